This is an optimization exercise on Yosys and OpenROAD, whose aim is small area, not a production implementation.
At most, simulation tests tie the RTL to the original design; equivalence was not proved.
Runs are listed by start time; runs that overlapped did not see each other's results, and the first one shown may already differ from the original design.
Some runs may be left out. An edit can pass the tests and still lose a function that they never use.
For runs 6 to 8, only the layout was checked, not whether the RTL still works.
The flow treats the clock pin as an ideal source, which a real chip does not have.
Power and IR drop assume default switching activity.

==> design.v <==
module		iic_if
(
	input			RSTN,
	input			MCK,
	input			iSCL,
	input			iSDA,
	output	reg		SDO,				 
	input	[ 6:0]	SLAVE,				 
	input	[ 3:0]	SDO_MARGIN,			 
	output	reg		SLAVE_EN,
	input	[31:0]	MDO,
	output	[15:0]	MAD,
	output	[31:0]	MDI,
	output	[31:0]	MBE,
	output			MWE,
	output			MRE
);
	reg				SCL;
	always @(posedge MCK or negedge RSTN) begin
		if(!RSTN)			SCL <= 1'd1;
		else				SCL <= iSCL;
	end
	reg				SDA;
	always @(posedge MCK or negedge RSTN) begin
		if(!RSTN)			SDA <= 1'd0;
		else				SDA <= iSDA;
	end
	reg				SCL_Q;
	always @(posedge MCK or negedge RSTN) begin
		if(!RSTN)			SCL_Q <= 1'd1;
		else				SCL_Q <= SCL;
	end
	reg				SDA_Q;
	always @(posedge MCK or negedge RSTN) begin
		if(!RSTN)			SDA_Q <= 1'd0;
		else				SDA_Q <= SDA;
	end
	wire			SCL_RE = SCL & ~SCL_Q;		 
	wire			SCL_FE = ~SCL & SCL_Q;		 
	wire			SDA_RE = SDA & ~SDA_Q;		 
	wire			SDA_FE = ~SDA & SDA_Q;		 
	reg				SP_T1;
	always @(posedge MCK or negedge RSTN) begin
		if(!RSTN)		SP_T1 <= 1'd0;
		else if(SDA_FE) begin
			if(SCL)	SP_T1 <= 1'd1;
			else			SP_T1 <= 1'd0;
		end
	end
	reg				SP_T2;
	always @(posedge MCK or negedge RSTN) begin
		if(!RSTN)		SP_T2 <= 1'd0;
		else if(SCL_RE) begin
			SP_T2 <= SP_T1;
		end
	end
	wire			SP = SP_T1 & ~SP_T2;
	reg				EP;
	always @(posedge MCK or negedge RSTN) begin
		if(!RSTN)		EP <= 1'd1;
		else if(SDA_RE) begin
			if(SCL)	EP <= 1'd1;
			else			EP <= 1'd0;
		end
	end
	wire			SDA_EN = ~EP | SP_T1;
	reg		[ 3:0]	SDA_CNT;			 
	wire			SDA_CNT_RS = SDA_CNT == 4'h8;
	always @(posedge MCK or negedge RSTN) begin
		if(!RSTN)			SDA_CNT <= 4'h0;
		else if(SCL_RE) begin
			if(SP)			SDA_CNT <= 4'h0;
			else if(SDA_EN)		begin
				if(SDA_CNT_RS)	SDA_CNT <= 4'h0;
				else			SDA_CNT <= SDA_CNT + 4'h1;
			end
			else 				SDA_CNT <= 4'h0;
		end
	end
	wire			SDA_CNTE = SDA_CNT == 4'd7;
	reg		[ 2:0]	DCNT;				 
	wire			DCNT_INC = SDA_CNT_RS & (~&DCNT);
	always @(posedge MCK or negedge RSTN) begin
		if(!RSTN)			DCNT <= 3'd0;
		else if(SCL_RE) begin
			if(SP)			DCNT <= 3'd0;
			else if(DCNT_INC)	DCNT <= DCNT + 3'd1;
		end
	end
	reg		[ 7:0]	SDA_SFT;			 
	always @(posedge MCK or negedge RSTN) begin
		if(!RSTN)			SDA_SFT <= 8'hFF;
		else if(SCL_RE) begin
			if(~SDA_CNTE)	SDA_SFT <= {SDA_SFT[6:0], SDA};
		end
	end
	wire			ID_OK_T = SDA_SFT[7:1] == SLAVE;
	reg				ID_OK_T2;				 
	wire			SDA_SFT1_CT = SDA_CNTE & (DCNT == 3'd0);
	always @(posedge MCK or negedge RSTN) begin
		if(!RSTN)			ID_OK_T2 <= 1'd0;
		else if(SCL_RE) begin
			if(SDA_SFT1_CT)ID_OK_T2 <= ID_OK_T;
			else if(SP)			ID_OK_T2 <= 1'd0;
		end
	end
	wire			ID_OK = ID_OK_T2 | (SDA_SFT1_CT&ID_OK_T);	 
	reg				RW;					 
	wire			RW_END = RW & SDA_CNTE & SDA;
	always @(posedge MCK or negedge RSTN) begin
		if(!RSTN)			RW <= 1'd0;
		else if(SCL_RE) begin
			if(SDA_SFT1_CT)RW <= SDA_SFT[0];
			else if(RW_END)		RW <= 1'd0;
		end
	end
	reg				RW_1D;				 
	always @(posedge MCK or negedge RSTN) begin
		if(!RSTN)			RW_1D <= 1'd0;
		else if(SCL_RE) begin
			RW_1D <= RW;
		end
	end
	reg		[15:0]	SDA_SFT2;			 
	wire			ADDR_EN = (DCNT == 3'd1) | (DCNT == 3'd2);
	wire			SDA_SFT2_CT = SDA_CNTE & ADDR_EN;
	always @(posedge MCK or negedge RSTN) begin
		if(!RSTN)			SDA_SFT2 <= 16'd0;
		else if(SCL_RE) begin
			if(SDA_SFT2_CT)SDA_SFT2 <= {SDA_SFT2[7:0],SDA_SFT};
		end
	end
	wire	[15:0]	MAD_T = SDA_SFT2;
	reg		[31:0]	SDA_SFT3;			 
	wire			DATA_EN = DCNT >= 3'd3;
	wire			SDA_SFT3_CT = SDA_CNTE & DATA_EN & (~RW);
	always @(posedge MCK or negedge RSTN) begin
		if(!RSTN)			SDA_SFT3 <= 32'd0;
		else if(SCL_RE) begin
			if(~SDA_EN)	SDA_SFT3 <= 32'hFFFFFFFF;
			else if(SDA_SFT3_CT)SDA_SFT3 <= {SDA_SFT, SDA_SFT3[31:8]};
		end
	end
	wire	[31:0]	MDI_T = {32{~RW}} & SDA_SFT3;
	wire			WEN_T1 = DCNT == 3'd6;
	wire			WEN_T2 = SDA_CNT_RS & ~RW_1D & ID_OK;
	wire			WEN = WEN_T1 & WEN_T2;
	reg		[ 3:0]	MWE_T1;				 
	always @(posedge MCK or negedge RSTN) begin
		if(!RSTN)			MWE_T1 <= 4'd0;
		else if(WEN)		MWE_T1 <= {MWE_T1[2:0], 1'd1};
		else if(EP)			MWE_T1 <= {MWE_T1[2:0], 1'd0};
	end
	wire			MWE_T = ~MWE_T1[2] & MWE_T1[3];
	reg				MWE8;				 
	always @(posedge MCK or negedge RSTN) begin
		if(!RSTN)			MWE8 <= 1'd0;
		else				MWE8 <= MWE_T;
	end
	wire			MRE_T0 = (DCNT >= 2'd1) & RW_1D & ID_OK;
	wire			MRE_T1 = SDA_CNT_RS & MRE_T0;
	reg		[ 5:0]	MRE_T2;				 
	always @(posedge MCK or negedge RSTN) begin
		if(!RSTN)			MRE_T2 <= 6'd0;
		else 				MRE_T2 <= {MRE_T2[4:0], MRE_T1};
	end
	wire			MRE_T = MRE_T2[4] & ~MRE_T2[5];
	wire			MREN_T0 = (DCNT == 2'd0) & RW & ID_OK;
	wire			MREN_T1 = SDA_CNT_RS & MREN_T0;
	reg		[ 3:0]	MREN_T2;				 
	always @(posedge MCK or negedge RSTN) begin
		if(!RSTN)			MREN_T2 <= 4'd0;
		else 				MREN_T2 <= {MREN_T2[2:0], MREN_T1};
	end
	wire			MREN_T = MREN_T2[2] & ~MREN_T2[3];
	wire			ADEN_T = DCNT == 2'd2;
	wire			ADEN = ADEN_T & SDA_CNT_RS & ID_OK & ~RW_1D;
	reg		[ 3:0]	ADE_T1;				 
	always @(posedge MCK or negedge RSTN) begin
		if(!RSTN)			ADE_T1 <= 4'd0;
		else 				ADE_T1 <= {ADE_T1[2:0], ADEN};
	end
	wire			ADE = ADE_T1[2] & ~ADE_T1[3];
	reg				MRE8;				 
	always @(posedge MCK or negedge RSTN) begin
		if(!RSTN)			MRE8 <= 1'd0;
		else				MRE8 <= (MREN_T) & RW ;
	end
	reg		[15:0]	MAD16;				 
	always @(posedge MCK or negedge RSTN) begin
		if(!RSTN)			MAD16 <= 16'd0;
		else if(ADE)		MAD16 <= MAD_T;
	end
	reg		[31:0]	MDI32;				 
	always @(posedge MCK or negedge RSTN) begin
		if(!RSTN)			MDI32 <= 32'd0;
		else if(MWE_T)		MDI32 <= MDI_T;
	end
	reg		[15:0]	MAD16_1D;
	reg		[31:0]	MDI32_1D;
	reg				MWE_TMP;
	always@(posedge MCK or negedge RSTN) begin
		if(!RSTN)	 	MWE_TMP <= 1'h0;
		else			MWE_TMP <= MWE8;
	end
	reg				MRE_TMP;
	always@(posedge MCK or negedge RSTN) begin
		if(!RSTN)	 	MRE_TMP <= 1'h0;
		else			MRE_TMP <= MRE8;
	end
	always@(posedge MCK or negedge RSTN) begin
		if(!RSTN)	 			MAD16_1D <= 16'hFFff;
		else if(MWE8 | MRE8)	MAD16_1D <= MAD16;
	end
	always@(posedge MCK or negedge RSTN) begin
		if(!RSTN)	 			MDI32_1D <= 32'hFFFFFFff;
		else if(MWE8 | MRE8)	MDI32_1D <= MDI32;
	end
	assign			MAD = 	MAD16_1D;
	assign			MDI = 	MDI32_1D;
	assign			MBE = 	{32{MWE_TMP}};
	assign			MWE = 	MWE_TMP;
	assign			MRE = 	MRE_TMP;
	reg		[31:0]	MDO32;
	always @(posedge MCK or negedge RSTN) begin
		if(!RSTN)			MDO32 <= 32'd0;
		else if(MRE)		MDO32 <= MDO;
		else if(MRE_T)		MDO32 <= {8'd0,MDO32[31:8]};
	end
	wire	[ 7:0]	MDO8 = MDO32[7:0];
	reg		[ 7:0]	SDO_SFT;			 
	wire			REN_T = RW & (~SDA_CNTE);
	wire			REN = ID_OK & REN_T;
	always @(posedge MCK or negedge RSTN) begin
		if(!RSTN)			SDO_SFT <= 8'hFF;
		else if(SCL_FE) begin
			if(SDA_CNT_RS)	SDO_SFT <= MDO8;
			else if(REN)		SDO_SFT <= {SDO_SFT[6:0], 1'd1};
		end
	end
	wire			ACK_T1 = (~RW) & SDA_EN & SDA_CNTE;
	wire			ACK_T2 = ACK_T1 & ID_OK;
	reg				ACK;
	always @(posedge MCK or negedge RSTN) begin
		if(!RSTN)			ACK <= 1'd0;
		else if(SCL_FE) begin
			ACK <= ACK_T2;
		end
	end
	reg				REN_NT;
	always @(posedge MCK or negedge RSTN) begin
		if(!RSTN)			REN_NT <= 1'd0;
		else if(SCL_FE) begin
			REN_NT <= REN;
		end
	end
	wire			REN_N = REN_NT & ~EP;
	wire			SDO_T = SDO_SFT[7];
	wire			SDO_T2 = 	REN_N ? SDO_T :
								ACK ? 1'd0 : 1'd1;
	reg		[17:0]	SDO_D;
	always @(posedge MCK or negedge RSTN) begin
		if(!RSTN)			SDO_D <= 18'h3FFFF;
		else 				SDO_D <= {SDO_D[16:0],SDO_T2};
	end
	wire			SDO_DT = 	(SDO_MARGIN == 4'h0) ? SDO_D[2]  :
								(SDO_MARGIN == 4'h1) ? SDO_D[3]  :
								(SDO_MARGIN == 4'h2) ? SDO_D[4]  :
								(SDO_MARGIN == 4'h3) ? SDO_D[5]  :
								(SDO_MARGIN == 4'h4) ? SDO_D[6]  :
								(SDO_MARGIN == 4'h5) ? SDO_D[7]  :
								(SDO_MARGIN == 4'h6) ? SDO_D[8]  :
								(SDO_MARGIN == 4'h7) ? SDO_D[9]  :
								(SDO_MARGIN == 4'h8) ? SDO_D[10] :
								(SDO_MARGIN == 4'h9) ? SDO_D[11] :
								(SDO_MARGIN == 4'hA) ? SDO_D[12] :
								(SDO_MARGIN == 4'hB) ? SDO_D[13] :
								(SDO_MARGIN == 4'hC) ? SDO_D[14] :
								(SDO_MARGIN == 4'hD) ? SDO_D[15] :
								(SDO_MARGIN == 4'hE) ? SDO_D[16] : SDO_D[17];
	always @(posedge MCK or negedge RSTN) begin
		if(!RSTN)			SDO <= 1'd1;
		else 				SDO <= SDO_DT;
	end
	always @(posedge MCK or negedge RSTN) begin
		if(!RSTN)			SLAVE_EN <= 1'd0;
		else if(SCL_FE) begin
			SLAVE_EN <= (REN_T|ACK_T1)&(~ID_OK);
		end
	end
endmodule
==> run.sh <==
#!/bin/bash
# synth_recipe.tcl (not shown) runs the flow's synth.tcl, then flattens the netlist and writes it again
# the make line also repeats each setting of config.mk as NAME=value (left out here)
make -C /OpenROAD-flow-scripts/flow DESIGN_CONFIG=/design/flow/config.mk WORK_HOME=/design/flow/orfs CLKGATE_MAP_FILE= SYNTH_SCRIPT=/design/flow/synth_recipe.tcl finish
==> config.mk <==
export PLATFORM = sky130hd
export DESIGN_NAME = iic_if
export DESIGN_NICKNAME = iic_if
export VERILOG_FILES = /design/flow/design.v
export SDC_FILE = /design/flow/constraint.sdc
export NUM_CORES = 4
export LEC_CHECK = 0
export CAP_MARGIN = 20
export CORE_MARGIN = 2
export CORE_UTILIZATION = 40
export SLEW_MARGIN = 20
==> constraint.sdc <==
create_clock -name core_clock -period 5.0 [get_ports {MCK}]
set_input_delay 1.0000 -clock core_clock [delete_from_list [all_inputs] [get_ports {MCK}]]
set_output_delay 1.0000 -clock core_clock [all_outputs]
set_load 0.01 [all_outputs]
==> flow_summary.ini, run 1 <==
[route]
viasPerCell = 4.89
num_vias = 6079
first_iter_violations = 322
first_pass_iters = 4
route.detailed.drc = 0
ant_nets = 0
drt_wl_total_um = 19000
wl_per_cell_um = 15.2

[global_routing]
grt_first_pass_wirelength_um = 32100
grt_antenna_before_repair = 0
grt_max_degree = 114
overflow = 0
grt.total_usage_pct = 14.6
grt_pass1_vias = 6211

[floorplan]
fp.dieW_um = 165
num_rows = 58
die_h_um = 165
fp.coreArea_sq_mm = 0.0253
die_area_sq_mm = 0.0271
io_pins = 131
start_util_pct = 40.8

[clocking]
cts.repair.resized = 0
cts_buffers = 27
clock_sinks = 253
htree_levels = 1
ctsRootBufferMaster = clkbuf_16
clk_pin_slew_ns = 0.06
clk_latency_ns = 0.53
cts_tree = built
cts_setup_buffers = 0
cts_hold_buf = 0
cts_buffer_depth = 3

[sta]
hold_viol_final = 0
setup_viol = 0
worst_slew_pin_slew_ns = 0.928
fin_crit_sh_pct = 60.7
grt_setup_unrepaired = no
slew_violations = 0
fin_setup_tns_ns = 0
fmax_mhz = 330
max_slew_margin_pct = 38.1
finalCriticalPeriod_ns = 3.03
setup_slack_ns = 1.97
clock_skew_ns = 0.0132

[critical_path]
arrival_ns = 2.03
endpoint_kind = primary output
slowest_stage = dfrtp_1
cp.required_ns = 4.00
worst_setup_path_start_kind = flop
slowest_delay_ns = 0.83
crit_chain = clkdlybuf4s50_1
path_buf_inv = 1
crit_fanout = 33
critPathTopFamily = flip-flops
crit_type = reg2out

[final_layout]
nets = 947
drive_gt1_share_pct = 26.9
diodes = 0
area_growth_pct = 21.8

[power]
p_leak_uw = 0.00547
power.density_mw_per_mm2 = 376
max-vdd-ir-drop_mv = 0.232

[yosys]
synth_edf_count = 0
synth_cell_types = 46
yosys_warnings = 1
netlist_instances = 803
syn-num-nets = 858
syn_area_sq_mm = 0.0103
syn_area_per_cell_sq_um = 12.8
synth.ff_latch_count = 253
ys.flop_type = dfrtp_1
ys_async_sr_fraction_pct = 100
ys_seq_area_share_pct = 62.5

[placement]
io_buffers = 130
place_congestion = 0.750
post-place-ws_ns = 2.17
dp_hpwl_um = 12500

[job]
maxCapViolCount = 0

[hold_path]
worstHoldPathType = reg2reg

[status]
status = no timing/DRC/antenna violations
## cell families after synthesis
family | share of synthesized area, %
mux | 14.2
xor+xnor | 0.595
fa+ha+maj | 0.971
compound gates | 8.06
flops | 62.5
buf+inv | 4.64
simple gates | 9.07
## through the flow
step / hold slack [ns] / cells / util (%) / power, uW / area [sq um]
floorplan: 0.331 / 803 / - / 2610 / 10300
global placement: 0.333 / 1192 / 46.2 / 2810 / 11700
detailed placement: 0.336 / 1192 / 46.2 / 2820 / 11700
CTS: 0.349 / 1242 / 49.6 / 4790 / 12500
global route: 0.361 / 1243 / 49.7 / 4950 / 12500
finish: 0.347 / 1243 / 49.7 / 4710 / 12500
## final timing paths
path	start	to	slack, ns	depth (start not counted)
max in group asynchronous	RSTN	MAD16_1D[11]	3.41	2
worst min-delay path	MRE_T2[3]	MRE_T2[4]	0.35	0
worst max register to register	SCL	SDA_SFT3[22]	2.54	4
worst min register to register	MRE_T2[3]	MRE_T2[4]	0.35	0
worst max-delay path	MWE_TMP	MBE[2]	1.97	1
min in group asynchronous	RSTN	MDO32[29]	0.51	1
## sequential cells by signal (all words and copies together), names as in the netlist, 3 cells and up
signal    count
MAD16        16
SDO_D        18
ADE_T1        4
SDA_CNT       4
MREN_T2       4
MDI32        32
SDO_SFT       8
DCNT          3
MDI32_1D     32
MRE_T2        6
SDA_SFT       8
SDA_SFT3     32
MDO32        32
MAD16_1D     16
MWE_T1        4
SDA_SFT2     16
## cell type report
cell class | instances | area, sq um
fillers | 2275 | 12700
flip-flops and latches | 253 | 6440
multi-input cells | 464 | 3410
repair buffers | 138 | 1380
clock buffers | 45 | 823
well taps | 330 | 413
clock inverters | 5 | 53.8
inverters | 8 | 30.0
## cells in the mapped netlist (all sizes together) (2+ instances only)
master	n	area [sq um]
nor2	6	30.0
a211oi	2	15.0
nor3b	2	15.0
nand2	107	402
ha	8	100
buf	50	343
a21o	3	22.5
nor2b	9	56.3
mux4	3	67.6
clkbuf	28	105
nand4	3	18.8
nand3	4	20.0
dfrtp	167	4180
inv	8	30.0
dfstp	86	2260
o22a	32	280
nor3	6	30.0
nor4	3	33.8
and3b	2	17.5
a32o	3	30.0
mux2i	28	280
nand3b	2	27.5
xor2	7	61.3
nand2b	38	238
mux2	99	1110
o21ai	80	400
a21oi	5	25.0
## layer usage
layer	part of all wire [%]	GRT usage [%]	routed length, um	vias up
met3	5.1	3.24	976	22
met4	1.7	3.52	323	0
met5	0	0	0	-
li1	-	-	-	2919
met1	45	19.5	8600	3017
met2	48	24.4	9060	121
## placed cells by master, fill, tap and decap left out, types with 2 or more instances in the layout
cell type	synthesis	layout
nor2_4	1	2
nor3_1	6	6
dfrtp_1	167	166
clkbuf_1	28	10
inv_1	8	8
mux2_2	98	98
dfstp_2	86	86
ha_1	8	8
a21oi_1	5	5
mux4_2	3	3
xor2_1	7	7
o22a_1	32	32
a32o_1	3	3
clkinv_2	0	3
nor3b_1	2	2
a21o_1	3	3
nand3_1	4	4
nor2b_1	9	9
o21ai_0	80	80
clkbuf_8	0	8
a211oi_1	2	2
nand2_1	107	107
clkdlybuf4s50_1	0	129
and3b_1	2	2
nand4_1	3	3
nor4_1	2	2
buf_4	33	6
nor2_1	5	4
nand2b_1	38	36
clkbuf_16	0	27
mux2i_1	28	28
## power breakdown
part | switching, uW | internal (uW)
Combinational | 224 | 212
Clock | 772 | 1170
Sequential | 137 | 2200
==> run 2: changes to the inputs <==
==> design.v (replaced) <==
module		iic_if
(
	input			RSTN,
	input			MCK,
	input			iSCL,
	input			iSDA,
	output			SDO,				 
	input	[ 6:0]	SLAVE,				 
	input	[ 3:0]	SDO_MARGIN,			 
	output	reg		SLAVE_EN,
	input	[31:0]	MDO,
	output	[15:0]	MAD,
	output	[31:0]	MDI,
	output	[31:0]	MBE,
	output			MWE,
	output			MRE
);
	reg				SCL;
	always @(posedge MCK or negedge RSTN) begin
		if(!RSTN)			SCL <= 1'd1;
		else				SCL <= iSCL;
	end
	reg				SDA;
	always @(posedge MCK or negedge RSTN) begin
		if(!RSTN)			SDA <= 1'd0;
		else				SDA <= iSDA;
	end
	reg				SCL_Q;
	always @(posedge MCK or negedge RSTN) begin
		if(!RSTN)			SCL_Q <= 1'd1;
		else				SCL_Q <= SCL;
	end
	reg				SDA_Q;
	always @(posedge MCK or negedge RSTN) begin
		if(!RSTN)			SDA_Q <= 1'd0;
		else				SDA_Q <= SDA;
	end
	wire			SCL_RE = SCL & ~SCL_Q;
	wire			SCL_FE = ~SCL & SCL_Q;
	wire			SDA_RE = SDA & ~SDA_Q;
	wire			SDA_FE = ~SDA & SDA_Q;
	reg				SP_T1;
	always @(posedge MCK or negedge RSTN) begin
		if(!RSTN)		SP_T1 <= 1'd0;
		else if(SDA_FE)	SP_T1 <= SCL;
	end
	reg				SP_T2;
	always @(posedge MCK or negedge RSTN) begin
		if(!RSTN)		SP_T2 <= 1'd0;
		else if(SCL_RE)	SP_T2 <= SP_T1;
	end
	wire			SP = SP_T1 & ~SP_T2;
	reg				EP;
	always @(posedge MCK or negedge RSTN) begin
		if(!RSTN)		EP <= 1'd1;
		else if(SDA_RE)	EP <= SCL;
	end
	wire			SDA_EN = ~EP | SP_T1;
	reg		[ 3:0]	SDA_CNT;
	wire			SDA_CNT_RS = SDA_CNT == 4'h8;
	wire			SDA_CNTE = SDA_CNT == 4'd7;
	always @(posedge MCK or negedge RSTN) begin
		if(!RSTN)			SDA_CNT <= 4'h0;
		else if(SCL_RE) begin
			if(SP | ~SDA_EN | SDA_CNT_RS)	SDA_CNT <= 4'h0;
			else							SDA_CNT <= SDA_CNT + 4'h1;
		end
	end
	reg		[ 2:0]	DCNT;
	always @(posedge MCK or negedge RSTN) begin
		if(!RSTN)			DCNT <= 3'd0;
		else if(SCL_RE) begin
			if(SP)			DCNT <= 3'd0;
			else if(SDA_CNT_RS & (~&DCNT))	DCNT <= DCNT + 3'd1;
		end
	end
	reg		[ 2:0]	RCNT;
	always @(posedge MCK) begin
		if(SCL_RE)			RCNT <= 3'd0;
		else if(~&RCNT)		RCNT <= RCNT + 3'd1;
	end
	wire			ACT = SDA_CNT_RS & (RCNT == 3'd5);
	reg		[ 7:0]	SDA_SFT;
	always @(posedge MCK or negedge RSTN) begin
		if(!RSTN)			SDA_SFT <= 8'hFF;
		else if(SCL_RE & ~SDA_CNTE)	SDA_SFT <= {SDA_SFT[6:0], SDA};
	end
	wire			ID_OK_T = SDA_SFT[7:1] == SLAVE;
	reg				ID_OK_T2;
	wire			SDA_SFT1_CT = SDA_CNTE & (DCNT == 3'd0);
	always @(posedge MCK or negedge RSTN) begin
		if(!RSTN)			ID_OK_T2 <= 1'd0;
		else if(SCL_RE) begin
			if(SDA_SFT1_CT)	ID_OK_T2 <= ID_OK_T;
			else if(SP)		ID_OK_T2 <= 1'd0;
		end
	end
	wire			ID_OK = ID_OK_T2 | (SDA_SFT1_CT & ID_OK_T);
	reg				RW;
	always @(posedge MCK or negedge RSTN) begin
		if(!RSTN)			RW <= 1'd0;
		else if(SCL_RE) begin
			if(SDA_SFT1_CT)	RW <= SDA_SFT[0];
			else if(RW & SDA_CNTE & SDA)	RW <= 1'd0;
		end
	end
	reg				RW_1D;
	always @(posedge MCK or negedge RSTN) begin
		if(!RSTN)			RW_1D <= 1'd0;
		else if(SCL_RE)		RW_1D <= RW;
	end
	reg		[ 7:0]	ADH;
	wire			ADH_CT = SDA_CNTE & ((DCNT == 3'd1) | ((DCNT == 3'd2) & (SP | ~SDA_EN)));
	always @(posedge MCK) begin
		if(SCL_RE & ADH_CT)	ADH <= SDA_SFT;
	end
	wire			ADE = ACT & (DCNT == 3'd2) & ID_OK_T2 & ~RW_1D;
	reg		[15:0]	MAD16;
	always @(posedge MCK or negedge RSTN) begin
		if(!RSTN)			MAD16 <= 16'd0;
		else if(ADE)		MAD16 <= {ADH, SDA_SFT};
	end
	reg		[31:0]	SDA_SFT3;
	wire			SDA_SFT3_CT = SDA_CNTE & (DCNT >= 3'd3) & (~RW);
	always @(posedge MCK or negedge RSTN) begin
		if(!RSTN)			SDA_SFT3 <= 32'd0;
		else if(SCL_RE) begin
			if(~SDA_EN)		SDA_SFT3 <= 32'hFFFFFFFF;
			else if(SDA_SFT3_CT)	SDA_SFT3 <= {SDA_SFT, SDA_SFT3[31:8]};
		end
	end
	wire			WEN = (DCNT == 3'd6) & SDA_CNT_RS & ~RW_1D & ID_OK_T2;
	reg		[ 3:0]	MWE_T1;
	always @(posedge MCK or negedge RSTN) begin
		if(!RSTN)			MWE_T1 <= 4'd0;
		else if(WEN)		MWE_T1 <= {MWE_T1[2:0], 1'd1};
		else if(EP)			MWE_T1 <= {MWE_T1[2:0], 1'd0};
	end
	reg		[ 1:0]	MWE_D;
	always @(posedge MCK or negedge RSTN) begin
		if(!RSTN)			MWE_D <= 2'd0;
		else				MWE_D <= {MWE_D[0], ~MWE_T1[2] & MWE_T1[3]};
	end
	wire			MRE_T = ACT & (DCNT != 3'd0) & RW_1D & ID_OK_T2;
	assign			MRE   = ACT & (DCNT == 3'd0) & RW & ID_OK_T2;
	assign			MAD = 	MAD16;
	assign			MDI = 	{32{~RW}} & SDA_SFT3;
	assign			MBE = 	{32{MWE_D[1]}};
	assign			MWE = 	MWE_D[1];
	reg		[31:0]	MDO32;
	always @(posedge MCK or negedge RSTN) begin
		if(!RSTN)			MDO32 <= 32'd0;
		else if(MRE)		MDO32 <= MDO;
		else if(MRE_T)		MDO32 <= {8'd0,MDO32[31:8]};
	end
	wire			REN_T = RW & (~SDA_CNTE);
	wire			REN = ID_OK & REN_T;
	reg		[ 3:0]	SBIT;
	always @(posedge MCK or negedge RSTN) begin
		if(!RSTN)			SBIT <= 4'd8;
		else if(SCL_FE) begin
			if(SDA_CNT_RS)	SBIT <= 4'd0;
			else if(REN & ~SBIT[3])	SBIT <= SBIT + 4'd1;
		end
	end
	wire			SDO_T = SBIT[3] | MDO32[~SBIT[2:0]];
	wire			ACK_T1 = (~RW) & SDA_EN & SDA_CNTE;
	reg				ACK;
	always @(posedge MCK or negedge RSTN) begin
		if(!RSTN)			ACK <= 1'd0;
		else if(SCL_FE)		ACK <= ACK_T1 & ID_OK;
	end
	reg				REN_NT;
	always @(posedge MCK or negedge RSTN) begin
		if(!RSTN)			REN_NT <= 1'd0;
		else if(SCL_FE)		REN_NT <= REN;
	end
	wire			REN_N = REN_NT & ~EP;
	wire			SDO_T2 = REN_N ? SDO_T : ~ACK;
	reg				SDO_V;
	reg		[ 4:0]	SDO_P;
	always @(posedge MCK or negedge RSTN) begin
		if(!RSTN) begin
			SDO_V <= 1'd1;
			SDO_P <= 5'd0;
		end
		else begin
			SDO_V <= SDO_T2;
			if(SDO_T2 ^ SDO_V)	SDO_P <= {1'b0, SDO_MARGIN} + 5'd3;
			else if(|SDO_P)		SDO_P <= SDO_P - 5'd1;
		end
	end
	assign			SDO = SDO_V ^ (|SDO_P);
	always @(posedge MCK or negedge RSTN) begin
		if(!RSTN)			SLAVE_EN <= 1'd0;
		else if(SCL_FE)		SLAVE_EN <= (REN_T|ACK_T1)&(~ID_OK);
	end
endmodule
==> run 2 against run 1 <==
Compared with the run above: clock skew fell by 0.0055 ns; non-clock buffer count did not move; sequential cell count fell by 118; wire length fell by 20%; register-to-register slack barely moved; combinational power rose by 130%; setup slack got worse by 0.63 ns; critical endpoint is now MRE; clock-buffer cell count fell by 22; critical path depth rose by 7; first-iteration DRC count fell by 25%; core utilization rose by 2.0 points.
==> flow_summary.ini, run 2 <==
[power]
p_seq_share_pct = 40.1
power.switching_uw = 1110
p_leak_uw = 0.00366
p_clk_share_pct = 32.9
max-vdd-ir-drop_mv = 0.299
netSwitchingFraction_pct = 29.4
internal_power_uw = 2670
comb_power_share_pct = 27.0
power.density_mw_per_mm2 = 445

[sta]
setup_slack_ns = 1.33
fin_setup_tns_ns = 0
setup_viol = 0
worst_slew_pin_slew_ns = 1.06
grt_setup_unrepaired = no
hold_viol_final = 0
slew_violations = 0
hold_slack_ns = 0.345
fmax_mhz = 273
clock_skew_ns = 0.00778
finalCriticalPeriod_ns = 3.67
max_slew_margin_pct = 29.3
fin_crit_sh_pct = 73.4

[critical_path]
endpoint_kind = primary output
worst_setup_path_start_kind = flop
slowest_stage = clkdlybuf4s50_1
crit_fanout = 33
crit_chain = inv_1, ha_1, and2b_2, nand3_1, buf_4, nor2_2, buf_4, clkdlybuf4s50_1
slowest_delay_ns = 0.61
cp.required_ns = 4.00
path_common_cell = buf_4
crit_type = reg2out
arrival_ns = 2.67

[yosys]
synth_fa_ha_area_share_pct = 2.81
synth.largest_area_cell = dfrtp_1
yosys-top-cells-count = 111 x dfrtp_1, 87 x nand2_1, 69 x nor2_1
netlist_instances = 678
ys_async_sr_fraction_pct = 91.9
synth_simple_gate_area_share_pct = 18.1
yosysMostFrequentCell = dfrtp_1
synth_xor_xnor_area_share_pct = 1.70
yosysTopAreaCellShare_pct = 41.5
synth_mux_area_share_pct = 7.07
yosys_warnings = 1
ys_seq_area_share_pct = 51.2
synth_cell_types = 58
syn_area_sq_mm = 0.00669
synth_top_family_by_area = simple AND/OR/NAND/NOR gates
synth.ff_latch_count = 135
synth.area.top_cells = dfrtp_1 42%, dfstp_2 5.1%, mux2_2 5.1%
synth_edf_count = 8
synth_compound_area_share_pct = 11.9
ys.flop_type = dfrtp_1
syn_area_per_cell_sq_um = 9.86
syn-num-nets = 740

[route]
wl_per_cell_um = 15.2
first_pass_iters = 4
viasPerCell = 5.02
first_iter_violations = 243
route.detailed.drc = 0
num_vias = 5023
drt_wl_total_um = 15200
ant_nets = 0

[clocking]
clk_pin_slew_ns = 0.05
cts_hold_buf = 0
cts_setup_buffers = 0
cts_buffers = 17
clock_sinks = 135
clk_latency_ns = 0.42
htree_levels = 4
cts.repair.resized = 0
ctsRootBufferMaster = clkbuf_16
cts_buffer_depth = 2
cts_tree = built

[final_layout]
instances_no_fill = 1000
fin_util_pct = 51.7
layout_common_cells = 129 x clkdlybuf4s50_1, 111 x dfrtp_1, 87 x nand2_1
diodes = 0
largestRegisters = MDO32 x32, SDA_SFT3 x32, MAD16 x16
area_growth_pct = 27.4
fillers = 1481
regArea_sq_mm = 0.00342
layout_commonest_cell = clkdlybuf4s50_1
drive_gt1_share_pct = 11.9
nets = 829
multi_input_area_sq_mm = 0.00282

[global_routing]
grt_first_pass_wirelength_um = 25400
overflow = 0
grt_max_degree = 65
grt_antenna_before_repair = 0
grt.total_usage_pct = 17.9
grt_pass1_vias = 5028

[job]
maxCapViolCount = 0

[floorplan]
num_rows = 47
die_h_um = 133
fp.coreArea_sq_mm = 0.0165
die_area_sq_mm = 0.0178
fp.dieW_um = 133
io_pins = 131
start_util_pct = 40.6

[placement]
io_buffers = 130
dp_hpwl_um = 10300
dp_cells = 967
place_congestion = 0.823
post-place-ws_ns = 1.78

[hold_path]
worstHoldPathType = reg2reg

[status]
status = no timing/DRC/antenna violations
run 2: path summary, 6_finish.rpt:
path | start | endpoint | slack, ns | cells past startpoint
hold reg to reg | MWE_D[0] | MWE_D[1] | 0.35 | 0
hold / removal | MWE_D[0] | MWE_D[1] | 0.35 | 0
max in group asynchronous | RSTN | MDO32[16] | 3.48 | 2
min in group asynchronous | RSTN | MAD16[6] | 0.52 | 1
setup / recovery | DCNT[0] | MRE | 1.33 | 8
setup reg to reg | EP | ADH[7] | 2.54 | 4
run 2: area by class of cell:
class	instances	area share, %
Sequential cell	135	40.2
Clock buffer	23	5.38
Multi-Input combinational cell	460	33.1
Clock inverter	9	1.50
Inverter	15	0.661
Tap cell	220	3.23
Timing Repair Buffer	138	16.0
run 2: power by group through the flow:
| stage | sequential (uW) | clock, uW | combinational [uW] |
|---|---|---|---|
| finish | 1520 | 1250 | 1020 |
| global route | 1550 | 1330 | 1140 |
| floorplan | 1460 | 0 | 586 |
| global placement | 1530 | 0 | 1000 |
| CTS | 1520 | 1280 | 1030 |
| detailed placement | 1530 | 0 | 1020 |
run 2: cells by family (layout without fill, tap and decap cells):
family	count (synthesis)	count (layout)
compound gates	139	139
xor+xnor	13	13
fa+ha+maj	15	15
buf+inv	83	185
flops	135	135
mux	43	43
simple gates	250	250
run 2: per-stage QoR:
stage | total power (uW) | cell area, sq um
after global placement | 2530 | 7900
after CTS | 3830 | 8490
after detailed placement | 2550 | 7900
after global routing | 4020 | 8520
after floorplan | 2050 | 6690
final | 3790 | 8520
run 2: metal layers:
metal / GRT usage, % / vias up / routed length [um]
met1: 23.6 / 2412 / 7110
met4: 6.91 / 0 / 274
li1: - / 2463 / -
met5: 0 / - / 0
met2: 28.6 / 127 / 7080
met3: 4.45 / 21 / 687
run 2: critical path, delay by kind of cell (launching register included):
kind / cells / cell delay [ns]
adder cells (fa/ha/maj): 1 / 0.15
buffers and inverters: 4 / 1.27
flip-flops: 1 / 0.44
AND/OR/NAND/NOR: 3 / 0.37
==> run 3: changes to the inputs <==
==> flow/run.sh (new file) <==
#!/bin/bash
# Standard ORFS layout, with the smallest buffer on each port and a clock tree
# built from small clock buffers without dummy loads.
set -euo pipefail
export BUFFER_PORTS_ARGS="-buffer_cell sky130_fd_sc_hd__buf_1"
export CTS_ARGS="-sink_clustering_enable -repair_clock_nets -dont_use_dummy_load -buf_list sky130_fd_sc_hd__clkbuf_8 -sink_clustering_size 20"
bash standard.sh > standard.log 2>&1
==> standard.sh (new file) <==
#!/bin/bash
# synth_recipe.tcl (not shown) runs the flow's synth.tcl, then flattens the netlist and writes it again
# the make line also repeats each setting of config.mk as NAME=value (left out here)
make -C /OpenROAD-flow-scripts/flow DESIGN_CONFIG=/design/flow/config.mk WORK_HOME=/design/flow/orfs CLKGATE_MAP_FILE= SYNTH_SCRIPT=/design/flow/synth_recipe.tcl "${@:-finish}"
--- a/config.mk
+++ b/config.mk
@@ -6,4 +6,5 @@
 export NUM_CORES = 4
 export LEC_CHECK = 0
+export ABC_AREA = 1
 export CAP_MARGIN = 20
 export CORE_MARGIN = 2
removed: run.sh
==> run 3 against run 2 <==
Compared with the run above: clock skew is 0.028 ns higher; sequential cell count stayed put; setup slack better by 0.41 ns; critical endpoint unchanged; highest routed layer unchanged.
==> flow_summary.ini, run 3 <==
[critical_path]
crit_end = MRE
worstSetupStartpoint = DCNT[0]
crit_fanout = 50
timing.rr.start = SCL
worst_setup_path_start_kind = flop
crit_type = reg2out
regToRegEndpoint = ADH[0]
worstRegToRegCells = 4
arrival_ns = 2.26
r2r_slack_ns = 2.67
endpoint_kind = primary output
cp.required_ns = 4.00

[global_routing]
grt.total_usage_pct = 15.2
grt_first_pass_wirelength_um = 21200
grt_antenna_before_repair = 0
grt_max_degree = 65
overflow = 0
grt_pass1_vias = 4363

[yosys]
yosysMostFrequentCell = o21ai_0
synth.area.top_cells = dfrtp_1 43%, o21ai_0 9.2%, nand2_1 6.1%
synth.largest_area_cell = dfrtp_1
ys_seq_area_share_pct = 52.6
synth_cell_types = 42
yosysTopAreaCellShare_pct = 42.7
ys_async_sr_fraction_pct = 91.9
syn_area_sq_mm = 0.00651
synth_edf_count = 8
yosys_warnings = 1
netlist_instances = 717
yosys-top-cells-count = 120 x o21ai_0, 111 x dfrtp_1, 106 x nand2_1
syn_area_per_cell_sq_um = 9.07
ys.flop_type = dfrtp_1
syn-num-nets = 779
synth.ff_latch_count = 135

[route]
route.detailed.drc = 0
viasPerCell = 4.68
num_vias = 4802
first_iter_violations = 236
ant_nets = 0
wl_per_cell_um = 12.5
first_pass_iters = 5
drt_wl_total_um = 12900

[sta]
fmax_mhz = 307
worst_slew_pin_slew_ns = 0.895
fin_crit_sh_pct = 65.2
clock_skew_ns = 0.0355
finalCriticalPeriod_ns = 3.26
fin_setup_tns_ns = 0
setup_viol = 0
max_slew_margin_pct = 40.2
hold_viol_final = 0
slew_violations = 0
grt_setup_unrepaired = no

[hold_path]
worstHoldPathType = reg2reg
holdPathStages = 0
hold_start = MWE_D[0]

[placement]
io_buffers = 130
dp_cells = 1008
dp_hpwl_um = 9060
place_congestion = 0.825

[clocking]
clk_pin_slew_ns = 0.07
clock_sinks = 135
cts.repair.resized = 0
cts_buffers = 17
cts_setup_buffers = 0
ctsRootBufferMaster = clkbuf_8
cts_buffer_depth = 2
clk_latency_ns = 0.45
cts_hold_buf = 0
htree_levels = 4
cts_tree = built

[power]
netSwitchingFraction_pct = 35.2
power.switching_uw = 1050
total_power_uw = 2990
p_seq_share_pct = 49.7
comb_power_share_pct = 28.7
internal_power_uw = 1940
max-vdd-ir-drop_mv = 0.183
p_leak_uw = 0.00323
power.density_mw_per_mm2 = 417
p_clk_share_pct = 21.6

[final_layout]
layout_commonest_cell = buf_1
largestRegisters = MDO32 x32, SDA_SFT3 x32, MAD16 x16
fillers = 1646
instances_no_fill = 1026
diodes = 0
regArea_sq_mm = 0.00342
area_growth_pct = 10.1
nets = 874
drive_gt1_share_pct = 8.02
multi_input_area_sq_mm = 0.00228
layout_common_cells = 129 x buf_1, 120 x o21ai_0, 111 x dfrtp_1

[floorplan]
die_area_sq_mm = 0.0173
fp.coreArea_sq_mm = 0.0159
io_pins = 131
fp.dieW_um = 132
start_util_pct = 41.0
num_rows = 46
die_h_um = 132

[status]
status = no timing/DRC/antenna violations

[job]
maxCapViolCount = 0
-- run 3: changes by cell type after synthesis, sizes merged, moves of 21 or more --
| cell | delta |
|---|---|
| inv | +91 |
| o21ai | +51 |
| nor2b | -40 |
| o22ai | -27 |
| o211ai | +25 |
| mux2 | -22 |
| nand2 | +21 |
-- run 3: kinds of logic (layout without fill, tap and decap cells) --
group	after synthesis	in the layout	share of synthesized area (%)
simple gates	204	204	13.6
compound gates	172	172	14.8
buf+inv	167	260	12.6
flops	135	135	52.6
fa+ha+maj	15	15	2.88
xor+xnor	15	15	2.02
mux	9	9	1.56
-- run 3: final cells by class --
class,count,share of cell area [%]
repair buffers,136,7.77
well taps,216,3.77
inverters,107,5.61
clock buffers,17,3.27
multi-input cells,415,31.9
flip-flops and latches,135,47.7
-- run 3: worst min-delay path by stage --
| stage | slack [ns] | to |
|---|---|---|
| floorplan | 0.33 | MWE_D[1] |
| global placement | 0.33 | MWE_D[1] |
| detailed placement | 0.34 | MWE_D[1] |
| CTS | 0.36 | MWE_D[1] |
| global route | 0.37 | MWE_D[1] |
| finish | 0.35 | MWE_D[1] |
-- run 3: through the flow --
step	worst slack, ns	instance area, sq um	utilization [%]	hold WS (ns)
final	1.74	7160	45.1	0.353
after detailed placement	2.19	6890	43.4	0.342
after CTS	1.70	7130	44.9	0.358
after floorplan	2.60	6510	-	0.331
after global routing	1.49	7160	45.1	0.368
after global placement	2.22	6890	43.4	0.335
-- run 3: critical path, cell delays in order, from the launching register on --
cell and delay [ns]:
dfrtp_1 0.38, inv_1 0.10, ha_1 0.20, nand2_1 0.12, nor3_1 0.08, nand2_2 0.05
buf_4 0.38, clkinv_1 0.31, buf_1 0.20
-- run 3: layer usage --
layer  GRT usage, %  wire (um)  vias up
li1               -          -     2460
met1           21.0       6200     2231
met2           23.2       5990      101
met3           4.13        535       10
met4           5.43        142        0
met5              0          0        -
-- run 3: power by group through the flow --
stage,sequential [uW],combinational (uW),clock [uW]
after floorplan,1470,667,0
after global placement,1500,857,0
after detailed placement,1510,866,0
after CTS,1490,870,670
after global routing,1520,981,722
final,1480,857,645
==> run 4: changes to the inputs <==
==> flow/run.sh (replaced) <==
#!/bin/bash
# Standard ORFS layout, with the smallest buffer on each port and a clock tree
# built from small clock buffers without dummy loads.
set -euo pipefail
export BUFFER_PORTS_ARGS="-buffer_cell sky130_fd_sc_hd__buf_1"
export CTS_ARGS="-sink_clustering_enable -repair_clock_nets -dont_use_dummy_load -buf_list sky130_fd_sc_hd__clkbuf_4 -sink_clustering_size 20"
bash standard.sh > standard.log 2>&1
--- a/config.mk
+++ b/config.mk
@@ -9,4 +9,5 @@
 export CAP_MARGIN = 20
 export CORE_MARGIN = 2
-export CORE_UTILIZATION = 40
+export CORE_UTILIZATION = 65
+export PLACE_DENSITY = 0.75
 export SLEW_MARGIN = 20
==> run 4 against run 3 <==
Compared with the run above: critical path depth down 3; sequential cell count unchanged; clock skew down 0.00067 ns; total power down 5.6%; clock-buffer cell count unchanged; fmax down 20%; largest cell class unchanged.
==> flow_summary.ini, run 4 <==
[sta]
hold_viol_final = 0
worst_slew_pin_slew_ns = 1.07
fin_crit_sh_pct = 81.6
slew_violations = 0
finalCriticalPeriod_ns = 4.08
fin_setup_tns_ns = 0
fmax_mhz = 245
grt_setup_unrepaired = no
max_slew_margin_pct = 28.3
setup_viol = 0
clock_skew_ns = 0.0348

[clocking]
clk_latency_ns = 0.52
ctsRootBufferMaster = clkbuf_4
cts.repair.resized = 0
clock_sinks = 135
cts_tree = built
clk_pin_slew_ns = 0.10
cts_setup_buffers = 0
htree_levels = 4
cts_buffer_depth = 2
cts_hold_buf = 0
cts_buffers = 17

[critical_path]
slowest_stage = dfrtp_1
endpoint_kind = primary output
worstRegToRegCells = 7
crit_fanout = 50
regToRegEndpoint = MDO32[2]
worstSetupStartpoint = RW
arrival_ns = 3.08
worst_setup_path_start_kind = flop
crit_type = reg2out
crit_chain = inv_2, nor3_1, nand2_2, clkinv_1, buf_1
cp.required_ns = 4.00
slowest_delay_ns = 1.03
timing.rr.start = RW
r2r_slack_ns = 1.97

[yosys]
yosys_warnings = 1
syn_area_sq_mm = 0.00651
yosysTopAreaCellShare_pct = 42.7
ys_async_sr_fraction_pct = 91.9
synth_cell_types = 42
synth.area.top_cells = dfrtp_1 43%, o21ai_0 9.2%, nand2_1 6.1%
synth.ff_latch_count = 135
ys.flop_type = dfrtp_1
syn_area_per_cell_sq_um = 9.07
synth.largest_area_cell = dfrtp_1
yosysMostFrequentCell = o21ai_0
synth_edf_count = 8
yosys-top-cells-count = 120 x o21ai_0, 111 x dfrtp_1, 106 x nand2_1
ys_seq_area_share_pct = 52.6
netlist_instances = 717
syn-num-nets = 779

[final_layout]
layout_commonest_cell = buf_1
nets = 872
layout_common_cells = 129 x buf_1, 120 x o21ai_0, 111 x dfrtp_1
largestRegisters = MDO32 x32, SDA_SFT3 x32, MAD16 x16
diodes = 0
area_growth_pct = 6.52
drive_gt1_share_pct = 7.80

[floorplan]
start_util_pct = 66.9
fp.dieW_um = 104
die_area_sq_mm = 0.0108
num_rows = 36
io_pins = 131
die_h_um = 104
fp.coreArea_sq_mm = 0.00973

[global_routing]
overflow = 0
grt_pass1_vias = 4646
grt_first_pass_wirelength_um = 21100
grt.total_usage_pct = 24.2
grt_max_degree = 65
grt_antenna_before_repair = 0

[hold_path]
hold_path_end = MWE_D[1]
hold_start = MWE_D[0]
worstHoldPathType = reg2reg
holdPathStages = 0

[power]
power.switching_uw = 1030
p_clk_share_pct = 16.8
p_seq_share_pct = 53.2
max-vdd-ir-drop_mv = 0.241
total_power_uw = 2820
comb_power_share_pct = 30.0
netSwitchingFraction_pct = 36.6
internal_power_uw = 1790
p_leak_uw = 0.00317
power.density_mw_per_mm2 = 407

[placement]
dp_hpwl_um = 9000
place_congestion = 0.845
io_buffers = 130

[route]
ant_nets = 0
viasPerCell = 5.26
first_pass_iters = 5
num_vias = 4949
wl_per_cell_um = 13.4
drt_wl_total_um = 12600
route.detailed.drc = 0
first_iter_violations = 246

[job]
maxCapViolCount = 0

[status]
status = no timing/DRC/antenna violations
run 4: cell counts after synthesis:
No cell type changed its count.
run 4: cell type report:
class                           instances  area [sq um]
Sequential cell                       135          3420
Fill cell                             809          2800
Multi-Input combinational cell        415          2270
Timing Repair Buffer                  134           542
Inverter                              107           402
Tap cell                              133           166
Clock buffer                           17           128
run 4: cell families (layout without fill, tap and decap cells):
group                      Yosys count  count (layout)  share of synthesized area (%)
AOI/OAI and AO/OA                  172             172                           14.8
xor gates and xnor gates            15              15                           2.02
adders and majority gates           15              15                           2.88
buffers and inverters              167             258                           12.6
DFF                                135             135                           52.6
muxes                                9               9                           1.56
and+or+nand+nor                    204             204                           13.6
run 4: how the worst max path moves through the flow:
stage               depth (start not counted)  slack [ns]  endpoint
finish                                      5        0.92       MRE
global route                                5        0.63       MRE
CTS                                         5        0.86       MRE
detailed placement                          5        1.45       MRE
global placement                            5        1.49       MRE
floorplan                                   5        2.60    ADH[0]
run 4: critical path, delay by kind of cell, from the launching register on:
family	cells	cell delay (ns)
flip-flops	1	1.03
AND/OR/NAND/NOR	2	0.82
buffers and inverters	3	0.72
run 4: power groups by stage:
stage	clock network, uW	logic [uW]	registers (uW)
floorplan	0	667	1470
global placement	0	817	1510
detailed placement	0	848	1530
CTS	489	853	1510
global route	534	963	1530
finish	474	846	1500
run 4: layer usage:
layer / routed length [um] / part of all wire (%) / global-route usage, % / vias up
met3: 607 / 4.8 / 6.39 / 17
li1: - / - / - / 2462
met1: 5650 / 45 / 32.4 / 2342
met2: 6180 / 49 / 39.1 / 128
met5: 0 / 0 / 0 / -
met4: 146 / 1.2 / 7.53 / 0
run 4: per-stage QoR:
step	util, %	instance area [sq um]	worst slack [ns]	hold WS, ns	cells
final	71.2	6930	0.921	0.359	941
after global routing	71.2	6930	0.628	0.377	941
after global placement	69.6	6780	1.49	0.337	923
after CTS	70.9	6900	0.856	0.360	940
after floorplan	-	6510	2.60	0.331	717
after detailed placement	69.6	6780	1.45	0.337	923
==> run 5: changes to the inputs <==
==> flow/run.sh (replaced) <==
#!/bin/bash
# Standard ORFS layout, with the smallest buffer on each port and a clock tree
# built from small clock buffers without dummy loads.
set -euo pipefail
export BUFFER_PORTS_ARGS="-buffer_cell sky130_fd_sc_hd__buf_1"
export CTS_ARGS="-sink_clustering_enable -repair_clock_nets -dont_use_dummy_load -buf_list {sky130_fd_sc_hd__clkbuf_2 sky130_fd_sc_hd__clkbuf_4 sky130_fd_sc_hd__clkbuf_8} -sink_clustering_size 20"
bash standard.sh > standard.log 2>&1
--- a/config.mk
+++ b/config.mk
@@ -9,5 +9,4 @@
 export CAP_MARGIN = 20
 export CORE_MARGIN = 2
-export CORE_UTILIZATION = 65
-export PLACE_DENSITY = 0.75
+export CORE_UTILIZATION = 40
 export SLEW_MARGIN = 20
==> run 5 against run 4 <==
Compared with the run above: still clean; wire length up 2.3%; final cell count up 9.0%; clock power up 36%; critical path type unchanged; critical endpoint unchanged.
==> flow_summary.ini, run 5 <==
[sta]
hold_slack_ns = 0.353
hold_viol_final = 0
fin_setup_tns_ns = 0
clock_skew_ns = 0.0355
fin_crit_sh_pct = 65.2
fmax_mhz = 307
grt_setup_unrepaired = no
slew_violations = 0
finalCriticalPeriod_ns = 3.26
setup_slack_ns = 1.74
worst_slew_pin_slew_ns = 0.895
setup_viol = 0
max_slew_margin_pct = 40.2

[yosys]
synth_top_family_by_area = compound AO/OA/AOI/OAI gates
synth_simple_gate_area_share_pct = 13.6
yosys_warnings = 1
ys_seq_area_share_pct = 52.6
syn_area_sq_mm = 0.00651
yosysTopAreaCellShare_pct = 42.7
ys.flop_type = dfrtp_1
synth.ff_latch_count = 135
synth_compound_area_share_pct = 14.8
synth_xor_xnor_area_share_pct = 2.02
synth.largest_area_cell = dfrtp_1
netlist_instances = 717
yosysMostFrequentCell = o21ai_0
syn-num-nets = 779
synth_mux_area_share_pct = 1.56
synth_fa_ha_area_share_pct = 2.88
synth_edf_count = 8
synth.area.top_cells = dfrtp_1 43%, o21ai_0 9.2%, nand2_1 6.1%
synth_cell_types = 42
ys_async_sr_fraction_pct = 91.9
syn_area_per_cell_sq_um = 9.07
yosys-top-cells-count = 120 x o21ai_0, 111 x dfrtp_1, 106 x nand2_1

[clocking]
cts.repair.resized = 0
cts_setup_buffers = 0
cts_tree = built
htree_levels = 4
clk_pin_slew_ns = 0.07
clk_latency_ns = 0.45
ctsRootBufferMaster = clkbuf_8
cts_buffers = 17
cts_hold_buf = 0
clock_sinks = 135
cts_buffer_depth = 2

[critical_path]
worstRegToRegCells = 4
regToRegEndpoint = ADH[0]
cp.required_ns = 4.00
crit_fanout = 50
r2r_slack_ns = 2.67
endpoint_kind = primary output
crit_end = MRE
crit_type = reg2out
timing.rr.start = SCL
worstSetupStartpoint = DCNT[0]
worst_setup_path_start_kind = flop
arrival_ns = 2.26

[power]
netSwitchingFraction_pct = 35.2
p_clk_share_pct = 21.6
p_leak_uw = 0.00323
power.switching_uw = 1050
max-vdd-ir-drop_mv = 0.183
internal_power_uw = 1940
power.density_mw_per_mm2 = 417
comb_power_share_pct = 28.7
p_seq_share_pct = 49.7
total_power_uw = 2990

[hold_path]
worstHoldPathType = reg2reg

[global_routing]
grt_first_pass_wirelength_um = 21200
grt.total_usage_pct = 15.2
grt_max_degree = 65
overflow = 0
grt_pass1_vias = 4363
grt_antenna_before_repair = 0

[route]
ant_nets = 0
num_vias = 4802
route.detailed.drc = 0
viasPerCell = 4.68
first_pass_iters = 5
wl_per_cell_um = 12.5
drt_wl_total_um = 12900
first_iter_violations = 236

[floorplan]
fp.coreArea_sq_mm = 0.0159
io_pins = 131
fp.dieW_um = 132
die_h_um = 132
start_util_pct = 41.0
num_rows = 46
die_area_sq_mm = 0.0173

[status]
status = no timing/DRC/antenna violations

[final_layout]
nets = 874
fillers = 1646
diodes = 0
layout_commonest_cell = buf_1
largestRegisters = MDO32 x32, SDA_SFT3 x32, MAD16 x16
instances_no_fill = 1026
drive_gt1_share_pct = 8.02
area_growth_pct = 10.1
layout_common_cells = 129 x buf_1, 120 x o21ai_0, 111 x dfrtp_1

[placement]
place_congestion = 0.825
dp_hpwl_um = 9060
io_buffers = 130
dp_cells = 1008
post-place-ws_ns = 2.19

[job]
maxCapViolCount = 0
[run 5: critical path, cell delays in order (launching register included)]
cell,delay [ns]
dfrtp_1,0.38
inv_1,0.10
ha_1,0.20
nand2_1,0.12
nor3_1,0.08
nand2_2,0.05
buf_4,0.38
clkinv_1,0.31
buf_1,0.20
[run 5: metal layers]
metal  wire length, um  global-route usage, %  vias to the layer above
li1                  -                      -                     2460
met5                 0                      0                        -
met1              6200                   21.0                     2231
met4               142                   5.43                        0
met3               535                   4.13                       10
met2              5990                   23.2                      101
[run 5: cell type report]
| class | instances | area [sq um] | area share [%] |
|---|---|---|---|
| clock buffers | 17 | 234 | 3.27 |
| flip-flops and latches | 135 | 3420 | 47.7 |
| repair buffers | 136 | 557 | 7.77 |
| multi-input cells | 415 | 2280 | 31.9 |
| inverters | 107 | 402 | 5.61 |
| well taps | 216 | 270 | 3.77 |
[run 5: worst min path at each step]
| stage | startpoint | to | slack [ns] | cells past startpoint |
|---|---|---|---|---|
| 5_1_grt | MWE_D[0] | MWE_D[1] | 0.37 | 0 |
| 6_report | MWE_D[0] | MWE_D[1] | 0.35 | 0 |
| 3_3_place_gp | MWE_D[0] | MWE_D[1] | 0.33 | 0 |
| 2_1_floorplan | MWE_D[0] | MWE_D[1] | 0.33 | 0 |
| 4_1_cts | MWE_D[0] | MWE_D[1] | 0.36 | 0 |
| 3_5_place_dp | MWE_D[0] | MWE_D[1] | 0.34 | 0 |
[run 5: power by group through the flow]
stage	clock network [uW]	registers, uW	logic [uW]
2_1_floorplan	0	1470	667
3_3_place_gp	0	1500	857
3_5_place_dp	0	1510	866
4_1_cts	670	1490	870
5_1_grt	722	1520	981
6_report	645	1480	857
[run 5: cell families after synthesis]
| kind of cell | after synthesis |
|---|---|
| DFF | 135 |
| adders and majority gates | 15 |
| AOI/OAI and AO/OA | 172 |
| buffers and inverters | 167 |
| and+or+nand+nor | 204 |
| muxes | 9 |
| xor gates and xnor gates | 15 |
[run 5: metrics by stage]
step | cell area, sq um | util [%]
3_3_place_gp | 6890 | 43.4
6_report | 7160 | 45.1
3_5_place_dp | 6890 | 43.4
2_1_floorplan | 6510 | -
5_1_grt | 7160 | 45.1
4_1_cts | 7130 | 44.9
==> run 6: changes to the inputs <==
--- a/design.v
+++ b/design.v
@@ -76,9 +76,13 @@
 	end
 	reg		[ 2:0]	RCNT;
+	reg				RCNT_SCL;
 	always @(posedge MCK) begin
-		if(SCL_RE)			RCNT <= 3'd0;
+		if(SCL_RE | SDA_RE)	RCNT <= 3'd0;
 		else if(~&RCNT)		RCNT <= RCNT + 3'd1;
-	end
-	wire			ACT = SDA_CNT_RS & (RCNT == 3'd5);
+		if(SCL_RE)			RCNT_SCL <= 1'd1;
+		else if(SDA_RE)		RCNT_SCL <= 1'd0;
+	end
+	wire			RCNT5 = RCNT == 3'd5;
+	wire			ACT = SDA_CNT_RS & RCNT_SCL & RCNT5;
 	reg		[ 7:0]	SDA_SFT;
 	always @(posedge MCK or negedge RSTN) begin
@@ -131,14 +135,10 @@
 	end
 	wire			WEN = (DCNT == 3'd6) & SDA_CNT_RS & ~RW_1D & ID_OK_T2;
-	reg		[ 3:0]	MWE_T1;
-	always @(posedge MCK or negedge RSTN) begin
-		if(!RSTN)			MWE_T1 <= 4'd0;
-		else if(WEN)		MWE_T1 <= {MWE_T1[2:0], 1'd1};
-		else if(EP)			MWE_T1 <= {MWE_T1[2:0], 1'd0};
-	end
-	reg		[ 1:0]	MWE_D;
-	always @(posedge MCK or negedge RSTN) begin
-		if(!RSTN)			MWE_D <= 2'd0;
-		else				MWE_D <= {MWE_D[0], ~MWE_T1[2] & MWE_T1[3]};
+	reg				WARM;
+	wire			MWE_T = WARM & ~WEN & EP & RCNT5;
+	always @(posedge MCK or negedge RSTN) begin
+		if(!RSTN)			WARM <= 1'd0;
+		else if(WEN)		WARM <= 1'd1;
+		else if(MWE_T)		WARM <= 1'd0;
 	end
 	wire			MRE_T = ACT & (DCNT != 3'd0) & RW_1D & ID_OK_T2;
@@ -146,11 +146,15 @@
 	assign			MAD = 	MAD16;
 	assign			MDI = 	{32{~RW}} & SDA_SFT3;
-	assign			MBE = 	{32{MWE_D[1]}};
-	assign			MWE = 	MWE_D[1];
+	assign			MBE = 	{32{MWE_T}};
+	assign			MWE = 	MWE_T;
 	reg		[31:0]	MDO32;
-	always @(posedge MCK or negedge RSTN) begin
-		if(!RSTN)			MDO32 <= 32'd0;
-		else if(MRE)		MDO32 <= MDO;
+	always @(posedge MCK) begin
+		if(MRE)				MDO32 <= MDO;
 		else if(MRE_T)		MDO32 <= {8'd0,MDO32[31:8]};
+	end
+	reg				MDO_OK;
+	always @(posedge MCK or negedge RSTN) begin
+		if(!RSTN)			MDO_OK <= 1'd0;
+		else if(MRE)		MDO_OK <= 1'd1;
 	end
 	wire			REN_T = RW & (~SDA_CNTE);
@@ -164,5 +168,5 @@
 		end
 	end
-	wire			SDO_T = SBIT[3] | MDO32[~SBIT[2:0]];
+	wire			SDO_T = SBIT[3] | (MDO_OK & MDO32[~SBIT[2:0]]);
 	wire			ACK_T1 = (~RW) & SDA_EN & SDA_CNTE;
 	reg				ACK;
==> flow/run.sh (replaced) <==
#!/bin/bash
# Standard ORFS layout, with the smallest buffer on each port and a clock tree
# built from small clock buffers without dummy loads.
set -euo pipefail
export BUFFER_PORTS_ARGS="-buffer_cell sky130_fd_sc_hd__buf_1"
export CTS_ARGS="-sink_clustering_enable -repair_clock_nets -dont_use_dummy_load -buf_list sky130_fd_sc_hd__clkbuf_4 -sink_clustering_size 20"
bash standard.sh > standard.log 2>&1
--- a/config.mk
+++ b/config.mk
@@ -9,4 +9,5 @@
 export CAP_MARGIN = 20
 export CORE_MARGIN = 2
-export CORE_UTILIZATION = 40
+export CORE_UTILIZATION = 65
+export PLACE_DENSITY = 0.75
 export SLEW_MARGIN = 20
==> run 6 against run 5 <==
Compared with the run above: total power fell by 19%; die area fell by 39%; area after synthesis shrank 2.5%; clock skew down 0.0072 ns; global-route usage rose by 8.3 points; sequential cell count decreased by 3; core utilization up 26 points; clock power down 28%; final cell count fell by 10%; setup slack got worse by 0.44 ns; largest cell class unchanged; largest power group unchanged.
==> flow_summary.ini, run 6 <==
[status]
status = no timing/DRC/antenna violations

[yosys]
synth.largest_area_cell = dfrtp_1
synth_edf_count = 40
yosys_warnings = 1
synth_cell_types = 43
synth.ff_latch_count = 132
syn-num-nets = 753
netlist_instances = 691
syn_area_sq_mm = 0.00635
ys_seq_area_share_pct = 55.1
yosysTopAreaCellShare_pct = 29.6
yosys-top-cells-count = 145 x nand2_1, 89 x inv_1, 85 x o21ai_0
ys.flop_type = dfrtp_1
yosysMostFrequentCell = nand2_1
syn_area_per_cell_sq_um = 9.18
ys_async_sr_fraction_pct = 66.7
synth.area.top_cells = dfrtp_1 30%, edfxtp_1 19%, nand2_1 8.6%

[global_routing]
grt_max_degree = 65
grt.total_usage_pct = 23.5
grt_pass1_vias = 4271
overflow = 0
grt_first_pass_wirelength_um = 19200
grt_antenna_before_repair = 0

[clocking]
htree_levels = 4
cts_buffers = 17
cts_hold_buf = 0
clk_pin_slew_ns = 0.10
cts_tree = built
ctsRootBufferMaster = clkbuf_4
clock_sinks = 132
clk_latency_ns = 0.51
cts_buffer_depth = 2
cts.repair.resized = 0
cts_setup_buffers = 0

[critical_path]
crit_type = reg2out
cp.required_ns = 4.00
crit_chain = inv_1, ha_1, nand2_1, nor2_4, nand4_2, inv_2, nand2_2, inv_2, buf_1
worstSetupStartpoint = SDA_CNT[0]
slowest_stage = inv_2
arrival_ns = 2.70
endpoint_kind = primary output
worst_setup_path_start_kind = flop
path_common_cell = inv_2
slowest_delay_ns = 0.47
crit_fanout = 33
timing.rr.start = SDA_CNT[0]

[route]
drt_wl_total_um = 11700
wl_per_cell_um = 12.7
num_vias = 4715
viasPerCell = 5.11
first_iter_violations = 171
first_pass_iters = 5
route.detailed.drc = 0
ant_nets = 0

[floorplan]
start_util_pct = 65.8
io_pins = 131
fp.dieW_um = 103
die_area_sq_mm = 0.0106
num_rows = 36
die_h_um = 103
fp.coreArea_sq_mm = 0.00964

[power]
max-vdd-ir-drop_mv = 0.183
p_clk_share_pct = 19.1
comb_power_share_pct = 23.7
p_seq_share_pct = 57.2
p_leak_uw = 0.00316
total_power_uw = 2430
power.switching_uw = 779
power.density_mw_per_mm2 = 354
internal_power_uw = 1650
netSwitchingFraction_pct = 32.1

[sta]
fmax_mhz = 270
fin_setup_tns_ns = 0
finalCriticalPeriod_ns = 3.70
max_slew_margin_pct = 57.8
clock_skew_ns = 0.0283
hold_viol_final = 0
slew_violations = 0
setup_viol = 0
worst_slew_pin_slew_ns = 0.633
fin_crit_sh_pct = 74.0
grt_setup_unrepaired = no

[final_layout]
fillers = 764
area_growth_pct = 8.10
nets = 853
fin_util_pct = 71.2
layout_commonest_cell = nand2_1
final_cell_area_sq_mm = 0.00686
instances_no_fill = 922
largestRegisters = MDO32 x32, SDA_SFT3 x32, MAD16 x16
drive_gt1_share_pct = 8.75
layout_common_cells = 145 x nand2_1, 129 x buf_1, 88 x inv_1
diodes = 0

[placement]
dp_hpwl_um = 8260
place_congestion = 0.865
dpl-instance-area_sq_mm = 0.00670
dp_cells = 904
io_buffers = 130

[hold_path]
worstHoldPathType = reg2reg
hold_start = SCL

[job]
maxCapViolCount = 0
==> run 6: changes by cell type after synthesis, moves of 7 or more <==
cell | before | now
o211ai_1 | 24 | 0
nand2_1 | 106 | 145
dfrtp_1 | 111 | 75
nor2_1 | 54 | 71
o21ai_0 | 120 | 85
edfxtp_1 | 8 | 40
buf_6 | 8 | 1
inv_1 | 102 | 89
==> run 6: area by class of cell <==
class / count / area, sq um / share of cell area [%]
flip-flops and latches: 132 / 3500 / 51.0
repair buffers: 135 / 549 / 8.01
inverters: 93 / 349 / 5.09
clock buffers: 17 / 128 / 1.86
multi-input cells: 412 / 2170 / 31.6
well taps: 133 / 166 / 2.43
==> run 6: cells by family after synthesis <==
group,share of synthesized area [%]
xor+xnor,2.07
compound gates,9.03
fa+ha+maj,2.96
buf+inv,10.8
flops,55.1
simple gates,17.8
mux,2.11
==> run 6: power groups by stage <==
stage	Clock, uW	Sequential [uW]	Combinational [uW]
global route	516	1410	659
CTS	472	1390	582
global placement	0	1400	552
floorplan	0	1380	395
detailed placement	0	1410	577
finish	463	1390	576
==> run 6: layer usage <==
layer  vias up  GRT usage, %  wire [um]
met1      2194          30.2       5200
met3        13          5.29        564
li1       2362             -          -
met4         0          8.70        131
met2       146          39.5       5800
met5         -             0          0
==> run 6: path summary, 6_finish.rpt <==
check / slack [ns] / to / cells after the start
min: 0.38 / SCL_Q / 0
min in group asynchronous: 0.46 / MAD16[4] / 1
min reg2reg: 0.38 / SCL_Q / 0
max reg2reg: 2.01 / MDO32[16] / 10
max in group asynchronous: 3.50 / SDA_SFT3[25] / 2
max: 1.30 / MRE / 9
==> run 6: metrics by stage <==
stage	setup WS (ns)	hold WS [ns]
finish	1.30	0.381
global route	1.06	0.396
CTS	1.28	0.389
detailed placement	1.67	0.370
global placement	1.77	0.373
floorplan	1.67	0.361
==> run 6: critical path: cells and delay by family (launching register included) <==
kind          cells  cell delay (ns)
buf+inv           4             0.89
fa+ha+maj         1             0.15
simple gates      4             0.72
flops             1             0.41
==> run 7: changes to the inputs <==
--- a/config.mk
+++ b/config.mk
@@ -9,5 +9,5 @@
 export CAP_MARGIN = 20
 export CORE_MARGIN = 2
-export CORE_UTILIZATION = 65
-export PLACE_DENSITY = 0.75
+export CORE_UTILIZATION = 80
+export PLACE_DENSITY = 0.9
 export SLEW_MARGIN = 20
==> run 7 against run 6 <==
Compared with the run above: via count is 6.8% higher; die area is 18% lower; total power is 1.3% higher; fmax hardly changed; setup slack better by 0.0013 ns; critical endpoint unchanged; largest power group unchanged.
==> flow_summary.ini, run 7 <==
[status]
status = no timing/DRC/antenna violations

[clocking]
cts.repair.resized = 0
cts_buffer_depth = 2
ctsRootBufferMaster = clkbuf_4
cts_setup_buffers = 0
htree_levels = 4
cts_hold_buf = 0
clk_pin_slew_ns = 0.08
cts_buffers = 17
clk_latency_ns = 0.52
clock_sinks = 132
cts_tree = built

[route]
wl_per_cell_um = 15.1
first_pass_iters = 7
route.detailed.drc = 0
drt_wl_total_um = 13500
ant_nets = 0
num_vias = 5034
viasPerCell = 5.65
first_iter_violations = 433

[floorplan]
die_area_sq_mm = 0.00866
fp.dieW_um = 93.1
io_pins = 131
start_util_pct = 82.6
die_h_um = 93.1
fp.coreArea_sq_mm = 0.00769
num_rows = 32

[critical_path]
slowest_stage = inv_2
critPathTopFamily = buffers and inverters
worst_setup_path_start_kind = flop
regToRegEndpoint = MDO32[2]
r2r_slack_ns = 2.00
crit_chain = inv_1, ha_1, nand2_1, nor2_4, nand4_2, inv_2, nand2_2, inv_2, buf_1
cp.depth = 9
cp.required_ns = 4.00
arrival_ns = 2.70
timing.rr.start = SDA_CNT[0]
crit_fanout = 33
path_buf_inv = 4
slowest_delay_ns = 0.48
path_common_cell = inv_2
crit_type = reg2out
endpoint_kind = primary output
worstRegToRegCells = 10

[global_routing]
grt_pass1_vias = 4769
overflow = 0
grt_max_degree = 65
grt_first_pass_wirelength_um = 21400
grt_antenna_before_repair = 0
grt.total_usage_pct = 32.0

[final_layout]
layout_common_cells = 145 x nand2_1, 129 x buf_1, 88 x inv_1
drive_gt1_share_pct = 8.75
multi_input_area_sq_mm = 0.00216
instances_no_fill = 891
area_growth_pct = 7.41
final_cell_area_sq_mm = 0.00682
regArea_sq_mm = 0.00350
fillers = 390
nets = 853
fin_util_pct = 88.7
largestRegisters = MDO32 x32, SDA_SFT3 x32, MAD16 x16
diodes = 0
layout_commonest_cell = nand2_1

[yosys]
yosysMostFrequentCell = nand2_1
synth.ff_latch_count = 132
synth_edf_count = 40
yosys_warnings = 1
ys_async_sr_fraction_pct = 66.7
syn_area_per_cell_sq_um = 9.18
syn-num-nets = 753
ys_seq_area_share_pct = 55.1
synth_cell_types = 43
yosys-top-cells-count = 145 x nand2_1, 89 x inv_1, 85 x o21ai_0
ys.flop_type = dfrtp_1
synth.largest_area_cell = dfrtp_1
netlist_instances = 691
yosysTopAreaCellShare_pct = 29.6
synth.area.top_cells = dfrtp_1 30%, edfxtp_1 19%, nand2_1 8.6%
syn_area_sq_mm = 0.00635

[placement]
dpl-instance-area_sq_mm = 0.00666
dp_cells = 873
dp_hpwl_um = 9480
place_congestion = 0.824
io_buffers = 130

[hold_path]
worstHoldPathType = reg2reg
hold_path_end = SCL_Q
hold_start = SCL
holdPathStages = 0

[power]
p_leak_uw = 0.00316
max-vdd-ir-drop_mv = 0.272
power.density_mw_per_mm2 = 360
total_power_uw = 2460

[sta]
fin_crit_sh_pct = 74.0
setup_viol = 0
finalCriticalPeriod_ns = 3.70
worst_slew_pin_slew_ns = 0.970
fin_setup_tns_ns = 0
max_slew_margin_pct = 35.3
clock_skew_ns = 0.0436
grt_setup_unrepaired = no
fmax_mhz = 270
hold_viol_final = 0
slew_violations = 0

[job]
maxCapViolCount = 0
==> run 7: cell counts after synthesis <==
Identical to the previous run, type by type.
==> run 7: cell type report <==
type,instances,share of cell area (%)
Clock buffer,17,1.87
Timing Repair Buffer,135,8.06
Multi-Input combinational cell,412,31.7
Inverter,93,5.12
Tap cell,102,1.87
Sequential cell,132,51.3
==> run 7: how the worst max path moves through the flow <==
stage                     startpoint        end  slack [ns]
after floorplan           SDA_CNT[0]     MBE[0]        1.67
after global placement    SDA_CNT[0]  MDO32[29]        1.79
final                     SDA_CNT[0]        MRE        1.30
after CTS                 SDA_CNT[0]        MRE        1.27
after detailed placement  SDA_CNT[0]  MDO32[26]        1.63
after global routing      SDA_CNT[0]        MRE        1.07
==> run 7: cells by family (layout without fill, tap and decap cells) <==
| family | Yosys count | in the layout | synth area share, % |
|---|---|---|---|
| buffers and inverters | 147 | 245 | 10.8 |
| multiplexers | 10 | 10 | 2.11 |
| AO/OA/AOI/OAI | 108 | 108 | 9.03 |
| AND/OR/NAND/NOR | 264 | 264 | 17.8 |
| XOR/XNOR | 15 | 15 | 2.07 |
| adder cells (fa/ha/maj) | 15 | 15 | 2.96 |
| flip-flops | 132 | 132 | 55.1 |
==> run 7: report_power, final <==
part | total [uW] | switching [uW] | internal [uW] | leakage, uW
registers | 1390 | 106 | 1280 | 0.00153
clock network | 469 | 314 | 155 | 0.0000782
logic | 598 | 390 | 208 | 0.00155
==> run 7: worst register-to-register path: stages, from the launching register on <==
cell and delay [ns]:
dfrtp_1 0.40, inv_1 0.11, ha_1 0.16, nand2_1 0.08, nor2_4 0.19, nand4_2 0.11, inv_2 0.13, nand2_2 0.34
inv_2 0.48, a41oi_1 0.11, inv_2 0.51
==> run 7: per-stage QoR <==
step | setup WS [ns] | hold WS [ns]
finish | 1.30 | 0.387
global route | 1.07 | 0.389
CTS | 1.27 | 0.385
detailed placement | 1.63 | 0.381
global placement | 1.79 | 0.384
floorplan | 1.67 | 0.361
==> run 7: per-layer routing <==
| layer | vias to the layer above | global-route usage (%) | routed length (um) |
|---|---|---|---|
| li1 | 2362 | - | - |
| met1 | 2348 | 39.4 | 5110 |
| met2 | 265 | 55.0 | 7030 |
| met3 | 59 | 6.77 | 950 |
| met4 | 0 | 14.1 | 366 |
| met5 | - | 0 | 0 |
==> run 8: changes to the inputs <==
==> flow/run.sh (replaced) <==
#!/bin/bash
# Standard ORFS layout, with the smallest buffer on each port, a clock tree
# built from small clock buffers without dummy loads, and cells with spare
# slack downsized after placement.
set -euo pipefail
export BUFFER_PORTS_ARGS="-buffer_cell sky130_fd_sc_hd__buf_1"
export CTS_ARGS="-sink_clustering_enable -repair_clock_nets -dont_use_dummy_load -buf_list sky130_fd_sc_hd__clkbuf_4 -sink_clustering_size 20"
export POST_RESIZE_TCL="$PWD/flow/post_resize.tcl"
bash standard.sh > standard.log 2>&1
==> flow/post_resize.tcl (new file) <==
# Downsize cells that have timing slack to spare (run after the placement resize step).
repair_timing -recover_power 100 -verbose
--- a/config.mk
+++ b/config.mk
@@ -9,5 +9,5 @@
 export CAP_MARGIN = 20
 export CORE_MARGIN = 2
-export CORE_UTILIZATION = 80
-export PLACE_DENSITY = 0.9
+export CORE_UTILIZATION = 65
+export PLACE_DENSITY = 0.75
 export SLEW_MARGIN = 20
==> run 8 against run 7 <==
Compared with the run above: worst hold slack got worse by 0.064 ns; critical path type unchanged; highest routed layer unchanged; final cell count rose by 3.7%; die area up 22%; largest power group unchanged; core utilization down 18 points.
==> flow_summary.ini, run 8 <==
[status]
status = no timing/DRC/antenna violations

[floorplan]
num_rows = 36
fp.coreArea_sq_mm = 0.00964
die_area_sq_mm = 0.0106
die_h_um = 103
fp.dieW_um = 103
io_pins = 131
start_util_pct = 65.8

[clocking]
cts_tree = built
cts_buffer_depth = 2
htree_levels = 4
clk_latency_ns = 0.50
cts_buffers = 17
cts_setup_buffers = 0
cts_hold_buf = 0
clock_sinks = 132
clk_pin_slew_ns = 0.11
ctsRootBufferMaster = clkbuf_4

[critical_path]
cp.required_ns = 4.00
arrival_ns = 3.41
crit_type = reg2out
endpoint_kind = primary output
crit_fanout = 33
slowest_stage = clkinvlp_4
r2r_slack_ns = 1.31
slowest_delay_ns = 0.65
crit_chain = inv_1, ha_1, nand2_1, nor2_1, nand4_2, inv_1, nand2_1, clkinvlp_4, buf_1
worst_setup_path_start_kind = flop

[yosys]
yosys-top-cells-count = 145 x nand2_1, 89 x inv_1, 85 x o21ai_0
synth_edf_count = 40
netlist_instances = 691
syn-num-nets = 753
syn_area_per_cell_sq_um = 9.18
ys.flop_type = dfrtp_1
synth.area.top_cells = dfrtp_1 30%, edfxtp_1 19%, nand2_1 8.6%
synth_xor_xnor_area_share_pct = 2.07
yosysTopAreaCellShare_pct = 29.6
yosys_warnings = 1
synth_cell_types = 43
synth_mux_area_share_pct = 2.11
syn_area_sq_mm = 0.00635
synth_top_family_by_area = simple AND/OR/NAND/NOR gates
synth.largest_area_cell = dfrtp_1
synth.ff_latch_count = 132
ys_seq_area_share_pct = 55.1
yosysMostFrequentCell = nand2_1
synth_compound_area_share_pct = 9.03
synth_simple_gate_area_share_pct = 17.8
ys_async_sr_fraction_pct = 66.7
synth_fa_ha_area_share_pct = 2.96

[hold_path]
worstHoldPathType = in2async

[final_layout]
drive_gt1_share_pct = 6.19
diodes = 0
instances_no_fill = 924
layout_common_cells = 147 x nand2_1, 129 x buf_1, 93 x o21ai_0
area_growth_pct = 7.57
layout_commonest_cell = nand2_1
final_cell_area_sq_mm = 0.00683
largestRegisters = MDO32 x32, SDA_SFT3 x32, MAD16 x16
nets = 855
fillers = 786

[sta]
finalCriticalPeriod_ns = 4.41
fin_crit_sh_pct = 88.2
max_slew_margin_pct = 29.3
fmax_mhz = 227
clock_skew_ns = 0.0308
slew_violations = 0
worst_slew_pin_slew_ns = 1.06
grt_setup_unrepaired = no
fin_setup_tns_ns = 0
hold_viol_final = 0
setup_viol = 0

[route]
wl_per_cell_um = 12.8
ant_nets = 0
first_iter_violations = 194
drt_wl_total_um = 11900
viasPerCell = 5.04
num_vias = 4660
route.detailed.drc = 0
first_pass_iters = 5

[global_routing]
overflow = 0
grt_max_degree = 65
grt_first_pass_wirelength_um = 19000
grt_antenna_before_repair = 0
grt_pass1_vias = 4180
grt.total_usage_pct = 23.5

[placement]
place_congestion = 0.865
dpl-instance-area_sq_mm = 0.00662
dp_cells = 904
dp_hpwl_um = 8370
io_buffers = 130

[power]
total_power_uw = 2420
max-vdd-ir-drop_mv = 0.204
p_leak_uw = 0.00314
power.density_mw_per_mm2 = 354

[job]
maxCapViolCount = 0
==> run 8: cell counts after synthesis <==
Identical to the previous run, type by type.
==> run 8: timing repair <==
item	4_1_cts	5_1_grt
endpoints found under the setup margin	0	1
hold endpoints to repair	0	0
gates resized for setup	0	1
==> run 8: metrics by stage <==
stage / hold WS (ns) / utilization, % / setup WS, ns
after detailed placement: 0.379 / 68.6 / 0.785
after global routing: 0.281 / 70.8 / 0.141
final: 0.323 / 70.8 / 0.589
after global placement: 0.373 / 69.5 / 1.77
after CTS: 0.391 / 70.0 / 0.348
after floorplan: 0.361 / - / 1.67
==> run 8: kinds of logic (layout without fill, tap and decap cells) <==
group                    after synthesis  after routing
AND/OR/NAND/NOR                      264            264
XOR/XNOR                              15             15
buffers and inverters                147            247
flip-flops                           132            132
adder cells (fa/ha/maj)               15             15
multiplexers                          10             10
AO/OA/AOI/OAI                        108            108
==> run 8: power breakdown <==
part	total, uW	switching, uW	internal [uW]	leakage, uW
Clock	464	308	156	0.0000782
Combinational	574	368	206	0.00153
Sequential	1380	103	1280	0.00153
==> run 8: area by class of cell <==
cell class	instances	area [sq um]	share of cell area (%)
Clock buffer	17	128	1.87
Sequential cell	132	3500	51.3
Multi-Input combinational cell	412	2110	30.9
Inverter	93	353	5.17
Tap cell	133	166	2.44
Timing Repair Buffer	137	569	8.34
==> run 8: worst paths after layout <==
check,endpoint,start,cells after the start
max,MRE,SDA_CNT[0],9
min,MAD16[4],RSTN,1
max reg2reg,MDO32[16],SDA_CNT[0],10
min reg2reg,SCL_Q,SCL,0
max in group asynchronous,MAD16[14],RSTN,3
min in group core_clock,SCL_Q,SCL,0
==> run 8: per-layer routing <==
metal  track usage, %  wire [um]  vias to the layer above
met4             6.78         66                        0
met1             31.0       5430                     2167
li1                 -          -                     2359
met5                0          0                        -
met3             6.44        493                        5
met2             38.7       5880                      129
==> run 8: worst max-delay path: cells and delay by family (launching register included) <==
kind / cells / cell delay (ns)
and+or+nand+nor: 4 / 1.19
buffers and inverters: 4 / 1.12
DFF: 1 / 0.43
adders and majority gates: 1 / 0.16
==> run 9: changes to the inputs <==
--- a/design.v
+++ b/design.v
@@ -149,6 +149,7 @@
 	assign			MWE = 	MWE_T;
 	reg		[31:0]	MDO32;
-	always @(posedge MCK) begin
-		if(MRE)				MDO32 <= MDO;
+	always @(posedge MCK or negedge RSTN) begin
+		if(!RSTN)			MDO32 <= 32'd0;
+		else if(MRE)		MDO32 <= MDO;
 		else if(MRE_T)		MDO32 <= {8'd0,MDO32[31:8]};
 	end
@@ -168,5 +169,5 @@
 		end
 	end
-	wire			SDO_T = SBIT[3] | (MDO_OK & MDO32[~SBIT[2:0]]);
+	wire			SDO_T = SBIT[3] | MDO32[~SBIT[2:0]];
 	wire			ACK_T1 = (~RW) & SDA_EN & SDA_CNTE;
 	reg				ACK;
--- a/config.mk
+++ b/config.mk
@@ -9,5 +9,5 @@
 export CAP_MARGIN = 20
 export CORE_MARGIN = 2
-export CORE_UTILIZATION = 65
-export PLACE_DENSITY = 0.75
+export CORE_UTILIZATION = 55
+export PLACE_DENSITY = 0.7
 export SLEW_MARGIN = 20
==> run 9 against run 8 <==
Compared with the run above: non-clock buffer count unchanged; design area shrank 0.31%; largest power group unchanged; die area is 16% higher; total power increased by 1.7%; global-route usage decreased by 2.5 points; setup slack improved by 0.50 ns; fmax up 13%; core utilization fell by 10 points; area after synthesis shrank 1.1%; combinational power grew about 10%; sequential share of layout area fell by 2.6 points; critical path type unchanged; wire length is 6.1% higher; still clean on timing, DRC and antenna.
==> flow_summary.ini, run 9 <==
[yosys]
syn_area_sq_mm = 0.00628
synth_cell_types = 41
synth_edf_count = 8
yosys-top-cells-count = 106 x dfrtp_1, 105 x inv_1, 101 x o21ai_0
synth_mux_area_share_pct = 1.77
syn_area_per_cell_sq_um = 8.82
synth.largest_area_cell = dfrtp_1
ys.flop_type = dfrtp_1
yosysMostFrequentCell = dfrtp_1
syn-num-nets = 774
synth.area.top_cells = dfrtp_1 42%, o21ai_0 8.1%, inv_1 6.3%
synth_simple_gate_area_share_pct = 11.8
yosysTopAreaCellShare_pct = 42.2
synth_fa_ha_area_share_pct = 2.99
synth_compound_area_share_pct = 16.2
synth_top_family_by_area = compound AO/OA/AOI/OAI gates
ys_async_sr_fraction_pct = 90.8
ys_seq_area_share_pct = 52.8
synth_xor_xnor_area_share_pct = 2.23
netlist_instances = 712
synth.ff_latch_count = 131
yosys_warnings = 1

[sta]
fmax_mhz = 255
clock_skew_ns = 0.0324
slew_violations = 0
worst_slew_pin_slew_ns = 1.04
fin_crit_sh_pct = 78.3
fin_setup_tns_ns = 0
finalCriticalPeriod_ns = 3.92
setup_viol = 0
hold_viol_final = 0
max_slew_margin_pct = 30.9
grt_setup_unrepaired = no

[floorplan]
start_util_pct = 55.7
io_pins = 131
fp.coreArea_sq_mm = 0.0113
num_rows = 39
fp.dieW_um = 111
die_area_sq_mm = 0.0123
die_h_um = 111

[global_routing]
grt_pass1_vias = 4578
grt_max_degree = 65
overflow = 0
grt_first_pass_wirelength_um = 21100
grt_antenna_before_repair = 0
grt.total_usage_pct = 21.0

[clocking]
cts_buffer_depth = 2
htree_levels = 4
cts_tree = built
cts_hold_buf = 0
clock_sinks = 131
ctsRootBufferMaster = clkbuf_4
cts_buffers = 17
cts_setup_buffers = 0
cts.repair.resized = 0
clk_pin_slew_ns = 0.10
clk_latency_ns = 0.51

[critical_path]
critPathTopFamily = flip-flops
crit_type = reg2out
crit_chain = inv_1, nor3_1, nand2_1, clkbuf_2, buf_12, inv_2, buf_1
arrival_ns = 2.92
slowest_delay_ns = 1.03
timing.rr.start = RW
worstSetupStartpoint = RW
crit_fanout = 43
slowest_stage = dfrtp_1
crit_end = MRE
worst_setup_path_start_kind = flop
r2r_slack_ns = 1.82
path_buf_inv = 5
regToRegEndpoint = MDO32[2]
cp.depth = 7
worstRegToRegCells = 5
cp.required_ns = 4.00
endpoint_kind = primary output

[route]
first_iter_violations = 255
wl_per_cell_um = 13.3
ant_nets = 0
num_vias = 4888
route.detailed.drc = 0
drt_wl_total_um = 12600
viasPerCell = 5.15
first_pass_iters = 4

[power]
max-vdd-ir-drop_mv = 0.219
power.density_mw_per_mm2 = 362
p_leak_uw = 0.00321

[final_layout]
nets = 871
drive_gt1_share_pct = 5.08
area_growth_pct = 8.39
largestRegisters = MDO32 x32, SDA_SFT3 x32, MAD16 x16
layout_commonest_cell = buf_1
fillers = 1012
diodes = 0
fin_util_pct = 60.4
layout_common_cells = 129 x buf_1, 128 x o21ai_0, 108 x inv_1

[placement]
place_congestion = 0.909
dp_hpwl_um = 8930
io_buffers = 130

[hold_path]
hold_start = SDA
worstHoldPathType = reg2reg

[status]
status = no timing/DRC/antenna violations

[job]
maxCapViolCount = 0
## run 9: worst min path at each step
stage	to	slack [ns]	depth (start not counted)
final	SDA_Q	0.38	0
after global routing	SCL_Q	0.41	0
after CTS	SDA_Q	0.39	0
after detailed placement	SDA_Q	0.36	0
after global placement	SDA_Q	0.36	0
after floorplan	SDA_Q	0.35	0
## run 9: power breakdown
group | total, uW | switching (uW) | internal, uW
Combinational | 633 | 406 | 226
Sequential | 1360 | 113 | 1250
Clock | 465 | 310 | 155
Total | 2460 | 828 | 1630
## run 9: kinds of logic (layout without fill, tap and decap cells)
family | count (synthesis) | after routing
adders and majority gates | 15 | 15
muxes | 10 | 10
xor gates and xnor gates | 16 | 16
AOI/OAI and AO/OA | 197 | 197
DFF | 131 | 131
and+or+nand+nor | 174 | 174
buffers and inverters | 169 | 264
## run 9: per-layer routing
metal  share of wire (%)  GRT usage (%)  vias up
met5                   0              0        -
met4                 1.1           6.25        0
met3                 4.5           4.81       12
met2                  48           33.9      130
met1                  46           28.7     2295
li1                    -              -     2451
## run 9: per-stage QoR
stage	cell area (sq um)	power, uW	setup slack (ns)	std cells	hold WS [ns]
2_1_floorplan	6280	1800	0.124	712	0.354
3_5_place_dp	6580	2020	0.906	930	0.365
5_1_grt	6810	2650	0.768	950	0.408
4_1_cts	6710	2480	0.362	947	0.391
3_3_place_gp	6640	2000	1.88	930	0.363
6_report	6810	2460	1.08	950	0.384
## run 9: area by class of cell
cell class	instances	area, sq um	share of cell area (%)
timing repair buffer	137	587	8.62
sequential	131	3310	48.7
tap	143	179	2.63
inverter	110	413	6.07
clock buffer	17	128	1.88
multi-input combinational	412	2180	32.1
==> run 10: changes to the inputs <==
==> flow/run.sh (replaced) <==
#!/bin/bash
# Standard ORFS layout with: the standard synthesis re-mapped for area (flip-flops
# untouched, equivalence proven, else the standard netlist is kept), the smallest
# buffer on each port, a clock tree of small clock buffers without dummy loads
# (leaves upsized where the clock slew is high), and cells with spare slack
# downsized after placement.
set -euo pipefail
W=$PWD
R=$W/orfs/results/$FLOW_PLATFORM/iic_if/base
YOSYS=$FLOW_HOME/../tools/install/yosys/bin/yosys
[[ -x $YOSYS ]] || YOSYS=yosys
export BUFFER_PORTS_ARGS="-buffer_cell sky130_fd_sc_hd__buf_1"
export CTS_ARGS="-sink_clustering_enable -repair_clock_nets -dont_use_dummy_load -buf_list sky130_fd_sc_hd__clkbuf_4 -sink_clustering_size 20"
export POST_CTS_TCL="$W/flow/post_cts.tcl"
export POST_RESIZE_TCL="$W/flow/post_resize.tcl"

bash standard.sh synth > synth.log 2>&1

export REMAP_LIB=$FLOW_HOME/platforms/$FLOW_PLATFORM/lib/sky130_fd_sc_hd__tt_025C_1v80.lib
export REMAP_DONT_USE=$W/flow/dont_use.txt
export REMAP_ABC=$W/flow/remap.abc
export REMAP_TOP=$FLOW_TOP
export REMAP_IN=$W/std_synth.v
export REMAP_OUT=$W/remap_synth.v
cp $R/1_2_yosys.v $REMAP_IN
if $YOSYS -c $W/flow/remap.tcl > remap.log 2>&1 && $YOSYS -c $W/flow/eqv.tcl > remap_eqv.log 2>&1; then
  echo "remap: using the re-mapped netlist" | tee -a remap.log
  cp $REMAP_OUT $R/1_2_yosys.v
  rm -f $R/1_synth.odb $R/1_synth.sdc
  bash standard.sh synth > synth2.log 2>&1
else
  echo "remap: failed, keeping the standard netlist" | tee -a remap.log
fi

bash standard.sh > standard.log 2>&1
==> flow/dont_use.txt (new file) <==
sky130_fd_sc_hd__lpflow_bleeder_1
sky130_fd_sc_hd__lpflow_clkbufkapwr_1
sky130_fd_sc_hd__lpflow_clkbufkapwr_16
sky130_fd_sc_hd__lpflow_clkbufkapwr_2
sky130_fd_sc_hd__lpflow_clkbufkapwr_4
sky130_fd_sc_hd__lpflow_clkbufkapwr_8
sky130_fd_sc_hd__lpflow_clkinvkapwr_1
sky130_fd_sc_hd__lpflow_clkinvkapwr_16
sky130_fd_sc_hd__lpflow_clkinvkapwr_2
sky130_fd_sc_hd__lpflow_clkinvkapwr_4
sky130_fd_sc_hd__lpflow_clkinvkapwr_8
sky130_fd_sc_hd__lpflow_decapkapwr_12
sky130_fd_sc_hd__lpflow_decapkapwr_3
sky130_fd_sc_hd__lpflow_decapkapwr_4
sky130_fd_sc_hd__lpflow_decapkapwr_6
sky130_fd_sc_hd__lpflow_decapkapwr_8
sky130_fd_sc_hd__lpflow_inputiso0n_1
sky130_fd_sc_hd__lpflow_inputiso0p_1
sky130_fd_sc_hd__lpflow_inputiso1n_1
sky130_fd_sc_hd__lpflow_inputiso1p_1
sky130_fd_sc_hd__lpflow_inputisolatch_1
sky130_fd_sc_hd__lpflow_isobufsrc_1
sky130_fd_sc_hd__lpflow_isobufsrc_16
sky130_fd_sc_hd__lpflow_isobufsrc_2
sky130_fd_sc_hd__lpflow_isobufsrc_4
sky130_fd_sc_hd__lpflow_isobufsrc_8
sky130_fd_sc_hd__lpflow_isobufsrckapwr_16
sky130_fd_sc_hd__lpflow_lsbuf_lh_hl_isowell_tap_1
sky130_fd_sc_hd__lpflow_lsbuf_lh_hl_isowell_tap_2
sky130_fd_sc_hd__lpflow_lsbuf_lh_hl_isowell_tap_4
sky130_fd_sc_hd__lpflow_lsbuf_lh_isowell_4
sky130_fd_sc_hd__lpflow_lsbuf_lh_isowell_tap_1
sky130_fd_sc_hd__lpflow_lsbuf_lh_isowell_tap_2
sky130_fd_sc_hd__lpflow_lsbuf_lh_isowell_tap_4
sky130_fd_sc_hd__probe_p_8
sky130_fd_sc_hd__probec_p_8
==> flow/eqv.tcl (new file) <==
# Prove the re-mapped netlist equivalent to the standard one (registers paired by name).
set lib $::env(REMAP_LIB)
yosys read_liberty -ignore_miss_func $lib
yosys read_verilog $::env(REMAP_IN)
yosys rename $::env(REMAP_TOP) gold
yosys read_verilog $::env(REMAP_OUT)
yosys rename $::env(REMAP_TOP) gate
yosys flatten gold gate
yosys async2sync
yosys opt_clean
yosys equiv_make gold gate equiv
yosys equiv_simple -seq 2
yosys equiv_induct
yosys equiv_status -assert
==> flow/post_cts.tcl (new file) <==
# Upsize any leaf clock buffer whose flip-flop clock pins see a slow slew.
estimate_parasitics -placement
set changed 0
foreach inst [get_cells clkbuf_*] {
  if {[get_property $inst ref_name] ne "sky130_fd_sc_hd__clkbuf_4"} { continue }
  set worst 0
  foreach opin [get_pins -of_objects $inst -filter "direction == output"] {
    foreach p [get_pins -of_objects [get_nets -of_objects $opin] -filter "direction == input"] {
      set s [get_property $p slew_max]
      if {$s > $worst} { set worst $s }
    }
  }
  if {$worst > 0.100} {
    puts "post_cts: [get_name $inst] worst sink slew $worst, upsizing"
    replace_cell $inst sky130_fd_sc_hd__clkbuf_8
    incr changed
  }
}
puts "post_cts: upsized $changed clock buffers"
if {$changed > 0} {
  estimate_parasitics -placement
  detailed_placement
  check_placement -verbose
}
==> flow/remap.abc (new file) <==
strash
ifraig
dc2
dch -f
amap
topo
==> flow/remap.tcl (new file) <==
# Re-map the combinational logic of the standard synthesis netlist for area.
# Flip-flop instances (names and cell types) are kept as they are.
set lib $::env(REMAP_LIB)
set dont_use {}
set f [open $::env(REMAP_DONT_USE)]
foreach c [split [read $f] "\n"] { if {$c ne ""} { lappend dont_use -dont_use $c } }
close $f
yosys read_liberty -overwrite -setattr liberty_cell -ignore_miss_func $lib
yosys read_verilog -overwrite $::env(REMAP_IN)
yosys hierarchy -top $::env(REMAP_TOP)
# sequential cells and tie cells stay as instances
foreach m [yosys tee -q -s result.string ls] {}
foreach c {dfrtp dfstp dfxtp edfxtp dfrbp dfbbp dfbbn dfsbp edfxbp dfrtn dfxbp sdfrtp sdfstp sdfxtp dlxtp dlxtn dlrtp conb} {
  foreach d {1 2 4} {
    catch { yosys setattr -mod -set keep_hierarchy 1 sky130_fd_sc_hd__${c}_$d }
  }
}
yosys flatten
yosys opt -purge
yosys abc -liberty $lib -script $::env(REMAP_ABC) {*}$dont_use
yosys opt_clean -purge
yosys stat -liberty $lib
yosys select -module $::env(REMAP_TOP)
yosys write_verilog -noattr -selected $::env(REMAP_OUT)
--- a/config.mk
+++ b/config.mk
@@ -9,5 +9,5 @@
 export CAP_MARGIN = 20
 export CORE_MARGIN = 2
-export CORE_UTILIZATION = 55
-export PLACE_DENSITY = 0.7
+export CORE_UTILIZATION = 65
+export PLACE_DENSITY = 0.75
 export SLEW_MARGIN = 20
==> run 10 against run 9 <==
Compared with the run above: largest cell class unchanged; sequential cell count stayed put; area after synthesis is 14% lower; register-to-register slack worse by 0.59 ns; critical endpoint unchanged; setup slack worse by 0.14 ns; design area is 7.9% lower.
==> flow_summary.ini, run 10 <==
[sta]
worst_slew_pin_slew_ns = 0.776
hold_viol_final = 0
fmax_mhz = 247
clock_skew_ns = 0.0310
finalCriticalPeriod_ns = 4.05
slew_violations = 0
max_slew_margin_pct = 46.9
setup_slack_ns = 0.947
setup_viol = 0
fin_setup_tns_ns = 0
grt_setup_unrepaired = no
fin_crit_sh_pct = 81.1

[placement]
dp_hpwl_um = 8180
place_congestion = 0.927
io_buffers = 130
post-place-ws_ns = 0.537

[clocking]
cts_tree = built
clock_sinks = 131
clk_latency_ns = 0.41
clk_pin_slew_ns = 0.08

[global_routing]
grt_antenna_before_repair = 0
grt_pass1_vias = 4112
overflow = 0
grt_max_degree = 47
grt.total_usage_pct = 26.8
grt_first_pass_wirelength_um = 18600

[yosys]
netlist_instances = 511
yosys_warnings = 1
syn_area_per_cell_sq_um = 10.6
syn_area_sq_mm = 0.00540
syn-num-nets = 558

[route]
route.detailed.drc = 0
first_iter_violations = 211
num_vias = 4319
first_pass_iters = 5
wl_met1_um = 4820
met2_length_um = 5800
drt_wl_total_um = 11400
wl_per_cell_um = 14.8
met3_length_um = 630
viasPerCell = 5.59
ant_nets = 0
routed.top_layer = met4

[final_layout]
nets = 716
diodes = 0
drive_gt1_share_pct = 4.50
layout_commonest_cell = buf_1
fillers = 597
layout_common_cells = 129 x buf_1, 106 x dfrtp_1, 81 x clkinv_1
largestRegisters = MDO32 x32, SDA_SFT3 x32, MAD16 x16
area_growth_pct = 16.0

[critical_path]
arrival_ns = 3.05
slowest_delay_ns = 0.50
slowest_stage = nor4_1
crit_chain = nor4_1, clkinv_1, or3_1, or2_0, nor3_1, clkbuf_1, buf_1
path_buf_inv = 3
cp.required_ns = 4.00
crit_type = reg2out
worst_setup_path_start_kind = flop
critPathTopFamily = simple AND/OR/NAND/NOR gates
crit_fanout = 11
endpoint_kind = primary output

[hold_path]
worstHoldPathType = reg2reg

[power]
power.density_mw_per_mm2 = 413
total_power_uw = 2590
p_leak_uw = 0.00238
max-vdd-ir-drop_mv = 0.217

[floorplan]
num_rows = 33
die_area_sq_mm = 0.00906
fp.coreArea_sq_mm = 0.00813
start_util_pct = 66.4
io_pins = 131
die_h_um = 95.2
fp.dieW_um = 95.2

[status]
status = no timing/DRC/antenna violations

[job]
maxCapViolCount = 0
-- run 10: final cells by class --
class	instances	area (sq um)	area share, %
multi-input cells	299	1810	28.8
clock buffers	17	159	2.53
repair buffers	139	554	8.84
well taps	105	131	2.09
inverters	81	304	4.85
flip-flops and latches	131	3310	52.9
-- run 10: power breakdown --
part	switching, uW	internal (uW)
clock	318	200
sequential	135	1270
combinational	395	277
-- run 10: worst paths after layout --
path	start	endpoint	slack (ns)	cells past startpoint
setup reg to reg	SDA_CNT[2]	MDO32[1]	1.23	8
setup / recovery	SDA_CNT[2]	MRE	0.95	7
max in group asynchronous	RSTN	SDA_CNT[3]	3.26	2
hold / removal	SDA	SDA_Q	0.40	0
min in group asynchronous	RSTN	SDA_SFT3[5]	0.65	1
hold reg to reg	SDA	SDA_Q	0.40	0
-- run 10: worst register-to-register path: cells and delay by family, from the launching register on --
| family | cells | cell delay [ns] |
|---|---|---|
| DFF | 1 | 0.40 |
| buffers and inverters | 3 | 1.46 |
| and+or+nand+nor | 4 | 1.30 |
| AOI/OAI and AO/OA | 1 | 0.49 |
-- run 10: per-layer routing --
metal,track usage (%),vias up
met2,45.1,132
met4,9.54,0
met3,7.27,21
met1,33.5,2044
met5,0,-
li1,-,2122
-- run 10: per-stage QoR --
stage	hold WS, ns	utilization, %	instance area [sq um]	std cells
floorplan	0.361	-	5420	511
finish	0.402	77.1	6270	772
global route	0.415	77.1	6270	772
detailed placement	0.376	74.6	6070	753
global placement	0.368	75.0	6100	753
==> run 11: changes to the inputs <==
--- a/flow/run.sh
+++ b/flow/run.sh
@@ -19,16 +19,27 @@
 export REMAP_LIB=$FLOW_HOME/platforms/$FLOW_PLATFORM/lib/sky130_fd_sc_hd__tt_025C_1v80.lib
 export REMAP_DONT_USE=$W/flow/dont_use.txt
-export REMAP_ABC=$W/flow/remap.abc
 export REMAP_TOP=$FLOW_TOP
 export REMAP_IN=$W/std_synth.v
-export REMAP_OUT=$W/remap_synth.v
 cp $R/1_2_yosys.v $REMAP_IN
-if $YOSYS -c $W/flow/remap.tcl > remap.log 2>&1 && $YOSYS -c $W/flow/eqv.tcl > remap_eqv.log 2>&1; then
-  echo "remap: using the re-mapped netlist" | tee -a remap.log
-  cp $REMAP_OUT $R/1_2_yosys.v
+# try several ABC scripts; keep the smallest netlist proven equivalent
+best=""; best_area=""
+for abc in $W/flow/remap*.abc; do
+  n=$(basename $abc .abc)
+  export REMAP_ABC=$abc REMAP_OUT=$W/$n.v
+  if $YOSYS -c $W/flow/remap.tcl > $n.log 2>&1 && $YOSYS -c $W/flow/eqv.tcl > ${n}_eqv.log 2>&1; then
+    a=$(grep "Chip area for top module" $n.log | tail -1 | awk '{print $NF}')
+    echo "remap: $n area $a (proven equivalent)" | tee -a remap.log
+    if [[ -z $best_area ]] || awk -v a=$a -v b=$best_area 'BEGIN{exit !(a<b)}'; then best=$REMAP_OUT; best_area=$a; fi
+  else
+    echo "remap: $n failed" | tee -a remap.log
+  fi
+done
+if [[ -n $best ]]; then
+  echo "remap: using $best ($best_area)" | tee -a remap.log
+  cp $best $R/1_2_yosys.v
   rm -f $R/1_synth.odb $R/1_synth.sdc
   bash standard.sh synth > synth2.log 2>&1
 else
-  echo "remap: failed, keeping the standard netlist" | tee -a remap.log
+  echo "remap: keeping the standard netlist" | tee -a remap.log
 fi
 
--- a/flow/eqv.tcl
+++ b/flow/eqv.tcl
@@ -7,4 +7,6 @@
 yosys rename $::env(REMAP_TOP) gate
 yosys flatten gold gate
+# pair only ports and registers: hide the netlists' auto-generated names
+yosys rename -hide gold/w:_* gate/w:_* gold/c:_* gate/c:_*
 yosys async2sync
 yosys opt_clean
==> flow/remap1.abc (new file) <==
strash
ifraig
dc2
dch -f
amap
topo
==> flow/remap2.abc (new file) <==
strash
dc2
dch -f
amap
topo
==> flow/remap3.abc (new file) <==
strash
dch -f
amap
topo
==> flow/remap4.abc (new file) <==
strash
ifraig
resub -K 8
dc2
dch -f
amap
topo
==> flow/remap5.abc (new file) <==
strash
dc2
dch -f
amap
strash
dc2
dch -f
amap
topo
==> flow/remap6.abc (new file) <==
strash
ifraig
drw
drf
dc2
dch -f
amap
topo
removed: flow/remap.abc
==> run 11 against run 10 <==
Compared with the run above: critical path type unchanged; largest cell class unchanged; sequential share of layout area rose by 0.96 points; clock power barely moved; combinational power fell by 21%; still clean on timing, DRC and antenna; area after synthesis fell by 1.4%; fmax rose by 15%.
==> flow_summary.ini, run 11 <==
[status]
status = no timing/DRC/antenna violations

[hold_path]
holdPathStages = 0
hold_path_end = SCL_Q
worstHoldPathType = reg2reg
hold_start = SCL

[floorplan]
die_h_um = 94.5
fp.dieW_um = 94.5
io_pins = 131
die_area_sq_mm = 0.00893
fp.coreArea_sq_mm = 0.00809
num_rows = 33
start_util_pct = 65.8

[clocking]
clock_sinks = 131
clk_pin_slew_ns = 0.08
clk_latency_ns = 0.41
cts_tree = built

[critical_path]
regToRegEndpoint = MDO32[6]
timing.rr.start = SDA_CNT[2]
crit_fanout = 11
arrival_ns = 2.52
cp.required_ns = 4.00
worst_setup_path_start_kind = flop
worstRegToRegCells = 9
r2r_slack_ns = 1.71
endpoint_kind = primary output
crit_type = reg2out

[yosys]
syn-num-nets = 552
syn_area_sq_mm = 0.00533
netlist_instances = 505
yosys_warnings = 1
syn_area_per_cell_sq_um = 10.5

[global_routing]
overflow = 0
grt_max_degree = 47
grt.total_usage_pct = 27.6
grt_first_pass_wirelength_um = 18700
grt_pass1_vias = 4050
grt_antenna_before_repair = 0

[sta]
fin_crit_sh_pct = 70.4
slew_violations = 0
setup_viol = 0
worst_slew_pin_slew_ns = 0.896
fin_setup_tns_ns = 0
grt_setup_unrepaired = no
fmax_mhz = 284
hold_viol_final = 0
finalCriticalPeriod_ns = 3.52
max_slew_margin_pct = 40.0
clock_skew_ns = 0.0306

[final_layout]
regArea_sq_mm = 0.00331
nets = 708
layout_commonest_cell = buf_1
diodes = 0
drive_gt1_share_pct = 4.55
layout_common_cells = 129 x buf_1, 106 x dfrtp_1, 80 x nor2_1
largestRegisters = MDO32 x32, SDA_SFT3 x32, MAD16 x16
multi_input_area_sq_mm = 0.00180
area_growth_pct = 15.6
instances_no_fill = 764
fillers = 578

[placement]
dp_cells = 746
place_congestion = 0.885
io_buffers = 130
dp_hpwl_um = 8300

[route]
viasPerCell = 5.70
route.detailed.drc = 0
met3_length_um = 789
wl_per_cell_um = 15.5
ant_nets = 0
met2_length_um = 5650
num_vias = 4353
wl_met1_um = 5150
routed.top_layer = met4
first_pass_iters = 5
drt_wl_total_um = 11800
first_iter_violations = 299

[power]
p_leak_uw = 0.00242
max-vdd-ir-drop_mv = 0.211
power.density_mw_per_mm2 = 383

[job]
maxCapViolCount = 0
## run 11: layout make-up
class | instances | share of cell area, %
clock buffer | 17 | 2.58
tap | 105 | 2.13
inverter | 57 | 3.47
sequential | 131 | 53.8
timing repair buffer | 137 | 8.73
multi-input combinational | 317 | 29.3
## run 11: critical path: stages (launching register included)
cell and delay (ns):
dfrtp_1 0.41, nor4_1 0.36, buf_4 0.19, nand4_1 0.11, or2_0 0.24, nor3_1 0.14
clkbuf_1 0.45, buf_1 0.20
## run 11: stage by stage
| stage | setup slack (ns) | total power, uW | area, sq um | util [%] | hold WS (ns) |
|---|---|---|---|---|---|
| 2_1_floorplan | 0.694 | 1670 | 5330 | - | 0.361 |
| 3_3_place_gp | 2.01 | 1840 | 6000 | 74.1 | 0.367 |
| 3_5_place_dp | 1.58 | 1860 | 5980 | 73.9 | 0.378 |
| 5_1_grt | 1.19 | 2490 | 6160 | 76.1 | 0.402 |
| 6_report | 1.48 | 2360 | 6160 | 76.1 | 0.387 |
## run 11: per-layer routing
| layer | vias to the layer above | track usage [%] |
|---|---|---|
| li1 | 2112 | - |
| met1 | 2036 | 36.4 |
| met2 | 179 | 44.2 |
| met3 | 26 | 7.34 |
| met4 | 0 | 10.9 |
| met5 | - | 0 |
## run 11: worst max-delay path by stage
stage          startpoint   endpoint  slack, ns  cells after the start
2_1_floorplan     RCNT[0]     MBE[0]       0.69                      5
3_3_place_gp   SDA_CNT[3]  MDO32[18]       2.01                     11
3_5_place_dp         RSTN    SBIT[3]       1.58                      2
5_1_grt        SDA_CNT[2]        MRE       1.19                      7
6_report       SDA_CNT[2]        MRE       1.48                      7
## run 11: power by group
part	total (uW)	switching (uW)	internal, uW	leakage [uW]
sequential	1310	95.8	1210	0.00154
clock	517	317	200	0.0000912
combinational	531	330	201	0.000783
total	2360	743	1610	0.00242
==> run 12: changes to the inputs <==
--- a/design.v
+++ b/design.v
@@ -17,12 +17,8 @@
 );
 	reg				SCL;
-	always @(posedge MCK or negedge RSTN) begin
-		if(!RSTN)			SCL <= 1'd1;
-		else				SCL <= iSCL;
-	end
 	reg				SDA;
-	always @(posedge MCK or negedge RSTN) begin
-		if(!RSTN)			SDA <= 1'd0;
-		else				SDA <= iSDA;
+	always @(posedge MCK) begin
+		SCL <= iSCL;
+		SDA <= iSDA;
 	end
 	reg				SCL_Q;
@@ -32,7 +28,6 @@
 	end
 	reg				SDA_Q;
-	always @(posedge MCK or negedge RSTN) begin
-		if(!RSTN)			SDA_Q <= 1'd0;
-		else				SDA_Q <= SDA;
+	always @(posedge MCK) begin
+		SDA_Q <= SDA;
 	end
 	wire			SCL_RE = SCL & ~SCL_Q;
@@ -109,8 +104,7 @@
 		end
 	end
-	reg				RW_1D;
-	always @(posedge MCK or negedge RSTN) begin
-		if(!RSTN)			RW_1D <= 1'd0;
-		else if(SCL_RE)		RW_1D <= RW;
+	reg				RW_1D;				 
+	always @(posedge MCK) begin
+		if(SCL_RE)			RW_1D <= RW;
 	end
 	reg		[ 7:0]	ADH;
==> flow/remap7.abc (new file) <==
strash
dc2
dch -f
amap -m
topo
==> flow/remap8.abc (new file) <==
strash
dc2
irw
dch -f
amap
topo
==> flow/remap9.abc (new file) <==
strash
&get -n
&deepsyn -T 20
&put
dc2
dch -f
amap
topo
==> flow/remapa.abc (new file) <==
strash
&get -n
&deepsyn -T 20 -S 7
&put
dch -f
amap
topo
==> flow/remapb.abc (new file) <==
strash
ifraig
dc2
dch -f
amap -m
topo
==> run 12 against run 11 <==
Compared with the run above: combinational power grew 26%; global-route usage shrank 0.46 points; total power grew 8.5%; critical path depth is the same; die area shrank 0.51%; clock power shrank 5.6%; fmax shrank 4.0%; core utilization grew 2.5 points; first-iteration DRC count shrank 10%; via count shrank 0.11%; design area shrank 0.41%; non-clock buffer count grew 2; critical path type unchanged; critical endpoint unchanged; largest cell class unchanged.
==> flow_summary.ini, run 12 <==
[floorplan]
fp.dieW_um = 94.3
io_pins = 131
start_util_pct = 67.9
fp.coreArea_sq_mm = 0.00781
die_h_um = 94.3
num_rows = 32
die_area_sq_mm = 0.00889

[critical_path]
crit_chain = clkinv_1, nand4_1, or2_0, or3_1, nor3_2, clkbuf_2, buf_1
slowest_stage = clkbuf_2
arrival_ns = 2.66
path_buf_inv = 3
slowest_delay_ns = 0.54
critPathTopFamily = simple AND/OR/NAND/NOR gates
cp.required_ns = 4.00
endpoint_kind = primary output
crit_type = reg2out
worst_setup_path_start_kind = flop
crit_fanout = 33

[route]
viasPerCell = 5.91
num_vias = 4348
ant_nets = 0
route.detailed.drc = 0
first_pass_iters = 6
drt_wl_total_um = 11500
wl_per_cell_um = 15.6
first_iter_violations = 269

[global_routing]
grt_antenna_before_repair = 0
overflow = 0
grt_pass1_vias = 3991
grt_first_pass_wirelength_um = 18500
grt.total_usage_pct = 27.2
grt_max_degree = 71

[final_layout]
nets = 683
final_cell_area_sq_mm = 0.00613
fin_util_pct = 78.6
layout_common_cells = 129 x buf_1, 103 x dfrtp_1, 74 x clkinv_1
diodes = 0
drive_gt1_share_pct = 5.21
area_growth_pct = 15.8
layout_commonest_cell = buf_1
largestRegisters = MDO32 x32, SDA_SFT3 x32, MAD16 x16

[job]
maxCapViolCount = 0

[power]
max-vdd-ir-drop_mv = 0.216
p_leak_uw = 0.00244
power.density_mw_per_mm2 = 417

[status]
status = no timing/DRC/antenna violations

[placement]
dpl-instance-area_sq_mm = 0.00597
place_congestion = 0.879
io_buffers = 130
dp_hpwl_um = 8190
post-place-ws_ns = 1.18

[hold_path]
worstHoldPathType = reg2reg

[sta]
max_slew_margin_pct = 38.8
grt_setup_unrepaired = no
clock_skew_ns = 0.0309
setup_viol = 0
fin_crit_sh_pct = 73.3
fmax_mhz = 273
fin_setup_tns_ns = 0
worst_slew_pin_slew_ns = 0.918
finalCriticalPeriod_ns = 3.66
slew_violations = 0
hold_viol_final = 0
setup_slack_ns = 1.34

[yosys]
yosys_warnings = 1
syn_area_sq_mm = 0.00530
syn-num-nets = 525
netlist_instances = 478
syn_area_per_cell_sq_um = 11.1

[clocking]
clock_sinks = 131
cts_tree = built
clk_latency_ns = 0.41
clk_pin_slew_ns = 0.09
## run 12: where the power goes
part / internal [uW] / leakage, uW / switching [uW]
registers: 1250 / 0.00154 / 143
clock network: 183 / 0.0000860 / 304
logic: 275 / 0.000817 / 395
## run 12: metal layers
layer / global-route usage (%) / vias up / part of all wire (%)
met3: 6.42 / 21 / 6.5
met1: 37.4 / 2108 / 43
met2: 44.0 / 175 / 49
met5: 0 / - / 0
met4: 7.00 / 0 / 1.4
li1: - / 2044 / -
## run 12: worst paths after layout
path / slack, ns / end / cells past startpoint / start
max reg2reg: 1.64 / SDA_SFT3[27] / 11 / SCL
max: 1.34 / MRE / 7 / SDA_CNT[1]
min: 0.30 / SCL_Q / 0 / SCL
min in group asynchronous: 0.75 / SDA_SFT3[8] / 1 / RSTN
min reg2reg: 0.30 / SCL_Q / 0 / SCL
max in group asynchronous: 3.11 / MDO32[8] / 2 / RSTN
## run 12: through the flow
step           hold WS, ns  total power, uW  instances
2_1_floorplan        0.301             1840        478
3_3_place_gp         0.303             2060        718
3_5_place_dp         0.312             2090        718
5_1_grt              0.306             2720        736
6_report             0.300             2560        736
## run 12: final cells by class
| cell class | count | area [sq um] |
|---|---|---|
| timing repair buffer | 139 | 547 |
| tap | 102 | 128 |
| sequential | 131 | 3300 |
| fill | 547 | 1670 |
| clock buffer | 17 | 146 |
| inverter | 74 | 278 |
| multi-input combinational | 273 | 1730 |
## run 12: worst reg2reg max path, cell delays in order (launching register included)
cell and delay (ns):
dfxtp_1 0.34, clkinv_1 0.12, nor2_1 0.27, clkinv_1 0.26
nor2_1 0.23, nand2_1 0.11, nor2_1 0.16, nand2_1 0.16
nor3_1 0.22, clkbuf_1 0.37, clkinv_1 0.64, o22a_1 0.36
==> run 13: changes to the inputs <==
--- a/design.v
+++ b/design.v
@@ -17,8 +17,12 @@
 );
 	reg				SCL;
+	always @(posedge MCK or negedge RSTN) begin
+		if(!RSTN)			SCL <= 1'd1;
+		else				SCL <= iSCL;
+	end
 	reg				SDA;
-	always @(posedge MCK) begin
-		SCL <= iSCL;
-		SDA <= iSDA;
+	always @(posedge MCK or negedge RSTN) begin
+		if(!RSTN)			SDA <= 1'd0;
+		else				SDA <= iSDA;
 	end
 	reg				SCL_Q;
@@ -28,6 +32,7 @@
 	end
 	reg				SDA_Q;
-	always @(posedge MCK) begin
-		SDA_Q <= SDA;
+	always @(posedge MCK or negedge RSTN) begin
+		if(!RSTN)			SDA_Q <= 1'd0;
+		else				SDA_Q <= SDA;
 	end
 	wire			SCL_RE = SCL & ~SCL_Q;
@@ -104,7 +109,8 @@
 		end
 	end
-	reg				RW_1D;				 
-	always @(posedge MCK) begin
-		if(SCL_RE)			RW_1D <= RW;
+	reg				RW_1D;
+	always @(posedge MCK or negedge RSTN) begin
+		if(!RSTN)			RW_1D <= 1'd0;
+		else if(SCL_RE)		RW_1D <= RW;
 	end
 	reg		[ 7:0]	ADH;
--- a/config.mk
+++ b/config.mk
@@ -7,7 +7,7 @@
 export LEC_CHECK = 0
 export ABC_AREA = 1
-export CAP_MARGIN = 20
+export CAP_MARGIN = 0
 export CORE_MARGIN = 2
 export CORE_UTILIZATION = 65
 export PLACE_DENSITY = 0.75
-export SLEW_MARGIN = 20
+export SLEW_MARGIN = 0
removed: flow/remap7.abc
removed: flow/remap8.abc
removed: flow/remap9.abc
removed: flow/remapa.abc
removed: flow/remapb.abc
==> run 13 against run 12 <==
Compared with the run above: via count is 0.78% higher; clock-buffer cell count stayed put; largest power group unchanged; fmax is 4.2% higher; clock skew is 0.0025 ns higher; clock power is 6.8% higher; total power is 7.6% lower; setup slack better by 0.15 ns; sequential power is 6% lower; combinational power is 21% lower.
==> flow_summary.ini, run 13 <==
[status]
status = no timing/DRC/antenna violations

[floorplan]
fp.dieW_um = 94.5
fp.coreArea_sq_mm = 0.00809
die_h_um = 94.5
num_rows = 33
die_area_sq_mm = 0.00893
start_util_pct = 65.8
io_pins = 131

[job]
maxCapViolCount = 0

[sta]
fin_setup_tns_ns = 0
max_slew_margin_pct = 24.5
fin_crit_sh_pct = 70.3
worst_slew_pin_slew_ns = 1.13
setup_slack_ns = 1.48
clock_skew_ns = 0.0334
grt_setup_unrepaired = no
hold_viol_final = 0
fmax_mhz = 284
finalCriticalPeriod_ns = 3.52
slew_violations = 0
setup_viol = 0

[critical_path]
crit_fanout = 11
slowest_stage = clkbuf_1
crit_type = reg2out
cp.depth = 7
worstRegToRegCells = 9
critPathTopFamily = simple AND/OR/NAND/NOR gates
crit_chain = nor4_1, buf_4, nand4_1, or2_0, nor3_1, clkbuf_1, buf_1
endpoint_kind = primary output
arrival_ns = 2.52
worst_setup_path_start_kind = flop
cp.required_ns = 4.00
path_buf_inv = 3
slowest_delay_ns = 0.45

[power]
max-vdd-ir-drop_mv = 0.211
p_seq_share_pct = 55.4
power.density_mw_per_mm2 = 383
p_clk_share_pct = 22.1
comb_power_share_pct = 22.6
power.switching_uw = 748
internal_power_uw = 1610
netSwitchingFraction_pct = 31.7
p_leak_uw = 0.00242
total_power_uw = 2360

[route]
drt_wl_total_um = 11800
ant_nets = 0
num_vias = 4382
first_pass_iters = 5
route.detailed.drc = 0
viasPerCell = 5.74
first_iter_violations = 265
wl_per_cell_um = 15.5

[clocking]
cts_tree = built
clk_latency_ns = 0.42
clock_sinks = 131
clk_pin_slew_ns = 0.08

[final_layout]
area_growth_pct = 15.7
final_cell_area_sq_mm = 0.00616
largestRegisters = MDO32 x32, SDA_SFT3 x32, MAD16 x16
layout_common_cells = 129 x buf_1, 106 x dfrtp_1, 80 x nor2_1
drive_gt1_share_pct = 4.25
layout_commonest_cell = buf_1
nets = 708
instances_no_fill = 764
diodes = 0

[global_routing]
grt_pass1_vias = 4050
grt_first_pass_wirelength_um = 18700
grt.total_usage_pct = 27.6
overflow = 0
grt_max_degree = 47
grt_antenna_before_repair = 0

[hold_path]
holdPathStages = 0
worstHoldPathType = reg2reg

[placement]
dp_cells = 746
post-place-ws_ns = 1.58
dp_hpwl_um = 8300
place_congestion = 0.885
dpl-instance-area_sq_mm = 0.00598
io_buffers = 130

[yosys]
syn-num-nets = 552
syn_area_sq_mm = 0.00533
syn_area_per_cell_sq_um = 10.5
yosys_warnings = 1
netlist_instances = 505
## run 13: power groups by stage
stage | clock (uW) | combinational, uW | sequential, uW
finish | 521 | 533 | 1310
global route | 572 | 598 | 1320
detailed placement | 0 | 531 | 1330
global placement | 0 | 510 | 1330
floorplan | 0 | 348 | 1320
## run 13: stage by stage
step	hold WS, ns	utilization (%)
after floorplan	0.361	-
after global placement	0.367	74.1
after detailed placement	0.378	73.9
after global routing	0.402	76.2
final	0.387	76.2
## run 13: final timing paths
check / from / endpoint / slack (ns)
max in group asynchronous: RSTN / SBIT[3] / 3.48
hold reg to reg: SCL / SCL_Q / 0.39
setup / recovery: SDA_CNT[2] / MRE / 1.48
hold / removal: SCL / SCL_Q / 0.39
min in group asynchronous: RSTN / SDA_SFT3[13] / 0.44
setup reg to reg: SDA_CNT[2] / MDO32[6] / 1.71
## run 13: cell type report
cell class | instances | area, sq um
Multi-Input combinational cell | 317 | 1800
Fill cell | 569 | 1930
Tap cell | 105 | 131
Inverter | 57 | 214
Clock buffer | 17 | 159
Timing Repair Buffer | 137 | 544
Sequential cell | 131 | 3310
## run 13: metal layers
metal	up-vias	global-route usage (%)	part of all wire [%]
met5	-	0	0
met1	2057	36.4	43
met4	0	10.9	2.0
met2	182	44.2	48
li1	2115	-	-
met3	28	7.34	6.8
==> run 14: changes to the inputs <==
--- a/design.v
+++ b/design.v
@@ -17,12 +17,8 @@
 );
 	reg				SCL;
-	always @(posedge MCK or negedge RSTN) begin
-		if(!RSTN)			SCL <= 1'd1;
-		else				SCL <= iSCL;
-	end
 	reg				SDA;
-	always @(posedge MCK or negedge RSTN) begin
-		if(!RSTN)			SDA <= 1'd0;
-		else				SDA <= iSDA;
+	always @(posedge MCK) begin
+		SCL <= iSCL;
+		SDA <= iSDA;
 	end
 	reg				SCL_Q;
@@ -32,7 +28,6 @@
 	end
 	reg				SDA_Q;
-	always @(posedge MCK or negedge RSTN) begin
-		if(!RSTN)			SDA_Q <= 1'd0;
-		else				SDA_Q <= SDA;
+	always @(posedge MCK) begin
+		SDA_Q <= SDA;
 	end
 	wire			SCL_RE = SCL & ~SCL_Q;
@@ -109,8 +104,7 @@
 		end
 	end
-	reg				RW_1D;
-	always @(posedge MCK or negedge RSTN) begin
-		if(!RSTN)			RW_1D <= 1'd0;
-		else if(SCL_RE)		RW_1D <= RW;
+	reg				RW_1D;				 
+	always @(posedge MCK) begin
+		if(SCL_RE)			RW_1D <= RW;
 	end
 	reg		[ 7:0]	ADH;
--- a/flow/run.sh
+++ b/flow/run.sh
@@ -22,17 +22,9 @@
 export REMAP_IN=$W/std_synth.v
 cp $R/1_2_yosys.v $REMAP_IN
-# try several ABC scripts; keep the smallest netlist proven equivalent
-best=""; best_area=""
-for abc in $W/flow/remap*.abc; do
-  n=$(basename $abc .abc)
-  export REMAP_ABC=$abc REMAP_OUT=$W/$n.v
-  if $YOSYS -c $W/flow/remap.tcl > $n.log 2>&1 && $YOSYS -c $W/flow/eqv.tcl > ${n}_eqv.log 2>&1; then
-    a=$(grep "Chip area for top module" $n.log | tail -1 | awk '{print $NF}')
-    echo "remap: $n area $a (proven equivalent)" | tee -a remap.log
-    if [[ -z $best_area ]] || awk -v a=$a -v b=$best_area 'BEGIN{exit !(a<b)}'; then best=$REMAP_OUT; best_area=$a; fi
-  else
-    echo "remap: $n failed" | tee -a remap.log
-  fi
-done
+# try several ABC scripts in parallel; keep the smallest netlist proven equivalent
+ls $W/flow/remap*.abc | xargs -P ${NUM_CORES:-4} -I{} bash $W/flow/remap_one.sh {} $W $YOSYS > remap_results.txt
+cat remap_results.txt >> remap.log
+best=$(grep -v '^failed' remap_results.txt | sort -g | head -1 | awk '{print $2}' || true)
+best_area=$(grep -v '^failed' remap_results.txt | sort -g | head -1 | awk '{print $1}' || true)
 if [[ -n $best ]]; then
   echo "remap: using $best ($best_area)" | tee -a remap.log
==> flow/remap7.abc (new file) <==
strash
dc2
dch -f
amap -m
topo
==> flow/remap8.abc (new file) <==
strash
dc2
irw
dch -f
amap
topo
==> flow/remap_one.sh (new file) <==
#!/bin/bash
# re-map with one ABC script and prove the result equivalent; prints "area file" on success
abc=$1; W=$2; YOSYS=$3
n=$(basename $abc .abc)
export REMAP_ABC=$abc REMAP_OUT=$W/$n.v
if $YOSYS -c $W/flow/remap.tcl > $W/$n.log 2>&1 && $YOSYS -c $W/flow/eqv.tcl > $W/${n}_eqv.log 2>&1; then
  echo "$(grep 'Chip area for top module' $W/$n.log | tail -1 | awk '{print $NF}') $REMAP_OUT"
else
  echo "failed $REMAP_OUT"
fi
==> flow/remapb.abc (new file) <==
strash
ifraig
dc2
dch -f
amap -m
topo
==> flow/remapd1.abc (new file) <==
strash
&get -n
&deepsyn -T 30 -S 1
&put
dch -f
amap
topo
==> flow/remapd2.abc (new file) <==
strash
&get -n
&deepsyn -T 30 -S 2
&put
dch -f
amap
topo
==> flow/remapd3.abc (new file) <==
strash
&get -n
&deepsyn -T 30 -S 3
&put
dch -f
amap
topo
==> flow/remapd4.abc (new file) <==
strash
&get -n
&deepsyn -T 30 -S 4
&put
dch -f
amap
topo
==> flow/remapd5.abc (new file) <==
strash
&get -n
&deepsyn -T 30 -S 5
&put
dch -f
amap
topo
==> flow/remapd6.abc (new file) <==
strash
&get -n
&deepsyn -T 30 -S 6
&put
dch -f
amap
topo
==> flow/remapd7.abc (new file) <==
strash
&get -n
&deepsyn -T 30 -S 7
&put
dch -f
amap
topo
==> flow/remapd8.abc (new file) <==
strash
&get -n
&deepsyn -T 30 -S 8
&put
dch -f
amap
topo
--- a/config.mk
+++ b/config.mk
@@ -7,7 +7,7 @@
 export LEC_CHECK = 0
 export ABC_AREA = 1
-export CAP_MARGIN = 0
+export CAP_MARGIN = 20
 export CORE_MARGIN = 2
 export CORE_UTILIZATION = 65
 export PLACE_DENSITY = 0.75
-export SLEW_MARGIN = 0
+export SLEW_MARGIN = 20
==> run 14 against run 13 <==
Compared with the run above: critical endpoint unchanged; combinational power rose by 14%; wire length decreased by 5.4%; worst hold slack lost 0.051 ns; sequential power rose by 8%; register-to-register slack lost 0.28 ns; clock power is 4.6% lower; fmax decreased by 7.6%; synthesized cell count shrank 9.7%.
==> flow_summary.ini, run 14 <==
[global_routing]
grt_max_degree = 41
grt_antenna_before_repair = 0
grt.total_usage_pct = 26.9
grt_first_pass_wirelength_um = 18300
grt_pass1_vias = 3919
overflow = 0

[critical_path]
cp.required_ns = 4.00
worstSetupStartpoint = RW
worst_setup_path_start_kind = flop
timing.rr.start = SCL
endpoint_kind = primary output
arrival_ns = 2.80
crit_type = reg2out
crit_fanout = 34

[final_layout]
drive_gt1_share_pct = 5.72
layout_commonest_cell = buf_1
fillers = 521
multi_input_area_sq_mm = 0.00176
area_growth_pct = 16.6
diodes = 0
largestRegisters = MDO32 x32, SDA_SFT3 x32, MAD16 x16
regArea_sq_mm = 0.00330
instances_no_fill = 714
nets = 661
layout_common_cells = 129 x buf_1, 103 x dfrtp_1, 59 x clkinv_1

[power]
power.density_mw_per_mm2 = 410
total_power_uw = 2510
max-vdd-ir-drop_mv = 0.200
p_leak_uw = 0.00242

[clocking]
clock_sinks = 131
clk_pin_slew_ns = 0.09
cts_tree = built
clk_latency_ns = 0.41

[floorplan]
fp.dieW_um = 93.9
die_area_sq_mm = 0.00882
start_util_pct = 67.6
fp.coreArea_sq_mm = 0.00777
num_rows = 32
die_h_um = 93.9
io_pins = 131

[route]
route.detailed.drc = 0
num_vias = 4179
first_iter_violations = 304
wl_per_cell_um = 15.7
viasPerCell = 5.85
drt_wl_total_um = 11200
first_pass_iters = 5
ant_nets = 0

[placement]
place_congestion = 0.922
dp_cells = 695
dp_hpwl_um = 7840
io_buffers = 130

[yosys]
syn-num-nets = 503
syn_area_per_cell_sq_um = 11.5
yosys_warnings = 1
syn_area_sq_mm = 0.00525
netlist_instances = 456

[sta]
max_slew_margin_pct = 28.9
finalCriticalPeriod_ns = 3.80
setup_viol = 0
fin_setup_tns_ns = 0
grt_setup_unrepaired = no
fin_crit_sh_pct = 76.1
hold_viol_final = 0
fmax_mhz = 263
clock_skew_ns = 0.0272
slew_violations = 0
worst_slew_pin_slew_ns = 1.06

[hold_path]
worstHoldPathType = reg2reg
hold_start = SCL

[job]
maxCapViolCount = 0

[status]
status = no timing/DRC/antenna violations
[run 14: final cells by class]
type,count,area share (%)
sequential,131,53.9
multi-input combinational,266,28.7
timing repair buffer,139,9.17
inverter,59,3.62
clock buffer,17,2.49
tap,102,2.08
[run 14: metal layers]
layer / track usage [%] / part of all wire (%)
met4: 9.06 / 1.4
met1: 37.6 / 42
met2: 41.8 / 48
met5: 0 / 0
met3: 6.58 / 8.1
[run 14: through the flow]
step	worst slack [ns]	hold slack [ns]	area, sq um	util, %
5_1_grt	0.925	0.351	6120	78.8
6_report	1.20	0.336	6120	78.8
3_3_place_gp	1.87	0.303	5950	76.6
3_5_place_dp	1.03	0.306	5930	76.3
2_1_floorplan	0.340	0.301	5260	-
[run 14: critical path, stage by stage, from the launching register on]
cell	delay [ns]
dfrtp_1	1.01
clkinv_1	0.36
nor4_2	0.27
clkbuf_2	0.55
buf_1	0.21
[run 14: report_power, final]
part           internal (uW)  switching (uW)
Sequential              1240             164
Combinational            275             330
Clock                    192             306
Total                   1710             799
[run 14: path summary, 6_finish.rpt]
path                                end  slack (ns)  depth (start not counted)
max                                 MRE        1.20                          4
max reg2reg                SDA_SFT3[20]        1.43                         12
min reg2reg                       SCL_Q        0.34                          0
min                               SCL_Q        0.34                          0
min in group asynchronous   SDA_SFT3[6]        0.43                          1
max in group asynchronous         SDO_V        3.55                          3
==> run 15: changes to the inputs <==
--- a/design.v
+++ b/design.v
@@ -178,17 +178,18 @@
 	wire			SDO_T2 = REN_N ? SDO_T : ~ACK;
 	reg				SDO_V;
-	reg		[ 4:0]	SDO_P;
+	reg		[ 4:0]	SDO_P;				 
+	wire			SDO_PE = SDO_P == 5'b11101;
 	always @(posedge MCK or negedge RSTN) begin
 		if(!RSTN) begin
 			SDO_V <= 1'd1;
-			SDO_P <= 5'd0;
+			SDO_P <= 5'b11101;
 		end
 		else begin
 			SDO_V <= SDO_T2;
-			if(SDO_T2 ^ SDO_V)	SDO_P <= {1'b0, SDO_MARGIN} + 5'd3;
-			else if(|SDO_P)		SDO_P <= SDO_P - 5'd1;
+			if(SDO_T2 ^ SDO_V)	SDO_P <= {1'b0, SDO_MARGIN};
+			else if(~SDO_PE)	SDO_P <= SDO_P - 5'd1;
 		end
 	end
-	assign			SDO = SDO_V ^ (|SDO_P);
+	assign			SDO = SDO_V ^ ~SDO_PE;
 	always @(posedge MCK or negedge RSTN) begin
 		if(!RSTN)			SLAVE_EN <= 1'd0;
==> flow/remape1.abc (new file) <==
strash
&get -n
&deepsyn -T 30 -S 1
&put
dch
amap
topo
==> flow/remape2.abc (new file) <==
strash
&get -n
&deepsyn -T 30 -S 2
&put
dch
amap
topo
==> flow/remape3.abc (new file) <==
strash
&get -n
&deepsyn -T 30 -S 3
&put
dch
amap
topo
==> flow/remape4.abc (new file) <==
strash
&get -n
&deepsyn -T 30 -S 4
&put
dch
amap
topo
==> run 15 against run 14 <==
Compared with the run above: die area fell by 0.41%; core utilization fell by 0.72 points; clock skew is 0.0012 ns higher; via count grew 1.7%.
==> flow_summary.ini, run 15 <==
[clocking]
clk_latency_ns = 0.40
clk_pin_slew_ns = 0.08
cts_tree = built
clock_sinks = 131

[critical_path]
regToRegEndpoint = MAD16[12]
slowest_stage = clkbuf_2
crit_chain = clkbuf_2, clkinv_1, nor3_2, buf_4, buf_1
worstRegToRegCells = 7
timing.rr.start = SDA_CNT[1]
crit_fanout = 34
r2r_slack_ns = 1.69
arrival_ns = 2.40
worst_setup_path_start_kind = flop
slowest_delay_ns = 0.53
endpoint_kind = primary output
crit_type = reg2out
cp.required_ns = 4.00

[route]
route.detailed.drc = 0
drt_wl_total_um = 11200
wl_per_cell_um = 15.3
first_pass_iters = 5
viasPerCell = 5.80
num_vias = 4249
ant_nets = 0
first_iter_violations = 245

[final_layout]
nets = 679
area_growth_pct = 16.0
multi_input_area_sq_mm = 0.00169
regArea_sq_mm = 0.00331
layout_common_cells = 129 x buf_1, 99 x dfrtp_1, 66 x clkinv_1
fillers = 557
diodes = 0
drive_gt1_share_pct = 6.83
largestRegisters = MDO32 x32, SDA_SFT3 x32, MAD16 x16
layout_commonest_cell = buf_1

[hold_path]
holdPathStages = 0
hold_path_end = SCL_Q
hold_start = SCL
worstHoldPathType = reg2reg

[sta]
worst_slew_pin_slew_ns = 1.02
setup_viol = 0
finalCriticalPeriod_ns = 3.40
fin_setup_tns_ns = 0
fin_crit_sh_pct = 68.0
hold_viol_final = 0
clock_skew_ns = 0.0284
slew_violations = 0
hold_slack_ns = 0.338
max_slew_margin_pct = 31.5
grt_setup_unrepaired = no
fmax_mhz = 294

[yosys]
syn-num-nets = 521
syn_area_per_cell_sq_um = 11.0
yosys_warnings = 1
netlist_instances = 474
syn_area_sq_mm = 0.00523

[power]
p_leak_uw = 0.00241
comb_power_share_pct = 28.0
internal_power_uw = 1720
power.switching_uw = 872
p_clk_share_pct = 18.9
p_seq_share_pct = 53.0
max-vdd-ir-drop_mv = 0.364
power.density_mw_per_mm2 = 428
netSwitchingFraction_pct = 33.6

[floorplan]
num_rows = 32
fp.coreArea_sq_mm = 0.00777
die_h_um = 93.7
io_pins = 131
fp.dieW_um = 93.7
die_area_sq_mm = 0.00878
start_util_pct = 67.3

[global_routing]
grt_pass1_vias = 3918
grt.total_usage_pct = 26.9
overflow = 0
grt_max_degree = 49
grt_first_pass_wirelength_um = 18100
grt_antenna_before_repair = 0

[placement]
io_buffers = 130
place_congestion = 0.826
dp_hpwl_um = 7820

[status]
status = no timing/DRC/antenna violations

[job]
maxCapViolCount = 0
[run 15: layout make-up]
type / instances / area share [%]
well taps: 102 / 2.10
clock buffers: 17 / 2.41
multi-input cells: 277 / 27.8
flip-flops and latches: 131 / 54.5
repair buffers: 139 / 9.09
inverters: 66 / 4.08
[run 15: routing by layer]
| layer | routed length (um) | share of wire (%) | track usage, % | vias up |
|---|---|---|---|---|
| li1 | - | - | - | 2009 |
| met1 | 4570 | 41 | 35.1 | 2066 |
| met2 | 5580 | 50 | 43.5 | 156 |
| met3 | 845 | 7.6 | 8.19 | 18 |
| met4 | 165 | 1.5 | 8.94 | 0 |
| met5 | 0 | 0 | 0 | - |
[run 15: worst max-delay path, delay by kind of cell (launching register included)]
kind | cells | cell delay (ns)
buffers and inverters | 4 | 1.43
DFF | 1 | 0.32
and+or+nand+nor | 1 | 0.24
[run 15: power groups by stage]
stage | logic (uW) | clock network, uW | registers [uW]
after floorplan | 459 | 0 | 1390
after global placement | 713 | 0 | 1390
after detailed placement | 732 | 0 | 1400
after global routing | 820 | 545 | 1400
final | 728 | 492 | 1380
[run 15: worst max-delay path by stage]
stage | startpoint | endpoint | slack, ns
finish | RW | MRE | 1.60
detailed placement | RW | SDA_SFT3[4] | 0.92
global route | SDA_CNT[1] | MAD16[5] | 1.33
global placement | SLAVE[2] | SBIT[2] | 1.72
floorplan | EP | MBE[0] | 0.72
[run 15: per-stage QoR]
step | cell area [sq um] | worst slack, ns | power (uW) | utilization (%) | instances
floorplan | 5230 | 0.720 | 1850 | - | 474
global placement | 5930 | 1.72 | 2100 | 76.3 | 714
detailed placement | 5900 | 0.922 | 2130 | 76.0 | 714
global route | 6070 | 1.33 | 2770 | 78.1 | 732
finish | 6070 | 1.60 | 2600 | 78.1 | 732
==> run 16: changes to the inputs <==
--- a/config.mk
+++ b/config.mk
@@ -9,5 +9,5 @@
 export CAP_MARGIN = 20
 export CORE_MARGIN = 2
-export CORE_UTILIZATION = 65
-export PLACE_DENSITY = 0.75
+export CORE_UTILIZATION = 75
+export PLACE_DENSITY = 0.85
 export SLEW_MARGIN = 20
==> run 16 against run 15 <==
Compared with the run above: non-clock buffer count fell by 1; combinational power rose by 2%; first-iteration DRC count rose by 67%; register-to-register slack got worse by 0.06 ns; fmax fell by 1.5%; synthesized cell count did not move; clock skew rose by 0.0020 ns; still clean on timing, DRC and antenna; core utilization rose by 11 points.
==> flow_summary.ini, run 16 <==
[status]
status = no timing/DRC/antenna violations

[placement]
dpl-instance-area_sq_mm = 0.00587
place_congestion = 0.805
dp_hpwl_um = 8330
io_buffers = 130
post-place-ws_ns = 0.875

[sta]
worst_slew_pin_slew_ns = 0.956
slew_violations = 0
fmax_mhz = 290
fin_setup_tns_ns = 0
clock_skew_ns = 0.0304
fin_crit_sh_pct = 69.1
finalCriticalPeriod_ns = 3.45
setup_slack_ns = 1.55
max_slew_margin_pct = 35.8
grt_setup_unrepaired = no
hold_viol_final = 0
hold_slack_ns = 0.359
setup_viol = 0

[global_routing]
grt_max_degree = 63
grt_pass1_vias = 4164
overflow = 0
grt.total_usage_pct = 33.0
grt_first_pass_wirelength_um = 19200
grt_antenna_before_repair = 0

[final_layout]
layout_common_cells = 129 x buf_1, 99 x dfrtp_1, 66 x clkinv_1
drive_gt1_share_pct = 6.68
multi_input_area_sq_mm = 0.00169
diodes = 0
nets = 678
layout_commonest_cell = buf_1
fillers = 306
final_cell_area_sq_mm = 0.00604
area_growth_pct = 15.5
regArea_sq_mm = 0.00331
largestRegisters = MDO32 x32, SDA_SFT3 x32, MAD16 x16

[power]
power.density_mw_per_mm2 = 435
power.switching_uw = 895
max-vdd-ir-drop_mv = 0.341
p_seq_share_pct = 52.5
p_clk_share_pct = 19.1
comb_power_share_pct = 28.4
netSwitchingFraction_pct = 34.1
p_leak_uw = 0.00241
internal_power_uw = 1730

[yosys]
yosys_warnings = 1
syn_area_per_cell_sq_um = 11.0
syn-num-nets = 521
netlist_instances = 474
syn_area_sq_mm = 0.00523

[clocking]
clk_latency_ns = 0.41
clk_pin_slew_ns = 0.09
clock_sinks = 131
cts_tree = built

[floorplan]
fp.coreArea_sq_mm = 0.00676
die_area_sq_mm = 0.00766
die_h_um = 87.5
io_pins = 131
num_rows = 30
start_util_pct = 77.4
fp.dieW_um = 87.5

[job]
maxCapViolCount = 0

[critical_path]
worst_setup_path_start_kind = flop
worstRegToRegCells = 7
cp.required_ns = 4.00
crit_type = reg2out
arrival_ns = 2.45
crit_fanout = 34
endpoint_kind = primary output

[route]
first_pass_iters = 8
route.detailed.drc = 0
drt_wl_total_um = 12000
num_vias = 4380
first_iter_violations = 408
wl_per_cell_um = 16.9
viasPerCell = 6.18
ant_nets = 0

[hold_path]
holdPathStages = 0
worstHoldPathType = reg2reg
==> run 16: worst max-delay path: stages (launching register included) <==
cell and delay (ns):
dfrtp_1 0.33, clkbuf_2 0.53, clkinv_1 0.39, nor3_2 0.27
buf_4 0.35, buf_1 0.19
==> run 16: through the flow <==
stage,power (uW),util (%),instances
final,2630,89.4,709
after global placement,2090,87.2,691
after global routing,2780,89.4,709
after detailed placement,2140,86.9,691
after floorplan,1850,-,474
==> run 16: cell type report <==
class | instances | area share (%)
sequential | 131 | 54.8
multi-input combinational | 277 | 27.9
timing repair buffer | 138 | 9.05
inverter | 66 | 4.10
clock buffer | 17 | 2.53
tap | 80 | 1.66
==> run 16: worst paths after layout <==
kind | from | to | slack (ns)
setup / recovery | RW | MRE | 1.55
hold / removal | SCL | SCL_Q | 0.36
setup reg to reg | RW | SDA_SFT3[10] | 1.63
hold reg to reg | SCL | SCL_Q | 0.36
min in group asynchronous | RSTN | MDO32[26] | 0.66
max in group asynchronous | RSTN | SDA_CNT[2] | 3.06
==> run 16: per-layer routing <==
metal,vias up,global-route usage [%],part of all wire [%]
met3,30,8.72,7.4
met1,2102,41.3,38
li1,2022,-,-
met5,-,0,0
met4,0,13.0,1.8
met2,226,55.6,52
==> run 16: power groups by stage <==
| stage | sequential, uW | combinational (uW) | clock (uW) |
|---|---|---|---|
| 2_1_floorplan | 1390 | 459 | 0 |
| 3_3_place_gp | 1390 | 702 | 0 |
| 3_5_place_dp | 1400 | 743 | 0 |
| 5_1_grt | 1400 | 823 | 552 |
| 6_report | 1380 | 746 | 503 |
==> run 17: changes to the inputs <==
--- a/flow/run.sh
+++ b/flow/run.sh
@@ -22,6 +22,16 @@
 export REMAP_IN=$W/std_synth.v
 cp $R/1_2_yosys.v $REMAP_IN
+export REMAP_GOLD=$REMAP_IN
 # try several ABC scripts in parallel; keep the smallest netlist proven equivalent
+# to the standard one; then a second round starting from that netlist
 ls $W/flow/remap*.abc | xargs -P ${NUM_CORES:-4} -I{} bash $W/flow/remap_one.sh {} $W $YOSYS > remap_results.txt
+best=$(grep -v '^failed' remap_results.txt | sort -g | head -1 | awk '{print $2}' || true)
+if [[ -n $best ]]; then
+  mkdir -p $W/round2
+  cp $best $W/round2/start.v
+  export REMAP_IN=$W/round2/start.v
+  ls $W/flow/remap*.abc | xargs -P ${NUM_CORES:-4} -I{} bash $W/flow/remap_one.sh {} $W/round2 $YOSYS $W > remap_results2.txt
+  cat remap_results2.txt >> remap_results.txt
+fi
 cat remap_results.txt >> remap.log
 best=$(grep -v '^failed' remap_results.txt | sort -g | head -1 | awk '{print $2}' || true)
--- a/flow/eqv.tcl
+++ b/flow/eqv.tcl
@@ -2,5 +2,5 @@
 set lib $::env(REMAP_LIB)
 yosys read_liberty -ignore_miss_func $lib
-yosys read_verilog $::env(REMAP_IN)
+yosys read_verilog $::env(REMAP_GOLD)
 yosys rename $::env(REMAP_TOP) gold
 yosys read_verilog $::env(REMAP_OUT)
==> flow/remap_one.sh (replaced) <==
#!/bin/bash
# re-map with one ABC script and prove the result equivalent to the standard
# netlist; prints "area file" on success
abc=$1; O=$2; YOSYS=$3; W=${4:-$2}
n=$(basename $abc .abc)
export REMAP_ABC=$abc REMAP_OUT=$O/$n.v
if $YOSYS -c $W/flow/remap.tcl > $O/$n.log 2>&1 && $YOSYS -c $W/flow/eqv.tcl > $O/${n}_eqv.log 2>&1; then
  echo "$(grep 'Chip area for top module' $O/$n.log | tail -1 | awk '{print $NF}') $REMAP_OUT"
else
  echo "failed $REMAP_OUT"
fi
--- a/config.mk
+++ b/config.mk
@@ -9,5 +9,5 @@
 export CAP_MARGIN = 20
 export CORE_MARGIN = 2
-export CORE_UTILIZATION = 75
-export PLACE_DENSITY = 0.85
+export CORE_UTILIZATION = 65
+export PLACE_DENSITY = 0.75
 export SLEW_MARGIN = 20
==> run 17 against run 16 <==
Compared with the run above: via count shrank 6.2%; worst hold slack lost 0.017 ns; critical path type unchanged; area after synthesis shrank 0.43%; die area grew 14%; core utilization shrank 11 points; sequential power is essentially flat; clock-buffer cell count is the same; wire length shrank 8.5%; first-iteration DRC count shrank 34%; sequential cell count is the same; design area grew 0.54%.
==> flow_summary.ini, run 17 <==
[status]
status = no timing/DRC/antenna violations

[hold_path]
hold_start = SCL
hold_path_end = SCL_Q
worstHoldPathType = reg2reg
holdPathStages = 0

[critical_path]
crit_fanout = 35
worst_setup_path_start_kind = flop
worstRegToRegCells = 13
endpoint_kind = primary output
timing.rr.start = SDA_CNT[0]
crit_type = reg2out
r2r_slack_ns = 1.68
regToRegEndpoint = SBIT[3]
cp.required_ns = 4.00
arrival_ns = 2.85

[sta]
setup_viol = 0
hold_viol_final = 0
fin_setup_tns_ns = 0
slew_violations = 0
grt_setup_unrepaired = no
fin_crit_sh_pct = 77.0
worst_slew_pin_slew_ns = 1.09
hold_slack_ns = 0.342
max_slew_margin_pct = 27.1
fmax_mhz = 260
clock_skew_ns = 0.0250
finalCriticalPeriod_ns = 3.85

[global_routing]
use_met3_pct = 5.24
use_met1_pct = 38.0
top_usage_layer = met2
met2_usage_pct = 42.2
grt_first_pass_wirelength_um = 18200
overflow = 0
grt_pass1_vias = 3824
grt.total_usage_pct = 27.0
grt_antenna_before_repair = 0
grt_max_degree = 44

[clocking]
clk_latency_ns = 0.40
clock_sinks = 131
clk_pin_slew_ns = 0.09
cts_tree = built

[floorplan]
fp.dieW_um = 93.5
fp.coreArea_sq_mm = 0.00773
die_h_um = 93.5
io_pins = 131
start_util_pct = 67.4
num_rows = 32
die_area_sq_mm = 0.00874

[final_layout]
largestRegisters = MDO32 x32, SDA_SFT3 x32, MAD16 x16
drive_gt1_share_pct = 6.36
layout_common_cells = 129 x buf_1, 99 x dfrtp_1, 58 x clkinv_1
diodes = 0
nets = 662
fin_util_pct = 78.6
area_growth_pct = 16.6
layout_commonest_cell = buf_1
fillers = 528
instances_no_fill = 715

[placement]
dp_hpwl_um = 7670
place_congestion = 0.849
io_buffers = 130
dp_cells = 696

[yosys]
syn-num-nets = 503
syn_area_per_cell_sq_um = 11.4
netlist_instances = 456
yosys_warnings = 1
syn_area_sq_mm = 0.00521

[power]
p_clk_share_pct = 20.7
p_leak_uw = 0.00242
power.switching_uw = 731
power.density_mw_per_mm2 = 395
internal_power_uw = 1670
total_power_uw = 2400
p_seq_share_pct = 57.5
max-vdd-ir-drop_mv = 0.256
comb_power_share_pct = 21.7
netSwitchingFraction_pct = 30.4

[route]
viasPerCell = 5.74
drt_wl_total_um = 11000
ant_nets = 0
first_pass_iters = 5
wl_per_cell_um = 15.3
num_vias = 4107
first_iter_violations = 270
route.detailed.drc = 0

[job]
maxCapViolCount = 0
[run 17: cell count changes in the layout (fill, tap and decap cells not counted), sizes merged, moves of 6 or more]
cell,previous run,this run
nor2,60,39
o22a,26,40
a21oi,23,14
clkinv,66,58
nor2b,26,33
o21a,6,0
o21ai,21,27
[run 17: worst max path at each step]
| stage | from | to | slack, ns | depth (start not counted) |
|---|---|---|---|---|
| after global placement | SLAVE[6] | SBIT[2] | 1.74 | 13 |
| after detailed placement | RW | SDA_SFT3[15] | 1.02 | 5 |
| after floorplan | RCNT[2] | MBE[0] | 0.53 | 5 |
| after global routing | RW | MRE | 0.99 | 4 |
| final | RW | MRE | 1.15 | 4 |
[run 17: layout make-up]
cell class / count / area (sq um) / share of cell area [%]
flip-flops and latches: 131 / 3310 / 54.5
multi-input cells: 267 / 1700 / 28.0
repair buffers: 140 / 567 / 9.33
inverters: 58 / 218 / 3.58
clock buffers: 17 / 153 / 2.51
well taps: 102 / 128 / 2.10
[run 17: through the flow]
step	area, sq um	worst slack [ns]
after detailed placement	5880	1.02
after floorplan	5210	0.531
after global placement	5900	1.74
final	6070	1.15
after global routing	6070	0.989
[run 17: critical path: stages (launching register included)]
cell and delay, ns:
dfrtp_1 1.07, clkinv_1 0.36, nor3_2 0.25, clkbuf_2 0.55, buf_1 0.21
[run 17: power groups by stage]
stage               sequential (uW)  clock (uW)  combinational [uW]
global placement               1400           0                 507
floorplan                      1360           0                 361
detailed placement             1400           0                 524
global route                   1410         544                 588
finish                         1380         498                 522
[run 17: metal layers]
metal,vias up,share of wire [%]
li1,1983,-
met1,1953,43
met2,160,50
met3,11,6.0
met4,0,1.1
met5,-,0
==> run 18: changes to the inputs <==
--- a/design.v
+++ b/design.v
@@ -17,8 +17,12 @@
 );
 	reg				SCL;
+	always @(posedge MCK or negedge RSTN) begin
+		if(!RSTN)			SCL <= 1'd1;
+		else				SCL <= iSCL;
+	end
 	reg				SDA;
-	always @(posedge MCK) begin
-		SCL <= iSCL;
-		SDA <= iSDA;
+	always @(posedge MCK or negedge RSTN) begin
+		if(!RSTN)			SDA <= 1'd0;
+		else				SDA <= iSDA;
 	end
 	reg				SCL_Q;
@@ -28,6 +32,7 @@
 	end
 	reg				SDA_Q;
-	always @(posedge MCK) begin
-		SDA_Q <= SDA;
+	always @(posedge MCK or negedge RSTN) begin
+		if(!RSTN)			SDA_Q <= 1'd0;
+		else				SDA_Q <= SDA;
 	end
 	wire			SCL_RE = SCL & ~SCL_Q;
@@ -104,7 +109,8 @@
 		end
 	end
-	reg				RW_1D;				 
-	always @(posedge MCK) begin
-		if(SCL_RE)			RW_1D <= RW;
+	reg				RW_1D;
+	always @(posedge MCK or negedge RSTN) begin
+		if(!RSTN)			RW_1D <= 1'd0;
+		else if(SCL_RE)		RW_1D <= RW;
 	end
 	reg		[ 7:0]	ADH;
==> run 18 against run 17 <==
Compared with the run above: still clean on timing, DRC and antenna; total power is 1.4% higher; critical path type unchanged; sequential share of layout area is essentially flat; largest cell class unchanged; sequential power is essentially flat; fmax up 3.4%; global-route usage decreased by 0.56 points; non-clock buffer count is 2 lower; worst hold slack improved by 0.042 ns.
==> flow_summary.ini, run 18 <==
[global_routing]
grt_pass1_vias = 3905
grt_max_degree = 50
grt.total_usage_pct = 26.4
grt_antenna_before_repair = 0
overflow = 0
grt_first_pass_wirelength_um = 18100

[route]
ant_nets = 0
num_vias = 4116
first_pass_iters = 5
route.detailed.drc = 0
wl_per_cell_um = 15.8
first_iter_violations = 273
viasPerCell = 5.81
drt_wl_total_um = 11200

[final_layout]
nets = 655
instances_no_fill = 708
largestRegisters = MDO32 x32, SDA_SFT3 x32, MAD16 x16
layout_commonest_cell = buf_1
area_growth_pct = 16.2
diodes = 0
drive_gt1_share_pct = 6.11
layout_common_cells = 129 x buf_1, 101 x dfrtp_1, 60 x clkinv_1

[sta]
clock_skew_ns = 0.0307
worst_slew_pin_slew_ns = 0.833
setup_slack_ns = 1.28
fmax_mhz = 269
slew_violations = 0
hold_viol_final = 0
grt_setup_unrepaired = no
setup_viol = 0
fin_crit_sh_pct = 74.4
finalCriticalPeriod_ns = 3.72
fin_setup_tns_ns = 0
max_slew_margin_pct = 44.5

[hold_path]
worstHoldPathType = reg2reg
hold_start = SDA
hold_path_end = SDA_Q
holdPathStages = 0

[critical_path]
regToRegEndpoint = MAD16[13]
endpoint_kind = primary output
worstRegToRegCells = 7
arrival_ns = 2.72
crit_type = reg2out
crit_fanout = 33
timing.rr.start = SDA_CNT[1]
cp.required_ns = 4.00
worst_setup_path_start_kind = flop
r2r_slack_ns = 1.63

[floorplan]
io_pins = 131
die_area_sq_mm = 0.00880
num_rows = 32
fp.dieW_um = 93.8
fp.coreArea_sq_mm = 0.00777
start_util_pct = 67.5
die_h_um = 93.8

[yosys]
syn_area_sq_mm = 0.00525
syn-num-nets = 498
netlist_instances = 451
yosys_warnings = 1
syn_area_per_cell_sq_um = 11.6

[placement]
place_congestion = 0.825
post-place-ws_ns = 0.961
dp_cells = 690
dp_hpwl_um = 7790
io_buffers = 130

[clocking]
clk_pin_slew_ns = 0.06
clk_latency_ns = 0.40
cts_tree = built
clock_sinks = 131

[power]
max-vdd-ir-drop_mv = 0.236
total_power_uw = 2440
p_leak_uw = 0.00239
power.density_mw_per_mm2 = 400

[job]
maxCapViolCount = 0

[status]
status = no timing/DRC/antenna violations
-- run 18: worst max-delay path, stage by stage, from the launching register on --
cell and delay [ns]:
dfrtp_1 0.41, nor4_1 0.50, nand2_1 0.16, or3_1 0.39, nor3_2 0.13, clkbuf_2 0.54, buf_1 0.21
-- run 18: stage by stage --
stage / util [%] / instance area (sq um) / hold slack (ns)
6_report: 78.5 / 6100 / 0.384
3_5_place_dp: 76.1 / 5910 / 0.372
2_1_floorplan: - / 5250 / 0.361
3_3_place_gp: 76.4 / 5940 / 0.369
5_1_grt: 78.5 / 6100 / 0.400
-- run 18: metal layers --
metal / up-vias / GRT usage (%) / share of wire, % / routed length (um)
met2: 134 / 44.2 / 51 / 5670
met5: - / 0 / 0 / 0
met4: 0 / 7.13 / 0.78 / 87
li1: 1978 / - / - / -
met1: 1992 / 35.5 / 43 / 4810
met3: 12 / 5.78 / 5.7 / 634
-- run 18: how the worst max path moves through the flow --
stage                from      endpoint  slack [ns]
6_report       SDA_CNT[1]           MRE        1.28
3_3_place_gp     SLAVE[0]       SBIT[2]        1.82
3_5_place_dp           RW  SDA_SFT3[16]        0.96
2_1_floorplan          EP        MBE[0]        0.63
5_1_grt        SDA_CNT[1]           MRE        1.12
-- run 18: cell type report --
class	instances	area, sq um
well taps	102	128
flip-flops and latches	131	3320
repair buffers	138	546
multi-input cells	260	1720
fillers	522	1670
inverters	60	225
clock buffers	17	159
-- run 18: power by group --
| group | switching (uW) | internal [uW] |
|---|---|---|
| logic | 280 | 239 |
| registers | 160 | 1250 |
| clock network | 305 | 200 |

-- what the ideal ports hide --
The flow's constraints put no driver on any port. The routed layouts listed below were extracted and timed again, unchanged, in two steps.
Step 1 sets driving cells, clkbuf_16 on the clock port and buf_2 on the other inputs (assumed; they add their load-dependent delay and slew).
Step 2 times the ports against the registers' clock, not the clock port: input delays grow and output delays shrink by t, the midpoint of the rising clock arrivals with the driver on.
Slacks: ideal ports / drivers / drivers and shift; pairs: ideal ports / drivers.
| run | t, ns | setup WS [ns] | worst hold slack (ns) | slew at the worst register clock pin (ns) | pins driven straight from the clock port |
|---|---|---|---|---|---|
| run 1 | 0.564 | 1.965 / 1.923 / 2.231 | 0.347 / 0.347 / 0.347 | 0.06 / 0.06 | 1 |
| run 2 | 0.461 | 1.332 / 1.289 / 1.750 | 0.345 / 0.345 / 0.345 | 0.06 / 0.06 | 1 |
| run 3 | 0.466 | 1.739 / 1.703 / 2.169 | 0.353 / 0.353 / 0.353 | 0.09 / 0.09 | 1 |
| run 4 | 0.532 | 0.921 / 0.890 / 1.422 | 0.359 / 0.359 / 0.359 | 0.11 / 0.11 | 1 |
| run 5 | 0.466 | 1.739 / 1.703 / 2.169 | 0.353 / 0.353 / 0.353 | 0.09 / 0.09 | 1 |
| run 6 | 0.528 | 1.301 / 1.269 / 1.797 | 0.381 / 0.381 / 0.381 | 0.11 / 0.11 | 1 |
| run 7 | 0.529 | 1.302 / 1.273 / 1.802 | 0.387 / 0.387 / 0.387 | 0.12 / 0.12 | 1 |
| run 8 | 0.518 | 0.589 / 0.557 / 1.075 | 0.323 / 0.318 / 0.382 | 0.11 / 0.11 | 1 |
| run 9 | 0.520 | 1.085 / 1.053 / 1.574 | 0.384 / 0.384 / 0.384 | 0.11 / 0.11 | 1 |
| run 10 | 0.424 | 0.947 / 0.915 / 1.203 | 0.402 / 0.402 / 0.402 | 0.10 / 0.10 | 1 |
| run 11 | 0.432 | 1.482 / 1.446 / 1.708 | 0.387 / 0.387 / 0.387 | 0.10 / 0.10 | 1 |
| run 12 | 0.418 | 1.337 / 1.310 / 1.640 | 0.300 / 0.300 / 0.300 | 0.10 / 0.10 | 1 |
| run 13 | 0.433 | 1.484 / 1.450 / 1.715 | 0.387 / 0.387 / 0.387 | 0.10 / 0.10 | 1 |
| run 14 | 0.421 | 1.197 / 1.168 / 1.425 | 0.336 / 0.336 / 0.336 | 0.09 / 0.09 | 1 |
| run 15 | 0.417 | 1.600 / 1.568 / 1.504 | 0.338 / 0.338 / 0.338 | 0.09 / 0.09 | 1 |
| run 16 | 0.422 | 1.547 / 1.516 / 1.212 | 0.359 / 0.359 / 0.359 | 0.10 / 0.10 | 1 |
| run 17 | 0.420 | 1.152 / 1.118 / 1.538 | 0.342 / 0.342 / 0.342 | 0.09 / 0.09 | 1 |
| run 18 | 0.416 | 1.279 / 1.248 / 1.625 | 0.384 / 0.384 / 0.384 | 0.10 / 0.10 | 1 |
After both steps setup and hold are still met in every run listed. The setup slack of run 16, which loses most, moves by -0.031 ns with the drivers and by -0.335 ns with both steps.
